Context: an optimization exercise on an open-source flow, tuned for small area. The choices shown serve that exercise and are no tape-out recipe. At most, simulation tests tie the RTL to the original design; equivalence was not proved. The runs stand in the order in which they began. Some may have run side by side, so a run need not build on the results above it, and the first need not be the original design. Not every run is shown, and edits may drop behaviour that the tests do not exercise. For runs 1 and 5 to 10, only the layout was checked, not whether the RTL still works.

**run.sh**
```bash
#!/bin/bash
# synth_recipe.tcl (not shown) runs the flow's synth.tcl, then flattens the netlist and writes it again
# the make line also repeats each setting of config.mk as NAME=value (left out here)
make -C /OpenROAD-flow-scripts/flow DESIGN_CONFIG=/design/flow/config.mk WORK_HOME=/design/flow/orfs CLKGATE_MAP_FILE= SYNTH_SCRIPT=/design/flow/synth_recipe.tcl finish
```
**constraint.sdc**
```tcl
create_clock -name core_clock -period 20.0 [get_ports {clk}]
set_input_delay 4.0000 -clock core_clock [delete_from_list [all_inputs] [get_ports {clk}]]
set_output_delay 4.0000 -clock core_clock [all_outputs]
set_load 0.01 [all_outputs]
```
**config.mk**
```make
export PLATFORM = sky130hd
export DESIGN_NAME = top_given
export DESIGN_NICKNAME = top_given
export VERILOG_FILES = /design/flow/design.v
export SDC_FILE = /design/flow/constraint.sdc
export NUM_CORES = 4
export LEC_CHECK = 0
export CAP_MARGIN = 20
export CORE_MARGIN = 2
export CORE_UTILIZATION = 40
export PLACE_DENSITY = 0.6
export SLEW_MARGIN = 20
```
**design.v**
```verilog
module FIFO(
    input clock,
    input sclr,
    input rdreq, wrreq,
    output reg full, empty,
    input [7 : 0] data,
    output [7 : 0] q
);
reg [7 : 0] mem [15 : 0];
reg [3 : 0] wp, rp;
reg w_flag, r_flag;
always @(posedge clock) begin
    if (~sclr) begin
        wp <= 0;
        w_flag <= 0;
    end else if(!full && wrreq) begin 
        wp<= (wp==16-1) ? 0 : wp+1;
        w_flag <= (wp==16-1) ? ~w_flag : w_flag;
    end
end
always @(posedge clock) begin
    if(wrreq && !full)begin
        mem[wp] <= data;
    end
end
always @(posedge clock) begin
    if (~sclr) begin
        rp<=0;
        r_flag <= 0;
    end else if(!empty && rdreq) begin 
        rp<= (rp==16-1) ? 0 : rp+1;
        r_flag <= (rp==16-1) ? ~r_flag : r_flag;
    end
end
assign q = mem[rp];
always @(*) begin
    if(wp==rp)begin
        if(r_flag==w_flag)begin
            full <= 0;
            empty <= 1;
        end else begin
            full <= 1;
            empty <= 0;
        end
    end else begin
        full <= 0;
        empty <= 0;
    end
end
endmodule
module UART_TX(
    input clk,
    input clk_uart,
    input RSTn,
    input [7:0] data,
    input tx_en,
    output reg TXD,
    output wire state,
    output wire bps_en
);
wire FIFOrd_en;
wire FIFOwr_en;
wire [7:0] FIFOdata;
wire FIFOempty;
wire FIFOfull;
FIFO FIFO(
    .clock(clk),
    .sclr(RSTn),
    .rdreq(FIFOrd_en),
    .wrreq(FIFOwr_en),
    .full(FIFOfull),
    .empty(FIFOempty),
    .data(data),
    .q(FIFOdata)
);
assign FIFOwr_en = (~FIFOfull) & tx_en;
assign state = FIFOfull;
reg counter_en;
reg [3:0] counter;
wire trans_finish;
assign trans_finish = (counter == 4'hb);
wire trans_start;
assign trans_start = (~FIFOempty) & (~counter_en);
always@(posedge clk or negedge RSTn) begin
    if(~RSTn) counter_en <= 1'b0;
    else if(trans_start) counter_en <= 1'b1;
    else if(trans_finish) counter_en <= 1'b0;
end
always@(posedge clk or negedge RSTn) begin
    if(~RSTn) counter <= 4'h0;
    else if(counter_en) begin 
        if(clk_uart) counter <= counter + 1'b1;
        else if(trans_finish) counter <= 4'h0;
    end
end
assign bps_en = counter_en;
wire [9:0] data_formed;
assign data_formed = {1'b1,FIFOdata,1'b0};
always@(posedge clk or negedge RSTn) begin
    if(~RSTn) TXD <= 1'b1;
    else if(counter_en) begin
        if(clk_uart && (counter <= 4'h9)) TXD <= data_formed[counter];
    end else TXD <= 1'b1;
end
assign FIFOrd_en = (~FIFOempty) & trans_finish;
endmodule
module UART_RX(
    input clk,
    input clk_uart,
    input RSTn,
    input TXD,
    output reg [7:0] data,
    output wire interrupt,
    output wire bps_en
);
reg [7:0] shift_reg;
always@(posedge clk) begin
    if(~RSTn) shift_reg <= 8'hff;
    else shift_reg <= {TXD,shift_reg[7:1]};
end
wire re_start;
assign re_start = (shift_reg == 8'h0f) ? 1'b1 : 1'b0;
reg counter_en;
reg [3:0] counter;
always@(posedge clk or negedge RSTn) begin
    if(~RSTn) counter_en <= 1'b0;
    else if(re_start&&(~counter_en)) counter_en <= 1'b1;
    else if(counter == 4'h9) counter_en <= 1'b0;
end
always@(posedge clk or negedge RSTn) begin
    if(~RSTn) counter <= 4'h0;
    else if(counter_en) begin 
        if(clk_uart) counter <= counter + 1'b1;
        else if(counter == 4'h9) counter <= 4'h0;
    end
end
assign bps_en = counter_en;
always@(posedge clk or negedge RSTn) begin
    if(~RSTn) data <= 8'h00;
    else if(counter_en) begin
        if(clk_uart && (counter <= 4'h8)) data[counter-1] <= TXD;
    end
end
assign interrupt = (counter == 4'h9) ? 1'b1 : 1'b0;
endmodule
module clkuart_pwm 
	#( parameter BPS_PARA = 434 )
	(
	input bps_en,
	input clk,
	input RSTn,		
	output reg clk_uart		
);	
reg	[12:0] cnt;
always @ (posedge clk or negedge RSTn) begin
	if(~RSTn) cnt <= 13'b0;
	else if((cnt >= BPS_PARA-1)||(!bps_en)) cnt <= 13'b0;		
	else cnt <= cnt + 1'b1;
end
always @ (posedge clk or negedge RSTn) begin
	if(~RSTn) clk_uart <= 1'b0;
	else if(cnt == (BPS_PARA>>1)) clk_uart <= 1'b1;
	else clk_uart <= 1'b0;	
end
endmodule
`timescale 1ns / 1ps
module neda(
x_in,y
    );
    input [63:0]x_in;
    output [23:0]y;
    wire [127:0]x;
    assign x[15:0]    = {(x_in[7] ? 8'hFF : 8'd0) , x_in[7:0]};
    assign x[31:16]   = {(x_in[15] ? 8'hFF : 8'd0) , x_in[15:8]};
    assign x[47:32]   = {(x_in[23] ? 8'hFF : 8'd0) , x_in[23:16]};
    assign x[63:48]   = {(x_in[31] ? 8'hFF : 8'd0) , x_in[31:24]};
    assign x[79:64]   = {(x_in[39] ? 8'hFF : 8'd0) , x_in[39:32]};
    assign x[95:80]   = {(x_in[47] ? 8'hFF : 8'd0) , x_in[47:40]};
    assign x[111:96]  = {(x_in[55] ? 8'hFF : 8'd0) , x_in[55:48]};
    assign x[127:112] = {(x_in[63] ? 8'hFF : 8'd0) , x_in[63:56]};
    wire [127:0]x_temp1;
    wire [15:0]x_sum1;
    assign x_temp1[15:0]    =  x[15:0]   ;
    assign x_temp1[31:16]   =  x[31:16]  ;
    assign x_temp1[47:32]   =  x[47:32]  ;
    assign x_temp1[63:48]   =  x[63:48]  ;
    assign x_temp1[79:64]   =  x[79:64]  ;
    assign x_temp1[95:80]   =  x[95:80]  ;
    assign x_temp1[111:96]  =  x[111:96] ;
    assign x_temp1[127:112] =  x[127:112];
   wire [15:0]temp1,temp2,temp3,temp4,temp5,temp6,temp7;
     assign temp1 = x_temp1[15:0]   
                  + x_temp1[31:16]   ; 
     assign temp2 = x_temp1[47:32]  
                  + x_temp1[63:48]   ;
     assign temp3 = x_temp1[79:64]  
                  + x_temp1[95:80]   ;
     assign temp4 = x_temp1[111:96] 
                  + x_temp1[127:112] ; 
     assign temp5 = temp1 + temp2;
     assign temp6 = temp3 + temp4;
     assign temp7 = temp5 + temp6; 
     assign x_sum1 = temp7;                         
     wire [127:0]x_temp2;
     wire [15:0]x_sum2;
    assign x_temp2[15:0]    =  16'd0      ;
    assign x_temp2[31:16]   =  16'd0      ;
    assign x_temp2[47:32]   =  x[47:32]   ;
    assign x_temp2[63:48]   =  x[63:48]   ;
    assign x_temp2[79:64]   =  x[79:64]   ;
    assign x_temp2[95:80]   =  x[95:80]   ;
    assign x_temp2[111:96]  =  16'd0      ;
    assign x_temp2[127:112] =  16'd0      ;
   wire [15:0]temp8,temp9,temp10,temp11,temp12,temp13,temp14;
                       assign temp8  = x_temp2[15:0]   
                                     + x_temp2[31:16]  ; 
                       assign temp9  = x_temp2[47:32]  
                                     + x_temp2[63:48]  ;
                       assign temp10 = x_temp2[79:64]  
                                     + x_temp2[95:80]  ;
                       assign temp11 = x_temp2[111:96] 
                                     + x_temp2[127:112];
                       assign temp12 = temp8 + temp9;
                       assign temp13 = temp10 + temp11;
                       assign temp14 = temp12 + temp13; 
                       assign x_sum2 = temp14;
    wire [127:0]x_temp3;
    wire [15:0]x_sum3;
    assign x_temp3[15:0]    = x[15:0]   ;
    assign x_temp3[31:16]   = 16'd0     ;
    assign x_temp3[47:32]   = 16'd0     ;
    assign x_temp3[63:48]   = x[63:48]  ;
    assign x_temp3[79:64]   = x[79:64]  ;
    assign x_temp3[95:80]   = 16'd0     ;
    assign x_temp3[111:96]  = 16'd0     ;
    assign x_temp3[127:112] = x[127:112]; 
   wire [15:0]temp15,temp16,temp17,temp18,temp19,temp20,temp21;
                       assign temp15 = x_temp3[15:0]   
                                     + x_temp3[31:16]  ;  
                       assign temp16 = x_temp3[47:32]  
                                     + x_temp3[63:48]  ;
                       assign temp17 = x_temp3[79:64]  
                                     + x_temp3[95:80]  ;
                       assign temp18 = x_temp3[111:96] 
                                     + x_temp3[127:112];
                       assign temp19 = temp15 + temp16;
                       assign temp20 = temp17 + temp18;
                       assign temp21 = temp19 + temp20; 
                       assign x_sum3 = temp21;
    wire [127:0]x_temp4;
    wire [15:0]x_sum4;
    assign x_temp4[15:0]    = 16'd0   ;
    assign x_temp4[31:16]   = 16'd0   ;
    assign x_temp4[47:32]   = x[47:32];
    assign x_temp4[63:48]   = x[63:48];
    assign x_temp4[79:64]   = x[79:64];
    assign x_temp4[95:80]   = x[95:80];
    assign x_temp4[111:96]  = 16'd0   ;
    assign x_temp4[127:112] = 16'd0   ;
     wire [15:0]temp22,temp23,temp24,temp25,temp26,temp27,temp28;
                    assign temp22 = x_temp4[15:0]   
                                  + x_temp4[31:16]  ; 
                    assign temp23 = x_temp4[47:32]  
                                  + x_temp4[63:48]  ;
                    assign temp24 = x_temp4[79:64]  
                                  + x_temp4[95:80]  ;
                    assign temp25 = x_temp4[111:96] 
                                  + x_temp4[127:112];
                    assign temp26 = temp22 + temp23;
                    assign temp27 = temp24 + temp25;
                    assign temp28 = temp26 + temp27; 
                    assign x_sum4 = temp28;
    wire [127:0]x_temp5;
    wire [15:0]x_sum5;
    assign x_temp5[15:0]    = 16'd0   ;
    assign x_temp5[31:16]   = x[31:16];
    assign x_temp5[47:32]   = 16'd0   ;
    assign x_temp5[63:48]   = x[63:48];
    assign x_temp5[79:64]   = x[79:64];
    assign x_temp5[95:80]   = 16'd0   ;
    assign x_temp5[111:96]  = x[111:96];
    assign x_temp5[127:112] = 16'd0   ;
     wire [15:0]temp29,temp30,temp31,temp32,temp33,temp34,temp35;
                    assign temp29 = x_temp5[15:0]   
                                  + x_temp5[31:16]  ; 
                    assign temp30 = x_temp5[47:32]  
                                  + x_temp5[63:48]  ;
                    assign temp31 = x_temp5[79:64]  
                                  + x_temp5[95:80]  ;
                    assign temp32 = x_temp5[111:96] 
                                  + x_temp5[127:112];
                    assign temp33 = temp29 + temp30;
                    assign temp34 = temp31 + temp32;
                    assign temp35 = temp33 + temp34; 
                    assign x_sum5 = temp35;
    wire [127:0]x_temp6;
    wire [15:0]x_sum6;
    assign x_temp6[15:0]    = 16'd0     ;
    assign x_temp6[31:16]   = 16'd0     ;
    assign x_temp6[47:32]   = x[47:32]  ;
    assign x_temp6[63:48]   = x[63:48]  ;
    assign x_temp6[79:64]   = x[79:64]  ;
    assign x_temp6[95:80]   = x[95:80]  ;
    assign x_temp6[111:96]  = 16'd0     ;
    assign x_temp6[127:112] = 16'd0     ;
     wire [15:0]temp36,temp37,temp38,temp39,temp40,temp41,temp42;
                    assign temp36 = x_temp6[15:0]   
                                  + x_temp6[31:16]  ; 
                    assign temp37 = x_temp6[47:32]  
                                  + x_temp6[63:48]  ;
                    assign temp38 = x_temp6[79:64]  
                                  + x_temp6[95:80]  ;
                    assign temp39 = x_temp6[111:96] 
                                  + x_temp6[127:112];
                    assign temp40 = temp36 + temp37;
                    assign temp41 = temp38 + temp39;
                    assign temp42 = temp40 + temp41; 
                    assign x_sum6 = temp42;
     wire [127:0]x_temp7;
    wire [15:0]x_sum7;
    assign x_temp7[15:0]    = 16'd0;
    assign x_temp7[31:16]   = 16'd0;
    assign x_temp7[47:32]   = 16'd0;
    assign x_temp7[63:48]   = 16'd0;
    assign x_temp7[79:64]   = 16'd0;
    assign x_temp7[95:80]   = 16'd0;
    assign x_temp7[111:96]  = 16'd0;
    assign x_temp7[127:112] = 16'd0;
     wire [15:0]temp43,temp44,temp45,temp46,temp47,temp48,temp49;
                    assign temp43 = x_temp7[15:0]   
                                  + x_temp7[31:16]  ; 
                    assign temp44 = x_temp7[47:32]  
                                  + x_temp7[63:48]  ;
                    assign temp45 = x_temp7[79:64]  
                                  + x_temp7[95:80]  ;
                    assign temp46 = x_temp7[111:96] 
                                  + x_temp7[127:112];
                    assign temp47 = temp43 + temp44;
                    assign temp48 = temp45 + temp46;
                    assign temp49 = temp47 + temp48; 
                    assign x_sum7 = temp49;
        wire [127:0]x_temp8;
        wire [15:0]x_sum8;
    assign x_temp8[15:0]    = 16'd0;
    assign x_temp8[31:16]   = 16'd0;
    assign x_temp8[47:32]   = 16'd0;
    assign x_temp8[63:48]   = 16'd0;
    assign x_temp8[79:64]   = 16'd0;
    assign x_temp8[95:80]   = 16'd0;
    assign x_temp8[111:96]  = 16'd0;
    assign x_temp8[127:112] = 16'd0;   
      wire [15:0]temp50,temp51,temp52,temp53,temp54,temp55,temp56;
                    assign temp50 = x_temp8[15:0]   
                                  + x_temp8[31:16]  ; 
                    assign temp51 = x_temp8[47:32]  
                                  + x_temp8[63:48]  ;
                    assign temp52 = x_temp8[79:64]  
                                  + x_temp8[95:80]  ;
                    assign temp53 = x_temp8[111:96] 
                                  + x_temp8[127:112];
                    assign temp54 = temp50 + temp51;
                    assign temp55 = temp52 + temp53;
                    assign temp56 = temp54 + temp55; 
                    assign x_sum8 = temp56;   
    wire [22:0]x_sum_8;
    wire [21:0]x_sum_7;
    wire [20:0]x_sum_6;
    wire [19:0]x_sum_5;
    wire [18:0]x_sum_4;
    wire [17:0]x_sum_3;
    wire [16:0]x_sum_2;
    wire [15:0]x_sum_1;
    wire [15:0]x__sum_8;
    wire [23:0]x_sum__1,x_sum__2,x_sum__3,x_sum__4,x_sum__5,x_sum__6,x_sum__7,x_sum__8;
    assign x__sum_8 = (~x_sum8) + 1'b1;
    assign x_sum_8 = (x__sum_8 << 7);
    assign x_sum_7 = (x_sum7 << 6);
    assign x_sum_6 = (x_sum6 << 5);
    assign x_sum_5 = (x_sum5 << 4);
    assign x_sum_4 = (x_sum4 << 3);
    assign x_sum_3 = (x_sum3 << 2);
    assign x_sum_2 = (x_sum2 << 1);
    assign x_sum_1 = (x_sum1 << 0);
    assign x_sum__8 = {(x_sum_8[22] ? 1'h1 : 1'd0) , x_sum_8};
    assign x_sum__7 = {(x_sum_7[21] ? 2'h3 : 2'd0) , x_sum_7};
    assign x_sum__6 = {(x_sum_6[20] ? 3'h7 : 3'd0) , x_sum_6};
    assign x_sum__5 = {(x_sum_5[19] ? 4'hF : 4'd0) , x_sum_5};
    assign x_sum__4 = {(x_sum_4[18] ? 5'h1F : 5'd0) , x_sum_4};
    assign x_sum__3 = {(x_sum_3[17] ? 6'h3F : 6'd0) , x_sum_3};
    assign x_sum__2 = {(x_sum_2[16] ? 7'h7F : 7'd0) , x_sum_2};
    assign x_sum__1 = {(x_sum_1[15] ? 8'hFF : 8'd0) , x_sum_1};
    wire [23:0]temp_temp_1,temp_temp_2,temp_temp_3,temp_temp_4,temp_temp_5,temp_temp_6;
    assign temp_temp_1 = x_sum__8 + x_sum__7;
    assign temp_temp_2 = x_sum__6 + x_sum__5;
    assign temp_temp_3 = x_sum__4 + x_sum__3;
    assign temp_temp_4 = x_sum__2 + x_sum__1;
    assign temp_temp_5 = temp_temp_1 + temp_temp_2;
    assign temp_temp_6 = temp_temp_3 + temp_temp_4;
    assign y = temp_temp_5 + temp_temp_6;
endmodule
`timescale 1ns / 1ps
module top_given(clk,rst_n,RXD,TXD);	 
	input clk;
	input rst_n;
	input RXD;
	output TXD;
	wire [7:0]UART_RX_data;
	reg [7:0]UART_TX_data;
	wire [23:0]Data_out;
    wire interrupt_UART;
	reg [7:0]  x_1;
	reg [7:0]  x_2;
	reg [7:0]  x_3;
	reg [7:0]  x_4;
	reg [7:0]  x_5;
	reg [7:0]  x_6;
	reg [7:0]  x_7;
	reg [7:0]  x_8;
	wire [7:0] temp [0:7];	 
	always @(posedge clk or negedge rst_n)
		begin
		if(!rst_n)
			begin
				x_1 <= 8'd0;
				x_2 <= 8'd0;
				x_3 <= 8'd0;
				x_4 <= 8'd0;
				x_5 <= 8'd0;
				x_6 <= 8'd0;
				x_7 <= 8'd0;
				x_8 <= 8'd0;
			end
		else if(interrupt_UART) 
			begin  
				x_1 <= UART_RX_data;
				x_2 <= x_1;
				x_3 <= x_2;
				x_4 <= x_3;
				x_5 <= x_4;
				x_6 <= x_5;
				x_7 <= x_6;
				x_8 <= x_7; 
			end	
		end
    wire [63:0]x;
    wire [63:0]A_in;
    assign x = {x_8 , x_7 , x_6 , x_5 , x_4 , x_3 , x_2 , x_1};
    neda u1(
    .x_in(x),
    .y(Data_out)
    );
    wire clk_uart;
    wire bps_en;
    wire bps_en_rx,bps_en_tx;
    assign bps_en = bps_en_rx | bps_en_tx;
    clkuart_pwm clkuart_pwm(
            .clk(clk),
            .RSTn(rst_n),
            .clk_uart(clk_uart),
            .bps_en(bps_en)
    );
    UART_RX UART_RX(
            .clk(clk),
            .clk_uart(clk_uart),
            .RSTn(rst_n),
            .TXD(RXD),
            .data(UART_RX_data),
            .interrupt(interrupt_UART),
            .bps_en(bps_en_rx)
    );
    reg [1:0]current_state;
    wire [1:0]next_state;
    reg trigger;
    reg [3:0]count;
    reg [3:0]count2;
    always@(posedge clk or negedge rst_n)
    begin
        if(!rst_n)
        begin
            current_state <= 2'b00;
        end
        else
            current_state <= next_state;
    end
    always@(posedge clk or negedge rst_n)
    begin
        if(!rst_n)
            count <= 4'd0;
        else
        begin
            if(current_state == 2'b01)
            begin
                if(count == 4'd4)
                    count <= 4'd0;
                else
                    count <= count +1'b1;
            end
            else
                count <= 4'd0;
        end
    end
    always@(posedge clk or negedge rst_n)
    begin
        if(!rst_n)
            count2 <= 4'd0;
        else
        begin
            if(current_state == 2'b10)
            begin
                case(count2)
                    4'd0:begin
                            count2 <= 4'd1;
                         end
                    4'd1:begin
                            count2 <= 4'd2;
                         end
                    4'd2:begin
                            count2 <= 4'd0;
                         end
                endcase
            end
            else
                count2 <= 4'd0;
        end
    end
    always@(posedge clk or negedge rst_n)
    begin
        if(!rst_n)
            UART_TX_data <= 8'h00;
        else
        begin
            if(current_state == 2'b10)
            begin
                case(count2)
                    4'd0:
                            UART_TX_data <= Data_out[23:16];
                    4'd1:
                            UART_TX_data <= Data_out[15:8];
                    4'd2:
                            UART_TX_data <= Data_out[7:0];
                   default:
                            UART_TX_data <= 8'h11;
                endcase
            end
        end
    end
    always@(posedge clk or negedge rst_n)
    begin
        if(!rst_n)
            trigger <= 1'b0;
        else
        begin
            if(current_state == 2'b10)
            begin
                case(count2)
                    4'd0:
                            trigger <= 1'b1;
                    default:
                            trigger <= trigger;
                endcase
            end
            else
                trigger <= 1'b0; 
        end
    end
    assign next_state = (current_state == 2'b00) ? ((!rst_n) ? 2'b00 : ((interrupt_UART) ? 2'b01 : 2'b00)) : (
                        (current_state == 2'b01) ? ((!rst_n) ? 2'b00 : (count == 4'd4 ? 2'b10 : 2'b01)) : (
                                                   (!rst_n) ? 2'b00 : ((count2 == 4'd2) ? 2'b00 : 2'b10)
                        )   
                        );
    UART_TX UART_TX(
            .clk(clk),
            .clk_uart(clk_uart),
            .RSTn(rst_n),
            .data(UART_TX_data),
            .tx_en(trigger),
            .TXD(TXD),
            .bps_en(bps_en_tx)
    );
	endmodule
```
==> results.txt, run 1 <==
run status complete, no violations; # hold bufs at CTS 0; Routed Antenna Nets 0; total track usage 16.0%; Initial Util 40.5%; fin area 0.0200 mm²; GR Overflow Total 0; residual DRC count 0; nets 1927; layout cells sized above 1 6.49%; # clock sinks 264; Root Driver clkbuf_16; post-CTS resize count 0; WHS Path Cells 1; Mapped Area 0.0183 mm²; core area 0.0453 mm²; most used cell, CP fa_1; YS warnings 5; maxcap violations 0; first-pass GRT wire length 61000 µm; DP HPWL 28300 µm; CTS H-tree depth 1; max reg flops 128; DR top layer met4; commonest non-fill, non-tap cell in the layout nand2_1; ant diodes 0; Final WS setup 10.42 ns; synthesized area per cell 11.2 µm²; asr flop ratio synth 43.2%; met1 wire length 17000 µm; EDFF count, synth 128; Cells after Synth 1641; Worst-path clk slew 0.07 ns; Die Y 218 µm; Max Clk Rate 104 MHz; num ports 4; met3 wire len 1340 µm; post-synthesis sequential area ratio 38.9%; routability cong. 0.875; top cells by area, synth edfxtp_1 21%, fa_1 17%, dfrtp_1 15%; crit-path max FO 6; worst-skew pair later-pin latency 0.57 ns; vias per inst 5.14; total number of vias 11600; Final min period 9.58 ns; biggest regs UART_TX.FIFO.mem (128), clkuart_pwm.cnt (13); Worst EP arrival 10.00 ns; die area 0.0475 mm²; worst hold endpoint UART_RX.shift_reg[4]; final period utilization 47.9%; Cell Area, Placed 0.0190 mm²; reg2reg path depth 32; worst r2r src x_4[1]; element type at the critical path end flop; crit-path max cell delay 0.54 ns; leading cell types in the layout, fill and taps excluded 229 x nand2_1, 190 x inv_1, 159 x fa_1, 128 x edfxtp_1, 124 x ha_1; final core occ 44.1%; worst reg-to-reg setup slack 10.42 ns; initial antenna violation count 0; port buffer count 3; Initial DRC Count 796; CTS tree done; largest reg by FF count UART_TX.FIFO.mem; Netlist cell types 74; FP Rows 78; measured slew at the worst slew-check pin 0.884 ns; Worst Path Class, Setup flop to flop; Clock Tree Buf Depth 3; TNS Setup 0 ns; Crit-path slowest cell fa_1; setup violators final 0; routed wire length 37200 µm; min-delay src UART_RX.shift_reg[5]; WL/cell 16.4 µm; Area Overhead vs Synth 9.07%; post-CTS setup buffers 0; main flop type after synthesis edfxtp_1; final slew viol count 0; Worst Skew 0.0139 ns; RSZ-0062 raised after global routing no; Fin. Hold Viols 0; Critical Path Start Type flop; Synth top area share 21.0%; met2 WL post-DR 18000 µm; Post-Place Setup Slack 10.48 ns; HP Class flop to flop; die width 218 µm; DRT Pass-1 Iters 5; number of global-route vias before repair 11600; Req. time, crit path 20.42 ns; slew margin rel. 41.0%; Num CTS Buffers 29; largest net degree at the start of global routing 70; largest area contributor in the netlist edfxtp_1; Synth Register Bits 264; Critical R2R Capture UART_TX_data[6]
[worst max-delay path by stage]
stage / startpoint / to / slack (ns) / cells past startpoint
final: x_4[1] / UART_TX_data[6] / 10.42 / 32
after global routing: x_4[1] / UART_TX_data[6] / 9.85 / 32
after CTS: x_4[1] / UART_TX_data[6] / 10.46 / 32
after floorplan: x_4[1] / UART_TX_data[6] / 11.36 / 32
after global placement: x_4[1] / UART_TX_data[6] / 10.65 / 32
after detailed placement: x_4[1] / UART_TX_data[6] / 10.48 / 32
[Yosys cell counts (5+ instances only)]
cell,instances
fa_1,159
edfxtp_1,128
o21ai_0,39
nand2_1,229
o21bai_1,12
nand3_1,21
and2_1,10
a221oi_1,5
o31ai_1,8
xor2_1,35
mux2i_1,5
a22o_1,22
a21o_1,22
mux4_2,33
nand2b_1,21
clkbuf_1,35
nor2_1,62
dfrtp_1,113
o21ai_1,20
buf_1,6
xnor2_1,61
inv_1,190
a22oi_1,15
ha_1,124
nor4_1,5
nand4_1,11
o21a_1,14
nor2b_1,19
a31oi_1,12
dfxtp_1,22
a211oi_1,8
nor3_1,23
a21oi_1,72
and3_1,9
[cell families after synthesis]
kind of cell	count (synthesis)	synth area share [%]
fa+ha+maj	283	25.8
simple gates	436	11.1
xor+xnor	96	4.59
other cells	1	0.0205
mux	42	4.57
flops	264	38.9
buf+inv	240	4.96
compound gates	279	9.95
[metrics by stage]
step                      hold WS [ns]  instances
final                            0.425       2264
after global routing             0.444       2264
after CTS                        0.425       2264
after detailed placement         0.420       2210
after global placement           0.414       2210
after floorplan                  0.401       1644
[area by class of cell]
cell class	count	area [µm²]
Clock buffer	41	851
Clock inverter	13	128
Fill cell	4226	25300
Inverter	195	732
Multi-Input combinational cell	1140	10300
Sequential cell	264	7140
Tap cell	600	751
Timing Repair Buffer	11	91.3
[worst max-delay path, delay by kind of cell, from the launching register on]
| family | cells | cell delay (ns) |
|---|---|---|
| fa+ha+maj | 10 | 4.60 |
| compound gates | 13 | 3.16 |
| simple gates | 4 | 0.51 |
| flops | 1 | 0.44 |
| xor+xnor | 1 | 0.35 |
| mux | 1 | 0.24 |
| buf+inv | 3 | 0.13 |
[per-layer routing]
| layer | GRT usage [%] | vias to the layer above |
|---|---|---|
| li1 | - | 5604 |
| met1 | 22.3 | 5795 |
| met2 | 26.7 | 178 |
| met3 | 1.97 | 51 |
| met4 | 3.88 | 0 |
| met5 | 0 | - |
Power of run 1 is not shown: the default activity estimate is doubtful for this run.
==> run 2, diff against run 1 <==
==> design.v (replaced) <==
module top_given(clk, rst_n, RXD, TXD);
    input clk;
    input rst_n;
    input RXD;
    output reg TXD;
    localparam IDLE = 3'd0, RX = 3'd1, TX0 = 3'd4, TX1 = 3'd5, TX2 = 3'd6;
    reg [8:0] c;
    reg [3:0] j;
    reg [2:0] f;
    reg       cleared;
    wire tx = f[2];
    wire pulse = (c == 9'd218);
    wire restart = ((f == RX) && (j == 4'd8) && (c == 9'd227)) ||
                   (tx && (j == 4'd10) && (c == 9'd220));
    always @(posedge clk or negedge rst_n) begin
        if (!rst_n) begin
            c <= 9'd0;
            j <= 4'd15;
            f <= IDLE;
            cleared <= 1'b0;
        end else if (f == IDLE) begin
            if (!cleared) begin
                c <= c + 1'b1;
                if (c[6]) cleared <= 1'b1;
            end else if (RXD) begin
                c <= 9'd0;
            end else if (c == 9'd4) begin
                c <= 9'd0;
                f <= RX;
            end else begin
                c <= c + 1'b1;
            end
        end else if (restart) begin
            c <= 9'd0;
            j <= 4'd15;
            case (f)
                RX:  f <= TX0;
                TX0: f <= TX1;
                TX1: f <= TX2;
                default: f <= IDLE;
            endcase
        end else begin
            c <= (c == 9'd433) ? 9'd0 : c + 1'b1;
            if (pulse) j <= j + 1'b1;
        end
    end
    reg [7:0] t;
    always @(posedge clk) t <= t + 1'b1;
    wire [2:0] phi = t[2:0];
    wire       rho = t[3];
    wire [3:0] col = t[7:4];
    reg [63:0] r;
    wire chain = !cleared || ((f == RX) && (j == 4'd15) && (c[8:3] == 6'd0));
    wire ins0 = chain || ((f == RX) && (c[8:3] == 6'd26) && (phi == j[2:0]));
    integer k;
    always @(posedge clk) begin
        for (k = 0; k < 8; k = k + 1)
            r[k*8 +: 7] <= r[k*8+1 +: 7];
        r[7] <= ins0 ? (RXD & cleared) : r[0];
        for (k = 1; k < 8; k = k + 1)
            r[k*8+7] <= chain ? r[(k-1)*8] : r[k*8];
    end
    wire [3:0] tapA = {r[3*8+6], r[2*8+2], r[1*8+1], r[0*8+0]};
    wire [3:0] tapB = {r[4*8+6], r[5*8+2], r[6*8+1], r[7*8+0]};
    wire [2:0] psi = phi - col[2:0];
    reg        pres;
    reg  [1:0] q;
    reg  [2:0] s;
    reg        dneg;
    always @(*) begin
        pres = 1'b1; q = 2'd0; s = 3'd0; dneg = 1'b0;
        case ({rho, psi})
            4'b0_000: begin q = 2'd0; s = 3'd0; end
            4'b0_001: begin q = 2'd2; s = 3'd5; end
            4'b0_010: begin q = 2'd3; s = 3'd0; dneg = 1'b1; end
            4'b0_011: begin q = 2'd1; s = 3'd4; end
            4'b0_100: begin q = 2'd3; s = 3'd6; end
            4'b0_101: begin q = 2'd2; s = 3'd1; end
            4'b0_110: begin q = 2'd0; s = 3'd2; end
            4'b0_111: begin q = 2'd1; s = 3'd0; end
            4'b1_011: begin q = 2'd2; s = 3'd3; end
            4'b1_110: begin q = 2'd2; s = 3'd0; end
            default: pres = 1'b0;
        endcase
    end
    wire [4:0] bidx = {1'b0, col} - {2'b0, s};
    wire valid = pres && !bidx[4] && !bidx[3];
    wire neg = dneg ^ (bidx[2:0] == 3'd7);
    wire [1:0] pairsum = {1'b0, tapA[q]} + {1'b0, tapB[q]};
    wire [5:0] delta = !valid ? 6'd0 : (neg ? -{4'd0, pairsum} : {4'd0, pairsum});
    reg  [5:0] a;
    wire [5:0] v = a + delta;
    wire colend = rho && (phi == 3'd7);
    always @(posedge clk) begin
        if (colend)
            a <= (col == 4'd15) ? 6'd0 : {v[5], v[5:1]};
        else
            a <= v;
    end
    wire [3:0] target = {f != TX2, (f == TX0) ? 3'd7 : j[2:0]};
    reg ybit;
    always @(posedge clk) begin
        if (colend && (col == target) && (c[8:6] != 3'd3))
            ybit <= v[0];
    end
    always @(posedge clk or negedge rst_n) begin
        if (!rst_n)
            TXD <= 1'b1;
        else if (tx && pulse)
            TXD <= (j == 4'd15) ? 1'b0 : (j[3] ? 1'b1 : ybit);
    end
endmodule
==> results.txt, run 2 <==
run status complete, no violations (unchanged); initial antenna violation count 0 (unchanged); layout cells sized above 1 10.9% (was 6.49%); worst-skew pair later-pin latency 0.36 ns (was 0.57 ns); Routed Antenna Nets 0 (unchanged); Netlist cell types 57 (was 74); number of global-route vias before repair 2255 (was 11600); YS warnings 1 (was 5); asr flop ratio synth 18.6% (was 43.2%); post-CTS setup buffers 0 (unchanged); Synth Register Bits 97 (was 264); largest reg by FF count r (was UART_TX.FIFO.mem); vias per inst 4.84 (was 5.14); Cells after Synth 341 (was 1641); crit-path max cell delay 0.54 ns (about the same); leading cell types in the layout, fill and taps excluded 78 x dfxtp_1, 25 x ha_1, 23 x nor2_1, 21 x nand2_1, 19 x inv_1 (was 229 x nand2_1, 190 x inv_1, 159 x fa_1, 128 x edfxtp_1, 124 x ha_1); Clock Tree Buf Depth 2 (was 3); Synth top area share 40.9% (was 21.0%); max reg flops 64 (was 128); DRT Pass-1 Iters 4 (was 5); maxcap violations 0 (unchanged); Mapped Area 0.00382 mm² (was 0.0183 mm²); GR Overflow Total 0 (unchanged); Worst Path Class, Setup flop to output port (was flop to flop); Die Y 102 µm (was 218 µm); routability cong. 0.813 (was 0.875); CP Cell Sequence clkdlybuf4s50_1; Max Clk Rate 185 MHz (was 104 MHz); Initial Util 41.4% (was 40.5%); Critical Path Start Type flop (unchanged); CTS H-tree depth 3 (was 1); top cells by area, synth dfxtp_1 41%, dfrtp_1 8.5%, ha_1 8.2% (was edfxtp_1 21%, fa_1 17%, dfrtp_1 15%); first-pass GRT wire length 10500 µm (was 61000 µm); placed insts 463 (was 2210); synthesized area per cell 11.2 µm² (about the same); EDFF count, synth 1 (was 128); FP Rows 35 (was 78); Multi-input gate area 0.00165 mm² (was 0.0103 mm²); FF/Latch Area 0.00205 mm² (was 0.00714 mm²); core area 0.00924 mm² (was 0.0453 mm²); DP HPWL 4330 µm (was 28300 µm); main flop type after synthesis dfxtp_1 (was edfxtp_1); RSZ-0062 raised after global routing no (unchanged); Worst EP arrival 1.42 ns (was 10.00 ns); residual DRC count 0 (unchanged); largest net degree at the start of global routing 19 (was 70); Num CTS Buffers 9 (was 29); num ports 4 (unchanged); post-CTS resize count 0 (unchanged); slew margin rel. 35.0% (was 41.0%); Initial DRC Count 72 (was 796); die width 102 µm (was 218 µm); biggest regs r (64), c (9), t (8) (was UART_TX.FIFO.mem (128), clkuart_pwm.cnt (13)); Buf/Inv on CP 1 (was 3); commonest non-fill, non-tap cell in the layout dfxtp_1 (was nand2_1); ant diodes 0 (unchanged); largest area contributor in the netlist dfxtp_1 (was edfxtp_1); setup violators final 0 (unchanged); crit-path max FO 2 (was 6); total number of vias 2318 (was 11600); Area Overhead vs Synth 8.94% (was 9.07%); # clock sinks 97 (was 264); crit-path leading delay family flip-flops (was adder cells); fill count 874 (was 4226); nets 376 (was 1927); Non-Filler Instances 479 (was 2264); post-synthesis sequential area ratio 53.6% (was 38.9%); Root Driver clkbuf_8 (was clkbuf_16); port buffer count 3 (unchanged); final period utilization 27.1% (was 47.9%); WL/cell 12.6 µm (was 16.4 µm); count leader, synth dfxtp_1 (was nand2_1); Worst Skew 0.0125 ns (was 0.0139 ns); Fin. Hold Viols 0 (unchanged); routed wire length 6050 µm (was 37200 µm); measured slew at the worst slew-check pin 0.966 ns (was 0.884 ns); total track usage 13.2% (was 16.0%); Req. time, crit path 16.00 ns (was 20.42 ns); # hold bufs at CTS 0 (unchanged); final slew viol count 0 (unchanged); die area 0.0104 mm² (was 0.0475 mm²); top post-synthesis cells by count 78 x dfxtp_1, 25 x ha_1, 23 x nor2_1 (was 229 x nand2_1, 190 x inv_1, 159 x fa_1); Final min period 5.42 ns (was 9.58 ns); element type at the critical path end output port (was flop); CTS tree done (unchanged); Worst-path clk slew 0.10 ns (was 0.07 ns); HP Class flop to flop (unchanged); TNS Setup 0 ns (unchanged); Crit-path slowest cell dfstp_2 (was fa_1)
run 2: cell types whose count changed in the layout (fill, tap and decap cells not counted), moves of 29 or more:
| cell | change |
|---|---|
| dfxtp_1 | +58 |
| ha_1 | -99 |
| dfrtp_1 | -100 |
| fa_1 | -156 |
| xnor2_1 | -45 |
| nor2_1 | -39 |
| mux4_2 | -33 |
| nand2_1 | -208 |
| clkbuf_16 | -29 |
| edfxtp_1 | -127 |
| inv_1 | -171 |
| a21oi_1 | -67 |
| o21ai_0 | -33 |
run 2: per-layer routing:
metal  vias to the layer above  share of wire (%)  routed length [µm]  global-route usage (%)
li1                       1193                  -                   -                       -
met1                      1102                 51                3080                    17.5
met2                        14                 45                2730                    20.2
met3                         9                2.3                 140                    3.73
met4                         0                1.6                  94                    5.61
met5                         -                  0                   0                       0
run 2: kinds of logic after synthesis:
logic type	Yosys count	synth area share [%]
AO/OA/AOI/OAI	42	8.25
XOR/XNOR	26	6.38
adder cells (fa/ha/maj)	28	9.75
buffers and inverters	29	3.17
flip-flops	97	53.6
multiplexers	19	5.34
AND/OR/NAND/NOR	100	13.5
run 2: through the flow:
stage	setup WS, ns	area (µm²)	hold slack, ns	utilization [%]
2_1_floorplan	15.07	3820	0.310	-
3_5_place_dp	14.51	3960	0.312	42.9
5_1_grt	14.17	4160	0.334	45.1
3_3_place_gp	14.60	3960	0.310	42.9
4_1_cts	14.55	4160	0.323	45.1
6_report	14.58	4160	0.322	45.1
run 2: final cells by class:
class                   instances  area share [%]
clock buffers                  10            3.06
well taps                     129            3.88
inverters                      19            1.71
multi-input cells             215            39.7
repair buffers                  3           0.721
clock inverters                 6            1.74
flip-flops and latches         97            49.2
run 2: worst paths after layout:
kind / cells after the start / from / to / slack [ns]
max: 1 / TXD / TXD / 14.58
min: 0 / r[55] / r[54] / 0.32
max reg2reg: 19 / t[4] / a[4] / 14.60
min reg2reg: 0 / r[55] / r[54] / 0.32
max in group asynchronous: 1 / rst_n / c[4] / 15.40
min in group asynchronous: 1 / rst_n / c[7] / 4.10
Power of run 2 is not shown: the default activity estimate is doubtful for this run.
==> run 3, diff against run 2 <==
--- a/design.v
+++ b/design.v
@@ -9,9 +9,9 @@
     reg [2:0] f;
     reg       cleared;
     wire tx = f[2];
-    wire pulse = (c == 9'd218);
-    wire restart = ((f == RX) && (j == 4'd8) && (c == 9'd227)) ||
-                   (tx && (j == 4'd10) && (c == 9'd220));
+    wire pulse = c[8] & c[7] & c[5] & c[4] & c[0];     
+    wire restart = ((f == RX) && (j == 4'd8) && c[3]) ||   
+                   (tx && (j == 4'd10) && c[0]);           
     always @(posedge clk or negedge rst_n) begin
         if (!rst_n) begin
             c <= 9'd0;
@@ -23,15 +23,13 @@
                 c <= c + 1'b1;
                 if (c[6]) cleared <= 1'b1;
             end else if (RXD) begin
-                c <= 9'd0;
-            end else if (c == 9'd4) begin
-                c <= 9'd0;
-                f <= RX;
+                c <= 9'd210;
             end else begin
                 c <= c + 1'b1;
+                if (c[2] & c[1]) f <= RX;    
             end
         end else if (restart) begin
-            c <= 9'd0;
+            c <= 9'd215;
             j <= 4'd15;
             case (f)
                 RX:  f <= TX0;
@@ -40,18 +38,15 @@
                 default: f <= IDLE;
             endcase
         end else begin
-            c <= (c == 9'd433) ? 9'd0 : c + 1'b1;
+            c <= pulse ? 9'd0 : c + 1'b1;
             if (pulse) j <= j + 1'b1;
         end
     end
-    reg [7:0] t;
-    always @(posedge clk) t <= t + 1'b1;
-    wire [2:0] phi = t[2:0];
-    wire       rho = t[3];
-    wire [3:0] col = t[7:4];
+    reg [2:0] phi;
+    always @(posedge clk) phi <= phi + 1'b1;
     reg [63:0] r;
-    wire chain = !cleared || ((f == RX) && (j == 4'd15) && (c[8:3] == 6'd0));
-    wire ins0 = chain || ((f == RX) && (c[8:3] == 6'd26) && (phi == j[2:0]));
+    wire chain = !cleared || ((f == RX) && (j == 4'd15) && (c[8:3] == 6'd27));
+    wire ins0 = chain || ((f == RX) && (c[8:3] == 6'd53) && (phi == j[2:0]));
     integer k;
     always @(posedge clk) begin
         for (k = 0; k < 8; k = k + 1)
@@ -62,6 +57,8 @@
     end
     wire [3:0] tapA = {r[3*8+6], r[2*8+2], r[1*8+1], r[0*8+0]};
     wire [3:0] tapB = {r[4*8+6], r[5*8+2], r[6*8+1], r[7*8+0]};
+    wire [3:0] col = c[7:4];
+    wire       rho = c[3];
     wire [2:0] psi = phi - col[2:0];
     reg        pres;
     reg  [1:0] q;
@@ -90,17 +87,19 @@
     wire [5:0] delta = !valid ? 6'd0 : (neg ? -{4'd0, pairsum} : {4'd0, pairsum});
     reg  [5:0] a;
     wire [5:0] v = a + delta;
-    wire colend = rho && (phi == 3'd7);
+    wire colend = (c[3:0] == 4'd15);
     always @(posedge clk) begin
-        if (colend)
-            a <= (col == 4'd15) ? 6'd0 : {v[5], v[5:1]};
+        if (c[8])
+            a <= 6'd0;
+        else if (colend)
+            a <= {v[5], v[5:1]};
         else
             a <= v;
     end
     wire [3:0] target = {f != TX2, (f == TX0) ? 3'd7 : j[2:0]};
     reg ybit;
     always @(posedge clk) begin
-        if (colend && (col == target) && (c[8:6] != 3'd3))
+        if (!c[8] && colend && (col == target))
             ybit <= v[0];
     end
     always @(posedge clk or negedge rst_n) begin
==> results.txt, run 3 <==
maxcap violations 0 (unchanged); Adder-Cell Fraction of Synth Area 9.03% (was 9.75%); top post-synthesis cells by count 73 x dfxtp_1, 22 x inv_1, 21 x ha_1 (was 78 x dfxtp_1, 25 x ha_1, 23 x nor2_1); WHS Path Cells 0 (unchanged); Synth top area share 40.9% (about the same); total number of vias 2214 (was 2318); DP HPWL 4270 µm (was 4330 µm); Critical Path Start Type flop (unchanged); reg2reg path depth 19 (unchanged); WL/cell 13.8 µm (was 12.6 µm); CTS H-tree depth 3 (unchanged); die width 98.6 µm (was 102 µm); mux cell area share after synthesis 5.67% (was 5.34%); run status complete, no violations (unchanged); CP Depth 1 (unchanged); Mapped Area 0.00358 mm² (was 0.00382 mm²); crit-path leading delay family flip-flops (unchanged); count leader, synth dfxtp_1 (unchanged); Cell Area, Placed 0.00370 mm² (was 0.00396 mm²); Worst Path Class, Setup flop to output port (unchanged); worst-skew pair later-pin latency 0.36 ns (about the same); Max Clk Rate 184 MHz (was 185 MHz); vias per inst 5.10 (was 4.84); worst r2r src c[5] (was t[4]); ant diodes 0 (unchanged); asr flop ratio synth 19.6% (was 18.6%); largest area contributor in the netlist dfxtp_1 (unchanged); Multi-input gate area 0.00151 mm² (was 0.00165 mm²); fill count 830 (was 874); Buf/Inv on CP 1 (unchanged); core area 0.00868 mm² (was 0.00924 mm²); initial antenna violation count 0 (unchanged); first-pass GRT wire length 10800 µm (was 10500 µm); Die Y 98.6 µm (was 102 µm); Root Driver clkbuf_8 (unchanged); routability cong. 0.802 (was 0.813); max reg flops 64 (unchanged); final period utilization 27.1% (about the same); Cells after Synth 315 (was 341); Req. time, crit path 16.00 ns (about the same); YS warnings 1 (unchanged); Synth Area in Compound Gates 10.6% (was 8.25%); largest family of logic cells by synthesized area simple AND/OR/NAND/NOR gates (unchanged); port buffer count 3 (unchanged); Num CTS Buffers 9 (unchanged); Worst EP arrival 1.43 ns (was 1.42 ns); main flop type after synthesis dfxtp_1 (unchanged); FF/Latch Area 0.00195 mm² (was 0.00205 mm²); EDFF count, synth 1 (unchanged); biggest regs r (64), c (9), a (6) (was r (64), c (9), t (8)); Fin. Hold Viols 0 (unchanged); Synth Register Bits 92 (was 97); TNS Setup 0 ns (unchanged); Netlist cell types 58 (was 57); crit-path max FO 2 (unchanged); commonest non-fill, non-tap cell in the layout dfxtp_1 (unchanged); layout cells sized above 1 12.9% (was 10.9%); routed wire length 6010 µm (was 6050 µm); num ports 4 (unchanged); # clock sinks 92 (was 97); post-synthesis sequential area ratio 54.5% (was 53.6%); Initial Util 41.2% (was 41.4%); XOR/XNOR Fraction of Synth Area 5.07% (was 6.38%); DRT Pass-1 Iters 4 (unchanged); post-CTS resize count 0 (unchanged); final slew viol count 0 (unchanged); # hold bufs at CTS 0 (unchanged); number of global-route vias before repair 2261 (was 2255); leading cell types in the layout, fill and taps excluded 73 x dfxtp_1, 22 x inv_1, 21 x ha_1, 18 x nand2_1, 15 x nor2_1 (was 78 x dfxtp_1, 25 x ha_1, 23 x nor2_1, 21 x nand2_1, 19 x inv_1); Worst-path clk slew 0.10 ns (about the same); Clock Tree Buf Depth 2 (unchanged); element type at the critical path end output port (unchanged); crit-path max cell delay 0.54 ns (about the same); RSZ-0062 raised after global routing no (unchanged); CP startpoint TXD (unchanged); largest reg by FF count r (unchanged); Routed Antenna Nets 0 (unchanged); Worst Skew 0.0144 ns (was 0.0125 ns); Initial DRC Count 109 (was 72); synthesized area per cell 11.4 µm² (was 11.2 µm²); slew margin rel. 31.3% (was 35.0%); HP Class flop to flop (unchanged); Final min period 5.43 ns (was 5.42 ns); Crit-path slowest cell dfstp_2 (unchanged); largest net degree at the start of global routing 20 (was 19); measured slew at the worst slew-check pin 1.02 ns (was 0.966 ns); total track usage 13.8% (was 13.2%); post-CTS setup buffers 0 (unchanged); die area 0.00971 mm² (was 0.0104 mm²); CTS tree done (unchanged); top cells by area, synth dfxtp_1 41%, dfrtp_1 9.1%, ha_1 7.3% (was dfxtp_1 41%, dfrtp_1 8.5%, ha_1 8.2%); GR Overflow Total 0 (unchanged); fin area 0.00391 mm² (was 0.00416 mm²); CP Cell Sequence clkdlybuf4s50_1 (unchanged); residual DRC count 0 (unchanged); min-delay src r[58] (was r[55]); FP Rows 34 (was 35); nets 348 (was 376); setup violators final 0 (unchanged); Area Overhead vs Synth 9.41% (was 8.94%); post-synthesis simple-gate area fraction 11.8% (was 13.5%)
==> run 3: kinds of logic after synthesis <==
family / Yosys count
buffers and inverters: 30
multiplexers: 19
flip-flops: 92
adder cells (fa/ha/maj): 24
XOR/XNOR: 17
AND/OR/NAND/NOR: 80
AO/OA/AOI/OAI: 53
==> run 3: final cells by class <==
cell class | instances | share of cell area, %
repair buffers | 3 | 0.768
multi-input cells | 193 | 38.7
flip-flops and latches | 92 | 49.8
inverters | 22 | 2.11
clock buffers | 9 | 3.17
clock inverters | 7 | 2.05
well taps | 108 | 3.45
==> run 3: final timing paths <==
kind / slack (ns) / end
setup / recovery: 14.57 / TXD
hold / removal: 0.32 / r[57]
setup reg to reg: 14.97 / a[5]
hold reg to reg: 0.32 / r[57]
max in group asynchronous: 15.39 / c[5]
min in group asynchronous: 4.11 / asynchronous set/reset pin
==> run 3: layer usage <==
layer / routed length, µm / up-vias / part of all wire (%) / track usage (%)
li1: - / 1117 / - / -
met1: 3140 / 1064 / 52 / 19.6
met2: 2560 / 24 / 43 / 20.0
met3: 207 / 9 / 3.4 / 4.47
met4: 100 / 0 / 1.7 / 4.00
met5: 0 / - / 0 / 0
==> run 3: stage by stage <==
| step | worst slack (ns) | std cells | utilization [%] | hold WS [ns] |
|---|---|---|---|---|
| floorplan | 15.34 | 315 | - | 0.310 |
| global placement | 14.83 | 418 | 42.7 | 0.311 |
| detailed placement | 14.79 | 418 | 42.7 | 0.312 |
| CTS | 14.55 | 434 | 45.0 | 0.326 |
| global route | 14.52 | 434 | 45.1 | 0.334 |
| finish | 14.57 | 434 | 45.1 | 0.324 |
Power of run 3 is not shown: the default activity estimate is doubtful for this run.
==> run 4, diff against run 3 <==
--- a/design.v
+++ b/design.v
@@ -55,44 +55,47 @@
         for (k = 1; k < 8; k = k + 1)
             r[k*8+7] <= chain ? r[(k-1)*8] : r[k*8];
     end
-    wire [3:0] tapA = {r[3*8+6], r[2*8+2], r[1*8+1], r[0*8+0]};
-    wire [3:0] tapB = {r[4*8+6], r[5*8+2], r[6*8+1], r[7*8+0]};
+    wire [3:0] tapA = {r[3*8+1], r[2*8+3], r[1*8+1], r[0*8+0]};
+    wire [3:0] tapB = {r[4*8+1], r[5*8+3], r[6*8+1], r[7*8+0]};
     wire [3:0] col = c[7:4];
     wire       rho = c[3];
     wire [2:0] psi = phi - col[2:0];
     reg        pres;
     reg  [1:0] q;
     reg  [2:0] s;
-    reg        dneg;
     always @(*) begin
-        pres = 1'b1; q = 2'd0; s = 3'd0; dneg = 1'b0;
+        pres = 1'b0; q = 2'd0; s = 3'd0;
         case ({rho, psi})
-            4'b0_000: begin q = 2'd0; s = 3'd0; end
-            4'b0_001: begin q = 2'd2; s = 3'd5; end
-            4'b0_010: begin q = 2'd3; s = 3'd0; dneg = 1'b1; end
-            4'b0_011: begin q = 2'd1; s = 3'd4; end
-            4'b0_100: begin q = 2'd3; s = 3'd6; end
-            4'b0_101: begin q = 2'd2; s = 3'd1; end
-            4'b0_110: begin q = 2'd0; s = 3'd2; end
-            4'b0_111: begin q = 2'd1; s = 3'd0; end
-            4'b1_011: begin q = 2'd2; s = 3'd3; end
-            4'b1_110: begin q = 2'd2; s = 3'd0; end
-            default: pres = 1'b0;
+            4'b0_000: begin pres = 1'b1; q = 2'd0; s = 3'd0; end
+            4'b1_000: begin pres = 1'b1; q = 2'd2; s = 3'd5; end
+            4'b0_010: begin pres = 1'b1; q = 2'd2; s = 3'd3; end
+            4'b1_010: begin pres = 1'b1; q = 2'd3; s = 3'd5; end
+            4'b0_011: begin pres = 1'b1; q = 2'd1; s = 3'd4; end
+            4'b1_011: begin pres = 1'b1; q = 2'd3; s = 3'd4; end
+            4'b0_100: begin pres = 1'b1; q = 2'd2; s = 3'd1; end
+            4'b1_100: begin pres = 1'b1; q = 2'd3; s = 3'd3; end
+            4'b0_101: begin pres = 1'b1; q = 2'd2; s = 3'd0; end
+            4'b1_101: begin pres = 1'b1; q = 2'd3; s = 3'd2; end
+            4'b0_110: begin pres = 1'b1; q = 2'd0; s = 3'd2; end
+            4'b1_110: begin pres = 1'b1; q = 2'd3; s = 3'd1; end
+            4'b0_111: begin pres = 1'b1; q = 2'd1; s = 3'd0; end
+            4'b1_111: begin pres = 1'b1; q = 2'd3; s = 3'd0; end
+            default: ;
         endcase
     end
     wire [4:0] bidx = {1'b0, col} - {2'b0, s};
     wire valid = pres && !bidx[4] && !bidx[3];
-    wire neg = dneg ^ (bidx[2:0] == 3'd7);
-    wire [1:0] pairsum = {1'b0, tapA[q]} + {1'b0, tapB[q]};
-    wire [5:0] delta = !valid ? 6'd0 : (neg ? -{4'd0, pairsum} : {4'd0, pairsum});
+    wire inv = (bidx[2:0] == 3'd7);
+    wire bA = valid & (tapA[q] ^ inv);
+    wire bB = valid & (tapB[q] ^ inv);
     reg  [5:0] a;
-    wire [5:0] v = a + delta;
+    wire [5:0] v = a + bA + bB;
     wire colend = (c[3:0] == 4'd15);
     always @(posedge clk) begin
         if (c[8])
             a <= 6'd0;
         else if (colend)
-            a <= {v[5], v[5:1]};
+            a <= {1'b0, v[5:1]};
         else
             a <= v;
     end
@@ -100,7 +103,7 @@
     reg ybit;
     always @(posedge clk) begin
         if (!c[8] && colend && (col == target))
-            ybit <= v[0];
+            ybit <= v[0] ^ (&col);
     end
     always @(posedge clk or negedge rst_n) begin
         if (!rst_n)
==> results.txt, run 4 <==
placed insts 371 (was 418); largest net degree at the start of global routing 19 (was 20); DP HPWL 3610 µm (was 4270 µm); slew margin rel. 45.2% (was 31.3%); total track usage 13.6% (was 13.8%); Fin. Hold Viols 0 (unchanged); main flop type after synthesis dfxtp_1 (unchanged); maxcap violations 0 (unchanged); Root Driver clkbuf_8 (unchanged); nets 297 (was 348); worst r2r src c[4] (was c[5]); reg2reg path depth 16 (was 19); CTS H-tree depth 3 (unchanged); commonest non-fill, non-tap cell in the layout dfxtp_1 (unchanged); top post-synthesis cells by count 73 x dfxtp_1, 14 x xnor2_1, 13 x dfrtp_1, 13 x nand2_1, 13 x nor2_1 (was 73 x dfxtp_1, 22 x inv_1, 21 x ha_1); post-CTS resize count 0 (unchanged); Worst Setup EP TXD (unchanged); post-synthesis sequential area ratio 59.6% (was 54.5%); total number of vias 1886 (was 2214); Post-Place Setup Slack 14.84 ns (was 14.79 ns); Routed Antenna Nets 0 (unchanged); DRT Pass-1 Iters 4 (unchanged); CTS tree done (unchanged); element type at the critical path end output port (unchanged); # clock sinks 92 (unchanged); Buf/Inv on CP 1 (unchanged); met2 WL post-DR 2280 µm (was 2560 µm); Synth top area share 44.7% (was 40.9%); Area Overhead vs Synth 9.53% (was 9.41%); Crit-path slowest cell dfstp_2 (unchanged); Max Clk Rate 185 MHz (was 184 MHz); Worst Path Class, Setup flop to output port (unchanged); first-pass GRT wire length 8960 µm (was 10800 µm); Netlist cell types 47 (was 58); ant diodes 0 (unchanged); layout cells sized above 1 13.0% (was 12.9%); Worst-path clk slew 0.10 ns (about the same); routed wire length 5220 µm (was 6010 µm); # hold bufs at CTS 0 (unchanged); Clock Tree Buf Depth 2 (unchanged); final slew viol count 0 (unchanged); crit-path max FO 2 (unchanged); run status complete, no violations (unchanged); die width 94.4 µm (was 98.6 µm); measured slew at the worst slew-check pin 0.819 ns (was 1.02 ns); largest reg by FF count r (unchanged); Worst Skew 0.0106 ns (was 0.0144 ns); residual DRC count 0 (unchanged); synthesized area per cell 11.8 µm² (was 11.4 µm²); GR Overflow Total 0 (unchanged); Non-Filler Instances 387 (was 434); port buffer count 3 (unchanged); Initial DRC Count 67 (was 109); setup violators final 0 (unchanged); post-CTS setup buffers 0 (unchanged); Cells after Synth 276 (was 315); max reg flops 64 (unchanged); crit-path leading delay family flip-flops (unchanged); CP startpoint TXD (unchanged); Num CTS Buffers 9 (unchanged); largest area contributor in the netlist dfxtp_1 (unchanged); Initial Util 41.9% (was 41.2%); leading cell types in the layout, fill and taps excluded 73 x dfxtp_1, 14 x xnor2_1, 13 x nand2_1, 13 x nor2_1, 13 x dfrtp_1 (was 73 x dfxtp_1, 22 x inv_1, 21 x ha_1, 18 x nand2_1, 15 x nor2_1); met3 wire len 114 µm (was 207 µm); Final WS setup 14.59 ns (was 14.57 ns); num ports 4 (unchanged); initial antenna violation count 0 (unchanged); top cells by area, synth dfxtp_1 45%, dfrtp_1 10%, ha_1 4.2% (was dfxtp_1 41%, dfrtp_1 9.1%, ha_1 7.3%); TNS Setup 0 ns (unchanged); asr flop ratio synth 19.6% (unchanged); CP Depth 1 (unchanged); Die Y 94.4 µm (was 98.6 µm); Req. time, crit path 16.00 ns (about the same); worst reg-to-reg setup slack 15.60 ns (was 14.97 ns); final period utilization 27.0% (was 27.1%); met1 wire length 2690 µm (was 3140 µm); Critical Path Start Type flop (unchanged); vias per inst 4.87 (was 5.10); routability cong. 0.795 (was 0.802); biggest regs r (64), c (9), a (6) (unchanged); Mapped Area 0.00327 mm² (was 0.00358 mm²); Final min period 5.41 ns (was 5.43 ns); Synth Register Bits 92 (unchanged); FP Rows 32 (was 34); count leader, synth dfxtp_1 (unchanged); Critical R2R Capture a[3] (was a[5]); YS warnings 1 (unchanged); RSZ-0062 raised after global routing no (unchanged); die area 0.00891 mm² (was 0.00971 mm²); EDFF count, synth 1 (unchanged); DR top layer met4 (unchanged); Worst EP arrival 1.41 ns (was 1.43 ns); core area 0.00781 mm² (was 0.00868 mm²); HP Class flop to flop (unchanged); CP Cell Sequence clkdlybuf4s50_1 (unchanged); number of global-route vias before repair 1870 (was 2261); WL/cell 13.5 µm (was 13.8 µm); worst-skew pair later-pin latency 0.36 ns (about the same); crit-path max cell delay 0.53 ns (was 0.54 ns)
[run 4: worst min-delay path by stage]
stage	start	end	slack (ns)	depth (start not counted)
2_1_floorplan	r[1]	r[0]	0.31	0
4_1_cts	r[37]	r[36]	0.33	0
3_5_place_dp	r[35]	r[34]	0.31	0
3_3_place_gp	r[44]	r[43]	0.31	0
6_report	r[37]	r[36]	0.33	0
5_1_grt	r[37]	r[36]	0.34	0
[run 4: through the flow]
stage / instance area, µm² / hold slack (ns) / utilization (%)
after global routing: 3580 / 0.339 / 45.9
after floorplan: 3270 / 0.310 / -
after global placement: 3380 / 0.310 / 43.3
final: 3580 / 0.327 / 45.9
after CTS: 3580 / 0.326 / 45.9
after detailed placement: 3390 / 0.312 / 43.4
[run 4: cell type report]
class | count | area (µm²)
repair buffers | 4 | 37.5
clock inverters | 7 | 70.1
multi-input cells | 161 | 1230
inverters | 12 | 45.0
fillers | 744 | 4230
clock buffers | 9 | 124
flip-flops and latches | 92 | 1950
well taps | 102 | 128
[run 4: logic make-up (layout without fill, tap and decap cells)]
family | Yosys count | after routing | share of synthesized area [%]
AOI/OAI and AO/OA | 36 | 36 | 8.15
adders and majority gates | 14 | 14 | 6.05
xor gates and xnor gates | 23 | 23 | 6.62
muxes | 17 | 17 | 5.51
buffers and inverters | 23 | 32 | 2.83
and+or+nand+nor | 71 | 71 | 11.3
DFF | 92 | 92 | 59.6
[run 4: layer usage]
| metal | global-route usage (%) | vias up |
|---|---|---|
| met1 | 18.3 | 907 |
| met3 | 3.67 | 9 |
| li1 | - | 954 |
| met5 | 0 | - |
| met4 | 7.73 | 0 |
| met2 | 19.6 | 16 |
Power of run 4 is not shown: the default activity estimate is doubtful for this run.
==> run 5, diff against run 4 <==
==> design.v (replaced) <==
module top_given(clk, rst_n, RXD, TXD);
    input clk;
    input rst_n;
    input RXD;
    output reg TXD;
    localparam RX = 2'd0, TX0 = 2'd1, TX2 = 2'd3;
    reg [8:0] c;
    reg [3:0] j;
    reg [1:0] f;
    wire tx = |f;
    wire j15 = (j == 4'd15);
    wire pulse = c[8] & c[7] & c[5] & c[4] & c[0];     
    wire restart = ((f == RX) && (j == 4'd8) && c[4] && c[2] && c[1]) ||   
                   (tx && (j == 4'd10) && c[0]);                           
    wire hold = (f == RX) && j15 && c[7] && c[6] && c[5] && RXD;
    always @(posedge clk or negedge rst_n) begin
        if (!rst_n) begin
            c <= 9'd0;
            j <= 4'd15;
            f <= RX;
        end else if (restart) begin
            c <= 9'd215;
            j <= 4'd15;
            f <= f + 1'b1;
        end else if (!hold) begin
            c <= pulse ? 9'd0 : c + 1'b1;
            if (pulse) j <= j + 1'b1;
        end
    end
    reg [2:0] phi;
    always @(posedge clk) phi <= phi + 1'b1;
    reg [63:0] r;
    wire clr = (f == RX) && j15 && (c[8:6] == 3'd0);
    wire chain = clr || ((f == RX) && j15 && (c[8:3] == 6'd27));
    wire ins0 = chain || ((f == RX) && (c[8:3] == 6'd53) && (phi == j[2:0]));
    integer k;
    always @(posedge clk) begin
        for (k = 0; k < 8; k = k + 1)
            r[k*8 +: 7] <= r[k*8+1 +: 7];
        r[7] <= ins0 ? (RXD & !chain) : r[0];
        for (k = 1; k < 8; k = k + 1)
            r[k*8+7] <= chain ? r[(k-1)*8] : r[k*8];
    end
    wire [3:0] tapA = {r[3*8+1], r[2*8+6], r[1*8+4], r[0*8+0]};
    wire [3:0] tapB = {r[4*8+1], r[5*8+6], r[6*8+4], r[7*8+0]};
    wire [3:0] col = c[7:4];
    wire       rho = c[3];
    wire [2:0] psi = phi - col[2:0];
    reg        pres;
    reg  [1:0] q;
    reg  [2:0] s;
    always @(*) begin
        pres = 1'b0; q = 2'd0; s = 3'd0;
        case ({rho, psi})
            4'b0_000: begin pres = 1'b1; q = 2'd0; s = 3'd0; end
            4'b1_000: begin pres = 1'b1; q = 2'd1; s = 3'd4; end
            4'b0_001: begin pres = 1'b1; q = 2'd2; s = 3'd1; end
            4'b0_010: begin pres = 1'b1; q = 2'd2; s = 3'd0; end
            4'b1_010: begin pres = 1'b1; q = 2'd3; s = 3'd5; end
            4'b0_011: begin pres = 1'b1; q = 2'd3; s = 3'd4; end
            4'b0_100: begin pres = 1'b1; q = 2'd1; s = 3'd0; end
            4'b1_100: begin pres = 1'b1; q = 2'd3; s = 3'd3; end
            4'b0_101: begin pres = 1'b1; q = 2'd2; s = 3'd5; end
            4'b1_101: begin pres = 1'b1; q = 2'd3; s = 3'd2; end
            4'b0_110: begin pres = 1'b1; q = 2'd0; s = 3'd2; end
            4'b1_110: begin pres = 1'b1; q = 2'd3; s = 3'd1; end
            4'b0_111: begin pres = 1'b1; q = 2'd2; s = 3'd3; end
            4'b1_111: begin pres = 1'b1; q = 2'd3; s = 3'd0; end
            default: ;
        endcase
    end
    wire [4:0] bidx = {1'b0, col} - {2'b0, s};
    wire valid = pres && !bidx[4] && !bidx[3];
    wire inv = (bidx[2:0] == 3'd7);
    wire bA = valid & (tapA[q] ^ inv);
    wire bB = valid & (tapB[q] ^ inv);
    reg  [5:0] a;
    wire [5:0] v = a + bA + bB;
    wire colend = (c[3:0] == 4'd15);
    always @(posedge clk) begin
        if (c[8])
            a <= 6'd0;
        else if (colend)
            a <= {1'b0, v[5:1]};
        else
            a <= v;
    end
    wire [3:0] target = {f != TX2, (f == TX0) ? 3'd7 : j[2:0]};
    reg ybit;
    always @(posedge clk) begin
        if (!c[8] && colend && (col == target))
            ybit <= v[0] ^ (&col);
    end
    always @(posedge clk or negedge rst_n) begin
        if (!rst_n)
            TXD <= 1'b1;
        else if (tx && pulse)
            TXD <= (j == 4'd15) ? 1'b0 : (j[3] ? 1'b1 : ybit);
    end
endmodule
==> flow/run.sh (new file) <==
#!/bin/bash
# Standard ORFS layout, with clock tree synthesis told not to add dummy
# load cells and to cluster the sinks into larger groups.
set -euo pipefail
export CTS_ARGS="-sink_clustering_enable -repair_clock_nets -dont_use_dummy_load -sink_clustering_size 100 -sink_clustering_max_diameter 500"
bash standard.sh > standard.log 2>&1
==> standard.sh (new file) <==
#!/bin/bash
# synth_recipe.tcl (not shown) runs the flow's synth.tcl, then flattens the netlist and writes it again
# the make line also repeats each setting of config.mk as NAME=value (left out here)
make -C /OpenROAD-flow-scripts/flow DESIGN_CONFIG=/design/flow/config.mk WORK_HOME=/design/flow/orfs CLKGATE_MAP_FILE= SYNTH_SCRIPT=/design/flow/synth_recipe.tcl "${@:-finish}"
removed: run.sh
==> results.txt, run 5 <==
CTS H-tree depth 3 (unchanged); num ports 4 (unchanged); final core occ 43.4% (was 45.9%); nets 308 (was 297); Cell Area, Placed 0.00339 mm² (about the same); YS warnings 1 (unchanged); top post-synthesis cells by count 73 x dfxtp_1, 15 x nor2_1, 13 x ha_1 (was 73 x dfxtp_1, 14 x xnor2_1, 13 x dfrtp_1, 13 x nand2_1, 13 x nor2_1); Worst-path clk slew 0.09 ns (was 0.10 ns); die width 94.5 µm (was 94.4 µm); Netlist cell types 49 (was 47); Worst Skew 0.0291 ns (was 0.0106 ns); worst-skew pair later-pin latency 0.35 ns (was 0.36 ns); final slew viol count 0 (unchanged); run status complete, no violations (unchanged); number of global-route vias before repair 1966 (was 1870); Crit-path slowest cell nor2_1 (was dfstp_2); main flop type after synthesis dfxtp_1 (unchanged); element type at the critical path end flop (was output port); Post-Place Setup Slack 14.25 ns (was 14.84 ns); post-synthesis sequential area ratio 57.9% (was 59.6%); Buf/Inv on CP 1 (unchanged); routability cong. 0.824 (was 0.795); leading cell types in the layout, fill and taps excluded 73 x dfxtp_1, 15 x nor2_1, 13 x ha_1 (was 73 x dfxtp_1, 14 x xnor2_1, 13 x nand2_1, 13 x nor2_1, 13 x dfrtp_1); HP Class flop to flop (unchanged); Fin. Hold Viols 0 (unchanged); ant diodes 0 (unchanged); synthesized area per cell 11.5 µm² (was 11.8 µm²); fin area 0.00351 mm² (was 0.00358 mm²); crit-path max FO 12 (was 2); maxcap violations 0 (unchanged); Initial DRC Count 81 (was 67); initial antenna violation count 0 (unchanged); Mapped Area 0.00328 mm² (was 0.00327 mm²); DRT Pass-1 Iters 4 (unchanged); asr flop ratio synth 17.8% (was 19.6%); layout cells sized above 1 10.1% (was 13.0%); EDFF count, synth 1 (unchanged); Cells after Synth 286 (was 276); # clock sinks 90 (was 92); CTS tree done (unchanged); TNS Setup 0 ns (unchanged); Final min period 5.42 ns (was 5.41 ns); first-pass GRT wire length 9380 µm (was 8960 µm); Root Driver clkbuf_8 (unchanged); largest reg by FF count r (unchanged); die area 0.00893 mm² (was 0.00891 mm²); setup violators final 0 (unchanged); Max Clk Rate 185 MHz (about the same); measured slew at the worst slew-check pin 0.773 ns (was 0.819 ns); total track usage 13.8% (was 13.6%); largest net degree at the start of global routing 18 (was 19); crit-path max cell delay 0.64 ns (was 0.53 ns); post-CTS resize count 0 (unchanged); top cells by area, synth dfxtp_1 45%, dfrtp_1 8.4%, ha_1 5.0% (was dfxtp_1 45%, dfrtp_1 10%, ha_1 4.2%); # hold bufs at CTS 0 (unchanged); commonest non-fill, non-tap cell in the layout dfxtp_1 (unchanged); Final WS setup 14.58 ns (was 14.59 ns); post-CTS setup buffers 0 (unchanged); vias per inst 5.11 (was 4.87); Clock Tree Buf Depth 2 (unchanged); total number of vias 2002 (was 1886); FP Rows 33 (was 32); Routed Antenna Nets 0 (unchanged); WL/cell 14.0 µm (was 13.5 µm); biggest regs r (64), c (9), a (6) (unchanged); DP HPWL 3770 µm (was 3610 µm); count leader, synth dfxtp_1 (unchanged); CP Cell Sequence clkdlybuf4s50_1, nand4_1, nor2_1, nor2_1, nand4_1, xnor2_1 (was clkdlybuf4s50_1); Die Y 94.5 µm (was 94.4 µm); Initial Util 40.5% (was 41.9%); GR Overflow Total 0 (unchanged); largest area contributor in the netlist dfxtp_1 (unchanged); port buffer count 3 (unchanged); fill count 815 (was 744); Worst Path Class, Setup primary input to flop (was flop to output port); max reg flops 64 (unchanged); Area Overhead vs Synth 7.18% (was 9.53%); residual DRC count 0 (unchanged); core area 0.00809 mm² (was 0.00781 mm²); crit-path leading delay family simple AND/OR/NAND/NOR gates (was flip-flops); Synth Register Bits 90 (was 92); slew margin rel. 48.3% (was 45.2%); routed wire length 5470 µm (was 5220 µm); Synth top area share 44.6% (was 44.7%); Worst EP arrival 5.69 ns (was 1.41 ns); RSZ-0062 raised after global routing no (unchanged); final period utilization 27.1% (was 27.0%); Req. time, crit path 20.27 ns (was 16.00 ns); Critical Path Start Type primary input (was flop); Num CTS Buffers 9 (unchanged)
## run 5: per-layer routing
layer	global-route usage, %	up-vias	routed length, µm
li1	-	997	-
met1	18.4	956	2650
met2	21.1	40	2460
met3	3.83	9	268
met4	5.56	0	96
met5	0	-	0
## run 5: worst paths after layout
kind / startpoint / end / slack, ns / cells past startpoint
worst max-delay path: RXD / j[3] / 14.58 / 6
worst min-delay path: r[42] / r[41] / 0.31 / 0
worst max register to register: c[4] / a[3] / 15.65 / 17
worst min register to register: r[42] / r[41] / 0.31 / 0
max in group asynchronous: rst_n / c[2] / 15.43 / 1
min in group asynchronous: rst_n / c[4] / 4.09 / 1
## run 5: logic make-up (layout without fill, tap and decap cells)
kind of cell             count (synthesis)  in the layout  synth area share (%)
adder cells (fa/ha/maj)                 16             16                  6.80
flip-flops                              90             90                  57.9
AO/OA/AOI/OAI                           46             46                  8.97
buffers and inverters                   23             24                  2.90
XOR/XNOR                                20             20                  5.80
AND/OR/NAND/NOR                         77             77                  12.6
multiplexers                            14             14                  5.00
## run 5: area by class of cell
| cell class | count | area (µm²) | area share [%] |
|---|---|---|---|
| inverters | 12 | 45.0 | 1.28 |
| flip-flops and latches | 90 | 1900 | 54.0 |
| clock buffers | 9 | 124 | 3.53 |
| repair buffers | 3 | 30.0 | 0.855 |
| well taps | 105 | 131 | 3.74 |
| multi-input cells | 173 | 1280 | 36.6 |
## run 5: stage by stage
stage	std cells	hold slack [ns]
CTS	392	0.311
floorplan	286	0.310
global placement	383	0.311
finish	392	0.307
detailed placement	383	0.312
global route	392	0.317
Power of run 5 is not shown: the default activity estimate is doubtful for this run.
==> run 6, diff against run 5 <==
==> run.sh (new file) <==
#!/bin/bash
# synth_recipe.tcl (not shown) runs the flow's synth.tcl, then flattens the netlist and writes it again
# the make line also repeats each setting of config.mk as NAME=value (left out here)
make -C /OpenROAD-flow-scripts/flow DESIGN_CONFIG=/design/flow/config.mk WORK_HOME=/design/flow/orfs CLKGATE_MAP_FILE= SYNTH_SCRIPT=/design/flow/synth_recipe.tcl finish
--- a/config.mk
+++ b/config.mk
@@ -8,5 +8,7 @@
 export CAP_MARGIN = 20
 export CORE_MARGIN = 2
 export CORE_UTILIZATION = 40
+export CTS_CLUSTER_DIAMETER = 500
+export CTS_CLUSTER_SIZE = 100
 export PLACE_DENSITY = 0.6
 export SLEW_MARGIN = 20
removed: flow/run.sh
removed: standard.sh
==> results.txt, run 6 <==
main flop type after synthesis dfxtp_1 (unchanged); initial antenna violation count 0 (unchanged); Initial DRC Count 67 (was 81); num ports 4 (unchanged); Final min period 5.43 ns (was 5.42 ns); biggest regs r (64), c (9), a (6) (unchanged); ant diodes 0 (unchanged); DRT Pass-1 Iters 4 (unchanged); measured slew at the worst slew-check pin 0.772 ns (was 0.773 ns); vias per inst 5.06 (was 5.11); Cell Area, Placed 0.00339 mm² (unchanged); Clock Tree Buf Depth 2 (unchanged); largest area contributor in the netlist dfxtp_1 (unchanged); Worst-path clk slew 0.09 ns (about the same); routability cong. 0.824 (unchanged); DP HPWL 3770 µm (unchanged); post-CTS resize count 0 (unchanged); core area 0.00809 mm² (unchanged); Die Y 94.5 µm (unchanged); Adder-Cell Fraction of Synth Area 6.80% (unchanged); largest family of logic cells by synthesized area simple AND/OR/NAND/NOR gates (unchanged); final slew viol count 0 (unchanged); Routed Antenna Nets 0 (unchanged); crit-path max cell delay 0.54 ns (was 0.64 ns); Critical R2R Capture a[3] (unchanged); element type at the critical path end output port (was flop); Req. time, crit path 16.00 ns (was 20.27 ns); slew margin rel. 48.3% (about the same); Mapped Area 0.00328 mm² (unchanged); largest reg by FF count r (unchanged); mux cell area share after synthesis 5.00% (unchanged); leading cell types in the layout, fill and taps excluded 73 x dfxtp_1, 15 x nor2_1, 13 x ha_1 (unchanged); met2 WL post-DR 2470 µm (was 2460 µm); # clock sinks 90 (unchanged); CTS H-tree depth 3 (unchanged); Worst Skew 0.00797 ns (was 0.0291 ns); TNS Setup 0 ns (unchanged); Crit-path slowest cell dfstp_2 (was nor2_1); max reg flops 64 (unchanged); layout cells sized above 1 12.2% (was 10.1%); Fin. Hold Viols 0 (unchanged); RSZ-0062 raised after global routing no (unchanged); port buffer count 3 (unchanged); XOR/XNOR Fraction of Synth Area 5.80% (unchanged); CP Cell Sequence clkdlybuf4s50_1 (was clkdlybuf4s50_1, nand4_1, nor2_1, nor2_1, nand4_1, xnor2_1); Cells after Synth 286 (unchanged); maxcap violations 0 (unchanged); Critical Path Start Type flop (was primary input); first-pass GRT wire length 9450 µm (was 9380 µm); WHS Path Cells 0 (unchanged); Synth Register Bits 90 (unchanged); run status complete, no violations (unchanged); FP Rows 33 (unchanged); Synth top area share 44.6% (unchanged); Worst Path Class, Setup flop to output port (was primary input to flop); reg2reg path depth 17 (unchanged); top cells by area, synth dfxtp_1 45%, dfrtp_1 8.4%, ha_1 5.0% (unchanged); largest net degree at the start of global routing 18 (unchanged); count leader, synth dfxtp_1 (unchanged); fin area 0.00362 mm² (was 0.00351 mm²); top post-synthesis cells by count 73 x dfxtp_1, 15 x nor2_1, 13 x ha_1 (unchanged); residual DRC count 0 (unchanged); Netlist cell types 49 (unchanged); crit-path max FO 2 (was 12); Max Clk Rate 184 MHz (was 185 MHz); synthesized area per cell 11.5 µm² (unchanged); worst hold endpoint r[41] (unchanged); final period utilization 27.1% (about the same); HP Class flop to flop (unchanged); total number of vias 2017 (was 2002); commonest non-fill, non-tap cell in the layout dfxtp_1 (unchanged); min-delay src r[42] (unchanged); total track usage 13.9% (was 13.8%); asr flop ratio synth 17.8% (unchanged); Num CTS Buffers 9 (unchanged); number of global-route vias before repair 1979 (was 1966); post-synthesis sequential area ratio 57.9% (unchanged); worst r2r src c[4] (unchanged); die width 94.5 µm (unchanged); post-synthesis simple-gate area fraction 12.6% (unchanged); GR Overflow Total 0 (unchanged); WL/cell 13.8 µm (was 14.0 µm); worst reg-to-reg setup slack 15.65 ns (about the same); EDFF count, synth 1 (unchanged); die area 0.00893 mm² (unchanged); crit-path leading delay family flip-flops (was simple AND/OR/NAND/NOR gates); Area Overhead vs Synth 10.4% (was 7.18%); CTS tree done (unchanged); Initial Util 40.5% (unchanged); Worst EP arrival 1.43 ns (was 5.69 ns); routed wire length 5520 µm (was 5470 µm); DR top layer met4 (unchanged); met3 wire len 191 µm (was 268 µm); Synth Area in Compound Gates 8.97% (unchanged); fill count 809 (was 815); Buf/Inv on CP 1 (unchanged); met1 wire length 2720 µm (was 2650 µm); Root Driver clkbuf_8 (unchanged); worst-skew pair later-pin latency 0.35 ns (about the same); setup violators final 0 (unchanged); YS warnings 1 (unchanged); # hold bufs at CTS 0 (unchanged); post-CTS setup buffers 0 (unchanged); nets 308 (unchanged)
-- run 6: cell counts after synthesis --
No cell type changed its count.
-- run 6: logic make-up after synthesis --
group | count (synthesis)
xor+xnor | 20
simple gates | 77
compound gates | 46
buf+inv | 23
flops | 90
mux | 14
fa+ha+maj | 16
-- run 6: area by class of cell --
class	count	area (µm²)	share of cell area [%]
inverters	12	45.0	1.25
repair buffers	3	30.0	0.830
well taps	105	131	3.63
clock buffers	10	149	4.12
flip-flops and latches	90	1900	52.5
clock inverters	6	80.1	2.21
multi-input cells	173	1280	35.5
-- run 6: layer usage --
layer / vias to the layer above / track usage (%)
li1: 1004 / -
met1: 971 / 18.3
met2: 30 / 21.5
met3: 12 / 2.87
met4: 0 / 7.37
met5: - / 0
-- run 6: worst max-delay path by stage --
stage / cells after the start / start / to
finish: 1 / TXD / TXD
global route: 6 / RXD / j[3]
CTS: 1 / TXD / TXD
detailed placement: 6 / RXD / j[3]
global placement: 6 / RXD / j[3]
floorplan: 5 / RXD / c[3]
-- run 6: through the flow --
step / hold WS, ns / cells / util [%] / setup slack, ns
2_1_floorplan: 0.310 / 286 / - / 15.04
3_3_place_gp: 0.311 / 383 / 41.9 / 14.27
3_5_place_dp: 0.312 / 383 / 41.9 / 14.25
4_1_cts: 0.329 / 399 / 44.7 / 14.55
5_1_grt: 0.328 / 399 / 44.7 / 14.44
6_report: 0.328 / 399 / 44.7 / 14.57
Power of run 6 is not shown: the default activity estimate is doubtful for this run.
==> run 7, diff against run 6 <==
==> flow/run.sh (new file) <==
#!/bin/bash
# Standard ORFS layout, with clock tree synthesis told not to add dummy
# load cells.
set -euo pipefail
export CTS_ARGS="-sink_clustering_enable -repair_clock_nets -dont_use_dummy_load -sink_clustering_levels 1 -sink_clustering_size 50 -sink_clustering_max_diameter 200"
bash standard.sh > standard.log 2>&1
==> standard.sh (new file) <==
#!/bin/bash
# synth_recipe.tcl (not shown) runs the flow's synth.tcl, then flattens the netlist and writes it again
# the make line also repeats each setting of config.mk as NAME=value (left out here)
make -C /OpenROAD-flow-scripts/flow DESIGN_CONFIG=/design/flow/config.mk WORK_HOME=/design/flow/orfs CLKGATE_MAP_FILE= SYNTH_SCRIPT=/design/flow/synth_recipe.tcl "${@:-finish}"
--- a/config.mk
+++ b/config.mk
@@ -8,7 +8,5 @@
 export CAP_MARGIN = 20
 export CORE_MARGIN = 2
 export CORE_UTILIZATION = 40
-export CTS_CLUSTER_DIAMETER = 500
-export CTS_CLUSTER_SIZE = 100
 export PLACE_DENSITY = 0.6
 export SLEW_MARGIN = 20
removed: run.sh
==> results.txt, run 7 <==
Fin. Hold Viols 0 (unchanged); total track usage 13.8% (was 13.9%); FF/Latch Area 0.00190 mm² (unchanged); asr flop ratio synth 17.8% (unchanged); Routed Antenna Nets 0 (unchanged); Die Y 94.5 µm (unchanged); setup violators final 0 (unchanged); main flop type after synthesis dfxtp_1 (unchanged); CP Cell Sequence clkdlybuf4s50_1, nand4_1, nor2_1, nor2_1, nand4_1, xnor2_1 (was clkdlybuf4s50_1); post-CTS setup buffers 0 (unchanged); DRT Pass-1 Iters 4 (unchanged); fill count 815 (was 809); layout cells sized above 1 10.1% (was 12.2%); Initial Util 40.5% (unchanged); Max Clk Rate 185 MHz (was 184 MHz); CTS H-tree depth 3 (unchanged); initial antenna violation count 0 (unchanged); final core occ 43.4% (was 44.7%); top post-synthesis cells by count 73 x dfxtp_1, 15 x nor2_1, 13 x ha_1 (unchanged); die area 0.00893 mm² (unchanged); first-pass GRT wire length 9380 µm (was 9450 µm); worst r2r src c[4] (unchanged); Req. time, crit path 20.27 ns (was 16.00 ns); nets 308 (unchanged); CTS tree done (unchanged); Cells after Synth 286 (unchanged); port buffer count 3 (unchanged); final period utilization 27.1% (about the same); Worst EP arrival 5.69 ns (was 1.43 ns); Num CTS Buffers 9 (unchanged); Root Driver clkbuf_8 (unchanged); crit-path max FO 12 (was 2); YS warnings 1 (unchanged); num ports 4 (unchanged); RSZ-0062 raised after global routing no (unchanged); EDFF count, synth 1 (unchanged); synthesized area per cell 11.5 µm² (unchanged); Worst Skew 0.0291 ns (was 0.00797 ns); post-synthesis sequential area ratio 57.9% (unchanged); min-delay src r[42] (unchanged); crit-path leading delay family simple AND/OR/NAND/NOR gates (was flip-flops); CP startpoint RXD (was TXD); routability cong. 0.824 (unchanged); final slew viol count 0 (unchanged); commonest non-fill, non-tap cell in the layout dfxtp_1 (unchanged); maxcap violations 0 (unchanged); number of global-route vias before repair 1966 (was 1979); # clock sinks 90 (unchanged); total number of vias 2002 (was 2017); routed wire length 5470 µm (was 5520 µm); crit-path max cell delay 0.64 ns (was 0.54 ns); top cells by area, synth dfxtp_1 45%, dfrtp_1 8.4%, ha_1 5.0% (unchanged); Multi-input gate area 0.00128 mm² (unchanged); vias per inst 5.11 (was 5.06); element type at the critical path end flop (was output port); core area 0.00809 mm² (unchanged); largest net degree at the start of global routing 18 (unchanged); biggest regs r (64), c (9), a (6) (unchanged); Worst Path Class, Setup primary input to flop (was flop to output port); TNS Setup 0 ns (unchanged); Netlist cell types 49 (unchanged); HP Class flop to flop (unchanged); count leader, synth dfxtp_1 (unchanged); Initial DRC Count 81 (was 67); max reg flops 64 (unchanged); WL/cell 14.0 µm (was 13.8 µm); die width 94.5 µm (unchanged); GR Overflow Total 0 (unchanged); ant diodes 0 (unchanged); FP Rows 33 (unchanged); Final min period 5.42 ns (was 5.43 ns); Critical Path Start Type primary input (was flop); Crit-path slowest cell nor2_1 (was dfstp_2); Buf/Inv on CP 1 (unchanged); slew margin rel. 48.3% (about the same); Synth top area share 44.6% (unchanged); residual DRC count 0 (unchanged); leading cell types in the layout, fill and taps excluded 73 x dfxtp_1, 15 x nor2_1, 13 x ha_1 (unchanged); worst-skew pair later-pin latency 0.35 ns (about the same); post-CTS resize count 0 (unchanged); Worst-path clk slew 0.09 ns (about the same); largest area contributor in the netlist dfxtp_1 (unchanged); measured slew at the worst slew-check pin 0.773 ns (was 0.772 ns); largest reg by FF count r (unchanged); Area Overhead vs Synth 7.18% (was 10.4%); run status complete, no violations (unchanged); # hold bufs at CTS 0 (unchanged); Mapped Area 0.00328 mm² (unchanged); DP HPWL 3770 µm (unchanged); Clock Tree Buf Depth 2 (unchanged); worst reg-to-reg setup slack 15.65 ns (about the same); Synth Register Bits 90 (unchanged)
## run 7: worst paths after layout
path	endpoint	cells after the start
max in group asynchronous	c[2]	1
hold / removal	r[41]	0
hold reg to reg	r[41]	0
setup / recovery	j[3]	6
min in group asynchronous	c[4]	1
setup reg to reg	a[3]	17
## run 7: area by class of cell
cell class              instances  share of cell area (%)
clock buffers                   9                    3.53
repair buffers                  3                   0.855
inverters                      12                    1.28
flip-flops and latches         90                    54.0
well taps                     105                    3.74
multi-input cells             173                    36.6
## run 7: worst reg2reg max path: stages, from the launching register on
cell	delay, ns
dfrtp_1	0.52
ha_1	0.28
fa_1	0.58
xnor2_1	0.15
a22oi_1	0.12
ha_1	0.23
fa_1	0.41
xor2_1	0.16
nor3_1	0.33
xnor2_1	0.16
nand3_1	0.11
fa_1	0.40
inv_1	0.08
ha_1	0.18
nand3_1	0.10
xnor2_1	0.19
nor2_1	0.06
a211oi_1	0.21
## run 7: kinds of logic (layout without fill, tap and decap cells)
| kind of cell | count (synthesis) | in the layout | synth area share [%] |
|---|---|---|---|
| flip-flops | 90 | 90 | 57.9 |
| AND/OR/NAND/NOR | 77 | 77 | 12.6 |
| AO/OA/AOI/OAI | 46 | 46 | 8.97 |
| buffers and inverters | 23 | 24 | 2.90 |
| XOR/XNOR | 20 | 20 | 5.80 |
| adder cells (fa/ha/maj) | 16 | 16 | 6.80 |
| multiplexers | 14 | 14 | 5.00 |
## run 7: through the flow
stage	hold WS [ns]	setup WS (ns)	instances	area [µm²]
floorplan	0.310	15.04	286	3280
global placement	0.311	14.27	383	3390
detailed placement	0.312	14.25	383	3390
CTS	0.311	14.58	392	3510
global route	0.317	14.42	392	3510
finish	0.307	14.58	392	3510
## run 7: routing by layer
| layer | wire (µm) | up-vias | track usage (%) |
|---|---|---|---|
| met1 | 2650 | 956 | 18.4 |
| li1 | - | 997 | - |
| met3 | 268 | 9 | 3.83 |
| met2 | 2460 | 40 | 21.1 |
| met4 | 96 | 0 | 5.56 |
| met5 | 0 | - | 0 |
Power of run 7 is not shown: the default activity estimate is doubtful for this run.
==> run 8, diff against run 7 <==
==> flow/run.sh (replaced) <==
#!/bin/bash
# Standard ORFS layout, with clock tree synthesis told not to add dummy
# load cells.
set -euo pipefail
export CTS_ARGS="-sink_clustering_enable -repair_clock_nets -dont_use_dummy_load -buf_list sky130_fd_sc_hd__clkbuf_16 -sink_clustering_size 100 -sink_clustering_max_diameter 500"
bash standard.sh > standard.log 2>&1
==> results.txt, run 8 <==
WHS Path Cells 0 (unchanged); WL/cell 14.2 µm (was 14.0 µm); Critical Path Start Type primary input (unchanged); Non-Filler Instances 392 (unchanged); measured slew at the worst slew-check pin 0.798 ns (was 0.773 ns); worst-skew pair later-pin latency 0.34 ns (was 0.35 ns); leading cell types in the layout, fill and taps excluded 73 x dfxtp_1, 15 x nor2_1, 13 x ha_1 (unchanged); DRT Pass-1 Iters 4 (unchanged); Root Driver clkbuf_16 (was clkbuf_8); count leader, synth dfxtp_1 (unchanged); CTS H-tree depth 3 (unchanged); routed wire length 5550 µm (was 5470 µm); placed insts 383 (unchanged); Cells after Synth 286 (unchanged); Num CTS Buffers 9 (unchanged); reg2reg path depth 17 (unchanged); top post-synthesis cells by count 73 x dfxtp_1, 15 x nor2_1, 13 x ha_1 (unchanged); Die Y 94.5 µm (unchanged); worst r2r src c[4] (unchanged); num ports 4 (unchanged); Mapped Area 0.00328 mm² (unchanged); layout cells sized above 1 10.1% (unchanged); initial antenna violation count 0 (unchanged); CTS tree done (unchanged); asr flop ratio synth 17.8% (unchanged); worst hold endpoint r[41] (unchanged); Final min period 5.47 ns (was 5.42 ns); Synth top area share 44.6% (unchanged); commonest non-fill, non-tap cell in the layout dfxtp_1 (unchanged); Clock Tree Buf Depth 2 (unchanged); largest reg by FF count r (unchanged); largest area contributor in the netlist dfxtp_1 (unchanged); Initial DRC Count 101 (was 81); post-CTS resize count 0 (unchanged); top cells by area, synth dfxtp_1 45%, dfrtp_1 8.4%, ha_1 5.0% (unchanged); final slew viol count 0 (unchanged); crit-path max cell delay 0.66 ns (was 0.64 ns); Netlist cell types 49 (unchanged); Initial Util 40.5% (unchanged); Multi-input gate area 0.00128 mm² (unchanged); Buf/Inv on CP 1 (unchanged); vias per inst 5.09 (was 5.11); FP Rows 33 (unchanged); Fin. Hold Viols 0 (unchanged); Worst EP arrival 5.73 ns (was 5.69 ns); residual DRC count 0 (unchanged); slew margin rel. 46.6% (was 48.3%); first-pass GRT wire length 9490 µm (was 9380 µm); HP Class flop to flop (unchanged); number of global-route vias before repair 1945 (was 1966); final period utilization 27.4% (was 27.1%); FF/Latch Area 0.00190 mm² (unchanged); element type at the critical path end flop (unchanged); GR Overflow Total 0 (unchanged); crit-path leading delay family simple AND/OR/NAND/NOR gates (unchanged); Max Clk Rate 183 MHz (was 185 MHz); DP HPWL 3770 µm (unchanged); total track usage 14.1% (was 13.8%); RSZ-0062 raised after global routing no (unchanged); routability cong. 0.824 (unchanged); nets 308 (unchanged); Req. time, crit path 20.25 ns (was 20.27 ns); biggest regs r (64), c (9), a (6) (unchanged); EDFF count, synth 1 (unchanged); Crit-path slowest cell nor2_1 (unchanged); Critical R2R Capture a[3] (unchanged); CP Cell Sequence clkdlybuf4s50_1, nand4_1, nor2_1, a21oi_1, mux2_2 (was clkdlybuf4s50_1, nand4_1, nor2_1, nor2_1, nand4_1, xnor2_1); die area 0.00893 mm² (unchanged); ant diodes 0 (unchanged); final core occ 44.7% (was 43.4%); # hold bufs at CTS 0 (unchanged); Area Overhead vs Synth 10.3% (was 7.18%); main flop type after synthesis dfxtp_1 (unchanged); Synth Register Bits 90 (unchanged); TNS Setup 0 ns (unchanged); total number of vias 1995 (was 2002); maxcap violations 0 (unchanged); YS warnings 1 (unchanged); post-synthesis sequential area ratio 57.9% (unchanged); min-delay src r[42] (unchanged); core area 0.00809 mm² (unchanged); port buffer count 3 (unchanged); die width 94.5 µm (unchanged); fill count 804 (was 815); run status complete, no violations (unchanged); synthesized area per cell 11.5 µm² (unchanged); # clock sinks 90 (unchanged); Worst Path Class, Setup primary input to flop (unchanged); largest net degree at the start of global routing 18 (unchanged); Worst Skew 0.0200 ns (was 0.0291 ns); crit-path max FO 12 (unchanged); Routed Antenna Nets 0 (unchanged); setup violators final 0 (unchanged); post-CTS setup buffers 0 (unchanged); Worst-path clk slew 0.07 ns (was 0.09 ns); max reg flops 64 (unchanged); worst reg-to-reg setup slack 15.65 ns (about the same)
==> run 8: cell counts after synthesis <==
Identical to the previous run, type by type.
==> run 8: final cells by class <==
type                            count  share of cell area (%)
Sequential cell                    90                    52.5
Multi-Input combinational cell    173                    35.5
Clock buffer                        9                    6.23
Tap cell                          105                    3.64
Inverter                           12                    1.25
Timing Repair Buffer                3                   0.831
==> run 8: worst reg2reg max path, stage by stage (launching register included) <==
cell      delay, ns
dfrtp_1        0.51
ha_1           0.28
fa_1           0.58
xnor2_1        0.15
a22oi_1        0.12
ha_1           0.23
fa_1           0.41
xor2_1         0.16
nor3_1         0.33
xnor2_1        0.16
nand3_1        0.11
fa_1           0.40
inv_1          0.08
ha_1           0.18
nand3_1        0.10
xnor2_1        0.19
nor2_1         0.06
a211oi_1       0.21
==> run 8: per-layer routing <==
| metal | up-vias | GRT usage (%) | share of wire (%) |
|---|---|---|---|
| li1 | 997 | - | - |
| met1 | 959 | 18.7 | 49 |
| met2 | 26 | 21.2 | 45 |
| met3 | 13 | 4.07 | 3.5 |
| met4 | 0 | 7.00 | 2.4 |
| met5 | - | 0 | 0 |
==> run 8: worst max path at each step <==
| stage | from | to | slack, ns | cells after the start |
|---|---|---|---|---|
| 2_1_floorplan | RXD | c[3] | 15.04 | 5 |
| 3_3_place_gp | RXD | j[3] | 14.27 | 6 |
| 3_5_place_dp | RXD | j[3] | 14.25 | 6 |
| 4_1_cts | RXD | j[3] | 14.59 | 6 |
| 5_1_grt | RXD | j[3] | 14.40 | 6 |
| 6_report | RXD | j[0] | 14.53 | 5 |
==> run 8: cells by family after synthesis <==
group	count (synthesis)	share of synthesized area (%)
flip-flops	90	57.9
AND/OR/NAND/NOR	77	12.6
AO/OA/AOI/OAI	46	8.97
buffers and inverters	23	2.90
XOR/XNOR	20	5.80
adder cells (fa/ha/maj)	16	6.80
multiplexers	14	5.00
==> run 8: metrics by stage <==
stage / setup WS [ns] / instance area [µm²] / hold slack (ns)
final: 14.53 / 3610 / 0.315
after global placement: 14.27 / 3390 / 0.311
after global routing: 14.40 / 3610 / 0.322
after CTS: 14.59 / 3610 / 0.317
after floorplan: 15.04 / 3280 / 0.310
after detailed placement: 14.25 / 3390 / 0.312
Power of run 8 is not shown: the default activity estimate is doubtful for this run.
==> run 9, diff against run 8 <==
--- a/design.v
+++ b/design.v
@@ -18,13 +18,10 @@
             c <= 9'd0;
             j <= 4'd15;
             f <= RX;
-        end else if (restart) begin
-            c <= 9'd215;
-            j <= 4'd15;
-            f <= f + 1'b1;
-        end else if (!hold) begin
-            c <= pulse ? 9'd0 : c + 1'b1;
-            if (pulse) j <= j + 1'b1;
+        end else begin
+            c <= restart ? 9'd215 : pulse ? 9'd0 : c + {8'd0, !hold};
+            if (restart) j <= 4'd15; else if (pulse) j <= j + 1'b1;
+            if (restart) f <= f + 1'b1;
         end
     end
     reg [2:0] phi;
@@ -37,12 +34,12 @@
     always @(posedge clk) begin
         for (k = 0; k < 8; k = k + 1)
             r[k*8 +: 7] <= r[k*8+1 +: 7];
-        r[7] <= ins0 ? (RXD & !chain) : r[0];
+        r[7] <= ins0 ? ((RXD & !chain) ^ (&phi)) : r[0];
         for (k = 1; k < 8; k = k + 1)
             r[k*8+7] <= chain ? r[(k-1)*8] : r[k*8];
     end
-    wire [3:0] tapA = {r[3*8+1], r[2*8+6], r[1*8+4], r[0*8+0]};
-    wire [3:0] tapB = {r[4*8+1], r[5*8+6], r[6*8+4], r[7*8+0]};
+    wire [3:0] tapA = {r[3*8+1], r[2*8+3], r[1*8+5], r[0*8+0]};
+    wire [3:0] tapB = {r[4*8+1], r[5*8+3], r[6*8+5], r[7*8+0]};
     wire [3:0] col = c[7:4];
     wire       rho = c[3];
     wire [2:0] psi = phi - col[2:0];
@@ -53,27 +50,25 @@
         pres = 1'b0; q = 2'd0; s = 3'd0;
         case ({rho, psi})
             4'b0_000: begin pres = 1'b1; q = 2'd0; s = 3'd0; end
-            4'b1_000: begin pres = 1'b1; q = 2'd1; s = 3'd4; end
-            4'b0_001: begin pres = 1'b1; q = 2'd2; s = 3'd1; end
-            4'b0_010: begin pres = 1'b1; q = 2'd2; s = 3'd0; end
+            4'b1_000: begin pres = 1'b1; q = 2'd2; s = 3'd5; end
+            4'b0_010: begin pres = 1'b1; q = 2'd2; s = 3'd3; end
             4'b1_010: begin pres = 1'b1; q = 2'd3; s = 3'd5; end
-            4'b0_011: begin pres = 1'b1; q = 2'd3; s = 3'd4; end
-            4'b0_100: begin pres = 1'b1; q = 2'd1; s = 3'd0; end
+            4'b0_011: begin pres = 1'b1; q = 2'd1; s = 3'd0; end
+            4'b1_011: begin pres = 1'b1; q = 2'd3; s = 3'd4; end
+            4'b0_100: begin pres = 1'b1; q = 2'd2; s = 3'd1; end
             4'b1_100: begin pres = 1'b1; q = 2'd3; s = 3'd3; end
-            4'b0_101: begin pres = 1'b1; q = 2'd2; s = 3'd5; end
+            4'b0_101: begin pres = 1'b1; q = 2'd2; s = 3'd0; end
             4'b1_101: begin pres = 1'b1; q = 2'd3; s = 3'd2; end
             4'b0_110: begin pres = 1'b1; q = 2'd0; s = 3'd2; end
             4'b1_110: begin pres = 1'b1; q = 2'd3; s = 3'd1; end
-            4'b0_111: begin pres = 1'b1; q = 2'd2; s = 3'd3; end
+            4'b0_111: begin pres = 1'b1; q = 2'd1; s = 3'd4; end
             4'b1_111: begin pres = 1'b1; q = 2'd3; s = 3'd0; end
             default: ;
         endcase
     end
-    wire [4:0] bidx = {1'b0, col} - {2'b0, s};
-    wire valid = pres && !bidx[4] && !bidx[3];
-    wire inv = (bidx[2:0] == 3'd7);
-    wire bA = valid & (tapA[q] ^ inv);
-    wire bB = valid & (tapB[q] ^ inv);
+    wire valid = pres && ((col[2:0] >= s) ^ col[3]);
+    wire bA = valid & tapA[q];
+    wire bB = valid & tapB[q];
     reg  [5:0] a;
     wire [5:0] v = a + bA + bB;
     wire colend = (c[3:0] == 4'd15);
==> flow/run.sh (replaced) <==
#!/bin/bash
# Standard ORFS layout, with clock tree synthesis told not to add dummy
# load cells and to use small clock buffers.
set -euo pipefail
export CTS_ARGS="-sink_clustering_enable -repair_clock_nets -dont_use_dummy_load -root_buf sky130_fd_sc_hd__clkbuf_8 -buf_list sky130_fd_sc_hd__clkbuf_4"
bash standard.sh > standard.log 2>&1
==> results.txt, run 9 <==
Worst Path Class, Setup flop to output port (was primary input to flop); commonest non-fill, non-tap cell in the layout dfxtp_1 (unchanged); leading cell types in the layout, fill and taps excluded 73 x dfxtp_1, 16 x ha_1, 15 x xnor2_1, 12 x nor2_1, 12 x nand2_1 (was 73 x dfxtp_1, 15 x nor2_1, 13 x ha_1); Num CTS Buffers 9 (unchanged); CTS tree done (unchanged); min-delay src r[34] (was r[42]); post-CTS setup buffers 0 (unchanged); Synth top area share 46.4% (was 44.6%); Critical Path Start Type flop (was primary input); WHS Path Cells 0 (unchanged); TNS Setup 0 ns (unchanged); largest reg by FF count r (unchanged); crit-path leading delay family flip-flops (was simple AND/OR/NAND/NOR gates); residual DRC count 0 (unchanged); run status complete, no violations (unchanged); port buffer count 3 (unchanged); worst reg-to-reg setup slack 15.92 ns (was 15.65 ns); # hold bufs at CTS 0 (unchanged); initial antenna violation count 0 (unchanged); die width 92.7 µm (was 94.5 µm); worst r2r src c[4] (unchanged); worst hold endpoint r[33] (was r[41]); WL/cell 14.0 µm (was 14.2 µm); ant diodes 0 (unchanged); FP Rows 32 (was 33); Die Y 92.7 µm (was 94.5 µm); measured slew at the worst slew-check pin 0.723 ns (was 0.798 ns); Clock Tree Buf Depth 2 (unchanged); reg2reg path depth 18 (was 17); num ports 4 (unchanged); number of global-route vias before repair 1781 (was 1945); crit-path max FO 2 (was 12); Worst EP arrival 1.41 ns (was 5.73 ns); top cells by area, synth dfxtp_1 46%, dfrtp_1 8.7%, ha_1 6.4% (was dfxtp_1 45%, dfrtp_1 8.4%, ha_1 5.0%); setup violators final 0 (unchanged); crit-path max cell delay 0.53 ns (was 0.66 ns); DP HPWL 3540 µm (was 3770 µm); Max Clk Rate 185 MHz (was 183 MHz); Req. time, crit path 16.00 ns (was 20.25 ns); YS warnings 1 (unchanged); top post-synthesis cells by count 73 x dfxtp_1, 16 x ha_1, 15 x xnor2_1 (was 73 x dfxtp_1, 15 x nor2_1, 13 x ha_1); Critical R2R Capture a[4] (was a[3]); largest area contributor in the netlist dfxtp_1 (unchanged); routability cong. 0.843 (was 0.824); count leader, synth dfxtp_1 (unchanged); # clock sinks 90 (unchanged); CTS H-tree depth 3 (unchanged); worst-skew pair later-pin latency 0.35 ns (was 0.34 ns); Netlist cell types 43 (was 49); element type at the critical path end output port (was flop); post-synthesis sequential area ratio 60.3% (was 57.9%); slew margin rel. 51.6% (was 46.6%); Buf/Inv on CP 1 (unchanged); Initial DRC Count 30 (was 101); largest net degree at the start of global routing 17 (was 18); RSZ-0062 raised after global routing no (unchanged); Mapped Area 0.00315 mm² (was 0.00328 mm²); total number of vias 1774 (was 1995); synthesized area per cell 12.2 µm² (was 11.5 µm²); Final min period 5.41 ns (was 5.47 ns); CP Cell Sequence clkdlybuf4s50_1 (was clkdlybuf4s50_1, nand4_1, nor2_1, a21oi_1, mux2_2); HP Class flop to flop (unchanged); die area 0.00860 mm² (was 0.00893 mm²); Synth Register Bits 90 (unchanged); DRT Pass-1 Iters 6 (was 4); Initial Util 41.0% (was 40.5%); maxcap violations 0 (unchanged); GR Overflow Total 0 (unchanged); routed wire length 5070 µm (was 5550 µm); core area 0.00769 mm² (was 0.00809 mm²); EDFF count, synth 1 (unchanged); Area Overhead vs Synth 7.59% (was 10.3%); biggest regs r (64), c (9), a (6) (unchanged); nets 284 (was 308); layout cells sized above 1 9.20% (was 10.1%); final period utilization 27.0% (was 27.4%); total track usage 13.4% (was 14.1%); Crit-path slowest cell dfstp_2 (was nor2_1); Root Driver clkbuf_8 (was clkbuf_16); Worst Skew 0.0232 ns (was 0.0200 ns); Routed Antenna Nets 0 (unchanged); asr flop ratio synth 17.8% (unchanged); Cells after Synth 259 (was 286); Worst-path clk slew 0.09 ns (was 0.07 ns); Fin. Hold Viols 0 (unchanged); first-pass GRT wire length 8780 µm (was 9490 µm); final slew viol count 0 (unchanged); vias per inst 4.89 (was 5.09); post-CTS resize count 0 (unchanged); main flop type after synthesis dfxtp_1 (unchanged); max reg flops 64 (unchanged)
-- run 9: changes by cell type in the layout (fill, tap and decap cells not counted), sizes merged, moves of 3 or more --
cell | previous run | this run
mux2i | 5 | 8
a21boi | 4 | 1
a21oi | 10 | 2
nor3 | 8 | 4
nor2 | 15 | 12
ha | 13 | 16
o22ai | 6 | 1
o22a | 3 | 0
xnor2 | 7 | 15
xor2 | 12 | 8
-- run 9: per-layer routing --
metal	share of wire (%)	wire (µm)	track usage [%]	up-vias
met3	3.0	153	3.42	8
met1	50	2560	17.7	854
met5	0	0	0	-
met2	44	2220	20.1	25
li1	-	-	-	887
met4	2.9	145	7.72	0
-- run 9: through the flow --
stage	worst slack, ns	util, %	instance area (µm²)	cells	hold WS (ns)
floorplan	14.93	-	3150	259	0.310
global placement	14.31	42.5	3260	354	0.310
detailed placement	14.24	42.5	3260	354	0.312
CTS	14.57	44.1	3390	363	0.306
global route	14.49	44.1	3390	363	0.319
finish	14.59	44.1	3390	363	0.306
-- run 9: cell families (layout without fill, tap and decap cells) --
group | after synthesis | in the layout | share of synthesized area (%)
AOI/OAI and AO/OA | 28 | 28 | 6.64
xor gates and xnor gates | 24 | 24 | 7.15
adders and majority gates | 18 | 18 | 7.63
buffers and inverters | 21 | 23 | 2.66
DFF | 90 | 90 | 60.3
muxes | 16 | 16 | 5.40
and+or+nand+nor | 62 | 62 | 10.2
-- run 9: layout make-up --
class	instances	area (µm²)
Clock buffer	9	124
Fill cell	722	4300
Inverter	11	41.3
Multi-Input combinational cell	148	1170
Sequential cell	90	1900
Tap cell	102	128
Timing Repair Buffer	3	30.0
-- run 9: worst max path at each step --
stage               from  endpoint  cells past startpoint
detailed placement   RXD      c[6]                      8
global route         RXD      c[6]                      8
CTS                  TXD       TXD                      1
global placement     RXD      c[6]                      8
finish               TXD       TXD                      1
floorplan            RXD      c[6]                      7
Power of run 9 is not shown: the default activity estimate is doubtful for this run.
==> run 10, diff against run 9 <==
--- a/config.mk
+++ b/config.mk
@@ -7,6 +7,6 @@
 export LEC_CHECK = 0
 export CAP_MARGIN = 20
 export CORE_MARGIN = 2
-export CORE_UTILIZATION = 40
-export PLACE_DENSITY = 0.6
+export CORE_UTILIZATION = 70
+export PLACE_DENSITY = 0.85
 export SLEW_MARGIN = 20
==> results.txt, run 10 <==
asr flop ratio synth 17.8% (unchanged); Cell Area, Placed 0.00320 mm² (was 0.00326 mm²); Routed Antenna Nets 0 (unchanged); Die Y 71.1 µm (was 92.7 µm); largest reg by FF count r (unchanged); post-synthesis sequential area ratio 60.3% (unchanged); slew margin rel. 52.7% (was 51.6%); first-pass GRT wire length 8200 µm (was 8780 µm); Initial Util 72.3% (was 41.0%); Mapped Area 0.00315 mm² (unchanged); total track usage 22.0% (was 13.4%); main flop type after synthesis dfxtp_1 (unchanged); Worst-path clk slew 0.08 ns (was 0.09 ns); die width 71.1 µm (was 92.7 µm); worst hold endpoint r[41] (was r[33]); CTS tree done (unchanged); Worst Skew 0.0252 ns (was 0.0232 ns); maxcap violations 0 (unchanged); Area Overhead vs Synth 5.60% (was 7.59%); FP Rows 24 (was 32); biggest regs r (64), c (9), a (6) (unchanged); Worst EP arrival 5.57 ns (was 1.41 ns); WL/cell 16.0 µm (was 14.0 µm); measured slew at the worst slew-check pin 0.708 ns (was 0.723 ns); Max Clk Rate 186 MHz (was 185 MHz); layout cells sized above 1 9.20% (unchanged); die area 0.00505 mm² (was 0.00860 mm²); run status complete, no violations (unchanged); setup violators final 0 (unchanged); routed wire length 5010 µm (was 5070 µm); routability cong. 0.846 (was 0.843); max reg flops 64 (unchanged); min-delay src r[42] (was r[34]); final period utilization 26.9% (was 27.0%); Worst Path Class, Setup primary input to flop (was flop to output port); TNS Setup 0 ns (unchanged); Critical Path Start Type primary input (was flop); commonest non-fill, non-tap cell in the layout dfxtp_1 (unchanged); number of global-route vias before repair 1664 (was 1781); count leader, synth dfxtp_1 (unchanged); WHS Path Cells 0 (unchanged); final slew viol count 0 (unchanged); nets 284 (unchanged); fin area 0.00333 mm² (was 0.00339 mm²); DRT Pass-1 Iters 4 (was 6); DP HPWL 3360 µm (was 3540 µm); Synth Register Bits 90 (unchanged); Num CTS Buffers 9 (unchanged); # hold bufs at CTS 0 (unchanged); YS warnings 1 (unchanged); Clock Tree Buf Depth 2 (unchanged); leading cell types in the layout, fill and taps excluded 73 x dfxtp_1, 16 x ha_1, 15 x xnor2_1, 12 x nor2_1, 12 x nand2_1 (unchanged); synthesized area per cell 12.2 µm² (unchanged); residual DRC count 0 (unchanged); Critical R2R Capture a[4] (unchanged); core area 0.00435 mm² (was 0.00769 mm²); ant diodes 0 (unchanged); port buffer count 3 (unchanged); GR Overflow Total 0 (unchanged); RSZ-0062 raised after global routing no (unchanged); worst r2r src c[4] (unchanged); # clock sinks 90 (unchanged); num ports 4 (unchanged); Netlist cell types 43 (unchanged); element type at the critical path end flop (was output port); Cells after Synth 259 (unchanged); Initial DRC Count 203 (was 30); EDFF count, synth 1 (unchanged); reg2reg path depth 18 (unchanged); top post-synthesis cells by count 73 x dfxtp_1, 16 x ha_1, 15 x xnor2_1 (unchanged); worst reg-to-reg setup slack 15.85 ns (was 15.92 ns); initial antenna violation count 0 (unchanged); crit-path max FO 3 (was 2); post-CTS resize count 0 (unchanged); Fin. Hold Viols 0 (unchanged); Root Driver clkbuf_8 (unchanged); top cells by area, synth dfxtp_1 46%, dfrtp_1 8.7%, ha_1 6.4% (unchanged); vias per inst 5.75 (was 4.89); worst-skew pair later-pin latency 0.35 ns (about the same); Final min period 5.39 ns (was 5.41 ns); total number of vias 1799 (was 1774); post-CTS setup buffers 0 (unchanged); Req. time, crit path 20.18 ns (was 16.00 ns); HP Class flop to flop (unchanged); largest net degree at the start of global routing 17 (unchanged); CTS H-tree depth 3 (unchanged); largest area contributor in the netlist dfxtp_1 (unchanged); Synth top area share 46.4% (unchanged)
==> run 10: worst max path at each step <==
stage,start,endpoint,cells after the start
global route,RXD,c[6],8
finish,RXD,c[6],8
global placement,RXD,c[6],8
CTS,TXD,TXD,1
floorplan,RXD,c[6],7
detailed placement,RXD,c[6],8
==> run 10: critical path, stage by stage <==
cell and delay (ns):
clkdlybuf4s50_1 0.45, nand4_1 0.11, ha_1 0.18, ha_1 0.21, nand3_1 0.15, nor3_1 0.23, xnor2_1 0.14, o21ai_0 0.08
==> run 10: through the flow <==
| stage | setup WS (ns) | utilization [%] | hold slack (ns) | cells |
|---|---|---|---|---|
| after floorplan | 14.93 | - | 0.310 | 259 |
| after global placement | 14.33 | 73.5 | 0.310 | 304 |
| after detailed placement | 14.25 | 73.5 | 0.312 | 304 |
| after CTS | 14.61 | 76.4 | 0.313 | 313 |
| after global routing | 14.41 | 76.4 | 0.317 | 313 |
| final | 14.61 | 76.4 | 0.308 | 313 |
==> run 10: per-layer routing <==
metal | share of wire, % | vias to the layer above | GRT usage, %
met5 | 0 | - | 0
met4 | 1.9 | 0 | 9.64
met3 | 4.8 | 12 | 6.27
met2 | 46 | 48 | 33.0
met1 | 47 | 851 | 29.9
li1 | - | 888 | -
==> run 10: area by class of cell <==
type,count,area (µm²)
Inverter,11,41.3
Tap cell,52,65.1
Clock buffer,9,124
Fill cell,273,1030
Multi-Input combinational cell,148,1170
Timing Repair Buffer,3,30.0
Sequential cell,90,1900
==> run 10: kinds of logic after synthesis <==
| logic type | after synthesis | share of synthesized area, % |
|---|---|---|
| multiplexers | 16 | 5.40 |
| adder cells (fa/ha/maj) | 18 | 7.63 |
| AO/OA/AOI/OAI | 28 | 6.64 |
| buffers and inverters | 21 | 2.66 |
| XOR/XNOR | 24 | 7.15 |
| AND/OR/NAND/NOR | 62 | 10.2 |
| flip-flops | 90 | 60.3 |
Power of run 10 is not shown: the default activity estimate is doubtful for this run.
==> run 11, diff against run 10 <==
--- a/design.v
+++ b/design.v
@@ -10,8 +10,7 @@
     wire tx = |f;
     wire j15 = (j == 4'd15);
     wire pulse = c[8] & c[7] & c[5] & c[4] & c[0];     
-    wire restart = ((f == RX) && (j == 4'd8) && c[4] && c[2] && c[1]) ||   
-                   (tx && (j == 4'd10) && c[0]);                           
+    wire last = tx ? (j == 4'd9) : (j == 4'd7);
     wire hold = (f == RX) && j15 && c[7] && c[6] && c[5] && RXD;
     always @(posedge clk or negedge rst_n) begin
         if (!rst_n) begin
@@ -19,9 +18,9 @@
             j <= 4'd15;
             f <= RX;
         end else begin
-            c <= restart ? 9'd215 : pulse ? 9'd0 : c + {8'd0, !hold};
-            if (restart) j <= 4'd15; else if (pulse) j <= j + 1'b1;
-            if (restart) f <= f + 1'b1;
+            c <= pulse ? (last ? (tx ? 9'd213 : 9'd192) : 9'd0) : c + {8'd0, !hold};
+            if (pulse) j <= last ? 4'd15 : j + 1'b1;
+            if (pulse && last) f <= f + 1'b1;
         end
     end
     reg [2:0] phi;
==> flow/run.sh (replaced) <==
#!/bin/bash
# The standard ORFS layout (standard.sh, standard synthesis unchanged), with
# clock tree synthesis told not to add dummy load cells for skew balancing.
# standard.sh's full output goes to standard.log; ORFS keeps each step's log
# under orfs/logs/.
set -euo pipefail
export CTS_ARGS="-sink_clustering_enable -repair_clock_nets -dont_use_dummy_load"
bash standard.sh > standard.log 2>&1
--- a/config.mk
+++ b/config.mk
@@ -7,6 +7,6 @@
 export LEC_CHECK = 0
 export CAP_MARGIN = 20
 export CORE_MARGIN = 2
-export CORE_UTILIZATION = 70
-export PLACE_DENSITY = 0.85
+export CORE_UTILIZATION = 40
+export PLACE_DENSITY = 0.6
 export SLEW_MARGIN = 20
==> results.txt, run 11 <==
run status complete, no violations (unchanged); post-CTS setup buffers 0 (unchanged); final period utilization 27.8% (was 26.9%); fin area 0.00334 mm² (was 0.00333 mm²); total number of vias 1721 (was 1799); reg2reg path depth 18 (unchanged); top post-synthesis cells by count 73 x dfxtp_1, 14 x ha_1, 13 x nor2_1 (was 73 x dfxtp_1, 16 x ha_1, 15 x xnor2_1); largest reg by FF count r (unchanged); Critical Path Start Type primary input (unchanged); number of global-route vias before repair 1738 (was 1664); EDFF count, synth 1 (unchanged); core area 0.00761 mm² (was 0.00435 mm²); Area Overhead vs Synth 7.80% (was 5.60%); initial antenna violation count 0 (unchanged); WHS Path Cells 0 (unchanged); routed wire length 4830 µm (was 5010 µm); final slew viol count 0 (unchanged); DRT Pass-1 Iters 4 (unchanged); die area 0.00845 mm² (was 0.00505 mm²); Worst-path clk slew 0.09 ns (was 0.08 ns); Clock Tree Buf Depth 2 (unchanged); routability cong. 0.768 (was 0.846); setup violators final 0 (unchanged); measured slew at the worst slew-check pin 0.751 ns (was 0.708 ns); leading cell types in the layout, fill and taps excluded 73 x dfxtp_1, 14 x ha_1, 13 x nor2_1, 12 x xnor2_1, 11 x dfrtp_1 (was 73 x dfxtp_1, 16 x ha_1, 15 x xnor2_1, 12 x nor2_1, 12 x nand2_1); RSZ-0062 raised after global routing no (unchanged); vias per inst 4.82 (was 5.75); WL/cell 13.5 µm (was 16.0 µm); layout cells sized above 1 10.6% (was 9.20%); FP Rows 32 (was 24); biggest regs r (64), c (9), a (6) (unchanged); nets 276 (was 284); CTS H-tree depth 3 (unchanged); DP HPWL 3270 µm (was 3360 µm); max reg flops 64 (unchanged); commonest non-fill, non-tap cell in the layout dfxtp_1 (unchanged); Initial DRC Count 84 (was 203); # hold bufs at CTS 0 (unchanged); first-pass GRT wire length 8400 µm (was 8200 µm); count leader, synth dfxtp_1 (unchanged); crit-path max FO 4 (was 3); num ports 4 (unchanged); Synth Register Bits 90 (unchanged); slew margin rel. 49.8% (was 52.7%); port buffer count 3 (unchanged); Fin. Hold Viols 0 (unchanged); Cells after Synth 251 (was 259); Die Y 92.0 µm (was 71.1 µm); final hold slack 0.308 ns (about the same); largest area contributor in the netlist dfxtp_1 (unchanged); GR Overflow Total 0 (unchanged); most used cell, CP ha_1 (unchanged); TNS Setup 0 ns (unchanged); total track usage 13.3% (was 22.0%); ant diodes 0 (unchanged); CP Cell Sequence clkdlybuf4s50_1, nand4_1, or2_2, ha_1, ha_1, nand3_1, nor3_1, xnor2_1, o21ai_0 (was clkdlybuf4s50_1, nand4_1, ha_1, ha_1, nand3_1, nor3_1, xnor2_1, o21ai_0); Routed Antenna Nets 0 (unchanged); HP Class flop to flop (unchanged); Synth top area share 47.2% (was 46.4%); Mapped Area 0.00309 mm² (was 0.00315 mm²); Crit-path slowest cell clkdlybuf4s50_1 (unchanged); post-synthesis sequential area ratio 61.3% (was 60.3%); largest net degree at the start of global routing 17 (unchanged); final core occ 43.8% (was 76.4%); Worst EP arrival 5.76 ns (was 5.57 ns); element type at the critical path end flop (unchanged); Max Clk Rate 180 MHz (was 186 MHz); top cells by area, synth dfxtp_1 47%, dfrtp_1 8.9%, ha_1 5.7% (was dfxtp_1 46%, dfrtp_1 8.7%, ha_1 6.4%); Num CTS Buffers 9 (unchanged); Worst Path Class, Setup primary input to flop (unchanged); CTS tree done (unchanged); Netlist cell types 44 (was 43); Root Driver clkbuf_8 (unchanged); post-CTS resize count 0 (unchanged); YS warnings 1 (unchanged); residual DRC count 0 (unchanged); synthesized area per cell 12.3 µm² (was 12.2 µm²); maxcap violations 0 (unchanged); Worst Skew 0.0281 ns (was 0.0252 ns); crit-path max cell delay 0.50 ns (was 0.45 ns); main flop type after synthesis dfxtp_1 (unchanged); Req. time, crit path 20.20 ns (was 20.18 ns); die width 92.0 µm (was 71.1 µm); worst-skew pair later-pin latency 0.35 ns (about the same); # clock sinks 90 (unchanged); Cell Area, Placed 0.00321 mm² (was 0.00320 mm²); asr flop ratio synth 17.8% (unchanged); Initial Util 40.7% (was 72.3%); Final min period 5.56 ns (was 5.39 ns)
-- run 11: cell count changes in the layout (fill, tap and decap cells not counted), sizes merged, moves of 2 or more --
cell | before | now
o22ai | 1 | 3
a21oi | 2 | 4
and3 | 9 | 4
ha | 16 | 14
inv | 11 | 9
nand4 | 5 | 7
nand2 | 12 | 7
xnor2 | 15 | 12
-- run 11: cells by family (layout without fill, tap and decap cells) --
| kind of cell | Yosys count | in the layout | share of synthesized area [%] |
|---|---|---|---|
| DFF | 90 | 90 | 61.3 |
| xor gates and xnor gates | 22 | 22 | 6.71 |
| buffers and inverters | 17 | 21 | 2.39 |
| muxes | 17 | 17 | 5.86 |
| adders and majority gates | 16 | 16 | 6.96 |
| and+or+nand+nor | 61 | 61 | 10.7 |
| AOI/OAI and AO/OA | 28 | 28 | 6.07 |
-- run 11: worst max-delay path: cells and delay by family --
kind / cells / cell delay, ns
and+or+nand+nor: 4 / 0.62
AOI/OAI and AO/OA: 1 / 0.08
buffers and inverters: 1 / 0.50
xor gates and xnor gates: 1 / 0.13
adders and majority gates: 2 / 0.42
-- run 11: per-stage QoR --
step                      setup slack [ns]  cells
after global placement               14.09    348
after floorplan                      14.73    251
after CTS                            14.45    357
after global routing                 14.30    357
after detailed placement             14.08    348
final                                14.44    357
-- run 11: final timing paths --
check                      startpoint    to  slack (ns)
setup reg to reg                 c[4]  a[4]       15.72
max in group asynchronous       rst_n  c[1]       15.42
hold reg to reg                  r[9]  r[8]        0.31
setup / recovery                  RXD  c[6]       14.44
min in group asynchronous       rst_n  f[0]        4.10
hold / removal                   r[9]  r[8]        0.31
-- run 11: layer usage --
metal / up-vias / GRT usage [%] / share of wire [%] / wire length, µm
met5: - / 0 / 0 / 0
met4: 0 / 5.22 / 1.6 / 75
met3: 6 / 5.67 / 3.3 / 159
met2: 15 / 19.9 / 45 / 2180
met1: 824 / 17.0 / 50 / 2410
li1: 876 / - / - / -
-- run 11: layout make-up --
class,instances,area (µm²)
Tap cell,102,128
Multi-Input combinational cell,144,1120
Clock buffer,9,124
Inverter,9,33.8
Fill cell,731,4270
Timing Repair Buffer,3,30.0
Sequential cell,90,1900
Power of run 11 is not shown: the default activity estimate is doubtful for this run.
==> run 12, diff against run 11 <==
==> flow/run.sh (replaced) <==
#!/bin/bash
set -euo pipefail
export CTS_ARGS="-sink_clustering_enable -dont_use_dummy_load -root_buf sky130_fd_sc_hd__clkbuf_8 -buf_list sky130_fd_sc_hd__clkbuf_4"
bash standard.sh > standard.log 2>&1
==> results.txt, run 12 <==
Fin. Hold Viols 0 (unchanged); Req. time, crit path 20.20 ns (about the same); FP Rows 32 (unchanged); HP Class flop to flop (unchanged); Initial DRC Count 84 (unchanged); Max Clk Rate 180 MHz (unchanged); Routed Antenna Nets 0 (unchanged); residual DRC count 0 (unchanged); Netlist cell types 44 (unchanged); post-CTS resize count 0 (unchanged); Critical Path Start Type primary input (unchanged); crit-path max FO 4 (unchanged); Synth top area share 47.2% (unchanged); final slew viol count 0 (unchanged); leading cell types in the layout, fill and taps excluded 73 x dfxtp_1, 14 x ha_1, 13 x nor2_1, 12 x xnor2_1, 11 x dfrtp_1 (unchanged); setup violators final 0 (unchanged); Worst Skew 0.0281 ns (unchanged); fill count 731 (unchanged); core area 0.00761 mm² (unchanged); Mapped Area 0.00309 mm² (unchanged); element type at the critical path end flop (unchanged); maxcap violations 0 (unchanged); port buffer count 3 (unchanged); max reg flops 64 (unchanged); routed wire length 4830 µm (unchanged); main flop type after synthesis dfxtp_1 (unchanged); # clock sinks 90 (unchanged); die area 0.00845 mm² (unchanged); final period utilization 27.8% (unchanged); WL/cell 13.5 µm (unchanged); post-CTS setup buffers 0 (unchanged); die width 92.0 µm (unchanged); GR Overflow Total 0 (unchanged); measured slew at the worst slew-check pin 0.751 ns (unchanged); total number of vias 1721 (unchanged); Num CTS Buffers 9 (unchanged); Final min period 5.56 ns (unchanged); Worst Path Class, Setup primary input to flop (unchanged); largest area contributor in the netlist dfxtp_1 (unchanged); Clock Tree Buf Depth 2 (unchanged); number of global-route vias before repair 1738 (unchanged); count leader, synth dfxtp_1 (unchanged); Initial Util 40.7% (unchanged); worst-skew pair later-pin latency 0.35 ns (about the same); TNS Setup 0 ns (unchanged); post-synthesis sequential area ratio 61.3% (unchanged); largest net degree at the start of global routing 17 (unchanged); largest reg by FF count r (unchanged); slew margin rel. 49.8% (unchanged); commonest non-fill, non-tap cell in the layout dfxtp_1 (unchanged); RSZ-0062 raised after global routing no (unchanged); EDFF count, synth 1 (unchanged); # hold bufs at CTS 0 (unchanged); Worst-path clk slew 0.09 ns (about the same); biggest regs r (64), c (9), a (6) (unchanged); YS warnings 1 (unchanged); Root Driver clkbuf_8 (unchanged); asr flop ratio synth 17.8% (unchanged); top cells by area, synth dfxtp_1 47%, dfrtp_1 8.9%, ha_1 5.7% (unchanged); total track usage 13.3% (unchanged); Die Y 92.0 µm (unchanged); num ports 4 (unchanged); initial antenna violation count 0 (unchanged); CTS tree done (unchanged); top post-synthesis cells by count 73 x dfxtp_1, 14 x ha_1, 13 x nor2_1 (unchanged); Worst EP arrival 5.76 ns (about the same); Cells after Synth 251 (unchanged); CTS H-tree depth 3 (unchanged); synthesized area per cell 12.3 µm² (unchanged); Synth Register Bits 90 (unchanged); ant diodes 0 (unchanged); run status complete, no violations (unchanged); nets 276 (unchanged); vias per inst 4.82 (unchanged); routability cong. 0.768 (unchanged); Area Overhead vs Synth 7.80% (unchanged); first-pass GRT wire length 8400 µm (unchanged); DRT Pass-1 Iters 4 (unchanged); layout cells sized above 1 10.6% (unchanged); DP HPWL 3270 µm (unchanged)
-- run 12: cell counts after synthesis --
No cell type changed its count.
-- run 12: final cells by class --
type	count	area [µm²]	area share, %
multi-input combinational	144	1120	33.6
sequential	90	1900	56.9
tap	102	128	3.83
timing repair buffer	3	30.0	0.900
clock buffer	9	124	3.71
inverter	9	33.8	1.01
-- run 12: routing by layer --
metal	routed length, µm	vias to the layer above	global-route usage, %
met5	0	-	0
li1	-	876	-
met2	2180	15	19.9
met3	159	6	5.67
met1	2410	824	17.0
met4	75	0	5.22
-- run 12: critical path, stage by stage --
cell and delay, ns:
clkdlybuf4s50_1 0.50, nand4_1 0.09, or2_2 0.30, ha_1 0.21, ha_1 0.21, nand3_1 0.15, nor3_1 0.08, xnor2_1 0.13
o21ai_0 0.08
-- run 12: through the flow --
stage	instance area [µm²]	util (%)	hold WS, ns	std cells	setup WS [ns]
2_1_floorplan	3090	-	0.310	251	14.73
3_3_place_gp	3210	42.2	0.311	348	14.09
3_5_place_dp	3210	42.2	0.312	348	14.08
4_1_cts	3340	43.8	0.310	357	14.45
5_1_grt	3340	43.8	0.322	357	14.30
6_report	3340	43.8	0.308	357	14.44
-- run 12: final timing paths --
kind                       slack (ns)    to  start  depth (start not counted)
setup / recovery                14.44  c[6]    RXD                          9
setup reg to reg                15.72  a[4]   c[4]                         18
hold / removal                   0.31  r[8]   r[9]                          0
min in group asynchronous        4.10  f[0]  rst_n                          1
hold reg to reg                  0.31  r[8]   r[9]                          0
max in group asynchronous       15.42  c[1]  rst_n                          1
-- run 12: logic make-up after synthesis --
| group | after synthesis | synth area share (%) |
|---|---|---|
| AOI/OAI and AO/OA | 28 | 6.07 |
| xor gates and xnor gates | 22 | 6.71 |
| adders and majority gates | 16 | 6.96 |
| buffers and inverters | 17 | 2.39 |
| DFF | 90 | 61.3 |
| muxes | 17 | 5.86 |
| and+or+nand+nor | 61 | 10.7 |
Power of run 12 is not shown: the default activity estimate is doubtful for this run.
==> run 13, diff against run 12 <==
==> flow/run.sh (replaced) <==
#!/bin/bash
set -euo pipefail
export CTS_ARGS="-dont_use_dummy_load -root_buf sky130_fd_sc_hd__clkbuf_8 -buf_list sky130_fd_sc_hd__clkbuf_4"
bash standard.sh > standard.log 2>&1
==> results.txt, run 13 <==
maxcap violations 0 (unchanged); DP HPWL 3270 µm (unchanged); post-CTS resize count 0 (unchanged); Area Overhead vs Synth 7.80% (unchanged); Num CTS Buffers 9 (unchanged); Routed Antenna Nets 0 (unchanged); YS warnings 1 (unchanged); CP Cell Sequence clkdlybuf4s50_1, nand4_1, or2_2, ha_1, ha_1, nand3_1, nor3_1, xnor2_1, o21ai_0 (unchanged); worst hold endpoint r[8] (unchanged); largest reg by FF count r (unchanged); element type at the critical path end flop (unchanged); count leader, synth dfxtp_1 (unchanged); worst reg-to-reg setup slack 15.72 ns (about the same); CTS tree done (unchanged); largest area contributor in the netlist dfxtp_1 (unchanged); layout cells sized above 1 10.6% (unchanged); final slew viol count 0 (unchanged); max reg flops 64 (unchanged); HP Class flop to flop (unchanged); core area 0.00761 mm² (unchanged); TNS Setup 0 ns (unchanged); total track usage 13.3% (unchanged); Crit-path slowest cell clkdlybuf4s50_1 (unchanged); crit-path max cell delay 0.50 ns (about the same); post-CTS setup buffers 0 (unchanged); most used cell, CP ha_1 (unchanged); vias per inst 4.82 (unchanged); crit-path leading delay family simple AND/OR/NAND/NOR gates (unchanged); Final min period 5.56 ns (unchanged); Worst-path clk slew 0.09 ns (about the same); Die Y 92.0 µm (unchanged); top cells by area, synth dfxtp_1 47%, dfrtp_1 8.9%, ha_1 5.7% (unchanged); FP Rows 32 (unchanged); Cells after Synth 251 (unchanged); Synth Register Bits 90 (unchanged); fin area 0.00334 mm² (unchanged); met2 WL post-DR 2180 µm (unchanged); # clock sinks 90 (unchanged); Fin. Hold Viols 0 (unchanged); slew margin rel. 49.8% (unchanged); Buf/Inv on CP 1 (unchanged); Critical Path Start Type primary input (unchanged); Synth top area share 47.2% (unchanged); top post-synthesis cells by count 73 x dfxtp_1, 14 x ha_1, 13 x nor2_1 (unchanged); GR Overflow Total 0 (unchanged); DR top layer met4 (unchanged); final period utilization 27.8% (unchanged); asr flop ratio synth 17.8% (unchanged); num ports 4 (unchanged); worst r2r src c[4] (unchanged); DRT Pass-1 Iters 4 (unchanged); # hold bufs at CTS 0 (unchanged); met3 wire len 159 µm (unchanged); biggest regs r (64), c (9), a (6) (unchanged); port buffer count 3 (unchanged); Mapped Area 0.00309 mm² (unchanged); RSZ-0062 raised after global routing no (unchanged); WHS Path Cells 0 (unchanged); CTS H-tree depth 3 (unchanged); measured slew at the worst slew-check pin 0.751 ns (unchanged); first-pass GRT wire length 8400 µm (unchanged); run status complete, no violations (unchanged); worst-skew pair later-pin latency 0.35 ns (about the same); largest net degree at the start of global routing 17 (unchanged); setup violators final 0 (unchanged); Initial Util 40.7% (unchanged); initial antenna violation count 0 (unchanged); ant diodes 0 (unchanged); Worst Skew 0.0281 ns (unchanged); routability cong. 0.768 (unchanged); crit-path max FO 4 (unchanged); Req. time, crit path 20.20 ns (about the same); synthesized area per cell 12.3 µm² (unchanged); nets 276 (unchanged); EDFF count, synth 1 (unchanged); Clock Tree Buf Depth 2 (unchanged); die width 92.0 µm (unchanged); Netlist cell types 44 (unchanged); Cell Area, Placed 0.00321 mm² (unchanged); routed wire length 4830 µm (unchanged); Critical R2R Capture a[4] (unchanged); reg2reg path depth 18 (unchanged); min-delay src r[9] (unchanged); Worst EP arrival 5.76 ns (about the same); Worst Path Class, Setup primary input to flop (unchanged); post-synthesis sequential area ratio 61.3% (unchanged); commonest non-fill, non-tap cell in the layout dfxtp_1 (unchanged); Root Driver clkbuf_8 (unchanged); number of global-route vias before repair 1738 (unchanged); die area 0.00845 mm² (unchanged); WL/cell 13.5 µm (unchanged); leading cell types in the layout, fill and taps excluded 73 x dfxtp_1, 14 x ha_1, 13 x nor2_1, 12 x xnor2_1, 11 x dfrtp_1 (unchanged); met1 wire length 2410 µm (unchanged); residual DRC count 0 (unchanged); main flop type after synthesis dfxtp_1 (unchanged); total number of vias 1721 (unchanged); Initial DRC Count 84 (unchanged); Max Clk Rate 180 MHz (unchanged)
run 13: cell counts after synthesis:
No cell type changed its count.
run 13: layout make-up:
type | instances | area [µm²]
multi-input cells | 144 | 1120
well taps | 102 | 128
flip-flops and latches | 90 | 1900
repair buffers | 3 | 30.0
fillers | 731 | 4270
inverters | 9 | 33.8
clock buffers | 9 | 124
run 13: worst max path at each step:
stage          from    to  slack, ns  cells after the start
5_1_grt         RXD  c[6]      14.30                      9
3_5_place_dp    RXD  c[6]      14.08                      9
2_1_floorplan   RXD  c[6]      14.73                      8
3_3_place_gp    RXD  c[6]      14.09                      9
6_report        RXD  c[6]      14.44                      9
4_1_cts         RXD  c[6]      14.45                      9
run 13: metal layers:
metal,GRT usage [%],up-vias
li1,-,876
met1,17.0,824
met2,19.9,15
met3,5.67,6
met4,5.22,0
met5,0,-
run 13: logic make-up after synthesis:
family                   after synthesis  synth area share, %
flip-flops                            90                 61.3
AND/OR/NAND/NOR                       61                 10.7
AO/OA/AOI/OAI                         28                 6.07
XOR/XNOR                              22                 6.71
buffers and inverters                 17                 2.39
multiplexers                          17                 5.86
adder cells (fa/ha/maj)               16                 6.96
run 13: metrics by stage:
step                setup slack, ns  hold WS (ns)  utilization, %  cells
finish                        14.44         0.308            43.8    357
CTS                           14.45         0.310            43.8    357
detailed placement            14.08         0.312            42.2    348
global route                  14.30         0.322            43.8    357
global placement              14.09         0.311            42.2    348
floorplan                     14.73         0.310               -    251
Power of run 13 is not shown: the default activity estimate is doubtful for this run.
==> run 14, diff against run 13 <==
==> flow/run.sh (replaced) <==
#!/bin/bash
set -euo pipefail
export CTS_ARGS="-sink_clustering_enable -dont_use_dummy_load -root_buf sky130_fd_sc_hd__clkbuf_8 -tree_buf sky130_fd_sc_hd__clkbuf_4 -buf_list sky130_fd_sc_hd__clkbuf_4"
bash standard.sh > standard.log 2>&1
==> results.txt, run 14 <==
run status complete, no violations (unchanged); setup violators final 0 (unchanged); Critical Path Start Type primary input (unchanged); WL/cell 13.5 µm (unchanged); worst r2r src c[4] (unchanged); number of global-route vias before repair 1738 (unchanged); crit-path leading delay family simple AND/OR/NAND/NOR gates (unchanged); # hold bufs at CTS 0 (unchanged); leading cell types in the layout, fill and taps excluded 73 x dfxtp_1, 14 x ha_1, 13 x nor2_1, 12 x xnor2_1, 11 x dfrtp_1 (unchanged); biggest regs r (64), c (9), a (6) (unchanged); # clock sinks 90 (unchanged); largest reg by FF count r (unchanged); vias per inst 4.82 (unchanged); Worst-path clk slew 0.09 ns (about the same); Die Y 92.0 µm (unchanged); CP Cell Sequence clkdlybuf4s50_1, nand4_1, or2_2, ha_1, ha_1, nand3_1, nor3_1, xnor2_1, o21ai_0 (unchanged); YS warnings 1 (unchanged); DRT Pass-1 Iters 4 (unchanged); total track usage 13.3% (unchanged); Routed Antenna Nets 0 (unchanged); Num CTS Buffers 9 (unchanged); Multi-input gate area 0.00112 mm² (unchanged); maxcap violations 0 (unchanged); CP Depth 9 (unchanged); Critical R2R Capture a[4] (unchanged); first-pass GRT wire length 8400 µm (unchanged); worst reg-to-reg setup slack 15.72 ns (about the same); Req. time, crit path 20.20 ns (about the same); Synth Register Bits 90 (unchanged); Synth top area share 47.2% (unchanged); Worst Setup EP c[6] (unchanged); fin area 0.00334 mm² (unchanged); Root Driver clkbuf_8 (unchanged); Crit-path slowest cell clkdlybuf4s50_1 (unchanged); Worst Path Class, Setup primary input to flop (unchanged); Cells after Synth 251 (unchanged); Initial Util 40.7% (unchanged); EDFF count, synth 1 (unchanged); post-CTS setup buffers 0 (unchanged); element type at the critical path end flop (unchanged); crit-path max cell delay 0.50 ns (about the same); synthesized area per cell 12.3 µm² (unchanged); slew margin rel. 49.8% (unchanged); fill count 731 (unchanged); most used cell, CP ha_1 (unchanged); CP startpoint RXD (unchanged); worst-skew pair later-pin latency 0.35 ns (about the same); total number of vias 1721 (unchanged); nets 276 (unchanged); top post-synthesis cells by count 73 x dfxtp_1, 14 x ha_1, 13 x nor2_1 (unchanged); Fin. Hold Viols 0 (unchanged); top cells by area, synth dfxtp_1 47%, dfrtp_1 8.9%, ha_1 5.7% (unchanged); GR Overflow Total 0 (unchanged); num ports 4 (unchanged); placed insts 348 (unchanged); Buf/Inv on CP 1 (unchanged); die area 0.00845 mm² (unchanged); routed wire length 4830 µm (unchanged); main flop type after synthesis dfxtp_1 (unchanged); routability cong. 0.768 (unchanged); CTS H-tree depth 3 (unchanged); max reg flops 64 (unchanged); count leader, synth dfxtp_1 (unchanged); CTS tree done (unchanged); port buffer count 3 (unchanged); largest area contributor in the netlist dfxtp_1 (unchanged); HP Class flop to flop (unchanged); Netlist cell types 44 (unchanged); Area Overhead vs Synth 7.80% (unchanged); layout cells sized above 1 10.6% (unchanged); die width 92.0 µm (unchanged); post-synthesis sequential area ratio 61.3% (unchanged); Cell Area, Placed 0.00321 mm² (unchanged); Clock Tree Buf Depth 2 (unchanged); Mapped Area 0.00309 mm² (unchanged); final slew viol count 0 (unchanged); post-CTS resize count 0 (unchanged); asr flop ratio synth 17.8% (unchanged); initial antenna violation count 0 (unchanged); ant diodes 0 (unchanged); RSZ-0062 raised after global routing no (unchanged); Initial DRC Count 84 (unchanged); TNS Setup 0 ns (unchanged); Final min period 5.56 ns (unchanged); residual DRC count 0 (unchanged); core area 0.00761 mm² (unchanged); largest net degree at the start of global routing 17 (unchanged); Non-Filler Instances 357 (unchanged); Final WS setup 14.44 ns (unchanged); crit-path max FO 4 (unchanged); Max Clk Rate 180 MHz (unchanged); Post-Place Setup Slack 14.08 ns (unchanged); FF/Latch Area 0.00190 mm² (unchanged); measured slew at the worst slew-check pin 0.751 ns (unchanged); final period utilization 27.8% (unchanged); FP Rows 32 (unchanged); Worst EP arrival 5.76 ns (about the same); Worst Skew 0.0281 ns (unchanged); commonest non-fill, non-tap cell in the layout dfxtp_1 (unchanged); reg2reg path depth 18 (unchanged); DP HPWL 3270 µm (unchanged)
[run 14: cell counts after synthesis]
No cell type changed its count.
[run 14: worst min path at each step]
stage,startpoint,end,slack [ns],cells after the start
floorplan,r[1],r[0],0.31,0
global placement,r[9],r[8],0.31,0
detailed placement,r[20],r[19],0.31,0
CTS,r[9],r[8],0.31,0
global route,r[9],r[8],0.32,0
finish,r[9],r[8],0.31,0
[run 14: kinds of logic after synthesis]
family,share of synthesized area [%]
compound gates,6.07
mux,5.86
xor+xnor,6.71
simple gates,10.7
fa+ha+maj,6.96
buf+inv,2.39
flops,61.3
[run 14: area by class of cell]
cell class / instances / share of cell area, %
flip-flops and latches: 90 / 56.9
multi-input cells: 144 / 33.6
well taps: 102 / 3.83
clock buffers: 9 / 3.71
inverters: 9 / 1.01
repair buffers: 3 / 0.900
[run 14: per-stage QoR]
| stage | hold slack, ns | utilization, % |
|---|---|---|
| 3_3_place_gp | 0.311 | 42.2 |
| 4_1_cts | 0.310 | 43.8 |
| 3_5_place_dp | 0.312 | 42.2 |
| 6_report | 0.308 | 43.8 |
| 2_1_floorplan | 0.310 | - |
| 5_1_grt | 0.322 | 43.8 |
[run 14: routing by layer]
metal	share of wire (%)	vias to the layer above	GRT usage (%)
met1	50	824	17.0
met2	45	15	19.9
met3	3.3	6	5.67
li1	-	876	-
met4	1.6	0	5.22
met5	0	-	0
Power of run 14 is not shown: the default activity estimate is doubtful for this run.
==> run 15, diff against run 14 <==
==> flow/run.sh (replaced) <==
#!/bin/bash
# The standard ORFS layout with two changes:
#  - after the standard synthesis (unchanged), OpenROAD's restructure remaps
#    the combinational logic for area (flow/restructure.tcl);
#  - clock tree synthesis adds no dummy load cells.
# Each step's full output goes to its own log in this folder.
set -euo pipefail
export CTS_ARGS="-sink_clustering_enable -repair_clock_nets -dont_use_dummy_load"
bash standard.sh synth > synth.log 2>&1
bash standard.sh run RUN_SCRIPT="$PWD/flow/restructure.tcl" RUN_LOG_NAME_STEM=1_4_restructure > restructure.log 2>&1
bash standard.sh > standard.log 2>&1
==> flow/filter_lib.py (new file) <==
#!/usr/bin/env python3
"""Copy a Liberty file without the cells whose names match any of the given
patterns (the platform's don't-use list), so that restructure cannot map to
them. usage: filter_lib.py IN OUT PATTERN..."""
import fnmatch
import re
import sys

src, dst, pats = sys.argv[1], sys.argv[2], sys.argv[3:]
text = open(src).read()
out = []
pos = 0
cell_re = re.compile(r'^\s*cell\s*\(\s*"?([A-Za-z0-9_]+)"?\s*\)\s*\{', re.M)
dropped = []
for m in cell_re.finditer(text):
    if m.start() < pos:
        continue
    name = m.group(1)
    if not any(fnmatch.fnmatchcase(name, p) for p in pats):
        continue
    # find the matching closing brace of this cell group
    depth = 0
    i = m.end() - 1
    while True:
        ch = text[i]
        if ch == '{':
            depth += 1
        elif ch == '}':
            depth -= 1
            if depth == 0:
                break
        i += 1
    out.append(text[pos:m.start()])
    pos = i + 1
    dropped.append(name)
out.append(text[pos:])
open(dst, 'w').write(''.join(out))
print(f"dropped {len(dropped)} cells: {' '.join(dropped)}")
==> flow/restructure.tcl (new file) <==
# Area recovery on the standard synthesis netlist: OpenROAD's restructure
# (ABC with an area target) remaps the combinational logic between the
# registers. Registers, their names and cell types are left as they are.
source $::env(SCRIPTS_DIR)/load.tcl
load_design 1_synth.odb 1_synth.sdc
set_dont_use $::env(DONT_USE_CELLS)
puts "before restructure:"
report_design_area
file mkdir $::env(RESULTS_DIR)/rmp
# restructure hands ABC the whole Liberty file; drop the don't-use cells first
set lib $::env(RESULTS_DIR)/rmp/restructure.lib
puts [exec python3 [file dirname [info script]]/filter_lib.py [lindex $::env(LIB_FILES) 0] $lib {*}$::env(DONT_USE_CELLS)]
restructure -target area \
  -liberty_file $lib \
  -tielo_port sky130_fd_sc_hd__conb_1/LO \
  -tiehi_port sky130_fd_sc_hd__conb_1/HI \
  -work_dir $::env(RESULTS_DIR)/rmp
puts "after restructure:"
report_design_area
write_db $::env(RESULTS_DIR)/1_synth.odb
==> results.txt, run 15 <==
run status complete, no violations (unchanged); Cell Area, Placed 0.00303 mm² (was 0.00321 mm²); Final min period 5.52 ns (was 5.56 ns); first-pass GRT wire length 8220 µm (was 8400 µm); Worst-path clk slew 0.08 ns (was 0.09 ns); post-CTS resize count 0 (unchanged); GR Overflow Total 0 (unchanged); FP Rows 30 (was 32); ant diodes 0 (unchanged); Fin. Hold Viols 0 (unchanged); Max Clk Rate 181 MHz (was 180 MHz); Initial DRC Count 104 (was 84); crit-path max cell delay 0.46 ns (was 0.50 ns); Final WS setup 14.48 ns (was 14.44 ns); core area 0.00687 mm² (was 0.00761 mm²); DP HPWL 3360 µm (was 3270 µm); initial antenna violation count 0 (unchanged); Die Y 88.9 µm (was 92.0 µm); layout cells sized above 1 5.04% (was 10.6%); Buf/Inv on CP 1 (unchanged); CP startpoint RXD (unchanged); Num CTS Buffers 9 (unchanged); vias per inst 5.03 (was 4.82); met3 Use GR 5.54% (was 5.67%); die area 0.00790 mm² (was 0.00845 mm²); maxcap violations 0 (unchanged); Worst EP arrival 5.78 ns (was 5.76 ns); total number of vias 1880 (was 1721); total track usage 14.0% (was 13.3%); commonest non-fill, non-tap cell in the layout dfxtp_1 (unchanged); TNS Setup 0 ns (unchanged); most used cell, CP nand2_1 (was ha_1); CP Cell Sequence clkdlybuf4s50_1, nand4_1, nand2_1, nor2_1, nand2_1, nor3_1, nand2_1, nor2_1, o21ai_0, o21ai_0 (was clkdlybuf4s50_1, nand4_1, or2_2, ha_1, ha_1, nand3_1, nor3_1, xnor2_1, o21ai_0); reg2reg path depth 22 (was 18); biggest regs r (64), c (9), a (6) (unchanged); Worst Path Class, Setup primary input to flop (unchanged); met2 Usage GRT 19.5% (was 19.9%); Critical Path Start Type primary input (unchanged); DRT Pass-1 Iters 4 (unchanged); post-CTS setup buffers 0 (unchanged); HP Class flop to flop (unchanged); element type at the critical path end flop (unchanged); largest net degree at the start of global routing 18 (was 17); routability cong. 0.845 (was 0.768); CP Depth 10 (was 9); Worst Skew 0.0330 ns (was 0.0281 ns); crit-path leading delay family simple AND/OR/NAND/NOR gates (unchanged); Critical R2R Capture a[4] (unchanged); YS warnings 1 (unchanged); leading cell types in the layout, fill and taps excluded 73 x dfxtp_1, 37 x clkinv_1, 28 x nor2_1, 21 x o21ai_0 (was 73 x dfxtp_1, 14 x ha_1, 13 x nor2_1, 12 x xnor2_1, 11 x dfrtp_1); num ports 4 (unchanged); nets 283 (was 276); fin area 0.00316 mm² (was 0.00334 mm²); routed wire length 4780 µm (was 4830 µm); final period utilization 27.6% (was 27.8%); Cells after Synth 266 (was 251); worst-skew pair later-pin latency 0.35 ns (about the same); Mapped Area 0.00288 mm² (was 0.00309 mm²); port buffer count 3 (unchanged); worst r2r src c[4] (unchanged); largest reg by FF count r (unchanged); RSZ-0062 raised after global routing no (unchanged); slew margin rel. 40.3% (was 49.8%); worst reg-to-reg setup slack 15.20 ns (was 15.72 ns); setup violators final 0 (unchanged); global route hottest layer met2 (unchanged); placed insts 365 (was 348); Worst Setup EP c[7] (was c[6]); max reg flops 64 (unchanged); synthesized area per cell 10.8 µm² (was 12.3 µm²); WL/cell 12.8 µm (was 13.5 µm); number of global-route vias before repair 1753 (was 1738); Post-Place Setup Slack 14.17 ns (was 14.08 ns); # hold bufs at CTS 0 (unchanged); residual DRC count 0 (unchanged); Clock Tree Buf Depth 2 (unchanged); measured slew at the worst slew-check pin 0.895 ns (was 0.751 ns); CTS H-tree depth 3 (unchanged); Non-Filler Instances 374 (was 357); Area Overhead vs Synth 9.51% (was 7.80%); # clock sinks 90 (unchanged); Req. time, crit path 20.25 ns (was 20.20 ns); Root Driver clkbuf_8 (unchanged); Initial Util 42.0% (was 40.7%); CTS tree done (unchanged); Routed Antenna Nets 0 (unchanged); final slew viol count 0 (unchanged); die width 88.9 µm (was 92.0 µm); met1 Track Usage GR 19.4% (was 17.0%); crit-path max FO 3 (was 4); fill count 645 (was 731); Crit-path slowest cell clkdlybuf4s50_1 (unchanged)
[run 15: cell count changes in the layout (fill, tap and decap cells not counted), sizes merged, moves of 8 or more]
cell and change:
inv -9, nor2 +15, o21ai +12, nand3 -8, xor2 -9, xnor2 -9
clkinv +37, mux2 -9, mux2i -8, ha -14
[run 15: how the worst min path moves through the flow]
stage,startpoint,endpoint,slack (ns),cells after the start
2_1_floorplan,r[1],r[0],0.31,0
3_3_place_gp,r[41],r[40],0.31,0
3_5_place_dp,r[55],r[54],0.31,0
4_1_cts,r[55],r[54],0.32,0
5_1_grt,r[55],r[54],0.32,0
6_report,r[38],r[37],0.32,0
[run 15: per-stage QoR]
stage / hold WS (ns) / utilization [%]
after global placement: 0.311 / 44.2
final: 0.315 / 46.0
after floorplan: 0.310 / -
after CTS: 0.317 / 46.0
after global routing: 0.319 / 46.0
after detailed placement: 0.312 / 44.2
[run 15: layout make-up]
cell class | count | area (µm²) | area share, %
flip-flops and latches | 90 | 1900 | 60.1
multi-input cells | 139 | 846 | 26.8
inverters | 37 | 139 | 4.40
clock buffers | 9 | 124 | 3.92
well taps | 96 | 120 | 3.80
repair buffers | 3 | 30.0 | 0.951
[run 15: routing by layer]
| metal | vias up | part of all wire (%) |
|---|---|---|
| met5 | - | 0 |
| met3 | 8 | 4.3 |
| met4 | 0 | 2.0 |
| met1 | 875 | 52 |
| met2 | 25 | 41 |
| li1 | 972 | - |
Power of run 15 is not shown: the default activity estimate is doubtful for this run.

-- static timing again, ports no longer ideal --
Ports are ideal in the flow. The routed layouts listed here were re-timed in OpenROAD. Step 1: set_driving_cell puts a clkbuf_16 on clk and a buf_2 on each other input, an assumption about the parent block. Step 2 also shifts input and output timing later by t, the mid clock arrival at the registers, as if the neighbouring blocks saw the same clock. a / b / c = ideal ports / drivers / drivers and shift; a / b = the first two.
run | shift t [ns] | setup slack, ns | hold WS [ns]
run 1 | 0.615 | 10.422 / 10.422 / 10.422 | 0.425 / 0.425 / 0.425
run 2 | 0.383 | 14.581 / 14.551 / 14.564 | 0.322 / 0.322 / 0.322
run 3 | 0.381 | 14.573 / 14.543 / 14.776 | 0.324 / 0.324 / 0.324
run 4 | 0.387 | 14.592 / 14.560 / 14.814 | 0.327 / 0.327 / 0.327
run 5 | 0.368 | 14.581 / 14.573 / 14.220 | 0.307 / 0.307 / 0.307
run 6 | 0.381 | 14.574 / 14.545 / 14.227 | 0.328 / 0.328 / 0.328
run 7 | 0.368 | 14.581 / 14.573 / 14.220 | 0.307 / 0.307 / 0.307
run 8 | 0.360 | 14.528 / 14.539 / 14.179 | 0.315 / 0.315 / 0.315
run 9 | 0.372 | 14.594 / 14.563 / 14.234 | 0.306 / 0.306 / 0.306
run 10 | 0.368 | 14.612 / 14.596 / 14.251 | 0.308 / 0.308 / 0.308
run 11 | 0.366 | 14.442 / 14.447 / 14.081 | 0.308 / 0.308 / 0.308
run 12 | 0.366 | 14.442 / 14.447 / 14.081 | 0.308 / 0.308 / 0.308
run 13 | 0.366 | 14.442 / 14.447 / 14.081 | 0.308 / 0.308 / 0.308
run 14 | 0.366 | 14.442 / 14.447 / 14.081 | 0.308 / 0.308 / 0.308
run 15 | 0.366 | 14.478 / 14.487 / 14.121 | 0.315 / 0.315 / 0.315
After both steps setup and hold are still met in every run listed.
